This design comes from an exercise in tuning for small area on the open sky130 flow, not from production work. At most, simulation tests tie the RTL to the original design; equivalence was not proved. Runs are listed by start time; runs that overlapped did not see each other's results, and the first one shown may already differ from the original design. Not every run is shown, and edits may drop behaviour that the tests do not exercise. Function not checked in runs 16 to 19 and 26: the RTL went through the layout flow alone. Power and IR drop assume default switching activity.

==> flow/design.v <==
module udp_rx #(
    parameter       BOARD_MAC   =   48'h00_11_22_33_44_55       , 
    parameter       BOARD_IP    =   {8'd192,8'd168,8'd1,8'd10}  , 
    parameter       BOARD_PORT  =   16'd1234                      
)(
    input                           clk                         , 
    input                           rst_n                       , 
    input                           gmii_rx_dv                  , 
    input           [7 : 0]         gmii_rxd                    , 
    input           [31 : 0]        crc_out                     , 
    output  reg     [7 : 0]         crc_data                    , 
    output  reg                     crc_en                      , 
    output  reg                     crc_clr                     , 
    output  reg     [1 : 0]         eth_rx_type                 , 
    output  reg                     rx_done                     , 
    output  reg     [ 7 : 0]        iudp_rx_data                , 
    output  reg                     iudp_rx_data_vld            , 
    output  reg     [15 : 0]        iudp_data_length            , 
    output  reg     [31 : 0]        data_checksum               , 
    output  reg     [7 : 0]         icmp_rx_type                , 
    output  reg     [7 : 0]         icmp_rx_code                , 
    output  reg     [15 : 0]        icmp_rx_id                  , 
    output  reg     [15 : 0]        icmp_rx_seq                 , 
    output  reg     [47 : 0]        src_mac                     , 
    output  reg     [31 : 0]        src_ip                      , 
    output  reg                     arp_rx_type                   
);
    localparam      IDLE        =   8'b0000_0001                ; 
    localparam      ETH_HEAD    =   8'b0000_0010                ; 
    localparam      IP_HEAD     =   8'b0000_0100                ; 
    localparam      IUDP_HEAD   =   8'b0000_1000                ; 
    localparam      IUDP_DATA   =   8'b0001_0000                ; 
    localparam      ARP_DATA    =   8'b0010_0000                ; 
    localparam      CRC         =   8'b0100_0000                ; 
    localparam      RX_END      =   8'b1000_0000                ; 
    localparam      IP_TPYE     =   16'h0800                    ; 
    localparam      ARP_TPYE    =   16'h0806                    ; 
    localparam      ICMP_TYPE   =   8'd01                       ; 
    localparam      UDP_TYPE    =   8'd17                       ; 
    reg                             start                       ; 
    reg                             error_flag                  ; 
    reg             [7 : 0]	        state_n                     ; 
    reg             [7 : 0]	        state_c                     ; 
    reg             [15 : 0]        cnt                         ; 
    reg             [15 : 0]        cnt_num                     ; 
    reg             [5 : 0]         ip_head_byte_num            ; 
    reg             [15 : 0]        ip_total_length             ; 
    reg             [15 : 0]        des_ip                      ; 
    reg             [7 : 0]         gmii_rxd_r      [6 : 0]     ; 
    reg             [6 : 0]         gmii_rx_dv_r                ;
    reg             [23 : 0]        des_crc                     ; 
    reg             [47 : 0]        des_mac                     ;
    reg             [15 : 0]        opcode                      ;
    reg             [47 : 0]        src_mac_t                   ;
    reg             [31 : 0]        src_ip_t                    ;
    reg             [31 : 0]        reply_checksum_add          ;
    wire       		                add_cnt                     ;
    wire       		                end_cnt                     ;
    always@(posedge clk)begin
        if(!rst_n)begin
            state_c <= IDLE;
        end
        else begin
            state_c <= state_n;
        end
    end
    always@(*)begin
        case(state_c)
            IDLE:begin
                if(start)begin 
                    state_n = ETH_HEAD;
                end
                else begin
                    state_n = state_c;
                end
            end
            ETH_HEAD:begin
                if(error_flag)begin 
                    state_n = RX_END;
                end
                else if(end_cnt)begin 
                    if(eth_rx_type == 2'd1) 
                        state_n = ARP_DATA;
                    else 
                        state_n = IP_HEAD;
                end
                else begin
                    state_n = state_c;
                end
            end
            IP_HEAD:begin
                if(error_flag)begin 
                    state_n = RX_END;
                end
                else if(end_cnt)begin 
                    state_n = IUDP_HEAD; 
                end
                else begin
                    state_n = state_c;
                end
            end
            IUDP_HEAD:begin
                if(end_cnt)begin 
                    state_n = IUDP_DATA;
                end
                else begin
                    state_n = state_c;
                end
            end
            IUDP_DATA:begin
                if(end_cnt)begin 
                    state_n = CRC;
                end
                else begin
                    state_n = state_c;
                end
            end
            ARP_DATA:begin
                if(error_flag)begin 
                    state_n = RX_END;
                end
                else if(end_cnt)begin 
                    state_n = CRC;
                end
                else begin
                    state_n = state_c;
                end
            end
            CRC:begin
                if(end_cnt)begin 
                    state_n = RX_END;
                end
                else begin
                    state_n = state_c;
                end
            end
            RX_END:begin
                if(~gmii_rx_dv)begin 
                    state_n = IDLE;
                end
                else begin
                    state_n = state_c;
                end
            end
            default:begin
                state_n = IDLE;
            end
        endcase
    end
    always@(posedge clk)begin
        gmii_rxd_r[6] <= gmii_rxd_r[5];
        gmii_rxd_r[5] <= gmii_rxd_r[4];
        gmii_rxd_r[4] <= gmii_rxd_r[3];
        gmii_rxd_r[3] <= gmii_rxd_r[2];
        gmii_rxd_r[2] <= gmii_rxd_r[1];
        gmii_rxd_r[1] <= gmii_rxd_r[0];
        gmii_rxd_r[0] <= gmii_rxd;
        gmii_rx_dv_r <= {gmii_rx_dv_r[5 : 0],gmii_rx_dv};
    end
    always@(posedge clk)begin
        if(rst_n==1'b0)begin 
            start <= 1'b0;
        end
        else if(state_c == IDLE)begin
            start <= ({gmii_rx_dv_r,gmii_rx_dv} == 8'hFF) && ({gmii_rxd,gmii_rxd_r[0],gmii_rxd_r[1],gmii_rxd_r[2],gmii_rxd_r[3],gmii_rxd_r[4],gmii_rxd_r[5],gmii_rxd_r[6]} == 64'hD5_55_55_55_55_55_55_55);
        end
    end
    always@(posedge clk)begin
        if(rst_n==1'b0)begin
            cnt <= 0;
        end
        else if(add_cnt)begin
            if(end_cnt)
                cnt <= 0;
            else
                cnt <= cnt + 1;
        end
        else begin 
            cnt <= 0;
        end
    end
    assign add_cnt = (state_c != IDLE) && (state_c != RX_END) && gmii_rx_dv_r[0];
    assign end_cnt = add_cnt && cnt == cnt_num - 1;
    always@(posedge clk)begin
        if(rst_n==1'b0)begin 
            cnt_num <= 16'd20;
        end
        else begin
            case(state_c)
                ETH_HEAD : cnt_num <= 16'd14; 
                IP_HEAD  : cnt_num <= ip_head_byte_num; 
                IUDP_HEAD : cnt_num <= 16'd8; 
                IUDP_DATA : cnt_num <= iudp_data_length; 
                ARP_DATA  : cnt_num <= 16'd46; 
                CRC      : cnt_num <= 16'd4; 
                default: cnt_num <= 16'd20;
            endcase
        end
    end
    always@(posedge clk)begin
        if(rst_n==1'b0)begin 
            des_mac <= 48'd0;
        end
        else if((state_c == ETH_HEAD) && add_cnt && cnt < 16'd6)begin
            des_mac <= {des_mac[39:0],gmii_rxd_r[0]};
        end
    end
    always@(posedge clk)begin
        if(rst_n==1'b0)begin 
            error_flag <= 1'b0;
        end
        else if(add_cnt)begin
            case(state_c)
                ETH_HEAD : begin
                    if(cnt == 6) 
                        error_flag <= ((des_mac != BOARD_MAC) && (des_mac != 48'HFF_FF_FF_FF_FF_FF));
                    else if(cnt == 12) 
                        error_flag <= ({gmii_rxd_r[0],gmii_rxd} != IP_TPYE) && ({gmii_rxd_r[0],gmii_rxd} != ARP_TPYE);
                end
                IP_HEAD : begin
                    if(cnt == 9) 
                        error_flag <= (gmii_rxd_r[0] != UDP_TYPE) && (gmii_rxd_r[0] != ICMP_TYPE);
                    else if(cnt == 16'd18) 
                        error_flag <= ({des_ip,gmii_rxd_r[0],gmii_rxd} != BOARD_IP);
                end
                ARP_DATA : begin
                    if(cnt == 27)begin 
                        error_flag <= ((opcode != 16'd1) && (opcode != 16'd2)) || ({des_ip,gmii_rxd_r[1],gmii_rxd_r[0]} != BOARD_IP);
                    end
                end
                IUDP_DATA : begin
                    if((cnt == 3) && (eth_rx_type == 2'd3))begin 
                        error_flag <= ({gmii_rxd_r[1],gmii_rxd_r[0]} != BOARD_PORT);
                    end
                end
                default: error_flag <= 1'b0;
            endcase
        end
        else begin
            error_flag <= 1'b0;
        end
    end
    always@(posedge clk)begin
        if(rst_n==1'b0)begin 
            eth_rx_type <= 2'd0;
        end 
        else if(state_c == ETH_HEAD && add_cnt && cnt == 12)begin
            if({gmii_rxd_r[0],gmii_rxd} == ARP_TPYE)begin
                eth_rx_type <= 1;
            end
            else begin
                eth_rx_type <= 0;
            end
        end
        else if(state_c == IP_HEAD && add_cnt && cnt == 9)begin
            if(gmii_rxd_r[0] == UDP_TYPE) 
                eth_rx_type <= 3;
            else if(gmii_rxd_r[0] == ICMP_TYPE) 
                eth_rx_type <= 2;
        end
    end
    always@(posedge clk)begin
        if(rst_n==1'b0)begin 
            ip_head_byte_num <= 6'd20;
            ip_total_length <= 16'd28;
            des_ip <= 16'd0;
            iudp_data_length <= 16'd0;
            opcode <= 16'd0; 
            src_mac_t <= 48'd0; 
            src_ip_t <= 32'd0; 
        end
        else if(state_c == IP_HEAD && add_cnt)begin
            case(cnt)
                16'd0 : ip_head_byte_num <= {gmii_rxd_r[0][3:0],2'd0}; 
                16'd3 : ip_total_length <= {gmii_rxd_r[1],gmii_rxd_r[0]}; 
                16'd4 : iudp_data_length <= ip_total_length - ip_head_byte_num - 8; 
                16'd17: des_ip <= {gmii_rxd_r[1],gmii_rxd_r[0]}; 
                default: ;
            endcase
        end
        else if(state_c == ARP_DATA && add_cnt)begin
            case(cnt)
                16'd7 : opcode <= {gmii_rxd_r[1],gmii_rxd_r[0]}; 
                16'd13 : src_mac_t <= {gmii_rxd_r[5],gmii_rxd_r[4],gmii_rxd_r[3],gmii_rxd_r[2],gmii_rxd_r[1],gmii_rxd_r[0]}; 
                16'd17 : src_ip_t <= {gmii_rxd_r[3],gmii_rxd_r[2],gmii_rxd_r[1],gmii_rxd_r[0]}; 
                16'd25 : des_ip <= {gmii_rxd_r[1],gmii_rxd_r[0]}; 
                default: ;
            endcase
        end
    end
    always@(posedge clk)begin
        if(rst_n==1'b0)begin 
            icmp_rx_type <= 8'd0; 
            icmp_rx_code <= 8'd0; 
            icmp_rx_id <= 16'd0; 
            icmp_rx_seq <= 16'd0; 
        end
        else if(state_c == IUDP_HEAD && add_cnt)begin
            if(eth_rx_type == 2'd2) 
                case(cnt)
                    16'd0 : icmp_rx_type <= gmii_rxd_r[0]; 
                    16'd1 : icmp_rx_code <= gmii_rxd_r[0]; 
                    16'd5 : icmp_rx_id <= {gmii_rxd_r[1],gmii_rxd_r[0]}; 
                    16'd7 : icmp_rx_seq <= {gmii_rxd_r[1],gmii_rxd_r[0]}; 
                    default: ;
                endcase
        end
    end
    always@(posedge clk)begin
        iudp_rx_data <= (state_c == IUDP_DATA) ? gmii_rxd_r[0] : iudp_rx_data; 
        iudp_rx_data_vld <= (state_c == IUDP_DATA); 
    end
    always@(posedge clk)begin
        crc_data <= gmii_rxd_r[0]; 
        crc_clr <= (state_c == IDLE); 
        crc_en <= (state_c != IDLE) && (state_c != RX_END) && (state_c != CRC); 
    end
    always@(posedge clk)begin
        if(rst_n==1'b0)begin 
            des_crc <= 24'hff_ff_ff;
        end
        else if(add_cnt && state_c == CRC)begin 
            des_crc <= {gmii_rxd_r[0],des_crc[23:8]};
        end
    end
    always@(posedge clk)begin
        if(rst_n==1'b0)begin 
            reply_checksum_add <= 32'd0;
        end
        else if(state_c == RX_END)begin 
            reply_checksum_add <= 32'd0;
        end
        else if(state_c == IUDP_DATA && add_cnt && eth_rx_type == 2'd2)begin
            if(end_cnt && iudp_data_length[0])begin 
                reply_checksum_add <= reply_checksum_add + {8'd0,gmii_rxd_r[0]};
            end
            else if(cnt[0]) 
                reply_checksum_add <= reply_checksum_add + {gmii_rxd_r[1],gmii_rxd_r[0]};
        end
    end
    always@(posedge clk)begin
        if(rst_n==1'b0)begin 
            rx_done <= 1'b0; 
            src_mac <= 48'd0; 
            src_ip <= 32'd0; 
            arp_rx_type <= 1'b0;
            data_checksum <= 32'd0; 
        end 
        else if(state_c == CRC && end_cnt && ({gmii_rxd_r[0],des_crc[23:0]} == crc_out))begin 
            if(eth_rx_type == 2'd1)begin 
                src_mac <= src_mac_t; 
                src_ip <= src_ip_t; 
                arp_rx_type <= (opcode == 16'd1) ? 1'b0 : 1'b1; 
            end
            else begin 
                data_checksum <= (eth_rx_type == 2'd2) ? reply_checksum_add : data_checksum; 
            end
            rx_done <= 1'b1; 
        end
        else begin
            rx_done <= 1'b0;
        end
    end
endmodule
==> flow/run.sh <==
#!/bin/bash
# synth_recipe.tcl (not shown) runs the flow's synth.tcl, then flattens the netlist and writes it again
# the make line also repeats each setting of config.mk as NAME=value (left out here)
make -C /OpenROAD-flow-scripts/flow DESIGN_CONFIG=/design/flow/config.mk WORK_HOME=/design/flow/orfs CLKGATE_MAP_FILE= SYNTH_SCRIPT=/design/flow/synth_recipe.tcl finish
==> flow/config.mk <==
export PLATFORM = sky130hd
export DESIGN_NAME = udp_rx
export DESIGN_NICKNAME = udp_rx
export VERILOG_FILES = /design/flow/design.v
export SDC_FILE = /design/flow/constraint.sdc
export NUM_CORES = 4
export LEC_CHECK = 0
export CAP_MARGIN = 20
export CORE_MARGIN = 2
export CORE_UTILIZATION = 40
export SLEW_MARGIN = 20
==> flow/constraint.sdc <==
create_clock -name core_clock -period 8.0 [get_ports {clk}]
set_input_delay 1.6000 -clock core_clock [delete_from_list [all_inputs] [get_ports {clk}]]
set_output_delay 1.6000 -clock core_clock [all_outputs]
set_load 0.01 [all_outputs]
==> flow_summary.ini, run 1 <==
[worst_hold_path]
worstHoldStart = gmii_rx_dv_r[2]
hp-class = flop to flop
worstHoldEndpoint = gmii_rx_dv_r[3]
hold-path-cell-count = 0

[yosys]
post_synthesis_cells = 2397
ys_dominant_reg_cell = sky130_fd_sc_hd__dfxtp_1
synth_nets = 2472
synth.cell_area_sq_um = 21200
yosys_warnings = 2
synth.lib_cells_used.distinct = 72
synth.area.top_cells = sky130_fd_sc_hd__dfxtp_1 (49%), sky130_fd_sc_hd__nand2_1 (9.0%), sky130_fd_sc_hd__mux2i_1 (7.4%)
synth_largest_area_cell = sky130_fd_sc_hd__dfxtp_1
synth_enable_flop_cells = 8
seq_area_frac_synth = 0.505
synth.ff_latch_count = 532
synth_top_area_frac = 0.494
async_set_or_reset_flop_fraction_in_the_synthesized_netlist = 0
postSynthAreaPerCell_sq_um = 8.86

[clock_tree]
cts.sinks = 532
bufs_on_longest_clock_path = 3
clk_latency_ps = 640
cts_htree_levels = 2
postCtsSetupRepairBufs = 0
cts_root_buf = sky130_fd_sc_hd__clkbuf_16
cts.hold.buffers_added = 0
cts.clk_slew.worst_paths_ps = 60
postCtsResizedCells = 0
cts_made_buffers = 57
clock_tree_from_tritoncts = built

[power]
power.leakage_nw = 9.16
power-per-cell-area_nw_per_um2 = 217
peak_supply_drop_mv = 0.162
post-layout-total-power_mw = 5.63

[detailed_routing]
wl_per_cell_microns = 19.0
vias_per_cell = 5.32
drt-pass1-iter-count = 5
final_antenna_net_count = 0
drt_wl_total_microns = 62800
drcViolationCount = 0
dr_total_vias = 17586
drt_iter0_drc = 1295

[floorplan]
ioPinCount = 242
dieArea_sq_um = 55000
die_width_microns = 234
std_cell_rows = 84
initial_core_util = 0.404
core_area_sq_um = 52600
die_height_microns = 234

[final_layout]
diodes = 0
synthToLayoutAreaGrowth_pct = 22.1
num-nets-final = 2648
final_cell_mix = sky130_fd_sc_hd__dfxtp_1 (524), sky130_fd_sc_hd__nand2_1 (509), sky130_fd_sc_hd__a21oi_1 (247), sky130_fd_sc_hd__clkdlybuf4s50_1 (240), sky130_fd_sc_hd__nor2_1 (220)
stdcell_count = 3308
fin_util = 0.493
fin_area_sq_um = 25900
share_of_layout_cells_above_drive_strength_1 = 0.0580
layout.cells.most_common = sky130_fd_sc_hd__dfxtp_1

[timing]
timing.final.crit_share = 0.666
tightestPinTransition_ps = 1090
max_freq_mhz = 188
setup_violations = 0
hold_violations = 0
period_needed_ps = 5330
rsz0062_at_grt = no
timing.clock.skew_ps = 40.4
max-slew-margin-rel = 0.273
final_max_slew_viol_count = 0
summed_negative_setup_slack_over_all_endpoints_ps = 0

[grt]
grtUsageMet3 = 0.0470
grt_use_met1 = 0.305
track_usage = 0.225
initial_antenna_violation_count = 4
vias_in_the_first_global_route = 16716
maximum_number_of_pins_on_one_net_before_global_route_repair = 244
grt_most_used_layer = met2
grt_first_pass_wirelength_microns = 96400
globalRouteOverflowTotal = 0
use_met2 = 0.358

[worst_setup_path]
endpoint_required_time_on_the_critical_path_ps = 8500
worst_ep_arrival_time_ps = 5820
critical_path.startpoint_type = flop
timing.rr.end = reply_checksum_add[13]
critical_path_class = flop to flop
reg2regPathDepth = 18
worstReg2RegStart = cnt_num[0]
critPathMaxFanout = 8
timing.critical_path.to_type = flop
r2r_slack_ps = 2670

[placement]
place.gp.congestion = 0.872
place.detailed.hpwl_microns = 41000
post_dp_cell_area_sq_um = 24000
portBuffers = 241
numPlacedInstances = 3202

[status]
status = timing/DRC/antenna clean

[flow_run]
timing.max_cap.violations = 0
## how the worst max path moves through the flow
stage	from	end	slack, ps	depth (start not counted)
after floorplan	cnt_num[3]	reply_checksum_add[31]	3810	18
after global placement	cnt_num[0]	reply_checksum_add[16]	2870	18
after detailed placement	cnt_num[0]	reply_checksum_add[16]	2740	18
after CTS	cnt_num[0]	reply_checksum_add[16]	2700	18
after global routing	cnt_num[0]	reply_checksum_add[30]	2320	18
final	cnt_num[0]	reply_checksum_add[13]	2670	18
## flip-flops by register name, summed over array words and instances (netlist names), 24 cells and up
name / count
reply_checksum_add: 32
src_mac: 48
src_ip_t: 32
gmii_rxd_r: 48
des_crc: 24
src_ip: 32
src_mac_t: 48
data_checksum: 32
des_mac: 48
## synthesized netlist by cell type (all sizes together) (2+ instances only)
library cell	count
dfxtp	524
nand2	510
a21oi	247
nor2	221
mux2i	157
clkbuf	124
xnor2	60
nand3	51
o21ai	49
nand4	45
inv	34
ha	31
nor4	31
xor2	31
buf	30
and3	27
nor3	23
nand4b	22
or4	15
and2	13
o211ai	13
or3	13
nand2b	10
a211oi	9
a31oi	8
edfxtp	8
nor4b	8
or2	8
nor4bb	7
and4	6
nor2b	6
o31ai	5
a2111oi	4
a21o	4
and4b	4
nor3b	4
o21bai	4
a221oi	3
a311oi	3
o21a	3
o211a	2
or4b	2
## routing by layer
layer / wire length [microns] / vias up
li1: - / 8548
met1: 28300 / 8364
met2: 28600 / 548
met3: 4070 / 124
met4: 1810 / 2
met5: 13 / -
## power breakdown
group	internal (mW)	total (mW)	switching [mW]	leakage (nW)
clock	1.53	2.64	1.11	0.929
combinational	0.0846	0.278	0.194	3.92
sequential	2.68	2.71	0.0254	4.32
total	4.30	5.63	1.33	9.16
## layout make-up
cell class,count,area (sq um)
sequential,532,10700
fill,4954,26600
multi-input combinational,1677,9630
tap,688,861
clock inverter,22,260
clock buffer,84,1650
inverter,34,135
timing repair buffer,271,2660
## through the flow
step | worst slack (ps) | hold WS (ps)
4_1_cts | 2700 | 352
5_1_grt | 2320 | 363
2_1_floorplan | 3810 | 330
3_5_place_dp | 2740 | 338
3_3_place_gp | 2870 | 339
6_report | 2670 | 352
## critical path: stages, from the launching register on
cell and delay [ps]:
sky130_fd_sc_hd__dfxtp_1 340, sky130_fd_sc_hd__inv_1 70, sky130_fd_sc_hd__ha_1 160, sky130_fd_sc_hd__nor2b_1 500, sky130_fd_sc_hd__nand4b_1 180, sky130_fd_sc_hd__xnor2_1 200, sky130_fd_sc_hd__or3_1 430, sky130_fd_sc_hd__nor4_4 550
sky130_fd_sc_hd__nand2_1 350, sky130_fd_sc_hd__and2_1 260, sky130_fd_sc_hd__ha_1 350, sky130_fd_sc_hd__a21o_1 200, sky130_fd_sc_hd__a221oi_1 280, sky130_fd_sc_hd__a21boi_0 460, sky130_fd_sc_hd__nor2_1 110, sky130_fd_sc_hd__a2111oi_0 480
sky130_fd_sc_hd__nor2_1 80, sky130_fd_sc_hd__mux2i_1 140, sky130_fd_sc_hd__nor2_1 60
## logic make-up after synthesis
logic type | share of synthesized area
flip-flops | 0.505
XOR/XNOR | 0.0375
multiplexers | 0.0745
adder cells (fa/ha/maj) | 0.0192
AND/OR/NAND/NOR | 0.224
AO/OA/AOI/OAI | 0.0970
buffers and inverters | 0.0422
==> inputs of run 2 (changes only) <==
==> flow/design.v (replaced) <==
module udp_rx #(
    parameter       BOARD_MAC   =   48'h00_11_22_33_44_55       ,
    parameter       BOARD_IP    =   {8'd192,8'd168,8'd1,8'd10}  ,
    parameter       BOARD_PORT  =   16'd1234
)(
    input                           clk                         ,
    input                           rst_n                       ,
    input                           gmii_rx_dv                  ,
    input           [7 : 0]         gmii_rxd                    ,
    input           [31 : 0]        crc_out                     ,
    output  reg     [7 : 0]         crc_data                    ,
    output  reg                     crc_en                      ,
    output  reg                     crc_clr                     ,
    output  reg     [1 : 0]         eth_rx_type                 ,
    output  reg                     rx_done                     ,
    output  reg     [ 7 : 0]        iudp_rx_data                ,
    output  reg                     iudp_rx_data_vld            ,
    output  reg     [15 : 0]        iudp_data_length            ,
    output  reg     [31 : 0]        data_checksum               ,
    output  reg     [7 : 0]         icmp_rx_type                ,
    output  reg     [7 : 0]         icmp_rx_code                ,
    output  reg     [15 : 0]        icmp_rx_id                  ,
    output  reg     [15 : 0]        icmp_rx_seq                 ,
    output  reg     [47 : 0]        src_mac                     ,
    output  reg     [31 : 0]        src_ip                      ,
    output  reg                     arp_rx_type
);
    localparam [2:0] IDLE      = 3'd0;
    localparam [2:0] ETH_HEAD  = 3'd1;
    localparam [2:0] IP_HEAD   = 3'd2;
    localparam [2:0] IUDP_HEAD = 3'd3;
    localparam [2:0] IUDP_DATA = 3'd4;
    localparam [2:0] ARP_DATA  = 3'd5;
    localparam [2:0] CRC       = 3'd6;
    localparam [2:0] RX_END    = 3'd7;
    reg     [2:0]   state_c, state_n;
    reg             start;
    reg     [2:0]   pre_cnt;         
    reg     [7:0]   rxd_r0;          
    reg             dv_r0;
    reg     [7:0]   rxd_r2;          
    reg     [15:0]  cnt;
    reg             error_flag;
    reg             mac_uc, mac_bc;  
    reg             hdr_ok;          
    reg             op_b1;           
    reg     [3:0]   ihl;
    reg     [79:0]  arp_sh;          
    reg     [23:0]  des_crc;
    wire    [7:0]   rxd_r1 = crc_data;
    wire    st_idle = (state_c == IDLE);
    wire    st_eth  = (state_c == ETH_HEAD);
    wire    st_ip   = (state_c == IP_HEAD);
    wire    st_uh   = (state_c == IUDP_HEAD);
    wire    st_data = (state_c == IUDP_DATA);
    wire    st_arp  = (state_c == ARP_DATA);
    wire    st_crc  = (state_c == CRC);
    wire    st_end  = (state_c == RX_END);
    wire    add_cnt = dv_r0 && !st_idle && !st_end;
    wire    [15:0] cnt_p1 = cnt + 16'd1;
    reg     end_hit;
    always @(*) begin
        case (state_c)
            ETH_HEAD  : end_hit = (cnt == 16'd13);
            IP_HEAD   : end_hit = (cnt_p1 == {10'd0, ihl, 2'd0});
            IUDP_HEAD : end_hit = (cnt == 16'd7);
            IUDP_DATA : end_hit = iudp_rx_data_vld && (cnt_p1 == iudp_data_length);
            ARP_DATA  : end_hit = (cnt == 16'd45);
            CRC       : end_hit = iudp_rx_data_vld ? (iudp_data_length == 16'd1) : (cnt == 16'd3);
            default   : end_hit = 1'b0;
        endcase
    end
    wire    end_cnt = add_cnt && end_hit;
    always @(*) begin
        state_n = state_c;
        case (state_c)
            IDLE      : if (start) state_n = ETH_HEAD;
            ETH_HEAD  : if (error_flag) state_n = RX_END;
                        else if (end_cnt) state_n = (eth_rx_type == 2'd1) ? ARP_DATA : IP_HEAD;
            IP_HEAD   : if (error_flag) state_n = RX_END;
                        else if (end_cnt) state_n = IUDP_HEAD;
            IUDP_HEAD : if (end_cnt) state_n = IUDP_DATA;
            IUDP_DATA : if (end_cnt) state_n = CRC;
            ARP_DATA  : if (error_flag) state_n = RX_END;
                        else if (end_cnt) state_n = CRC;
            CRC       : if (end_cnt) state_n = RX_END;
            RX_END    : if (!gmii_rx_dv) state_n = IDLE;
        endcase
    end
    always @(posedge clk) begin
        if (!rst_n) state_c <= IDLE;
        else        state_c <= state_n;
    end
    always @(posedge clk) begin
        rxd_r0   <= gmii_rxd;
        dv_r0    <= gmii_rx_dv;
        crc_data <= rxd_r0;
        rxd_r2   <= crc_data;
        if (gmii_rx_dv && gmii_rxd == 8'h55)
            pre_cnt <= (pre_cnt == 3'd7) ? 3'd7 : pre_cnt + 3'd1;
        else
            pre_cnt <= 3'd0;
    end
    always @(posedge clk) begin
        if (!rst_n)
            start <= 1'b0;
        else if (st_idle)
            start <= gmii_rx_dv && (gmii_rxd == 8'hD5) && (pre_cnt == 3'd7);
    end
    always @(posedge clk) begin
        if (add_cnt && !end_cnt) cnt <= cnt_p1;
        else                     cnt <= 16'd0;
    end
    reg [7:0] mac_byte;
    always @(*) begin
        case (cnt[2:0])
            3'd0: mac_byte = BOARD_MAC[47:40];
            3'd1: mac_byte = BOARD_MAC[39:32];
            3'd2: mac_byte = BOARD_MAC[31:24];
            3'd3: mac_byte = BOARD_MAC[23:16];
            3'd4: mac_byte = BOARD_MAC[15:8];
            default: mac_byte = BOARD_MAC[7:0];
        endcase
    end
    always @(posedge clk) begin
        if (st_eth && add_cnt && cnt < 16'd6) begin
            mac_uc <= (mac_uc || cnt == 16'd0) && (rxd_r0 == mac_byte);
            mac_bc <= (mac_bc || cnt == 16'd0) && (rxd_r0 == 8'hFF);
        end
    end
    always @(posedge clk) begin
        if (!add_cnt)
            error_flag <= 1'b0;
        else if (st_eth) begin
            if (cnt == 16'd6)
                error_flag <= !(mac_uc || mac_bc);
            else if (cnt == 16'd12)
                error_flag <= ({rxd_r0, gmii_rxd} != 16'h0800) && ({rxd_r0, gmii_rxd} != 16'h0806);
        end
        else if (st_ip) begin
            if (cnt == 16'd9)
                error_flag <= (rxd_r0 != 8'd17) && (rxd_r0 != 8'd1);
            else if (cnt == 16'd18)
                error_flag <= !(hdr_ok && {rxd_r0, gmii_rxd} == BOARD_IP[15:0]);
        end
        else if (st_arp) begin
            if (cnt == 16'd27)
                error_flag <= !(hdr_ok && {rxd_r1, rxd_r0} == BOARD_IP[15:0]);
        end
        else
            error_flag <= 1'b0;
    end
    always @(posedge clk) begin
        if (!rst_n)
            eth_rx_type <= 2'd0;
        else if (st_eth && add_cnt && cnt == 16'd12)
            eth_rx_type <= ({rxd_r0, gmii_rxd} == 16'h0806) ? 2'd1 : 2'd0;
        else if (st_ip && add_cnt && cnt == 16'd9) begin
            if (rxd_r0 == 8'd17)     eth_rx_type <= 2'd3;
            else if (rxd_r0 == 8'd1) eth_rx_type <= 2'd2;
        end
    end
    always @(posedge clk) begin
        if (st_ip && add_cnt && cnt == 16'd0)
            ihl <= rxd_r0[3:0];
        if (st_ip && add_cnt && cnt == 16'd17)
            hdr_ok <= ({rxd_r1, rxd_r0} == BOARD_IP[31:16]);
        else if (st_arp && add_cnt && cnt == 16'd7)
            hdr_ok <= ({rxd_r1, rxd_r0} == 16'd1) || ({rxd_r1, rxd_r0} == 16'd2);
        else if (st_arp && add_cnt && cnt == 16'd25)
            hdr_ok <= hdr_ok && ({rxd_r1, rxd_r0} == BOARD_IP[31:16]);
        if (st_arp && add_cnt && cnt == 16'd7)
            op_b1 <= rxd_r0[1];
    end
    always @(posedge clk) begin
        if (!rst_n)
            iudp_data_length <= 16'd0;
        else if (st_ip && add_cnt && cnt == 16'd4)
            iudp_data_length <= {rxd_r2, rxd_r1} - {10'd0, ihl, 2'd0} - 16'd8;
    end
    always @(posedge clk) begin
        if (!rst_n) begin
            icmp_rx_type <= 8'd0;
            icmp_rx_code <= 8'd0;
            icmp_rx_id   <= 16'd0;
            icmp_rx_seq  <= 16'd0;
        end
        else if (st_uh && add_cnt && eth_rx_type == 2'd2) begin
            case (cnt)
                16'd0 : icmp_rx_type <= rxd_r0;
                16'd1 : icmp_rx_code <= rxd_r0;
                16'd5 : icmp_rx_id   <= {rxd_r1, rxd_r0};
                16'd7 : icmp_rx_seq  <= {rxd_r1, rxd_r0};
                default: ;
            endcase
        end
    end
    always @(posedge clk) begin
        if (st_data) iudp_rx_data <= rxd_r0;
        iudp_rx_data_vld <= st_data;
        crc_clr <= st_idle;
        crc_en  <= !st_idle && !st_end && !st_crc;
    end
    always @(posedge clk) begin
        if (!rst_n)
            des_crc <= 24'hff_ff_ff;
        else if (add_cnt && st_crc)
            des_crc <= {rxd_r0, des_crc[23:8]};
    end
    wire arp_shift = st_arp && add_cnt && cnt >= 16'd8 && cnt <= 16'd17;
    always @(posedge clk) begin
        if (arp_shift)
            arp_sh[79:32] <= arp_sh[71:24];
    end
    always @(posedge clk) begin
        if (!rst_n || st_end)
            arp_sh[31:0] <= 32'd0;
        else if (arp_shift)
            arp_sh[31:0] <= {arp_sh[23:0], rxd_r0};
        else if (st_data && add_cnt && eth_rx_type == 2'd2) begin
            if (end_cnt && iudp_data_length[0])
                arp_sh[31:0] <= arp_sh[31:0] + {24'd0, rxd_r0};
            else if (cnt[0])
                arp_sh[31:0] <= arp_sh[31:0] + {16'd0, rxd_r1, rxd_r0};
        end
    end
    always @(posedge clk) begin
        if (!rst_n) begin
            rx_done       <= 1'b0;
            src_mac       <= 48'd0;
            src_ip        <= 32'd0;
            arp_rx_type   <= 1'b0;
            data_checksum <= 32'd0;
        end
        else if (st_crc && end_cnt && ({rxd_r0, des_crc} == crc_out)) begin
            if (eth_rx_type == 2'd1) begin
                src_mac     <= arp_sh[79:32];
                src_ip      <= arp_sh[31:0];
                arp_rx_type <= op_b1;
            end
            else if (eth_rx_type == 2'd2)
                data_checksum <= arp_sh[31:0];
            rx_done <= 1'b1;
        end
        else
            rx_done <= 1'b0;
    end
endmodule
==> flow_summary.ini, run 2 <==
[detailed_routing]
drt_iter0_drc = 1145
vias_per_cell = 5.46
dr_total_vias = 13503
wl_per_cell_microns = 20.2
final_antenna_net_count = 0
drt-pass1-iter-count = 5
drt_wl_total_microns = 49900
drcViolationCount = 0

[final_layout]
top_regs = arp_sh (80), src_mac (48)
fin_util = 0.509
final.fill_count = 3648
registers.top_by_ff_count = arp_sh
synthToLayoutAreaGrowth_pct = 26.2
num-nets-final = 1991
share_of_layout_cells_above_drive_strength_1 = 0.0565
fin_area_sq_um = 20100
final_cell_mix = sky130_fd_sc_hd__dfxtp_1 (288), sky130_fd_sc_hd__clkdlybuf4s50_1 (241), sky130_fd_sc_hd__nor2_1 (235), sky130_fd_sc_hd__nand2_1 (193), sky130_fd_sc_hd__mux2i_1 (140)
diodes = 0
largest_reg_flops = 80
layout.cells.most_common = sky130_fd_sc_hd__dfxtp_1

[worst_setup_path]
path_buf_inv = 1
r2r_slack_ps = 890
critical_path_class = flop to flop
max_stage_delay_ps = 770
worstReg2RegStart = cnt[0]
timing.rr.end = arp_sh[30]
family_with_the_most_delay_on_the_worst_path = simple AND/OR/NAND/NOR gates
reg2regPathDepth = 20
cp_slowest_cell = sky130_fd_sc_hd__nor3_1
critPathMaxFanout = 16
endpoint_required_time_on_the_critical_path_ps = 8500
timing.critical_path.to_type = flop
worst_ep_arrival_time_ps = 7610
critical_path.startpoint_type = flop
critical_path.cell_chain = ha_1, nand4_1, nor4_1, mux2_2, o22a_1, o41ai_1, a41oi_1, buf_4, nor2_1, nor2_1, ha_1, and3_1, and3_1, nand3_1, a2111oi_0, nor3_1, nor3_1, nand3_1, xor2_1, o21ai_0

[timing]
period_needed_ps = 7110
rsz0062_at_grt = no
timing.clock.skew_ps = 20.7
hold_violations = 0
final_max_slew_viol_count = 0
summed_negative_setup_slack_over_all_endpoints_ps = 0
max_freq_mhz = 141
timing.final.crit_share = 0.889
tightestPinTransition_ps = 1180
setup_violations = 0
max-slew-margin-rel = 0.211

[clock_tree]
cts.sinks = 352
clk_latency_ps = 570
clock_tree_from_tritoncts = built
cts_root_buf = sky130_fd_sc_hd__clkbuf_16
bufs_on_longest_clock_path = 3
cts.clk_slew.worst_paths_ps = 60
cts_made_buffers = 40
cts_htree_levels = 2
postCtsSetupRepairBufs = 0
cts.hold.buffers_added = 0
postCtsResizedCells = 0

[power]
power.leakage_nw = 7.91
power_switching_mw = 0.865
power-per-cell-area_nw_per_um2 = 191
pwr-share-seq = 0.472
share_comb_of_total_power = 0.035
power.clock.fraction = 0.493
switching_share = 0.225
peak_supply_drop_mv = 0.155
p_int_mw = 2.98

[yosys]
synth.cell_area_sq_um = 16000
yosys_warnings = 1
synth.area.top_cells = sky130_fd_sc_hd__dfxtp_1 (36%), sky130_fd_sc_hd__edfxtp_1 (12%), sky130_fd_sc_hd__mux2i_1 (8.8%)
synth_nets = 1785
synth_top_area_frac = 0.361
synth.lib_cells_used.distinct = 75
synth.ff_latch_count = 352
most_instantiated_library_cell_after_synthesis = sky130_fd_sc_hd__dfxtp_1
synth_largest_area_cell = sky130_fd_sc_hd__dfxtp_1
async_set_or_reset_flop_fraction_in_the_synthesized_netlist = 0
seq_area_frac_synth = 0.482
synth_enable_flop_cells = 64
ys_dominant_reg_cell = sky130_fd_sc_hd__dfxtp_1
synth_commonest_cells = sky130_fd_sc_hd__dfxtp_1 (288), sky130_fd_sc_hd__nor2_1 (236), sky130_fd_sc_hd__nand2_1 (193), sky130_fd_sc_hd__mux2i_1 (140), sky130_fd_sc_hd__clkbuf_1 (75)
post_synthesis_cells = 1709
postSynthAreaPerCell_sq_um = 9.34

[floorplan]
dieArea_sq_um = 41500
ioPinCount = 242
die_height_microns = 204
initial_core_util = 0.404
die_width_microns = 204
core_area_sq_um = 39500
std_cell_rows = 73

[placement]
place.gp.congestion = 0.944
portBuffers = 241
post_dp_cell_area_sq_um = 18800
place.detailed.hpwl_microns = 34800

[grt]
initial_antenna_violation_count = 0
globalRouteOverflowTotal = 0
grt_first_pass_wirelength_microns = 77100
maximum_number_of_pins_on_one_net_before_global_route_repair = 92
vias_in_the_first_global_route = 13173
track_usage = 0.238

[status]
status = timing/DRC/antenna clean

[flow_run]
timing.max_cap.violations = 0

[worst_hold_path]
worstHoldStart = arp_sh[58]
hp-class = flop to flop
hold-path-cell-count = 0
worstHoldEndpoint = arp_sh[66]
-- run 2: cell count changes after synthesis, moves of 14 or more --
cell / change
sky130_fd_sc_hd__nand2_1: -316
sky130_fd_sc_hd__dfxtp_1: -236
sky130_fd_sc_hd__a21oi_1: -179
sky130_fd_sc_hd__edfxtp_1: +56
sky130_fd_sc_hd__clkbuf_1: -49
sky130_fd_sc_hd__nand4b_1: -19
sky130_fd_sc_hd__mux2i_1: -17
sky130_fd_sc_hd__nor3_1: +17
sky130_fd_sc_hd__nor2_1: +15
sky130_fd_sc_hd__nor2b_1: +14
-- run 2: through the flow --
step,setup slack [ps],hold slack (ps),instances,total power [mW]
after floorplan,2790,364,1709,1.92
after global placement,1230,424,2398,1.99
after detailed placement,980,432,2398,1.99
after CTS,955,446,2472,3.89
after global routing,344,455,2472,3.96
final,890,445,2472,3.85
-- run 2: how the worst max path moves through the flow --
| stage | slack (ps) | end | start | cells past startpoint |
|---|---|---|---|---|
| after floorplan | 2790 | arp_sh[30] | cnt[0] | 19 |
| after global placement | 1230 | arp_sh[30] | cnt[0] | 20 |
| after detailed placement | 980 | arp_sh[30] | cnt[0] | 20 |
| after CTS | 950 | arp_sh[30] | cnt[0] | 20 |
| after global routing | 340 | arp_sh[30] | cnt[0] | 20 |
| final | 890 | arp_sh[30] | cnt[0] | 20 |
-- run 2: kinds of logic after synthesis --
group / synth area share
AOI/OAI and AO/OA: 0.106
DFF: 0.482
buffers and inverters: 0.0405
muxes: 0.0892
xor gates and xnor gates: 0.0528
adders and majority gates: 0.0263
and+or+nand+nor: 0.204
-- run 2: power groups by stage --
stage | Combinational (mW) | Sequential, mW | Clock (mW)
2_1_floorplan | 0.0672 | 1.85 | 0
3_3_place_gp | 0.131 | 1.85 | 0
3_5_place_dp | 0.132 | 1.85 | 0
4_1_cts | 0.132 | 1.82 | 1.95
5_1_grt | 0.143 | 1.82 | 2.00
6_report | 0.133 | 1.82 | 1.90
-- run 2: area by class of cell --
type	count	area (sq um)	share of cell area
flip-flops and latches	352	7690	0.382
clock buffers	59	1160	0.0578
clock inverters	15	216	0.0107
inverters	42	163	0.00807
repair buffers	268	2620	0.130
well taps	525	657	0.0326
multi-input cells	1211	7640	0.379
-- run 2: per-layer routing --
metal,wire [microns],GRT usage,up-vias
li1,-,-,6461
met1,22500,0.318,6510
met2,22700,0.383,450
met3,3230,0.0492,82
met4,1450,0.0795,0
met5,0,0,-
==> inputs of run 3 (changes only) <==
==> flow/flow/run.sh (new file) <==
#!/bin/bash
# Standard ORFS layout with smaller port buffers and a leaner clock tree.
set -euo pipefail
bash standard.sh \
  BUFFER_PORTS_ARGS="-buffer_cell sky130_fd_sc_hd__buf_1" \
  CTS_ARGS="-sink_clustering_enable -repair_clock_nets -dont_use_dummy_load -buf_list sky130_fd_sc_hd__clkbuf_8 -sink_clustering_size 22 -sink_clustering_max_diameter 60" \
  finish > standard.log 2>&1
==> flow/standard.sh (new file) <==
#!/bin/bash
# synth_recipe.tcl (not shown) runs the flow's synth.tcl, then flattens the netlist and writes it again
# the make line also repeats each setting of config.mk as NAME=value (left out here)
make -C /OpenROAD-flow-scripts/flow DESIGN_CONFIG=/design/flow/config.mk WORK_HOME=/design/flow/orfs CLKGATE_MAP_FILE= SYNTH_SCRIPT=/design/flow/synth_recipe.tcl "${@:-finish}"
removed: flow/run.sh
==> flow_summary.ini, run 3 <==
[status]
status = timing/DRC/antenna clean

[floorplan]
die_width_microns = 204
initial_core_util = 0.404
core_area_sq_um = 39500
die_height_microns = 204
std_cell_rows = 73
ioPinCount = 242
dieArea_sq_um = 41500

[timing]
summed_negative_setup_slack_over_all_endpoints_ps = 0
max-slew-margin-rel = 0.249
hold_violations = 0
timing.clock.skew_ps = 119
tightestPinTransition_ps = 1120
timing.final.crit_share = 0.876
rsz0062_at_grt = no
final_max_slew_viol_count = 0
period_needed_ps = 7010
max_freq_mhz = 143
post-route-worst-setup-slack_ps = 991
setup_violations = 0

[detailed_routing]
drt_wl_total_microns = 48100
drcViolationCount = 0
wl_per_cell_microns = 19.8
drt_iter0_drc = 1178
drt-pass1-iter-count = 8
vias_per_cell = 5.53
final_antenna_net_count = 0
dr_total_vias = 13415

[yosys]
ys_dominant_reg_cell = sky130_fd_sc_hd__dfxtp_1
synth.area.top_cells = sky130_fd_sc_hd__dfxtp_1 (36%), sky130_fd_sc_hd__edfxtp_1 (12%), sky130_fd_sc_hd__mux2i_1 (8.8%)
largest_family_of_logic_cells_by_synthesized_area = simple AND/OR/NAND/NOR gates
simple_gate_share_of_the_synthesized_area = 0.204
synth.lib_cells_used.distinct = 75
most_instantiated_library_cell_after_synthesis = sky130_fd_sc_hd__dfxtp_1
synth_largest_area_cell = sky130_fd_sc_hd__dfxtp_1
postSynthAreaPerCell_sq_um = 9.34
multiplexer_share_of_the_synthesized_area = 0.0892
synth_nets = 1785
synth_commonest_cells = sky130_fd_sc_hd__dfxtp_1 (288), sky130_fd_sc_hd__nor2_1 (236), sky130_fd_sc_hd__nand2_1 (193), sky130_fd_sc_hd__mux2i_1 (140), sky130_fd_sc_hd__clkbuf_1 (75)
yosys.area_share.xor_xnor = 0.0528
synth.ff_latch_count = 352
synth.cell_area_sq_um = 16000
synth_top_area_frac = 0.361
synth_compound_gate_area_share = 0.106
seq_area_frac_synth = 0.482
synth_enable_flop_cells = 64
yosys_warnings = 1
async_set_or_reset_flop_fraction_in_the_synthesized_netlist = 0
synth_fa_ha_area_frac = 0.0263
post_synthesis_cells = 1709

[grt]
track_usage = 0.228
grt_first_pass_wirelength_microns = 74500
maximum_number_of_pins_on_one_net_before_global_route_repair = 94
globalRouteOverflowTotal = 0
vias_in_the_first_global_route = 12764
initial_antenna_violation_count = 0

[placement]
portBuffers = 241
numPlacedInstances = 2397
dp_worst_setup_slack_ps = 1020
place.gp.congestion = 0.935
place.detailed.hpwl_microns = 33900
post_dp_cell_area_sq_um = 17200

[clock_tree]
postCtsSetupRepairBufs = 0
postCtsResizedCells = 0
cts_root_buf = sky130_fd_sc_hd__clkbuf_8
cts.clk_slew.worst_paths_ps = 120
clock_tree_from_tritoncts = built
clk_latency_ps = 690
cts_htree_levels = 1
cts_made_buffers = 31
cts.sinks = 352
cts.hold.buffers_added = 0
bufs_on_longest_clock_path = 3

[worst_setup_path]
path_buf_inv = 1
worstReg2RegStart = cnt[0]
reg2regPathDepth = 20
max_stage_delay_ps = 760
critical_path.cell_chain = ha_1, nand4_1, nor4_1, mux2_2, o22a_1, o41ai_1, a41oi_1, buf_4, nor2_1, nor2_1, ha_1, and3_1, and3_1, nand3_1, a2111oi_0, nor3_1, nor3_1, nand3_1, xor2_1, o21ai_0
r2r_slack_ps = 990
timing.critical_path.from = cnt[0]
family_with_the_most_delay_on_the_worst_path = simple AND/OR/NAND/NOR gates
critical_path.startpoint_type = flop
endpoint_required_time_on_the_critical_path_ps = 8600
timing.critical_path.to_type = flop
timing.rr.end = arp_sh[30]
cp_slowest_cell = sky130_fd_sc_hd__nor4_1
critPathMaxFanout = 16
critical_path_class = flop to flop
worst_ep_arrival_time_ps = 7610

[final_layout]
top_regs = arp_sh (80), src_mac (48)
stdcell_count = 2428
final.fill_count = 3942
largest_reg_flops = 80
final_cell_mix = sky130_fd_sc_hd__dfxtp_1 (288), sky130_fd_sc_hd__buf_1 (241), sky130_fd_sc_hd__nor2_1 (236), sky130_fd_sc_hd__nand2_1 (193), sky130_fd_sc_hd__mux2i_1 (140)
synthToLayoutAreaGrowth_pct = 10.7
share_of_layout_cells_above_drive_strength_1 = 0.0405
layout.cells.most_common = sky130_fd_sc_hd__dfxtp_1
registers.top_by_ff_count = arp_sh
diodes = 0
fin_area_sq_um = 17700
num-nets-final = 1981

[power]
switching_share = 0.231
p_int_mw = 2.18
power-per-cell-area_nw_per_um2 = 161
power.leakage_nw = 6.89
share_comb_of_total_power = 0.041
post-layout-total-power_mw = 2.84
pwr-share-seq = 0.639
peak_supply_drop_mv = 0.127
power_switching_mw = 0.655
power.clock.fraction = 0.320

[flow_run]
timing.max_cap.violations = 0

[worst_hold_path]
worstHoldStart = arp_sh[32]
hp-class = flop to flop
worstHoldEndpoint = arp_sh[40]
hold-path-cell-count = 0
-- run 3: cell counts after synthesis --
Identical to the previous run, type by type.
-- run 3: worst reg2reg max path: stages (launching register included) --
cell and delay [ps]:
sky130_fd_sc_hd__dfxtp_1 650, sky130_fd_sc_hd__ha_1 560, sky130_fd_sc_hd__nand4_1 390, sky130_fd_sc_hd__nor4_1 760, sky130_fd_sc_hd__mux2_2 410, sky130_fd_sc_hd__o22a_1 210
sky130_fd_sc_hd__o41ai_1 420, sky130_fd_sc_hd__a41oi_1 90, sky130_fd_sc_hd__buf_4 190, sky130_fd_sc_hd__nor2_1 450, sky130_fd_sc_hd__nor2_1 120, sky130_fd_sc_hd__ha_1 390
sky130_fd_sc_hd__and3_1 210, sky130_fd_sc_hd__and3_1 210, sky130_fd_sc_hd__nand3_1 90, sky130_fd_sc_hd__a2111oi_0 400, sky130_fd_sc_hd__nor3_1 190, sky130_fd_sc_hd__nor3_1 730
sky130_fd_sc_hd__nand3_1 200, sky130_fd_sc_hd__xor2_1 180, sky130_fd_sc_hd__o21ai_0 140
-- run 3: through the flow --
step / util / hold WS (ps)
floorplan: - / 364
global placement: 0.436 / 427
detailed placement: 0.436 / 431
CTS: 0.447 / 424
global route: 0.447 / 429
finish: 0.447 / 433
-- run 3: final cells by class --
class / count / area [sq um] / area share
Sequential cell: 352 / 7690 / 0.435
Multi-Input combinational cell: 1211 / 7640 / 0.432
Timing Repair Buffer: 267 / 1100 / 0.0622
Tap cell: 525 / 657 / 0.0372
Clock buffer: 31 / 427 / 0.0241
Inverter: 42 / 163 / 0.00920
-- run 3: cell families (layout without fill, tap and decap cells) --
logic type | Yosys count | in the layout
multiplexers | 142 | 142
AND/OR/NAND/NOR | 698 | 698
adder cells (fa/ha/maj) | 33 | 33
AO/OA/AOI/OAI | 245 | 245
XOR/XNOR | 93 | 93
flip-flops | 352 | 352
buffers and inverters | 146 | 340
-- run 3: how the worst max path moves through the flow --
stage / to / depth (start not counted)
3_5_place_dp: arp_sh[30] / 20
6_report: arp_sh[30] / 20
2_1_floorplan: arp_sh[30] / 19
3_3_place_gp: arp_sh[30] / 20
4_1_cts: arp_sh[30] / 20
5_1_grt: arp_sh[30] / 20
-- run 3: metal layers --
| layer | GRT usage | wire length, microns |
|---|---|---|
| met1 | 0.322 | 22000 |
| met2 | 0.356 | 21500 |
| met3 | 0.0347 | 3040 |
| met4 | 0.0795 | 1560 |
| met5 | 0 | 0 |
-- run 3: power groups by stage --
| stage | clock (mW) | combinational (mW) | sequential [mW] |
|---|---|---|---|
| floorplan | 0 | 0.0672 | 1.85 |
| global placement | 0 | 0.115 | 1.85 |
| detailed placement | 0 | 0.117 | 1.85 |
| CTS | 0.943 | 0.117 | 1.81 |
| global route | 1.01 | 0.128 | 1.81 |
| finish | 0.908 | 0.118 | 1.81 |
==> inputs of run 4 (changes only) <==
==> flow/flow/run.sh (replaced) <==
#!/bin/bash
# Standard ORFS layout with smaller port buffers and a leaner clock tree.
set -euo pipefail
bash standard.sh \
  BUFFER_PORTS_ARGS="-buffer_cell sky130_fd_sc_hd__buf_1" \
  CTS_ARGS="-sink_clustering_enable -repair_clock_nets -dont_use_dummy_load -buf_list sky130_fd_sc_hd__clkbuf_8 -sink_clustering_size 16 -sink_clustering_max_diameter 60" \
  finish > standard.log 2>&1
==> flow_summary.ini, run 4 <==
[clock_tree]
cts.clk_slew.worst_paths_ps = 90
clock_tree_from_tritoncts = built
cts_made_buffers = 34
postCtsSetupRepairBufs = 0
cts_root_buf = sky130_fd_sc_hd__clkbuf_8
postCtsResizedCells = 0
cts.hold.buffers_added = 0
clk_latency_ps = 600
bufs_on_longest_clock_path = 3
cts.sinks = 352
cts_htree_levels = 2

[timing]
holdWs_ps = 434
hold_violations = 0
summed_negative_setup_slack_over_all_endpoints_ps = 0
timing.clock.skew_ps = 74.2
final_max_slew_viol_count = 0
timing.final.crit_share = 0.879
max-slew-margin-rel = 0.251
tightestPinTransition_ps = 1120
rsz0062_at_grt = no
setup_violations = 0
max_freq_mhz = 142
period_needed_ps = 7030

[detailed_routing]
dr_total_vias = 13374
drt_wl_total_microns = 48300
drt-pass1-iter-count = 7
highest-signal-layer = met4
wl_per_cell_microns = 19.9
drt_iter0_drc = 1105
vias_per_cell = 5.50
metal1_wirelength_microns = 21900
met2RoutedLength_microns = 21700
final_antenna_net_count = 0
drcViolationCount = 0
met3_wirelength_microns = 3060

[grt]
track_usage = 0.230
grt_first_pass_wirelength_microns = 74700
vias_in_the_first_global_route = 12740
initial_antenna_violation_count = 0
globalRouteOverflowTotal = 0
maximum_number_of_pins_on_one_net_before_global_route_repair = 94

[placement]
portBuffers = 241
numPlacedInstances = 2397
post_dp_cell_area_sq_um = 17200
place.gp.congestion = 0.935
place.detailed.hpwl_microns = 33900

[floorplan]
die_width_microns = 204
die_height_microns = 204
std_cell_rows = 73
dieArea_sq_um = 41500
ioPinCount = 242
initial_core_util = 0.404
core_area_sq_um = 39500

[final_layout]
share_of_layout_cells_above_drive_strength_1 = 0.0420
layout.cells.most_common = sky130_fd_sc_hd__dfxtp_1
num-nets-final = 1984
stdcell_count = 2431
top_regs = arp_sh (80), src_mac (48)
registers.top_by_ff_count = arp_sh
final_cell_mix = sky130_fd_sc_hd__dfxtp_1 (288), sky130_fd_sc_hd__buf_1 (241), sky130_fd_sc_hd__nor2_1 (236), sky130_fd_sc_hd__nand2_1 (193), sky130_fd_sc_hd__mux2i_1 (140)
synthToLayoutAreaGrowth_pct = 11.0
fin_area_sq_um = 17700
diodes = 0
largest_reg_flops = 80

[status]
status = timing/DRC/antenna clean

[yosys]
synth.cell_area_sq_um = 16000
yosys.area_share.xor_xnor = 0.0528
synth_compound_gate_area_share = 0.106
post_synthesis_cells = 1709
ys_dominant_reg_cell = sky130_fd_sc_hd__dfxtp_1
yosys_warnings = 1
synth_top_area_frac = 0.361
multiplexer_share_of_the_synthesized_area = 0.0892
synth.area.top_cells = sky130_fd_sc_hd__dfxtp_1 (36%), sky130_fd_sc_hd__edfxtp_1 (12%), sky130_fd_sc_hd__mux2i_1 (8.8%)
most_instantiated_library_cell_after_synthesis = sky130_fd_sc_hd__dfxtp_1
seq_area_frac_synth = 0.482
synth_nets = 1785
synth_enable_flop_cells = 64
synth.ff_latch_count = 352
synth_largest_area_cell = sky130_fd_sc_hd__dfxtp_1
synth_commonest_cells = sky130_fd_sc_hd__dfxtp_1 (288), sky130_fd_sc_hd__nor2_1 (236), sky130_fd_sc_hd__nand2_1 (193), sky130_fd_sc_hd__mux2i_1 (140), sky130_fd_sc_hd__clkbuf_1 (75)
synth.lib_cells_used.distinct = 75
async_set_or_reset_flop_fraction_in_the_synthesized_netlist = 0
synth_fa_ha_area_frac = 0.0263
postSynthAreaPerCell_sq_um = 9.34
largest_family_of_logic_cells_by_synthesized_area = simple AND/OR/NAND/NOR gates
simple_gate_share_of_the_synthesized_area = 0.204

[worst_setup_path]
critical_path_class = flop to flop
max_stage_delay_ps = 760
endpoint_required_time_on_the_critical_path_ps = 8510
critPathMaxFanout = 16
timing.critical_path.from = cnt[0]
path_buf_inv = 1
family_with_the_most_delay_on_the_worst_path = simple AND/OR/NAND/NOR gates
critical_path.cell_chain = ha_1, nand4_1, nor4_1, mux2_2, o22a_1, o41ai_1, a41oi_1, buf_4, nor2_1, nor2_1, ha_1, and3_1, and3_1, nand3_1, a2111oi_0, nor3_1, nor3_1, nand3_1, xor2_1, o21ai_0
cp_slowest_cell = sky130_fd_sc_hd__nor4_1
worstReg2RegStart = cnt[0]
worst_ep_arrival_time_ps = 7540
timing.critical_path.to_type = flop
critical_path.startpoint_type = flop

[power]
peak_supply_drop_mv = 0.129
post-layout-total-power_mw = 2.89
power-per-cell-area_nw_per_um2 = 163
power.leakage_nw = 6.91

[flow_run]
timing.max_cap.violations = 0

[worst_hold_path]
worstHoldStart = arp_sh[45]
hp-class = flop to flop
==> run 4: routing by layer <==
| layer | track usage | vias to the layer above |
|---|---|---|
| li1 | - | 6389 |
| met1 | 0.321 | 6429 |
| met2 | 0.358 | 462 |
| met3 | 0.0355 | 94 |
| met4 | 0.0871 | 0 |
| met5 | 0 | - |
==> run 4: area by class of cell <==
| cell class | count | area [sq um] |
|---|---|---|
| Sequential cell | 352 | 7690 |
| Timing Repair Buffer | 267 | 1100 |
| Inverter | 42 | 163 |
| Multi-Input combinational cell | 1211 | 7640 |
| Tap cell | 525 | 657 |
| Fill cell | 3936 | 21800 |
| Clock buffer | 34 | 468 |
==> run 4: worst paths after layout <==
kind	to	slack, ps	cells past startpoint
worst min-delay path	arp_sh[53]	430	0
worst max register to register	arp_sh[30]	970	20
worst min register to register	arp_sh[53]	430	0
worst max-delay path	arp_sh[30]	970	20
==> run 4: worst reg2reg max path: cells and delay by family (launching register included) <==
kind	cells	cell delay, ps
muxes	1	410
and+or+nand+nor	10	3340
AOI/OAI and AO/OA	5	1270
buffers and inverters	1	190
adders and majority gates	2	960
xor gates and xnor gates	1	180
DFF	1	650
==> run 4: cells by family (layout without fill, tap and decap cells) <==
family | Yosys count | in the layout
AND/OR/NAND/NOR | 698 | 698
flip-flops | 352 | 352
multiplexers | 142 | 142
AO/OA/AOI/OAI | 245 | 245
XOR/XNOR | 93 | 93
adder cells (fa/ha/maj) | 33 | 33
buffers and inverters | 146 | 343
==> run 4: through the flow <==
stage,utilization,setup WS [ps]
final,0.448,970
after global routing,0.448,214
after CTS,0.448,1040
after detailed placement,0.436,1020
after global placement,0.436,1350
after floorplan,-,2790
==> run 4: power by group <==
group          internal (mW)  total [mW]  switching, mW
logic                 0.0369       0.117         0.0803
registers               1.80        1.81        0.00868
clock network          0.381       0.958          0.578
total                   2.22        2.89          0.666
==> inputs of run 5 (changes only) <==
--- a/flow/flow/run.sh
+++ b/flow/flow/run.sh
@@ -1,5 +1,37 @@
 #!/bin/bash
-# Standard ORFS layout with smaller port buffers and a leaner clock tree.
+# Standard ORFS synthesis, then an area-oriented ABC re-mapping of the
+# combinational logic (registers untouched), then the standard layout with
+# small port buffers and a leaner clock tree.
 set -euo pipefail
+HERE=$(pwd)
+R=$HERE/orfs/results/sky130hd/udp_rx/base
+LIB=$FLOW_HOME/platforms/sky130hd/lib/sky130_fd_sc_hd__tt_025C_1v80.lib
+YOSYS=$(command -v yosys || echo $FLOW_HOME/../tools/install/yosys/bin/yosys)
+
+bash standard.sh synth > standard_synth.log 2>&1
+
+cp $R/1_2_yosys.v $HERE/std_1_2_yosys.v
+FFS=$(grep -o 'sky130_fd_sc_hd__[a-z0-9_]*' $R/1_2_yosys.v | sort -u | grep -E '__(df|edf|sdf|dl|conb)' | tr '\n' ' ')
+cat > remap.ys <<EOY
+read_liberty -ignore_miss_func -ignore_miss_data_latch $LIB
+blackbox $FFS
+read_verilog $HERE/std_1_2_yosys.v
+hierarchy -top $FLOW_TOP
+flatten
+opt_clean -purge
+abc -dont_use sky130_fd_sc_hd__probe_p_8 -dont_use sky130_fd_sc_hd__probec_p_8 -dont_use sky130_fd_sc_hd__lpflow_* -liberty $LIB -script $HERE/flow/abc_remap.script
+opt_clean -purge
+setundef -zero
+hilomap -singleton -hicell sky130_fd_sc_hd__conb_1 HI -locell sky130_fd_sc_hd__conb_1 LO
+splitnets
+opt_clean -purge
+rename -enumerate -pattern remap_n% w:*:* w:*/*
+rename -enumerate -pattern remap_c% c:*:* c:*/*
+stat -liberty $LIB
+write_verilog -noattr -nohex -nodec $R/1_2_yosys.v
+EOY
+$YOSYS -l remap_yosys.log remap.ys > /dev/null 2>&1
+rm -f $R/1_synth.odb $R/1_synth.sdc
+
 bash standard.sh \
   BUFFER_PORTS_ARGS="-buffer_cell sky130_fd_sc_hd__buf_1" \
==> flow/flow/abc_remap.script (new file) <==
strash
&get -n
&deepsyn -T 60
&dch -f
&nf -R 1000
&put
==> flow_summary.ini, run 5 <==
[detailed_routing]
drcViolationCount = 0
final_antenna_net_count = 0
drt_wl_total_microns = 39200
drt_iter0_drc = 695
wl_per_cell_microns = 19.9
drt-pass1-iter-count = 5
vias_per_cell = 5.54
dr_total_vias = 10933

[final_layout]
synthToLayoutAreaGrowth_pct = 16.9
num-nets-final = 1575
stdcell_count = 1972
multi_input_comb_area_sq_um = 5560
final_cell_mix = sky130_fd_sc_hd__dfxtp_1 (285), sky130_fd_sc_hd__buf_1 (241), sky130_fd_sc_hd__a22o_1 (163), sky130_fd_sc_hd__nand2_1 (113), sky130_fd_sc_hd__nor2_1 (83)
fin_area_sq_um = 15400
diodes = 0
fin_util = 0.474
layout.cells.most_common = sky130_fd_sc_hd__dfxtp_1
largest_reg_flops = 80
share_of_layout_cells_above_drive_strength_1 = 0.0582
top_regs = arp_sh (80), src_mac (48)
registers.top_by_ff_count = arp_sh
final.fill_count = 3130
seqCellArea_sq_um = 7690

[clock_tree]
cts_root_buf = sky130_fd_sc_hd__clkbuf_8
bufs_on_longest_clock_path = 3
cts.sinks = 352
clock_tree_from_tritoncts = built
cts_made_buffers = 30
clk_latency_ps = 630
cts_htree_levels = 1
cts.clk_slew.worst_paths_ps = 100
cts.hold.buffers_added = 0

[worst_setup_path]
r2r_slack_ps = 460
max_stage_delay_ps = 410
critical_path.startpoint_type = flop
worst_ep_arrival_time_ps = 8020
endpoint_required_time_on_the_critical_path_ps = 8480
family_with_the_most_delay_on_the_worst_path = simple AND/OR/NAND/NOR gates
critPathMaxFanout = 12
cp_slowest_cell = sky130_fd_sc_hd__or3_4
path_buf_inv = 1
timing.critical_path.to_type = flop
critical_path_class = flop to flop

[yosys]
postSynthAreaPerCell_sq_um = 10.8
synth_nets = 1270
synth.cell_area_sq_um = 13200
yosys_warnings = 1
post_synthesis_cells = 1227

[timing]
post-route-worst-setup-slack_ps = 462
timing.clock.skew_ps = 90.4
period_needed_ps = 7540
final_max_slew_viol_count = 0
max_freq_mhz = 133
summed_negative_setup_slack_over_all_endpoints_ps = 0
hold_violations = 0
max-slew-margin-rel = 0.287
setup_violations = 0
timing.final.crit_share = 0.942
holdWs_ps = 415
tightestPinTransition_ps = 1060

[placement]
dp_worst_setup_slack_ps = -226
portBuffers = 241
place.gp.congestion = 0.929
post_dp_cell_area_sq_um = 14900
numPlacedInstances = 1941
place.detailed.hpwl_microns = 27200

[power]
post-layout-total-power_mw = 2.81
power.leakage_nw = 5.46
peak_supply_drop_mv = 0.104
power-per-cell-area_nw_per_um2 = 182

[grt]
track_usage = 0.219
vias_in_the_first_global_route = 10096
initial_antenna_violation_count = 0
globalRouteOverflowTotal = 0
grt_first_pass_wirelength_microns = 58900
maximum_number_of_pins_on_one_net_before_global_route_repair = 73

[floorplan]
ioPinCount = 242
die_width_microns = 186
core_area_sq_um = 32500
dieArea_sq_um = 34500
die_height_microns = 186
initial_core_util = 0.406
std_cell_rows = 66

[worst_hold_path]
hp-class = flop to flop

[flow_run]
timing.max_cap.violations = 0

[status]
status = timing/DRC/antenna clean
run 5: path summary, 6_finish.rpt:
| check | to | cells past startpoint | from |
|---|---|---|---|
| min reg2reg | arp_sh[71] | 0 | arp_sh[63] |
| max | arp_sh[31] | 38 | cnt[1] |
| max reg2reg | arp_sh[31] | 38 | cnt[1] |
| min | arp_sh[71] | 0 | arp_sh[63] |
run 5: final cells by class:
class	count	share of cell area
Clock buffer	30	0.0268
Inverter	18	0.00438
Multi-Input combinational cell	857	0.360
Sequential cell	352	0.498
Tap cell	442	0.0358
Timing Repair Buffer	273	0.0744
run 5: power by group:
| part | switching, mW | internal (mW) |
|---|---|---|
| sequential | 0.0166 | 1.80 |
| clock | 0.555 | 0.333 |
| combinational | 0.0684 | 0.0327 |
| total | 0.640 | 2.17 |
run 5: timing repair:
| action | in CTS | in global routing |
|---|---|---|
| resized for setup | 3 | 21 |
| buffers inserted | 0 | 1 |
| gates cloned | 0 | 0 |
| pin swaps | 0 | 3 |
| endpoints found under the setup margin | 3 | 5 |
run 5: layer usage:
metal | GRT usage | vias up | routed length (microns)
met4 | 0.0602 | 0 | 964
met5 | 0 | - | 0
met3 | 0.0444 | 61 | 2660
li1 | - | 5213 | -
met1 | 0.310 | 5269 | 18200
met2 | 0.339 | 390 | 17400
==> inputs of run 6 (changes only) <==
--- a/flow/design.v
+++ b/flow/design.v
@@ -39,5 +39,4 @@
     reg     [7:0]   rxd_r0;          
     reg             dv_r0;
-    reg     [7:0]   rxd_r2;          
     reg     [15:0]  cnt;
     reg             error_flag;
@@ -45,6 +44,6 @@
     reg             hdr_ok;          
     reg             op_b1;           
-    reg     [3:0]   ihl;
     reg     [79:0]  arp_sh;          
+    wire    [3:0]   ihl = arp_sh[71:68];
     reg     [23:0]  des_crc;
     wire    [7:0]   rxd_r1 = crc_data;
@@ -96,5 +95,4 @@
         dv_r0    <= gmii_rx_dv;
         crc_data <= rxd_r0;
-        rxd_r2   <= crc_data;
         if (gmii_rx_dv && gmii_rxd == 8'h55)
             pre_cnt <= (pre_cnt == 3'd7) ? 3'd7 : pre_cnt + 3'd1;
@@ -162,6 +160,4 @@
     end
     always @(posedge clk) begin
-        if (st_ip && add_cnt && cnt == 16'd0)
-            ihl <= rxd_r0[3:0];
         if (st_ip && add_cnt && cnt == 16'd17)
             hdr_ok <= ({rxd_r1, rxd_r0} == BOARD_IP[31:16]);
@@ -177,5 +173,5 @@
             iudp_data_length <= 16'd0;
         else if (st_ip && add_cnt && cnt == 16'd4)
-            iudp_data_length <= {rxd_r2, rxd_r1} - {10'd0, ihl, 2'd0} - 16'd8;
+            iudp_data_length <= {arp_sh[79:72], rxd_r1} - {10'd0, ihl, 2'd0} - 16'd8;
     end
     always @(posedge clk) begin
@@ -212,4 +208,10 @@
         if (arp_shift)
             arp_sh[79:32] <= arp_sh[71:24];
+        else begin
+            if (st_ip && add_cnt && cnt == 16'd3)
+                arp_sh[79:72] <= rxd_r1;
+            if (st_ip && add_cnt && cnt == 16'd0)
+                arp_sh[71:68] <= rxd_r0[3:0];
+        end
     end
     always @(posedge clk) begin
--- a/flow/flow/run.sh
+++ b/flow/flow/run.sh
@@ -28,4 +28,5 @@
 rename -enumerate -pattern remap_n% w:*:* w:*/*
 rename -enumerate -pattern remap_c% c:*:* c:*/*
+rename -enumerate -pattern remap_w% w:*.*
 stat -liberty $LIB
 write_verilog -noattr -nohex -nodec $R/1_2_yosys.v
==> flow_summary.ini, run 6 <==
[status]
status = timing/DRC/antenna clean

[power]
power.leakage_nw = 5.24
pwr-share-seq = 0.637
p_int_mw = 2.11
power.clock.fraction = 0.320
power_switching_mw = 0.642
peak_supply_drop_mv = 0.112
power-per-cell-area_nw_per_um2 = 183
post-layout-total-power_mw = 2.75
switching_share = 0.233
share_comb_of_total_power = 0.043

[clock_tree]
bufs_on_longest_clock_path = 3
cts_root_buf = sky130_fd_sc_hd__clkbuf_8
clock_tree_from_tritoncts = built
postCtsSetupRepairBufs = 0
clk_latency_ps = 630
cts.hold.buffers_added = 0
cts_made_buffers = 30
cts_htree_levels = 1
cts.sinks = 340
postCtsResizedCells = 0
cts.clk_slew.worst_paths_ps = 110

[timing]
final_max_slew_viol_count = 0
tightestPinTransition_ps = 1130
max-slew-margin-rel = 0.247
period_needed_ps = 6580
timing.final.crit_share = 0.823
timing.clock.skew_ps = 72.9
setup_violations = 0
summed_negative_setup_slack_over_all_endpoints_ps = 0
max_freq_mhz = 152
hold_violations = 0
rsz0062_at_grt = no

[final_layout]
largest_reg_flops = 80
fin_area_sq_um = 15000
num-nets-final = 1542
seqCellArea_sq_um = 7410
final_cell_mix = sky130_fd_sc_hd__dfxtp_1 (280), sky130_fd_sc_hd__buf_1 (241), sky130_fd_sc_hd__a22o_1 (164), sky130_fd_sc_hd__nand2_1 (108), sky130_fd_sc_hd__nor2_1 (70)
synthToLayoutAreaGrowth_pct = 15.9
registers.top_by_ff_count = arp_sh
multi_input_comb_area_sq_um = 5540
share_of_layout_cells_above_drive_strength_1 = 0.0428
top_regs = arp_sh (80), src_mac (48)
stdcell_count = 1900
layout.cells.most_common = sky130_fd_sc_hd__dfxtp_1
final.fill_count = 3047

[worst_setup_path]
family_with_the_most_delay_on_the_worst_path = adder cells
critical_path.most_common_cell = sky130_fd_sc_hd__maj3_1
path_buf_inv = 0
cp_slowest_cell = sky130_fd_sc_hd__dfxtp_1
critPathMaxFanout = 6
critical_path_class = flop to flop
r2r_slack_ps = 1420
max_stage_delay_ps = 450
endpoint_required_time_on_the_critical_path_ps = 8500
worst_ep_arrival_time_ps = 7080
critical_path.startpoint_type = flop
timing.critical_path.to_type = flop

[detailed_routing]
drcViolationCount = 0
vias_per_cell = 5.71
drt_iter0_drc = 796
drt_wl_total_microns = 39800
wl_per_cell_microns = 21.0
final_antenna_net_count = 0
drt-pass1-iter-count = 5
dr_total_vias = 10840

[placement]
numPlacedInstances = 1869
place.detailed.hpwl_microns = 27500
place.gp.congestion = 0.867
portBuffers = 241
post_dp_cell_area_sq_um = 14600

[yosys]
synth.cell_area_sq_um = 12900
yosys_warnings = 1
post_synthesis_cells = 1202
synth_nets = 1245
postSynthAreaPerCell_sq_um = 10.8

[floorplan]
std_cell_rows = 65
die_width_microns = 184
ioPinCount = 242
core_area_sq_um = 31700
initial_core_util = 0.408
die_height_microns = 184
dieArea_sq_um = 33800

[grt]
maximum_number_of_pins_on_one_net_before_global_route_repair = 82
vias_in_the_first_global_route = 10201
grt_first_pass_wirelength_microns = 60600
initial_antenna_violation_count = 2
globalRouteOverflowTotal = 0
track_usage = 0.229

[worst_hold_path]
hp-class = flop to flop

[flow_run]
timing.max_cap.violations = 0
run 6: cell types whose count changed in the layout (fill, tap and decap cells not counted), sizes merged, moves of 8 or more:
cell    change
nor2b      -39
buf         -8
o21ai      +10
nor3        +8
nor2       -13
dfxtp       -8
nand2b      +8
xnor2      +12
a22oi      +11
xor2       +13
run 6: cell type report:
type,count,area share
diodes,1,0.000167
well taps,402,0.0335
inverters,16,0.00400
repair buffers,265,0.0723
clock buffers,30,0.0275
flip-flops and latches,340,0.494
multi-input cells,846,0.369
run 6: final timing paths:
kind | from | endpoint | cells after the start
setup reg to reg | arp_sh[1] | arp_sh[31] | 28
hold / removal | arp_sh[54] | arp_sh[62] | 0
setup / recovery | arp_sh[1] | arp_sh[31] | 28
hold reg to reg | arp_sh[54] | arp_sh[62] | 0
run 6: metal layers:
layer / track usage / up-vias / wire length [microns] / share of wire
met5: 0 / - / 0 / 0
met4: 0.0544 / 0 / 963 / 0.024
met3: 0.0339 / 55 / 2580 / 0.065
met1: 0.335 / 5285 / 18600 / 0.47
met2: 0.356 / 369 / 17700 / 0.45
li1: - / 5131 / - / -
run 6: power groups by stage:
| stage | combinational [mW] | sequential [mW] | clock (mW) |
|---|---|---|---|
| after floorplan | 0.0553 | 1.80 | 0 |
| after global placement | 0.115 | 1.79 | 0 |
| after CTS | 0.116 | 1.75 | 0.908 |
| final | 0.117 | 1.75 | 0.881 |
| after detailed placement | 0.115 | 1.79 | 0 |
| after global routing | 0.126 | 1.76 | 0.970 |
run 6: through the flow:
stage / worst slack (ps) / utilization / hold slack, ps
6_report: 1420 / 0.473 / 442
5_1_grt: 875 / 0.473 / 450
4_1_cts: 1430 / 0.473 / 443
3_5_place_dp: 1470 / 0.460 / 423
3_3_place_gp: 1600 / 0.459 / 416
2_1_floorplan: 1160 / - / 427
==> inputs of run 7 (changes only) <==
--- a/flow/flow/run.sh
+++ b/flow/flow/run.sh
@@ -37,4 +37,5 @@
 bash standard.sh \
   BUFFER_PORTS_ARGS="-buffer_cell sky130_fd_sc_hd__buf_1" \
-  CTS_ARGS="-sink_clustering_enable -repair_clock_nets -dont_use_dummy_load -buf_list sky130_fd_sc_hd__clkbuf_8 -sink_clustering_size 16 -sink_clustering_max_diameter 60" \
+  CTS_ARGS="-sink_clustering_enable -repair_clock_nets -dont_use_dummy_load -buf_list sky130_fd_sc_hd__clkbuf_8 -sink_clustering_size 20 -sink_clustering_max_diameter 40" \
+  GPL_TIMING_DRIVEN=0 \
   finish > standard.log 2>&1
==> flow_summary.ini, run 7 <==
[worst_setup_path]
critPathMaxFanout = 16
worstSetupEndpoint = arp_sh[31]
r2r_slack_ps = 860
timing.rr.end = arp_sh[31]
critical_path_class = flop to flop
endpoint_required_time_on_the_critical_path_ps = 8390
critical_path.most_common_cell = sky130_fd_sc_hd__maj3_1
path_buf_inv = 0
cp.depth = 27
reg2regPathDepth = 27
timing.critical_path.to_type = flop
family_with_the_most_delay_on_the_worst_path = adder cells
timing.critical_path.from = rxd_r0[2]
worst_ep_arrival_time_ps = 7530
critical_path.startpoint_type = flop
max_stage_delay_ps = 930
worstReg2RegStart = rxd_r0[2]
cp_slowest_cell = sky130_fd_sc_hd__dfxtp_1

[yosys]
post_synthesis_cells = 1202
synth.cell_area_sq_um = 12900
postSynthAreaPerCell_sq_um = 10.8
yosys_warnings = 1
synth_nets = 1245

[detailed_routing]
drcViolationCount = 0
drt-pass1-iter-count = 5
drt_wl_total_microns = 38800
final_antenna_net_count = 0
vias_per_cell = 5.70
wl_per_cell_microns = 20.4
drt_iter0_drc = 827
dr_total_vias = 10866

[worst_hold_path]
hold-path-cell-count = 0
hp-class = flop to flop

[final_layout]
largest_reg_flops = 80
share_of_layout_cells_above_drive_strength_1 = 0.0505
fin_util = 0.481
fin_area_sq_um = 15300
num-nets-final = 1549
diodes = 0
final.fill_count = 3113
synthToLayoutAreaGrowth_pct = 17.8
top_regs = arp_sh (80), src_mac (48)
registers.top_by_ff_count = arp_sh
final_cell_mix = sky130_fd_sc_hd__dfxtp_1 (279), sky130_fd_sc_hd__buf_1 (241), sky130_fd_sc_hd__a22o_1 (164), sky130_fd_sc_hd__nand2_1 (108), sky130_fd_sc_hd__nor2_1 (68)
layout.cells.most_common = sky130_fd_sc_hd__dfxtp_1

[timing]
max-slew-margin-rel = 0.268
setup_violations = 0
timing.final.crit_share = 0.892
holdWs_ps = 439
timing.clock.skew_ps = 71.0
hold_violations = 0
summed_negative_setup_slack_over_all_endpoints_ps = 0
rsz0062_at_grt = no
tightestPinTransition_ps = 1100
max_freq_mhz = 140
final_max_slew_viol_count = 0
period_needed_ps = 7140

[clock_tree]
cts_made_buffers = 45
clock_tree_from_tritoncts = built
bufs_on_longest_clock_path = 3
cts.sinks = 340
cts.hold.buffers_added = 0
postCtsResizedCells = 0
postCtsSetupRepairBufs = 0
cts_root_buf = sky130_fd_sc_hd__clkbuf_8
clk_latency_ps = 590
cts.clk_slew.worst_paths_ps = 70
cts_htree_levels = 2

[power]
power.clock.fraction = 0.367
share_comb_of_total_power = 0.032
switching_share = 0.229
pwr-share-seq = 0.601
peak_supply_drop_mv = 0.147
power-per-cell-area_nw_per_um2 = 193
p_int_mw = 2.27
power_switching_mw = 0.677
power.leakage_nw = 5.33

[grt]
maximum_number_of_pins_on_one_net_before_global_route_repair = 34
track_usage = 0.225
globalRouteOverflowTotal = 0
vias_in_the_first_global_route = 10262
grt_first_pass_wirelength_microns = 59200
initial_antenna_violation_count = 0

[placement]
portBuffers = 241
place.gp.congestion = 0.869
post_dp_cell_area_sq_um = 14600
place.detailed.hpwl_microns = 26900

[floorplan]
std_cell_rows = 65
dieArea_sq_um = 33800
initial_core_util = 0.408
ioPinCount = 242
core_area_sq_um = 31700
die_height_microns = 184
die_width_microns = 184

[status]
status = timing/DRC/antenna clean

[flow_run]
timing.max_cap.violations = 0
-- run 7: cell count changes in the layout (fill, tap and decap cells not counted), moves of 2 or more --
cell / previous run / this run
sky130_fd_sc_hd__buf_12: 0 / 3
sky130_fd_sc_hd__buf_4: 24 / 3
sky130_fd_sc_hd__buf_6: 0 / 9
sky130_fd_sc_hd__clkbuf_8: 30 / 45
sky130_fd_sc_hd__nor2_1: 70 / 68
sky130_fd_sc_hd__nor2_4: 1 / 3
-- run 7: worst min-delay path by stage --
stage                from          to  slack, ps
3_5_place_dp   arp_sh[38]  arp_sh[46]        440
6_report       arp_sh[38]  arp_sh[46]        440
2_1_floorplan  arp_sh[32]  arp_sh[40]        430
4_1_cts        arp_sh[38]  arp_sh[46]        430
3_3_place_gp   arp_sh[38]  arp_sh[46]        430
5_1_grt        arp_sh[38]  arp_sh[46]        430
-- run 7: layout make-up --
type                       count  area [sq um]  share of cell area
clock buffer                  45           619              0.0406
inverter                      16          61.3             0.00402
multi-input combinational    846          5550               0.364
sequential                   340          7410               0.486
tap                          402           503              0.0330
timing repair buffer         257          1120              0.0732
-- run 7: metal layers --
metal  vias to the layer above  GRT usage  share of wire
li1                       5159          -              -
met1                      5265      0.312           0.46
met2                       370      0.355           0.45
met3                        72     0.0456          0.065
met4                         0     0.0659          0.023
met5                         -          0              0
-- run 7: worst reg2reg max path: stages (launching register included) --
cell and delay, ps:
sky130_fd_sc_hd__dfxtp_1 930, sky130_fd_sc_hd__xnor2_1 220, sky130_fd_sc_hd__nor3_1 110, sky130_fd_sc_hd__a21oi_1 220, sky130_fd_sc_hd__a21oi_1 160, sky130_fd_sc_hd__maj3_1 410
sky130_fd_sc_hd__nand2_1 100, sky130_fd_sc_hd__nand3_1 110, sky130_fd_sc_hd__a21oi_1 210, sky130_fd_sc_hd__nor2_1 90, sky130_fd_sc_hd__a21o_1 190, sky130_fd_sc_hd__maj3_1 370
sky130_fd_sc_hd__maj3_1 360, sky130_fd_sc_hd__and3_1 240, sky130_fd_sc_hd__maj3_1 360, sky130_fd_sc_hd__a41o_1 230, sky130_fd_sc_hd__maj3_1 380, sky130_fd_sc_hd__maj3_1 390
sky130_fd_sc_hd__maj3_1 380, sky130_fd_sc_hd__nand2_1 110, sky130_fd_sc_hd__nor2_1 60, sky130_fd_sc_hd__and3_1 220, sky130_fd_sc_hd__and3_1 250, sky130_fd_sc_hd__and4_1 270
sky130_fd_sc_hd__and3_1 240, sky130_fd_sc_hd__nand3_1 130, sky130_fd_sc_hd__xor2_1 150, sky130_fd_sc_hd__o21ai_0 80
-- run 7: through the flow --
stage	total power, mW	cells	setup slack [ps]
global route	3.06	1906	379
floorplan	1.85	1202	1160
finish	2.95	1906	863
global placement	1.90	1845	-4450
detailed placement	1.91	1861	625
CTS	2.98	1906	540
-- run 7: power by group through the flow --
stage / Combinational, mW / Clock (mW) / Sequential [mW]
after global routing: 0.105 / 1.18 / 1.77
after CTS: 0.0944 / 1.11 / 1.77
final: 0.0949 / 1.08 / 1.77
after global placement: 0.0883 / 0 / 1.81
after detailed placement: 0.0941 / 0 / 1.81
after floorplan: 0.0553 / 0 / 1.80
==> inputs of run 8 (changes only) <==
--- a/flow/flow/run.sh
+++ b/flow/flow/run.sh
@@ -37,5 +37,5 @@
 bash standard.sh \
   BUFFER_PORTS_ARGS="-buffer_cell sky130_fd_sc_hd__buf_1" \
-  CTS_ARGS="-sink_clustering_enable -repair_clock_nets -dont_use_dummy_load -buf_list sky130_fd_sc_hd__clkbuf_8 -sink_clustering_size 20 -sink_clustering_max_diameter 40" \
+  CTS_ARGS="-sink_clustering_enable -repair_clock_nets -dont_use_dummy_load -buf_list sky130_fd_sc_hd__clkbuf_8 -sink_clustering_size 16 -sink_clustering_max_diameter 60" \
   GPL_TIMING_DRIVEN=0 \
   finish > standard.log 2>&1
==> flow_summary.ini, run 8 <==
[status]
status = timing/DRC/antenna clean

[worst_setup_path]
critPathMaxFanout = 22
timing.critical_path.to_type = flop
endpoint_required_time_on_the_critical_path_ps = 8460
critical_path.startpoint_type = flop
cp_slowest_cell = sky130_fd_sc_hd__dfxtp_1
critical_path_class = flop to flop
worst_ep_arrival_time_ps = 7880
max_stage_delay_ps = 1050
critical_path.most_common_cell = sky130_fd_sc_hd__maj3_1

[power]
power.leakage_nw = 5.22
peak_supply_drop_mv = 0.127
power-per-cell-area_nw_per_um2 = 182
post-layout-total-power_mw = 2.73

[clock_tree]
cts.sinks = 340
postCtsSetupRepairBufs = 0
clock_tree_from_tritoncts = built
cts_made_buffers = 29
bufs_on_longest_clock_path = 3
cts_root_buf = sky130_fd_sc_hd__clkbuf_8
postCtsResizedCells = 0
clk_latency_ps = 600
cts_htree_levels = 1
cts.hold.buffers_added = 0
cts.clk_slew.worst_paths_ps = 100

[detailed_routing]
drt_iter0_drc = 762
wl_per_cell_microns = 20.3
vias_per_cell = 5.64
drt_wl_total_microns = 38400
dr_total_vias = 10664
drt-pass1-iter-count = 5
drcViolationCount = 0
final_antenna_net_count = 0

[timing]
period_needed_ps = 7430
summed_negative_setup_slack_over_all_endpoints_ps = 0
holdWs_ps = 437
hold_violations = 0
max-slew-margin-rel = 0.253
max_freq_mhz = 135
tightestPinTransition_ps = 1120
final_max_slew_viol_count = 0
timing.final.crit_share = 0.928
timing.clock.skew_ps = 45.0
setup_violations = 0
rsz0062_at_grt = no

[grt]
vias_in_the_first_global_route = 10165
globalRouteOverflowTotal = 0
track_usage = 0.222
grt_first_pass_wirelength_microns = 58800
initial_antenna_violation_count = 0
maximum_number_of_pins_on_one_net_before_global_route_repair = 34

[final_layout]
layout.cells.most_common = sky130_fd_sc_hd__dfxtp_1
share_of_layout_cells_above_drive_strength_1 = 0.0397
num-nets-final = 1533
synthToLayoutAreaGrowth_pct = 16.1
stdcell_count = 1890
largest_reg_flops = 80
registers.top_by_ff_count = arp_sh
fin_util = 0.474
top_regs = arp_sh (80), src_mac (48)
diodes = 0
final_cell_mix = sky130_fd_sc_hd__dfxtp_1 (280), sky130_fd_sc_hd__buf_1 (241), sky130_fd_sc_hd__a22o_1 (164), sky130_fd_sc_hd__nand2_1 (108), sky130_fd_sc_hd__nor2_1 (68)

[floorplan]
dieArea_sq_um = 33800
ioPinCount = 242
initial_core_util = 0.408
core_area_sq_um = 31700
die_width_microns = 184
die_height_microns = 184
std_cell_rows = 65

[placement]
place.gp.congestion = 0.869
portBuffers = 241
numPlacedInstances = 1861
place.detailed.hpwl_microns = 26900

[worst_hold_path]
hp-class = flop to flop

[yosys]
post_synthesis_cells = 1202
postSynthAreaPerCell_sq_um = 10.8
synth.cell_area_sq_um = 12900
synth_nets = 1245
yosys_warnings = 1

[flow_run]
timing.max_cap.violations = 0
-- run 8: layout make-up --
type                    instances  area [sq um]
fillers                      3114         16700
flip-flops and latches        340          7410
multi-input cells             846          5550
repair buffers                257          1120
well taps                     402           503
clock buffers                  29           399
inverters                      16          61.3
-- run 8: critical path, delay by kind of cell, from the launching register on --
| family | cells | cell delay [ps] |
|---|---|---|
| AOI/OAI and AO/OA | 7 | 1340 |
| xor gates and xnor gates | 2 | 320 |
| adders and majority gates | 7 | 2660 |
| DFF | 1 | 1050 |
| and+or+nand+nor | 12 | 1910 |
-- run 8: metrics by stage --
stage	setup slack, ps	cell area [sq um]
2_1_floorplan	1160	13000
3_3_place_gp	-4450	14400
3_5_place_dp	625	14600
4_1_cts	564	15000
5_1_grt	21.7	15000
6_report	575	15000
-- run 8: path summary, 6_finish.rpt --
path / endpoint / start / depth (start not counted) / slack (ps)
worst max-delay path: arp_sh[31] / rxd_r0[1] / 28 / 570
worst min-delay path: arp_sh[62] / arp_sh[54] / 0 / 440
worst max register to register: arp_sh[31] / rxd_r0[1] / 28 / 570
worst min register to register: arp_sh[62] / arp_sh[54] / 0 / 440
-- run 8: routing by layer --
| layer | global-route usage | share of wire | vias to the layer above |
|---|---|---|---|
| met5 | 0 | 0 | - |
| met4 | 0.0554 | 0.024 | 0 |
| met3 | 0.0368 | 0.052 | 50 |
| met2 | 0.355 | 0.45 | 298 |
| met1 | 0.313 | 0.47 | 5193 |
| li1 | - | - | 5123 |
-- run 8: power by group --
part | total (mW) | switching [mW] | internal, mW
combinational | 0.0950 | 0.0600 | 0.0350
sequential | 1.77 | 0.0304 | 1.74
clock | 0.867 | 0.545 | 0.322
==> inputs of run 9 (changes only) <==
--- a/flow/design.v
+++ b/flow/design.v
@@ -127,25 +127,13 @@
         end
     end
-    always @(posedge clk) begin
-        if (!add_cnt)
-            error_flag <= 1'b0;
-        else if (st_eth) begin
-            if (cnt == 16'd6)
-                error_flag <= !(mac_uc || mac_bc);
-            else if (cnt == 16'd12)
-                error_flag <= ({rxd_r0, gmii_rxd} != 16'h0800) && ({rxd_r0, gmii_rxd} != 16'h0806);
-        end
-        else if (st_ip) begin
-            if (cnt == 16'd9)
-                error_flag <= (rxd_r0 != 8'd17) && (rxd_r0 != 8'd1);
-            else if (cnt == 16'd18)
-                error_flag <= !(hdr_ok && {rxd_r0, gmii_rxd} == BOARD_IP[15:0]);
-        end
-        else if (st_arp) begin
-            if (cnt == 16'd27)
-                error_flag <= !(hdr_ok && {rxd_r1, rxd_r0} == BOARD_IP[15:0]);
-        end
-        else
-            error_flag <= 1'b0;
+    always @(*) begin
+        case (state_c)
+            ETH_HEAD : error_flag = (cnt == 16'd7  && !(mac_uc || mac_bc)) ||
+                                    (cnt == 16'd13 && {rxd_r1, rxd_r0} != 16'h0800 && {rxd_r1, rxd_r0} != 16'h0806);
+            IP_HEAD  : error_flag = (cnt == 16'd10 && rxd_r1 != 8'd17 && rxd_r1 != 8'd1) ||
+                                    (cnt == 16'd19 && !(hdr_ok && {rxd_r1, rxd_r0} == BOARD_IP[15:0]));
+            ARP_DATA : error_flag = (cnt == 16'd28 && !(hdr_ok && rxd_r1 == BOARD_IP[7:0]));
+            default  : error_flag = 1'b0;
+        endcase
     end
     always @(posedge clk) begin
@@ -166,4 +154,6 @@
         else if (st_arp && add_cnt && cnt == 16'd25)
             hdr_ok <= hdr_ok && ({rxd_r1, rxd_r0} == BOARD_IP[31:16]);
+        else if (st_arp && add_cnt && cnt == 16'd26)
+            hdr_ok <= hdr_ok && (rxd_r0 == BOARD_IP[15:8]);
         if (st_arp && add_cnt && cnt == 16'd7)
             op_b1 <= rxd_r0[1];
--- a/flow/flow/run.sh
+++ b/flow/flow/run.sh
@@ -37,5 +37,4 @@
 bash standard.sh \
   BUFFER_PORTS_ARGS="-buffer_cell sky130_fd_sc_hd__buf_1" \
-  CTS_ARGS="-sink_clustering_enable -repair_clock_nets -dont_use_dummy_load -buf_list sky130_fd_sc_hd__clkbuf_8 -sink_clustering_size 16 -sink_clustering_max_diameter 60" \
-  GPL_TIMING_DRIVEN=0 \
+  CTS_ARGS="-sink_clustering_enable -repair_clock_nets -dont_use_dummy_load -buf_list sky130_fd_sc_hd__clkbuf_16 -sink_clustering_size 30 -sink_clustering_max_diameter 80" \
   finish > standard.log 2>&1
--- a/flow/config.mk
+++ b/flow/config.mk
@@ -6,6 +6,6 @@
 export NUM_CORES = 4
 export LEC_CHECK = 0
-export CAP_MARGIN = 20
+export CAP_MARGIN = 0
 export CORE_MARGIN = 2
 export CORE_UTILIZATION = 40
-export SLEW_MARGIN = 20
+export SLEW_MARGIN = 0
==> flow_summary.ini, run 9 <==
[grt]
globalRouteOverflowTotal = 0
grt_most_used_layer = met2
initial_antenna_violation_count = 0
vias_in_the_first_global_route = 9887
use_met2 = 0.368
grt_use_met1 = 0.320
grt_first_pass_wirelength_microns = 59200
grtUsageMet3 = 0.0293
maximum_number_of_pins_on_one_net_before_global_route_repair = 82
track_usage = 0.225

[floorplan]
std_cell_rows = 65
die_width_microns = 182
core_area_sq_um = 31400
ioPinCount = 242
die_height_microns = 182
initial_core_util = 0.404
dieArea_sq_um = 33100

[timing]
max_freq_mhz = 135
period_needed_ps = 7430
timing.final.crit_share = 0.929
setup_violations = 0
post-route-worst-setup-slack_ps = 567
max-slew-margin-rel = 0.231
tightestPinTransition_ps = 1150
holdWs_ps = 454
final_max_slew_viol_count = 0
timing.clock.skew_ps = 36.7
hold_violations = 0

[detailed_routing]
drt_iter0_drc = 941
drt-pass1-iter-count = 7
drt_wl_total_microns = 38600
vias_per_cell = 5.69
final_antenna_net_count = 0
dr_total_vias = 10530
drcViolationCount = 0
wl_per_cell_microns = 20.9

[worst_setup_path]
max_stage_delay_ps = 460
cp_slowest_cell = sky130_fd_sc_hd__dfxtp_4
reg2regPathDepth = 34
critical_path_class = flop to flop
timing.rr.end = arp_sh[31]
critPathMaxFanout = 17
r2r_slack_ps = 570
endpoint_required_time_on_the_critical_path_ps = 8420
critical_path.most_common_cell = sky130_fd_sc_hd__and3_1
worst_ep_arrival_time_ps = 7850
worstReg2RegStart = cnt[2]
timing.critical_path.to_type = flop
critical_path.startpoint_type = flop

[yosys]
synth.cell_area_sq_um = 12700
post_synthesis_cells = 1158
yosys_warnings = 1
postSynthAreaPerCell_sq_um = 10.9
synth_nets = 1201

[placement]
place.gp.congestion = 0.960
portBuffers = 241
dp_worst_setup_slack_ps = 416
place.detailed.hpwl_microns = 26900

[status]
status = timing/DRC/antenna clean

[worst_hold_path]
hold-path-cell-count = 0
worstHoldStart = arp_sh[53]
worstHoldEndpoint = arp_sh[61]
hp-class = flop to flop

[final_layout]
registers.top_by_ff_count = arp_sh
share_of_layout_cells_above_drive_strength_1 = 0.0428
synthToLayoutAreaGrowth_pct = 16.8
final.fill_count = 3054
diodes = 0
top_regs = arp_sh (80), src_mac (48)
final_cell_mix = sky130_fd_sc_hd__dfxtp_1 (277), sky130_fd_sc_hd__buf_1 (241), sky130_fd_sc_hd__a22o_1 (166), sky130_fd_sc_hd__nand2_1 (82), sky130_fd_sc_hd__nor2_1 (73)
layout.cells.most_common = sky130_fd_sc_hd__dfxtp_1
largest_reg_flops = 80
num-nets-final = 1493

[power]
peak_supply_drop_mv = 0.176
power.leakage_nw = 5.17
post-layout-total-power_mw = 2.90
power-per-cell-area_nw_per_um2 = 196

[clock_tree]
clk_latency_ps = 520
cts_htree_levels = 1
bufs_on_longest_clock_path = 3
cts_root_buf = sky130_fd_sc_hd__clkbuf_16
cts_made_buffers = 17
cts.hold.buffers_added = 0
cts.sinks = 339
clock_tree_from_tritoncts = built
cts.clk_slew.worst_paths_ps = 110

[flow_run]
timing.max_cap.violations = 0
run 9: cell types whose count changed in the layout (fill, tap and decap cells not counted), moves of 15 or more:
cell / previous run / this run
sky130_fd_sc_hd__clkbuf_8: 29 / 0
sky130_fd_sc_hd__clkinv_1: 15 / 39
sky130_fd_sc_hd__buf_4: 3 / 32
sky130_fd_sc_hd__xnor2_1: 42 / 27
sky130_fd_sc_hd__nand2b_1: 55 / 9
sky130_fd_sc_hd__clkbuf_16: 0 / 17
sky130_fd_sc_hd__nand2_1: 108 / 82
run 9: where the power goes:
| part | switching [mW] | total [mW] | internal [mW] | leakage (nW) |
|---|---|---|---|---|
| clock network | 0.526 | 0.910 | 0.383 | 0.209 |
| logic | 0.153 | 0.222 | 0.0694 | 2.18 |
| registers | 0.0196 | 1.77 | 1.75 | 2.78 |
| total | 0.699 | 2.90 | 2.20 | 5.17 |
run 9: metal layers:
layer	share of wire	wire length, microns
met5	0	0
met4	0.019	736
met3	0.055	2140
met2	0.47	18000
met1	0.46	17700
run 9: critical path, delay by kind of cell (launching register included):
| kind | cells | cell delay, ps |
|---|---|---|
| AO/OA/AOI/OAI | 8 | 1630 |
| XOR/XNOR | 4 | 800 |
| adder cells (fa/ha/maj) | 1 | 390 |
| buffers and inverters | 2 | 160 |
| flip-flops | 1 | 460 |
| AND/OR/NAND/NOR | 19 | 3900 |
run 9: timing repair:
item / in CTS / in global routing
resized for setup: 0 / 7
setup buffers: 0 / 0
setup endpoints to repair: 0 / 5
run 9: final cells by class:
class | count | area (sq um) | area share
Multi-Input combinational cell | 779 | 5180 | 0.350
Tap cell | 402 | 503 | 0.0340
Sequential cell | 339 | 7390 | 0.500
Timing Repair Buffer | 273 | 1140 | 0.0774
Clock buffer | 17 | 425 | 0.0288
Inverter | 40 | 150 | 0.0101
run 9: metrics by stage:
| step | utilization | instances | instance area (sq um) | TNS [ps] |
|---|---|---|---|---|
| floorplan | - | 1158 | 12700 | 0 |
| global placement | 0.457 | 1833 | 14300 | 0 |
| detailed placement | 0.457 | 1833 | 14300 | 0 |
| CTS | 0.471 | 1850 | 14800 | 0 |
| global route | 0.471 | 1850 | 14800 | -21.0 |
| finish | 0.471 | 1850 | 14800 | 0 |
run 9: how the worst max path moves through the flow:
| stage | start | to | slack, ps | depth (start not counted) |
|---|---|---|---|---|
| after global placement | cnt[2] | arp_sh[31] | 640 | 34 |
| final | cnt[2] | arp_sh[31] | 570 | 34 |
| after detailed placement | cnt[2] | arp_sh[31] | 420 | 34 |
| after floorplan | state_c[2] | arp_sh[31] | 880 | 32 |
| after global routing | cnt[2] | arp_sh[30] | -20 | 34 |
| after CTS | cnt[2] | arp_sh[31] | 370 | 34 |
==> inputs of run 10 (changes only) <==
--- a/flow/flow/run.sh
+++ b/flow/flow/run.sh
@@ -37,4 +37,4 @@
 bash standard.sh \
   BUFFER_PORTS_ARGS="-buffer_cell sky130_fd_sc_hd__buf_1" \
-  CTS_ARGS="-sink_clustering_enable -repair_clock_nets -dont_use_dummy_load -buf_list sky130_fd_sc_hd__clkbuf_16 -sink_clustering_size 30 -sink_clustering_max_diameter 80" \
+  CTS_ARGS="-sink_clustering_enable -repair_clock_nets -dont_use_dummy_load -buf_list sky130_fd_sc_hd__clkbuf_8 -sink_clustering_size 16 -sink_clustering_max_diameter 60" \
   finish > standard.log 2>&1
==> flow_summary.ini, run 10 <==
[status]
status = timing/DRC/antenna clean

[timing]
holdWs_ps = 391
timing.final.crit_share = 0.926
tightestPinTransition_ps = 1190
max_freq_mhz = 135
setup_violations = 0
final_max_slew_viol_count = 0
max-slew-margin-rel = 0.205
summed_negative_setup_slack_over_all_endpoints_ps = 0
period_needed_ps = 7410
hold_violations = 0
timing.clock.skew_ps = 97.5

[final_layout]
stdcell_count = 1862
num-nets-final = 1505
registers.top_by_ff_count = arp_sh
final_cell_mix = sky130_fd_sc_hd__dfxtp_1 (277), sky130_fd_sc_hd__buf_1 (241), sky130_fd_sc_hd__a22o_1 (166), sky130_fd_sc_hd__nand2_1 (82), sky130_fd_sc_hd__nor2_1 (73)
largest_reg_flops = 80
diodes = 0
share_of_layout_cells_above_drive_strength_1 = 0.0500
top_regs = arp_sh (80), src_mac (48)
layout.cells.most_common = sky130_fd_sc_hd__dfxtp_1
synthToLayoutAreaGrowth_pct = 16.5

[floorplan]
die_height_microns = 182
std_cell_rows = 65
core_area_sq_um = 31400
dieArea_sq_um = 33100
die_width_microns = 182
ioPinCount = 242
initial_core_util = 0.404

[worst_setup_path]
cp_slowest_cell = sky130_fd_sc_hd__dfxtp_4
critical_path.startpoint_type = flop
reg2regPathDepth = 34
path_buf_inv = 1
worstReg2RegStart = cnt[2]
timing.rr.end = arp_sh[31]
critical_path_class = flop to flop
family_with_the_most_delay_on_the_worst_path = simple AND/OR/NAND/NOR gates
endpoint_required_time_on_the_critical_path_ps = 8510
critPathMaxFanout = 17
timing.critical_path.to_type = flop
critical_path.most_common_cell = sky130_fd_sc_hd__and3_1
r2r_slack_ps = 590
cp.depth = 34
worst_ep_arrival_time_ps = 7920
max_stage_delay_ps = 460

[worst_hold_path]
worstHoldStart = rxd_r0[4]
hp-class = flop to flop
hold-path-cell-count = 0
worstHoldEndpoint = crc_data[4]

[detailed_routing]
drt_iter0_drc = 927
wl_per_cell_microns = 20.8
drt_wl_total_microns = 38800
drcViolationCount = 0
dr_total_vias = 10574
vias_per_cell = 5.68
drt-pass1-iter-count = 6
final_antenna_net_count = 0

[placement]
place.gp.congestion = 0.960
portBuffers = 241
place.detailed.hpwl_microns = 26900
numPlacedInstances = 1833

[power]
peak_supply_drop_mv = 0.142
share_comb_of_total_power = 0.078
power-per-cell-area_nw_per_um2 = 193
post-layout-total-power_mw = 2.85
p_int_mw = 2.14
pwr-share-seq = 0.622
power.leakage_nw = 5.17
power_switching_mw = 0.706
power.clock.fraction = 0.300
switching_share = 0.248

[yosys]
synth_nets = 1201
postSynthAreaPerCell_sq_um = 10.9
yosys_warnings = 1
post_synthesis_cells = 1158
synth.cell_area_sq_um = 12700

[clock_tree]
cts.clk_slew.worst_paths_ps = 110
bufs_on_longest_clock_path = 3
cts_htree_levels = 1
cts_made_buffers = 29
postCtsResizedCells = 0
clock_tree_from_tritoncts = built
clk_latency_ps = 620
cts.hold.buffers_added = 0
cts.sinks = 339
postCtsSetupRepairBufs = 0
cts_root_buf = sky130_fd_sc_hd__clkbuf_8

[grt]
globalRouteOverflowTotal = 0
grt_first_pass_wirelength_microns = 59300
track_usage = 0.226
vias_in_the_first_global_route = 9943
initial_antenna_violation_count = 0
maximum_number_of_pins_on_one_net_before_global_route_repair = 82

[flow_run]
timing.max_cap.violations = 0
## run 10: cell type report
type / instances / area (sq um)
inverter: 40 / 150
timing repair buffer: 273 / 1140
tap: 402 / 503
sequential: 339 / 7390
clock buffer: 29 / 399
multi-input combinational: 779 / 5170
fill: 3051 / 16600
## run 10: how the worst max path moves through the flow
stage | start | endpoint | slack, ps
CTS | cnt[2] | arp_sh[31] | 400
detailed placement | cnt[2] | arp_sh[31] | 420
finish | cnt[2] | arp_sh[31] | 590
global route | cnt[2] | arp_sh[30] | -30
global placement | cnt[2] | arp_sh[31] | 640
floorplan | state_c[2] | arp_sh[31] | 880
## run 10: worst register-to-register path, delay by kind of cell (launching register included)
family	cells	cell delay, ps
and+or+nand+nor	15	2880
buffers and inverters	1	80
xor gates and xnor gates	4	850
adders and majority gates	1	390
AOI/OAI and AO/OA	13	2710
DFF	1	460
## run 10: through the flow
| stage | cell area [sq um] | setup WS, ps | util |
|---|---|---|---|
| final | 14800 | 589 | 0.470 |
| after global routing | 14800 | -32.3 | 0.470 |
| after CTS | 14700 | 400 | 0.470 |
| after detailed placement | 14300 | 416 | 0.457 |
| after global placement | 14300 | 643 | 0.457 |
| after floorplan | 12700 | 880 | - |
## run 10: metal layers
layer	wire (microns)	vias to the layer above	GRT usage	part of all wire
met2	18100	316	0.366	0.47
met1	17800	5167	0.320	0.46
met3	1990	50	0.0331	0.051
li1	-	5041	-	-
met4	815	0	0.0539	0.021
met5	0	-	0	0
## run 10: power by group through the flow
stage / Sequential [mW] / Clock (mW) / Combinational [mW]
floorplan: 1.83 / 0 / 0.107
global placement: 1.81 / 0 / 0.218
detailed placement: 1.81 / 0 / 0.220
CTS: 1.77 / 0.885 / 0.221
global route: 1.77 / 0.945 / 0.245
finish: 1.77 / 0.855 / 0.223
==> inputs of run 11 (changes only) <==
--- a/flow/config.mk
+++ b/flow/config.mk
@@ -8,4 +8,4 @@
 export CAP_MARGIN = 0
 export CORE_MARGIN = 2
-export CORE_UTILIZATION = 40
+export CORE_UTILIZATION = 65
 export SLEW_MARGIN = 0
==> flow_summary.ini, run 11 <==
[detailed_routing]
final_antenna_net_count = 0
vias_per_cell = 6.25
drt-pass1-iter-count = 5
wl_per_cell_microns = 20.1
drcViolationCount = 0
drt_wl_total_microns = 34600
dr_total_vias = 10757
drt_iter0_drc = 823

[clock_tree]
cts_root_buf = sky130_fd_sc_hd__clkbuf_8
clock_tree_from_tritoncts = built
cts.clk_slew.worst_paths_ps = 100
cts_made_buffers = 26
cts_htree_levels = 1
clk_latency_ps = 570
cts.hold.buffers_added = 0
bufs_on_longest_clock_path = 3
cts.sinks = 339

[timing]
period_needed_ps = 7400
holdWs_ps = 453
summed_negative_setup_slack_over_all_endpoints_ps = 0
timing.final.crit_share = 0.925
max-slew-margin-rel = 0.195
timing.clock.skew_ps = 32.7
final_max_slew_viol_count = 0
max_freq_mhz = 135
tightestPinTransition_ps = 1210
setup_violations = 0
hold_violations = 0

[worst_setup_path]
critical_path_class = flop to flop
endpoint_required_time_on_the_critical_path_ps = 8470
critPathMaxFanout = 18
reg2regPathDepth = 34
cp_slowest_cell = sky130_fd_sc_hd__dfxtp_4
max_stage_delay_ps = 460
critical_path.startpoint_type = flop
timing.critical_path.to_type = flop
worst_ep_arrival_time_ps = 7860
timing.rr.end = arp_sh[31]
worstReg2RegStart = cnt[0]
critical_path.most_common_cell = sky130_fd_sc_hd__and3_1
r2r_slack_ps = 600

[placement]
place.gp.congestion = 0.926
post_dp_cell_area_sq_um = 14200
place.detailed.hpwl_microns = 24100
portBuffers = 241

[grt]
globalRouteOverflowTotal = 0
vias_in_the_first_global_route = 9801
track_usage = 0.321
grt_first_pass_wirelength_microns = 52500
maximum_number_of_pins_on_one_net_before_global_route_repair = 55
initial_antenna_violation_count = 0

[floorplan]
die_width_microns = 144
dieArea_sq_um = 20600
initial_core_util = 0.657
core_area_sq_um = 19300
die_height_microns = 144
ioPinCount = 242
std_cell_rows = 51

[worst_hold_path]
worstHoldStart = arp_sh[36]
hold-path-cell-count = 0
worstHoldEndpoint = arp_sh[44]
hp-class = flop to flop

[final_layout]
diodes = 0
share_of_layout_cells_above_drive_strength_1 = 0.0481
layout.cells.most_common = sky130_fd_sc_hd__dfxtp_1
num-nets-final = 1501
fin_util = 0.755
registers.top_by_ff_count = arp_sh
seqCellArea_sq_um = 7390
top_regs = arp_sh (80), src_mac (48)
largest_reg_flops = 80
final_cell_mix = sky130_fd_sc_hd__dfxtp_1 (278), sky130_fd_sc_hd__buf_1 (241), sky130_fd_sc_hd__a22o_1 (166), sky130_fd_sc_hd__nand2_1 (81), sky130_fd_sc_hd__nor2_1 (72)
final.fill_count = 1372
synthToLayoutAreaGrowth_pct = 14.8
multi_input_comb_area_sq_um = 5170
fin_area_sq_um = 14500

[status]
status = timing/DRC/antenna clean

[power]
pwr-share-seq = 0.640
power_switching_mw = 0.673
power.leakage_nw = 5.14
peak_supply_drop_mv = 0.148
share_comb_of_total_power = 0.074
power.clock.fraction = 0.287
switching_share = 0.242
post-layout-total-power_mw = 2.78
p_int_mw = 2.11
power-per-cell-area_nw_per_um2 = 191

[yosys]
postSynthAreaPerCell_sq_um = 10.9
synth_nets = 1201
post_synthesis_cells = 1158
yosys_warnings = 1
synth.cell_area_sq_um = 12700

[flow_run]
timing.max_cap.violations = 0
## run 11: worst max-delay path, delay by kind of cell, from the launching register on
kind                     cells  cell delay [ps]
AND/OR/NAND/NOR             17             3330
AO/OA/AOI/OAI               11             2430
XOR/XNOR                     3              500
flip-flops                   1              460
adder cells (fa/ha/maj)      1              390
buffers and inverters        2              180
## run 11: worst max-delay path by stage
stage,slack (ps),endpoint,start,depth (start not counted)
final,600,arp_sh[31],cnt[0],34
after CTS,300,arp_sh[31],cnt[0],34
after floorplan,880,arp_sh[31],state_c[2],32
after global placement,670,arp_sh[31],cnt[0],34
after detailed placement,360,arp_sh[31],cnt[0],34
after global routing,-9,arp_sh[31],cnt[0],34
## run 11: routing by layer
metal	vias up	GRT usage	wire [microns]
met5	-	0	0
met4	0	0.104	1100
met2	487	0.512	15900
met1	5164	0.450	14800
met3	76	0.0553	2850
li1	5030	-	-
## run 11: through the flow
stage / cells / setup WS, ps
global placement: 1694 / 666
finish: 1721 / 603
CTS: 1720 / 299
detailed placement: 1694 / 361
floorplan: 1158 / 880
global route: 1721 / -8.99
## run 11: power by group through the flow
stage	Sequential (mW)	Combinational (mW)	Clock, mW
6_report	1.78	0.206	0.797
2_1_floorplan	1.83	0.107	0
5_1_grt	1.78	0.222	0.860
3_3_place_gp	1.82	0.198	0
3_5_place_dp	1.82	0.200	0
4_1_cts	1.78	0.201	0.803
## run 11: layout make-up
| cell class | instances | area share |
|---|---|---|
| inverter | 40 | 0.0103 |
| tap | 265 | 0.0228 |
| clock buffer | 26 | 0.0246 |
| sequential | 339 | 0.508 |
| timing repair buffer | 272 | 0.0782 |
| multi-input combinational | 779 | 0.356 |
## run 11: repair_timing
| action | CTS | global route |
|---|---|---|
| hold endpoints to repair | 0 | 0 |
| setup endpoints to repair | 0 | 6 |
| gates resized for setup | 0 | 6 |
| setup buffers | 0 | 1 |
==> inputs of run 12 (changes only) <==
--- a/flow/config.mk
+++ b/flow/config.mk
@@ -9,3 +9,4 @@
 export CORE_MARGIN = 2
 export CORE_UTILIZATION = 65
+export PLACE_DENSITY = 0.75
 export SLEW_MARGIN = 0
==> flow_summary.ini, run 12 <==
[detailed_routing]
wl_per_cell_microns = 20.4
dr_total_vias = 10827
final_antenna_net_count = 0
drcViolationCount = 0
drt_iter0_drc = 922
drt_wl_total_microns = 35100
drt-pass1-iter-count = 6
vias_per_cell = 6.30

[power]
switching_share = 0.245
p_int_mw = 2.12
power-per-cell-area_nw_per_um2 = 193
power.clock.fraction = 0.293
power_switching_mw = 0.686
pwr-share-seq = 0.634
peak_supply_drop_mv = 0.167
post-layout-total-power_mw = 2.81
share_comb_of_total_power = 0.073
power.leakage_nw = 5.13

[clock_tree]
cts_made_buffers = 27
cts.sinks = 339
cts.clk_slew.worst_paths_ps = 100
cts.hold.buffers_added = 0
bufs_on_longest_clock_path = 3
clk_latency_ps = 580
cts_htree_levels = 1
clock_tree_from_tritoncts = built
cts_root_buf = sky130_fd_sc_hd__clkbuf_8

[worst_setup_path]
endpoint_required_time_on_the_critical_path_ps = 8470
timing.critical_path.to_type = flop
critPathMaxFanout = 17
cp_slowest_cell = sky130_fd_sc_hd__dfxtp_4
critical_path_class = flop to flop
max_stage_delay_ps = 460
critical_path.startpoint_type = flop
worst_ep_arrival_time_ps = 7950
critical_path.most_common_cell = sky130_fd_sc_hd__and3_1

[grt]
vias_in_the_first_global_route = 10016
maximum_number_of_pins_on_one_net_before_global_route_repair = 56
grt_first_pass_wirelength_microns = 54000
globalRouteOverflowTotal = 0
initial_antenna_violation_count = 0
track_usage = 0.332

[placement]
portBuffers = 241
place.detailed.hpwl_microns = 24500
numPlacedInstances = 1692
place.gp.congestion = 0.947

[yosys]
yosys_warnings = 1
synth_nets = 1201
postSynthAreaPerCell_sq_um = 10.9
post_synthesis_cells = 1158
synth.cell_area_sq_um = 12700

[flow_run]
timing.max_cap.violations = 0

[timing]
period_needed_ps = 7480
setup_violations = 0
tightestPinTransition_ps = 1200
final_max_slew_viol_count = 0
max-slew-margin-rel = 0.200
max_freq_mhz = 134
timing.clock.skew_ps = 54.9
summed_negative_setup_slack_over_all_endpoints_ps = 0
timing.final.crit_share = 0.935
holdWs_ps = 454
hold_violations = 0

[floorplan]
std_cell_rows = 51
initial_core_util = 0.657
ioPinCount = 242
core_area_sq_um = 19300
dieArea_sq_um = 20600
die_height_microns = 144
die_width_microns = 144

[final_layout]
synthToLayoutAreaGrowth_pct = 14.7
diodes = 0
fin_util = 0.754
top_regs = arp_sh (80), src_mac (48)
final_cell_mix = sky130_fd_sc_hd__dfxtp_1 (277), sky130_fd_sc_hd__buf_1 (241), sky130_fd_sc_hd__a22o_1 (166), sky130_fd_sc_hd__nand2_1 (81), sky130_fd_sc_hd__nor2_1 (73)
num-nets-final = 1499
largest_reg_flops = 80
registers.top_by_ff_count = arp_sh
stdcell_count = 1719
share_of_layout_cells_above_drive_strength_1 = 0.0461
layout.cells.most_common = sky130_fd_sc_hd__dfxtp_1

[status]
status = timing/DRC/antenna clean

[worst_hold_path]
hp-class = flop to flop
-- run 12: worst paths after layout --
check,from,to,slack [ps],cells past startpoint
setup / recovery,cnt[2],arp_sh[31],520,34
hold reg to reg,arp_sh[46],arp_sh[54],450,0
setup reg to reg,cnt[2],arp_sh[31],520,34
hold / removal,arp_sh[46],arp_sh[54],450,0
-- run 12: per-stage QoR --
step | instance area [sq um] | setup slack [ps]
2_1_floorplan | 12700 | 880
3_3_place_gp | 14100 | 755
3_5_place_dp | 14100 | 350
4_1_cts | 14500 | 283
5_1_grt | 14500 | -11.1
6_report | 14500 | 519
-- run 12: power by group through the flow --
| stage | registers, mW | logic (mW) | clock network [mW] |
|---|---|---|---|
| after floorplan | 1.83 | 0.107 | 0 |
| after global placement | 1.82 | 0.199 | 0 |
| after detailed placement | 1.82 | 0.200 | 0 |
| after CTS | 1.78 | 0.201 | 0.826 |
| after global routing | 1.78 | 0.226 | 0.889 |
| final | 1.78 | 0.206 | 0.821 |
-- run 12: final cells by class --
cell class	instances	area (sq um)
fillers	1432	4740
flip-flops and latches	339	7390
clock buffers	27	372
repair buffers	269	1110
multi-input cells	779	5170
inverters	40	150
well taps	265	332
-- run 12: layer usage --
layer	vias to the layer above	global-route usage	routed length [microns]
li1	5019	-	-
met1	5207	0.453	14900
met2	519	0.543	16300
met3	82	0.0523	2720
met4	0	0.113	1140
met5	-	0	0
-- run 12: timing repair --
action                     CTS  global route
gates resized for setup      0             7
setup endpoints to repair    0             5
setup buffers                0             0
-- run 12: critical path, delay by kind of cell, from the launching register on --
family          cells  cell delay (ps)
xor+xnor            4              820
simple gates       19             3890
flops               1              460
compound gates      8             1640
fa+ha+maj           1              390
buf+inv             2              160
==> inputs of run 13 (changes only) <==
--- a/flow/flow/run.sh
+++ b/flow/flow/run.sh
@@ -37,4 +37,4 @@
 bash standard.sh \
   BUFFER_PORTS_ARGS="-buffer_cell sky130_fd_sc_hd__buf_1" \
-  CTS_ARGS="-sink_clustering_enable -repair_clock_nets -dont_use_dummy_load -buf_list sky130_fd_sc_hd__clkbuf_8 -sink_clustering_size 16 -sink_clustering_max_diameter 60" \
+  CTS_ARGS="-sink_clustering_enable -repair_clock_nets -dont_use_dummy_load -buf_list sky130_fd_sc_hd__clkbuf_8 -sink_clustering_size 20 -sink_clustering_max_diameter 40" \
   finish > standard.log 2>&1
==> flow_summary.ini, run 13 <==
[floorplan]
initial_core_util = 0.657
die_width_microns = 144
std_cell_rows = 51
ioPinCount = 242
core_area_sq_um = 19300
die_height_microns = 144
dieArea_sq_um = 20600

[grt]
initial_antenna_violation_count = 0
globalRouteOverflowTotal = 0
track_usage = 0.341
maximum_number_of_pins_on_one_net_before_global_route_repair = 56
vias_in_the_first_global_route = 10169
grt_first_pass_wirelength_microns = 55000

[timing]
tightestPinTransition_ps = 1150
hold_violations = 0
max_freq_mhz = 134
timing.final.crit_share = 0.932
max-slew-margin-rel = 0.235
summed_negative_setup_slack_over_all_endpoints_ps = 0
period_needed_ps = 7450
final_max_slew_viol_count = 0
rsz0062_at_grt = no
setup_violations = 0
timing.clock.skew_ps = 76.1
holdWs_ps = 410

[detailed_routing]
drt_iter0_drc = 1000
vias_per_cell = 6.30
metal1_wirelength_microns = 14800
dr_total_vias = 10899
drt-pass1-iter-count = 5
drcViolationCount = 0
wl_per_cell_microns = 20.6
highest-signal-layer = met4
drt_wl_total_microns = 35700
met3_wirelength_microns = 2890
final_antenna_net_count = 0
met2RoutedLength_microns = 16700

[worst_setup_path]
critPathMaxFanout = 17
critical_path_class = flop to flop
critical_path.startpoint_type = flop
critical_path.most_common_cell = sky130_fd_sc_hd__and3_1
cp_slowest_cell = sky130_fd_sc_hd__dfxtp_4
max_stage_delay_ps = 460
timing.critical_path.to_type = flop
worst_ep_arrival_time_ps = 7870
endpoint_required_time_on_the_critical_path_ps = 8420

[power]
power.leakage_nw = 5.21
power-per-cell-area_nw_per_um2 = 201
share_comb_of_total_power = 0.070
p_int_mw = 2.24
peak_supply_drop_mv = 0.139
power.clock.fraction = 0.328
switching_share = 0.241
power_switching_mw = 0.712
pwr-share-seq = 0.603

[placement]
portBuffers = 241
place.gp.congestion = 0.947
place.detailed.hpwl_microns = 24500

[yosys]
post_synthesis_cells = 1158
synth_nets = 1201
synth.cell_area_sq_um = 12700
yosys_warnings = 1
postSynthAreaPerCell_sq_um = 10.9

[final_layout]
layout.cells.most_common = sky130_fd_sc_hd__dfxtp_1
multi_input_comb_area_sq_um = 5170
final_cell_mix = sky130_fd_sc_hd__dfxtp_1 (277), sky130_fd_sc_hd__buf_1 (241), sky130_fd_sc_hd__a22o_1 (166), sky130_fd_sc_hd__nand2_1 (81), sky130_fd_sc_hd__nor2_1 (73)
final.fill_count = 1407
num-nets-final = 1510
share_of_layout_cells_above_drive_strength_1 = 0.0539
diodes = 0
registers.top_by_ff_count = arp_sh
synthToLayoutAreaGrowth_pct = 15.9
seqCellArea_sq_um = 7390
top_regs = arp_sh (80), src_mac (48)
largest_reg_flops = 80

[clock_tree]
cts_root_buf = sky130_fd_sc_hd__clkbuf_8
cts_htree_levels = 2
clock_tree_from_tritoncts = built
bufs_on_longest_clock_path = 3
cts.sinks = 339
cts.clk_slew.worst_paths_ps = 70
clk_latency_ps = 570
cts.hold.buffers_added = 0
cts_made_buffers = 38

[flow_run]
timing.max_cap.violations = 0

[status]
status = timing/DRC/antenna clean

[worst_hold_path]
hp-class = flop to flop
## run 13: stage by stage
| step | util | instances | power, mW | worst slack, ps | cell area (sq um) |
|---|---|---|---|---|---|
| after floorplan | - | 1158 | 1.93 | 880 | 12700 |
| after global placement | 0.734 | 1692 | 2.01 | 755 | 14100 |
| after detailed placement | 0.734 | 1692 | 2.02 | 350 | 14100 |
| after CTS | 0.761 | 1730 | 2.95 | 260 | 14700 |
| after global routing | 0.762 | 1730 | 3.05 | 28.4 | 14700 |
| final | 0.762 | 1730 | 2.95 | 547 | 14700 |
## run 13: cell type report
| type | instances | share of cell area |
|---|---|---|
| timing repair buffer | 269 | 0.0759 |
| inverter | 40 | 0.0102 |
| sequential | 339 | 0.504 |
| multi-input combinational | 779 | 0.352 |
| tap | 265 | 0.0226 |
| clock buffer | 38 | 0.0356 |
## run 13: worst paths after layout
check | startpoint | cells past startpoint | slack, ps | end
worst max-delay path | cnt[2] | 34 | 550 | arp_sh[31]
worst max register to register | cnt[2] | 34 | 550 | arp_sh[31]
worst min register to register | arp_sh[46] | 0 | 410 | arp_sh[54]
worst min-delay path | arp_sh[46] | 0 | 410 | arp_sh[54]
## run 13: routing by layer
layer | global-route usage | up-vias
li1 | - | 5041
met1 | 0.457 | 5210
met2 | 0.550 | 541
met3 | 0.0640 | 107
met4 | 0.132 | 0
met5 | 0 | -
## run 13: critical path, delay by kind of cell (launching register included)
family                   cells  cell delay (ps)
AO/OA/AOI/OAI                8             1640
XOR/XNOR                     4              810
adder cells (fa/ha/maj)      1              390
buffers and inverters        2              160
flip-flops                   1              460
AND/OR/NAND/NOR             19             3840
## run 13: timing repair
item	4_1_cts	5_1_grt
buffers inserted	0	0
endpoints found under the setup margin	0	5
gates resized for setup	0	8
## run 13: power by group through the flow
stage / Sequential (mW) / Clock, mW / Combinational, mW
2_1_floorplan: 1.83 / 0 / 0.107
3_5_place_dp: 1.82 / 0 / 0.200
3_3_place_gp: 1.82 / 0 / 0.199
4_1_cts: 1.78 / 0.974 / 0.201
6_report: 1.78 / 0.968 / 0.206
5_1_grt: 1.78 / 1.04 / 0.226
==> inputs of run 14 (changes only) <==
--- a/flow/flow/run.sh
+++ b/flow/flow/run.sh
@@ -37,4 +37,4 @@
 bash standard.sh \
   BUFFER_PORTS_ARGS="-buffer_cell sky130_fd_sc_hd__buf_1" \
-  CTS_ARGS="-sink_clustering_enable -repair_clock_nets -dont_use_dummy_load -buf_list sky130_fd_sc_hd__clkbuf_8 -sink_clustering_size 20 -sink_clustering_max_diameter 40" \
+  CTS_ARGS="-sink_clustering_enable -repair_clock_nets -dont_use_dummy_load -buf_list sky130_fd_sc_hd__clkbuf_8 -sink_clustering_size 18 -sink_clustering_max_diameter 100" \
   finish > standard.log 2>&1
==> flow_summary.ini, run 14 <==
[clock_tree]
postCtsSetupRepairBufs = 0
cts.sinks = 339
cts.hold.buffers_added = 0
cts_made_buffers = 22
cts_htree_levels = 1
clock_tree_from_tritoncts = built
bufs_on_longest_clock_path = 3
cts.clk_slew.worst_paths_ps = 120
postCtsResizedCells = 0
clk_latency_ps = 570
cts_root_buf = sky130_fd_sc_hd__clkbuf_8

[final_layout]
final_cell_mix = sky130_fd_sc_hd__dfxtp_1 (277), sky130_fd_sc_hd__buf_1 (241), sky130_fd_sc_hd__a22o_1 (166), sky130_fd_sc_hd__nand2_1 (81), sky130_fd_sc_hd__nor2_1 (73)
num-nets-final = 1494
registers.top_by_ff_count = arp_sh
final.fill_count = 1437
share_of_layout_cells_above_drive_strength_1 = 0.0428
layout.cells.most_common = sky130_fd_sc_hd__dfxtp_1
top_regs = arp_sh (80), src_mac (48)
stdcell_count = 1714
diodes = 0
synthToLayoutAreaGrowth_pct = 14.2
largest_reg_flops = 80

[placement]
place.gp.congestion = 0.947
portBuffers = 241
numPlacedInstances = 1692
place.detailed.hpwl_microns = 24500

[floorplan]
core_area_sq_um = 19300
initial_core_util = 0.657
std_cell_rows = 51
dieArea_sq_um = 20600
die_height_microns = 144
ioPinCount = 242
die_width_microns = 144

[power]
power-per-cell-area_nw_per_um2 = 190
peak_supply_drop_mv = 0.172
pwr-share-seq = 0.649
p_int_mw = 2.07
post-layout-total-power_mw = 2.74
power_switching_mw = 0.674
switching_share = 0.246
power.clock.fraction = 0.277
share_comb_of_total_power = 0.075
power.leakage_nw = 5.09

[worst_hold_path]
hp-class = flop to flop
worstHoldStart = arp_sh[46]
worstHoldEndpoint = arp_sh[54]
hold-path-cell-count = 0

[worst_setup_path]
reg2regPathDepth = 34
endpoint_required_time_on_the_critical_path_ps = 8470
worstReg2RegStart = cnt[2]
cp_slowest_cell = sky130_fd_sc_hd__dfxtp_4
timing.rr.end = arp_sh[31]
max_stage_delay_ps = 480
critical_path.most_common_cell = sky130_fd_sc_hd__and3_1
critical_path.startpoint_type = flop
worst_ep_arrival_time_ps = 7930
timing.critical_path.to_type = flop
critical_path_class = flop to flop
critPathMaxFanout = 17
r2r_slack_ps = 540

[timing]
setup_violations = 0
period_needed_ps = 7460
summed_negative_setup_slack_over_all_endpoints_ps = 0
max-slew-margin-rel = 0.203
tightestPinTransition_ps = 1190
timing.final.crit_share = 0.933
max_freq_mhz = 134
final_max_slew_viol_count = 0
hold_violations = 0
timing.clock.skew_ps = 36.7
rsz0062_at_grt = no

[grt]
grt_first_pass_wirelength_microns = 53800
vias_in_the_first_global_route = 9901
globalRouteOverflowTotal = 0
track_usage = 0.331
maximum_number_of_pins_on_one_net_before_global_route_repair = 56
initial_antenna_violation_count = 0

[flow_run]
timing.max_cap.violations = 0

[detailed_routing]
vias_per_cell = 6.23
final_antenna_net_count = 0
drt_iter0_drc = 924
drcViolationCount = 0
drt-pass1-iter-count = 5
drt_wl_total_microns = 34800
wl_per_cell_microns = 20.3
dr_total_vias = 10685

[status]
status = timing/DRC/antenna clean

[yosys]
yosys_warnings = 1
post_synthesis_cells = 1158
synth.cell_area_sq_um = 12700
postSynthAreaPerCell_sq_um = 10.9
synth_nets = 1201
## run 14: cell type report
class / count / area, sq um / area share
Sequential cell: 339 / 7390 / 0.511
Multi-Input combinational cell: 779 / 5170 / 0.357
Timing Repair Buffer: 269 / 1110 / 0.0771
Tap cell: 265 / 332 / 0.0229
Clock buffer: 22 / 303 / 0.0209
Inverter: 40 / 150 / 0.0104
## run 14: power groups by stage
stage	sequential [mW]	clock (mW)	combinational (mW)
6_report	1.78	0.759	0.204
5_1_grt	1.78	0.827	0.225
2_1_floorplan	1.83	0	0.107
3_5_place_dp	1.82	0	0.200
4_1_cts	1.78	0.764	0.201
3_3_place_gp	1.82	0	0.199
## run 14: how the worst max path moves through the flow
stage / start / to / slack [ps] / depth (start not counted)
floorplan: state_c[2] / arp_sh[31] / 880 / 32
global placement: cnt[2] / arp_sh[31] / 750 / 34
detailed placement: cnt[2] / arp_sh[31] / 350 / 34
CTS: cnt[2] / arp_sh[31] / 280 / 34
global route: cnt[2] / arp_sh[31] / 0.9 / 34
finish: cnt[2] / arp_sh[31] / 540 / 34
## run 14: routing by layer
metal  track usage  vias up  share of wire
met4         0.106        0          0.031
met3        0.0630       82          0.083
met2         0.533      488           0.46
met1         0.456     5107           0.42
li1              -     5008              -
met5             0        -              0
## run 14: critical path: cells and delay by family (launching register included)
kind | cells | cell delay (ps)
and+or+nand+nor | 19 | 3880
AOI/OAI and AO/OA | 8 | 1630
xor gates and xnor gates | 4 | 810
DFF | 1 | 480
adders and majority gates | 1 | 390
buffers and inverters | 2 | 160
## run 14: through the flow
stage	cell area, sq um	hold slack, ps	worst slack [ps]	util
4_1_cts	14400	455	276	0.749
6_report	14500	454	539	0.750
3_3_place_gp	14100	430	755	0.734
5_1_grt	14500	471	0.884	0.750
3_5_place_dp	14100	434	350	0.734
2_1_floorplan	12700	427	880	-
==> inputs of run 15 (changes only) <==
--- a/flow/flow/run.sh
+++ b/flow/flow/run.sh
@@ -37,4 +37,4 @@
 bash standard.sh \
   BUFFER_PORTS_ARGS="-buffer_cell sky130_fd_sc_hd__buf_1" \
-  CTS_ARGS="-sink_clustering_enable -repair_clock_nets -dont_use_dummy_load -buf_list sky130_fd_sc_hd__clkbuf_8 -sink_clustering_size 18 -sink_clustering_max_diameter 100" \
+  CTS_ARGS="-sink_clustering_enable -repair_clock_nets -dont_use_dummy_load -buf_list sky130_fd_sc_hd__clkbuf_16 -sink_clustering_size 26 -sink_clustering_max_diameter 120" \
   finish > standard.log 2>&1
==> flow_summary.ini, run 15 <==
[clock_tree]
clk_latency_ps = 510
cts.sinks = 339
clock_tree_from_tritoncts = built
bufs_on_longest_clock_path = 3
cts_made_buffers = 17
cts_root_buf = sky130_fd_sc_hd__clkbuf_16
cts_htree_levels = 1
cts.hold.buffers_added = 0
postCtsSetupRepairBufs = 0
cts.clk_slew.worst_paths_ps = 110

[detailed_routing]
drt_wl_total_microns = 35600
dr_total_vias = 10866
drt_iter0_drc = 886
final_antenna_net_count = 0
vias_per_cell = 6.36
wl_per_cell_microns = 20.8
drt-pass1-iter-count = 5
drcViolationCount = 0

[final_layout]
largest_reg_flops = 80
stdcell_count = 1709
fin_area_sq_um = 14600
synthToLayoutAreaGrowth_pct = 15.2
share_of_layout_cells_above_drive_strength_1 = 0.0402
registers.top_by_ff_count = arp_sh
final.fill_count = 1412
fin_util = 0.757
top_regs = arp_sh (80), src_mac (48)
layout.cells.most_common = sky130_fd_sc_hd__dfxtp_1
final_cell_mix = sky130_fd_sc_hd__dfxtp_1 (277), sky130_fd_sc_hd__buf_1 (241), sky130_fd_sc_hd__a22o_1 (166), sky130_fd_sc_hd__nand2_1 (81), sky130_fd_sc_hd__nor2_1 (73)
num-nets-final = 1489
diodes = 0

[grt]
grt_first_pass_wirelength_microns = 54800
maximum_number_of_pins_on_one_net_before_global_route_repair = 56
initial_antenna_violation_count = 0
track_usage = 0.337
globalRouteOverflowTotal = 0
vias_in_the_first_global_route = 10035

[worst_setup_path]
timing.critical_path.to_type = flop
critical_path.most_common_cell = sky130_fd_sc_hd__and3_1
worst_ep_arrival_time_ps = 7840
cp_slowest_cell = sky130_fd_sc_hd__dfxtp_4
critical_path.startpoint_type = flop
critPathMaxFanout = 17
endpoint_required_time_on_the_critical_path_ps = 8390
critical_path_class = flop to flop
max_stage_delay_ps = 470

[yosys]
yosys_warnings = 1
post_synthesis_cells = 1158
postSynthAreaPerCell_sq_um = 10.9
synth.cell_area_sq_um = 12700
synth_nets = 1201

[placement]
place.detailed.hpwl_microns = 24500
post_dp_cell_area_sq_um = 14100
portBuffers = 241
dp_worst_setup_slack_ps = 350
numPlacedInstances = 1692
place.gp.congestion = 0.947

[timing]
summed_negative_setup_slack_over_all_endpoints_ps = 0
post-route-worst-setup-slack_ps = 552
hold_violations = 0
tightestPinTransition_ps = 1200
timing.clock.skew_ps = 64.9
rsz0062_at_grt = no
timing.final.crit_share = 0.931
final_max_slew_viol_count = 0
max_freq_mhz = 134
holdWs_ps = 452
max-slew-margin-rel = 0.202
period_needed_ps = 7450
setup_violations = 0

[floorplan]
die_height_microns = 144
core_area_sq_um = 19300
ioPinCount = 242
initial_core_util = 0.657
die_width_microns = 144
dieArea_sq_um = 20600
std_cell_rows = 51

[power]
power.leakage_nw = 5.15
power-per-cell-area_nw_per_um2 = 197
post-layout-total-power_mw = 2.88
peak_supply_drop_mv = 0.170

[worst_hold_path]
hp-class = flop to flop

[status]
status = timing/DRC/antenna clean

[flow_run]
timing.max_cap.violations = 0
run 15: final timing paths:
kind / cells past startpoint / end / slack [ps] / start
worst max-delay path: 34 / arp_sh[31] / 550 / cnt[2]
worst min-delay path: 0 / arp_sh[54] / 450 / arp_sh[46]
worst min register to register: 0 / arp_sh[54] / 450 / arp_sh[46]
worst max register to register: 34 / arp_sh[31] / 550 / cnt[2]
run 15: critical path, delay by kind of cell (launching register included):
kind,cells,cell delay [ps]
AND/OR/NAND/NOR,19,3890
adder cells (fa/ha/maj),1,400
buffers and inverters,2,160
XOR/XNOR,4,810
flip-flops,1,470
AO/OA/AOI/OAI,8,1600
run 15: cell type report:
class	instances	area [sq um]	area share
tap	265	332	0.0227
sequential	339	7390	0.507
multi-input combinational	779	5170	0.354
clock buffer	17	425	0.0292
inverter	40	150	0.0103
timing repair buffer	269	1110	0.0764
run 15: where the power goes:
group / switching, mW / internal [mW] / total, mW
clock: 0.509 / 0.383 / 0.892
sequential: 0.0273 / 1.75 / 1.78
combinational: 0.140 / 0.0669 / 0.207
run 15: what timing repair did:
action                                  CTS  global route
resized for setup                         0             8
hold endpoints to repair                  0             0
endpoints found under the setup margin    0             5
run 15: metal layers:
layer  up-vias  wire (microns)  GRT usage
met5         -               0          0
met4         0            1340      0.109
met3       106            2930     0.0536
met2       534           16600      0.552
met1      5222           14800      0.462
li1       5004               -          -
==> inputs of run 16 (changes only) <==
--- a/flow/design.v
+++ b/flow/design.v
@@ -41,5 +41,4 @@
     reg     [15:0]  cnt;
     reg             error_flag;
-    reg             mac_uc, mac_bc;  
     reg             hdr_ok;          
     reg             op_b1;           
@@ -100,10 +99,8 @@
             pre_cnt <= 3'd0;
     end
-    always @(posedge clk) begin
-        if (!rst_n)
-            start <= 1'b0;
-        else if (st_idle)
-            start <= gmii_rx_dv && (gmii_rxd == 8'hD5) && (pre_cnt == 3'd7);
-    end
+    reg sfd_seen;
+    always @(posedge clk)
+        sfd_seen <= rst_n && gmii_rx_dv && (gmii_rxd == 8'hD5) && (pre_cnt == 3'd7);
+    always @(*) start = crc_clr && sfd_seen;
     always @(posedge clk) begin
         if (add_cnt && !end_cnt) cnt <= cnt_p1;
@@ -121,10 +118,7 @@
         endcase
     end
-    always @(posedge clk) begin
-        if (st_eth && add_cnt && cnt < 16'd6) begin
-            mac_uc <= (mac_uc || cnt == 16'd0) && (rxd_r0 == mac_byte);
-            mac_bc <= (mac_bc || cnt == 16'd0) && (rxd_r0 == 8'hFF);
-        end
-    end
+    wire mac_uc = arp_sh[32];
+    wire mac_bc = arp_sh[33];
+    wire mac_upd = st_eth && add_cnt && cnt < 16'd6;
     always @(*) begin
         case (state_c)
@@ -203,4 +197,8 @@
             if (st_ip && add_cnt && cnt == 16'd0)
                 arp_sh[71:68] <= rxd_r0[3:0];
+            if (mac_upd) begin
+                arp_sh[32] <= (mac_uc || cnt == 16'd0) && (rxd_r0 == mac_byte);
+                arp_sh[33] <= (mac_bc || cnt == 16'd0) && (rxd_r0 == 8'hFF);
+            end
         end
     end
==> flow/flow/run.sh (replaced) <==
#!/bin/bash
# Standard ORFS synthesis, then an area-oriented ABC re-mapping of the
# combinational logic (registers untouched; several random seeds, smallest
# kept), then the standard layout with small port buffers and a leaner
# clock tree.
set -euo pipefail
HERE=$(pwd)
R=$HERE/orfs/results/sky130hd/udp_rx/base
LIB=$FLOW_HOME/platforms/sky130hd/lib/sky130_fd_sc_hd__tt_025C_1v80.lib
YOSYS=$(command -v yosys || echo $FLOW_HOME/../tools/install/yosys/bin/yosys)
SEEDS="0 1 2 3"

bash standard.sh synth > standard_synth.log 2>&1

cp $R/1_2_yosys.v $HERE/std_1_2_yosys.v
FFS=$(grep -o 'sky130_fd_sc_hd__[a-z0-9_]*' $R/1_2_yosys.v | sort -u | grep -E '__(df|edf|sdf|dl|conb)' | tr '\n' ' ')
for s in $SEEDS; do
  sed "s/@SEED@/$s/" flow/abc_remap.script > abc_remap_$s.script
  cat > remap_$s.ys <<EOY
read_liberty -ignore_miss_func -ignore_miss_data_latch $LIB
blackbox $FFS
read_verilog $HERE/std_1_2_yosys.v
hierarchy -top $FLOW_TOP
flatten
opt_clean -purge
abc -dont_use sky130_fd_sc_hd__probe_p_8 -dont_use sky130_fd_sc_hd__probec_p_8 -dont_use sky130_fd_sc_hd__lpflow_* -liberty $LIB -script $HERE/abc_remap_$s.script
opt_clean -purge
setundef -zero
hilomap -singleton -hicell sky130_fd_sc_hd__conb_1 HI -locell sky130_fd_sc_hd__conb_1 LO
splitnets
opt_clean -purge
rename -enumerate -pattern remap_n% w:*:* w:*/*
rename -enumerate -pattern remap_c% c:*:* c:*/*
rename -enumerate -pattern remap_w% w:*.*
tee -o remap_area_$s.txt stat -liberty $LIB
write_verilog -noattr -nohex -nodec $HERE/remap_$s.v
EOY
  ( $YOSYS -l remap_yosys_$s.log remap_$s.ys > /dev/null 2>&1 || true ) &
done
wait
best=""; best_area=""
for s in $SEEDS; do
  a=$(grep 'Chip area' remap_area_$s.txt 2>/dev/null | awk '{print $NF}')
  [[ -n "$a" && -s remap_$s.v ]] || continue
  echo "seed $s area $a" >> remap_choice.log
  if [[ -z "$best" ]] || awk "BEGIN{exit !($a < $best_area)}"; then best=$s; best_area=$a; fi
done
if [[ -n "$best" ]]; then
  echo "chosen seed $best area $best_area" >> remap_choice.log
  cp remap_$best.v $R/1_2_yosys.v
  rm -f $R/1_synth.odb $R/1_synth.sdc
else
  echo "remap failed; keeping the standard netlist" >> remap_choice.log
fi

bash standard.sh \
  BUFFER_PORTS_ARGS="-buffer_cell sky130_fd_sc_hd__buf_1" \
  CTS_ARGS="-sink_clustering_enable -repair_clock_nets -dont_use_dummy_load -buf_list sky130_fd_sc_hd__clkbuf_8 -sink_clustering_size 16 -sink_clustering_max_diameter 100" \
  finish > standard.log 2>&1
==> flow/flow/abc_remap.script (replaced) <==
strash
&get -n
&deepsyn -T 60 -S @SEED@
&dch -f
&nf -R 1000
&put
==> flow_summary.ini, run 16 <==
[status]
status = timing/DRC/antenna clean

[placement]
place.detailed.hpwl_microns = 25200
place.gp.congestion = 0.980
dp_worst_setup_slack_ps = 561
numPlacedInstances = 1741
portBuffers = 241

[final_layout]
top_regs = arp_sh (80), src_mac (48)
synthToLayoutAreaGrowth_pct = 14.9
registers.top_by_ff_count = arp_sh
stdcell_count = 1767
final_cell_mix = sky130_fd_sc_hd__dfxtp_1 (274), sky130_fd_sc_hd__buf_1 (241), sky130_fd_sc_hd__a22o_1 (160), sky130_fd_sc_hd__nand2_1 (123), sky130_fd_sc_hd__nor2_1 (76)
diodes = 0
num-nets-final = 1547
share_of_layout_cells_above_drive_strength_1 = 0.0546
largest_reg_flops = 80
layout.cells.most_common = sky130_fd_sc_hd__dfxtp_1

[timing]
post-route-worst-setup-slack_ps = 547
holdWs_ps = 451
max_freq_mhz = 134
tightestPinTransition_ps = 1240
setup_violations = 0
period_needed_ps = 7450
timing.final.crit_share = 0.932
hold_violations = 0
final_max_slew_viol_count = 0
timing.clock.skew_ps = 90.5
max-slew-margin-rel = 0.168

[clock_tree]
cts_root_buf = sky130_fd_sc_hd__clkbuf_8
bufs_on_longest_clock_path = 3
clock_tree_from_tritoncts = built
clk_latency_ps = 580
cts.sinks = 337
cts.clk_slew.worst_paths_ps = 100
cts.hold.buffers_added = 0
cts_made_buffers = 25
cts_htree_levels = 1

[power]
post-layout-total-power_mw = 2.62
power-per-cell-area_nw_per_um2 = 180
power.leakage_nw = 5.10
peak_supply_drop_mv = 0.174

[floorplan]
die_height_microns = 144
dieArea_sq_um = 20700
die_width_microns = 144
core_area_sq_um = 19300
ioPinCount = 242
std_cell_rows = 51
initial_core_util = 0.657

[grt]
globalRouteOverflowTotal = 0
vias_in_the_first_global_route = 10535
track_usage = 0.342
grt_first_pass_wirelength_microns = 55900
initial_antenna_violation_count = 0
maximum_number_of_pins_on_one_net_before_global_route_repair = 83

[worst_setup_path]
path_buf_inv = 2
timing.critical_path.from = cnt[4]
cp_slowest_cell = sky130_fd_sc_hd__dfxtp_1
family_with_the_most_delay_on_the_worst_path = simple AND/OR/NAND/NOR gates
endpoint_required_time_on_the_critical_path_ps = 8500
critical_path.startpoint_type = flop
critPathMaxFanout = 11
worstReg2RegStart = cnt[4]
max_stage_delay_ps = 550
critical_path_class = flop to flop
critical_path.most_common_cell = sky130_fd_sc_hd__and3_1
timing.critical_path.to_type = flop
worst_ep_arrival_time_ps = 7950

[detailed_routing]
final_antenna_net_count = 0
wl_per_cell_microns = 20.6
drcViolationCount = 0
vias_per_cell = 6.29
dr_total_vias = 11112
drt-pass1-iter-count = 6
drt_iter0_drc = 902
drt_wl_total_microns = 36500

[worst_hold_path]
hp-class = flop to flop
worstHoldStart = arp_sh[55]

[yosys]
yosys_warnings = 1
synth.cell_area_sq_um = 12700
post_synthesis_cells = 1204
synth_nets = 1247
postSynthAreaPerCell_sq_um = 10.6

[flow_run]
timing.max_cap.violations = 0
## run 16: timing repair
action                                  in CTS  in global routing
endpoints found under the setup margin       0                  4
setup buffers                                0                  1
resized for setup                            0                 20
## run 16: cell type report
cell class                      instances  area [sq um]
Inverter                               53           199
Sequential cell                       337          7330
Tap cell                              265           332
Timing Repair Buffer                  273          1140
Clock buffer                           25           344
Multi-Input combinational cell        814          5250
Fill cell                            1421          4730
## run 16: worst reg2reg max path, delay by kind of cell, from the launching register on
kind,cells,cell delay (ps)
AOI/OAI and AO/OA,11,2160
xor gates and xnor gates,4,650
buffers and inverters,2,170
DFF,1,550
and+or+nand+nor,22,3840
## run 16: power by group
group          internal (mW)  total [mW]  switching (mW)
logic                 0.0299       0.101          0.0707
clock network          0.280       0.789           0.509
registers               1.72        1.73          0.0104
total                   2.03        2.62           0.590
## run 16: final timing paths
kind                            cells after the start          to  slack, ps
worst max-delay path                               39  arp_sh[31]        550
worst min-delay path                                0  arp_sh[63]        450
worst max register to register                     39  arp_sh[31]        550
worst min register to register                      0  arp_sh[63]        450
## run 16: metrics by stage
stage               utilization  area, sq um  TNS (ps)
global placement          0.734        14200         0
detailed placement        0.734        14200         0
global route              0.755        14600     -76.8
CTS                       0.752        14500         0
finish                    0.755        14600         0
floorplan                     -        12700         0
## run 16: layer usage
layer / share of wire / global-route usage / up-vias
met2: 0.46 / 0.545 / 550
met5: 0 / 0 / -
met1: 0.42 / 0.472 / 5337
met4: 0.038 / 0.132 / 0
met3: 0.079 / 0.0516 / 107
li1: - / - / 5118
==> inputs of run 17 (changes only) <==
--- a/flow/flow/run.sh
+++ b/flow/flow/run.sh
@@ -56,4 +56,4 @@
 bash standard.sh \
   BUFFER_PORTS_ARGS="-buffer_cell sky130_fd_sc_hd__buf_1" \
-  CTS_ARGS="-sink_clustering_enable -repair_clock_nets -dont_use_dummy_load -buf_list sky130_fd_sc_hd__clkbuf_8 -sink_clustering_size 16 -sink_clustering_max_diameter 100" \
+  CTS_ARGS="-sink_clustering_enable -repair_clock_nets -dont_use_dummy_load -buf_list sky130_fd_sc_hd__clkbuf_8 -sink_clustering_size 14 -sink_clustering_max_diameter 100" \
   finish > standard.log 2>&1
==> flow_summary.ini, run 17 <==
[detailed_routing]
drt-pass1-iter-count = 5
dr_total_vias = 11194
final_antenna_net_count = 0
drt_wl_total_microns = 36500
drt_iter0_drc = 944
drcViolationCount = 0
wl_per_cell_microns = 20.6
vias_per_cell = 6.31

[clock_tree]
cts_made_buffers = 28
cts.clk_slew.worst_paths_ps = 100
cts_root_buf = sky130_fd_sc_hd__clkbuf_8
clock_tree_from_tritoncts = built
bufs_on_longest_clock_path = 3
cts_htree_levels = 1
clk_latency_ps = 570
cts.sinks = 337

[grt]
maximum_number_of_pins_on_one_net_before_global_route_repair = 83
grtUsageMet3 = 0.0550
grt_use_met1 = 0.464
grt_most_used_layer = met2
use_met2 = 0.534
grt_first_pass_wirelength_microns = 54500
track_usage = 0.334
vias_in_the_first_global_route = 10281
globalRouteOverflowTotal = 0
initial_antenna_violation_count = 0

[timing]
timing.clock.skew_ps = 63.4
post-route-worst-setup-slack_ps = 351
hold_violations = 0
timing.final.crit_share = 0.956
max-slew-margin-rel = 0.187
max_freq_mhz = 131
final_max_slew_viol_count = 0
period_needed_ps = 7650
setup_violations = 0
tightestPinTransition_ps = 1220

[placement]
place.detailed.hpwl_microns = 25200
numPlacedInstances = 1743
place.gp.congestion = 0.960
dp_worst_setup_slack_ps = 21.9
post_dp_cell_area_sq_um = 14200
portBuffers = 241

[floorplan]
initial_core_util = 0.658
std_cell_rows = 51
die_width_microns = 144
ioPinCount = 242
core_area_sq_um = 19300
dieArea_sq_um = 20700
die_height_microns = 144

[final_layout]
num-nets-final = 1553
largest_reg_flops = 80
synthToLayoutAreaGrowth_pct = 15.3
diodes = 0
final.fill_count = 1467
top_regs = arp_sh (80), src_mac (48)
registers.top_by_ff_count = arp_sh
final_cell_mix = sky130_fd_sc_hd__dfxtp_1 (274), sky130_fd_sc_hd__buf_1 (241), sky130_fd_sc_hd__a22o_1 (163), sky130_fd_sc_hd__nor2_1 (115), sky130_fd_sc_hd__nand2_1 (103)
stdcell_count = 1773
layout.cells.most_common = sky130_fd_sc_hd__dfxtp_1
share_of_layout_cells_above_drive_strength_1 = 0.0537
fin_area_sq_um = 14700

[worst_setup_path]
reg2regPathDepth = 38
timing.rr.end = arp_sh[31]
path_buf_inv = 2
cp_slowest_cell = sky130_fd_sc_hd__dfxtp_2
critical_path_class = flop to flop
worstReg2RegStart = cnt[0]
endpoint_required_time_on_the_critical_path_ps = 8480
max_stage_delay_ps = 420
critPathMaxFanout = 13
critical_path.most_common_cell = sky130_fd_sc_hd__and3_1
worst_ep_arrival_time_ps = 8130
critical_path.startpoint_type = flop
timing.critical_path.to_type = flop
r2r_slack_ps = 350
family_with_the_most_delay_on_the_worst_path = simple AND/OR/NAND/NOR gates

[worst_hold_path]
hp-class = flop to flop
worstHoldEndpoint = arp_sh[59]
hold-path-cell-count = 0
worstHoldStart = arp_sh[51]

[yosys]
yosys_warnings = 1
synth_nets = 1247
synth.cell_area_sq_um = 12700
postSynthAreaPerCell_sq_um = 10.6
post_synthesis_cells = 1204

[power]
power.leakage_nw = 5.20
p_int_mw = 2.09
pwr-share-seq = 0.643
power_switching_mw = 0.636
switching_share = 0.233
share_comb_of_total_power = 0.054
post-layout-total-power_mw = 2.72
power.clock.fraction = 0.303
peak_supply_drop_mv = 0.153
power-per-cell-area_nw_per_um2 = 186

[status]
status = timing/DRC/antenna clean

[flow_run]
timing.max_cap.violations = 0
run 17: how the worst max path moves through the flow:
stage,start,to,slack [ps],depth (start not counted)
2_1_floorplan,cnt[2],arp_sh[31],160,37
3_3_place_gp,cnt[1],arp_sh[31],340,38
3_5_place_dp,cnt[1],arp_sh[31],20,38
4_1_cts,cnt[3],arp_sh[31],30,38
5_1_grt,cnt[2],arp_sh[31],-9,39
6_report,cnt[0],arp_sh[31],350,38
run 17: through the flow:
step / utilization / hold WS (ps) / setup TNS (ps)
global placement: 0.736 / 428 / 0
detailed placement: 0.736 / 436 / 0
finish: 0.759 / 452 / 0
floorplan: - / 427 / 0
CTS: 0.756 / 453 / 0
global route: 0.759 / 467 / -8.79
run 17: layout make-up:
class,instances,area (sq um),area share
flip-flops and latches,337,7340,0.500
repair buffers,276,1170,0.0798
multi-input cells,821,5280,0.360
well taps,265,332,0.0226
inverters,46,173,0.0118
clock buffers,28,385,0.0263
run 17: what timing repair did:
action | CTS | global route
gates resized for setup | 1 | 19
hold buffers | 0 | 0
setup endpoints to repair | 1 | 7
buffers inserted | 0 | 2
pin swaps | 0 | 2
run 17: power by group through the flow:
stage          Sequential, mW  Clock [mW]  Combinational (mW)
6_report                 1.75       0.827               0.146
3_3_place_gp             1.79           0               0.138
5_1_grt                  1.75       0.885               0.157
2_1_floorplan            1.79           0              0.0723
4_1_cts                  1.75       0.828               0.141
3_5_place_dp             1.79           0               0.140
run 17: layer usage:
metal  wire length, microns  vias to the layer above
met2                  17000                      571
li1                       -                     5147
met1                  15300                     5395
met4                   1150                        0
met3                   3020                       81
met5                      0                        -
==> inputs of run 18 (changes only) <==
--- a/flow/design.v
+++ b/flow/design.v
@@ -142,5 +142,7 @@
     end
     always @(posedge clk) begin
-        if (st_ip && add_cnt && cnt == 16'd17)
+        if (!rst_n)
+            hdr_ok <= 1'b0;
+        else if (st_ip && add_cnt && cnt == 16'd17)
             hdr_ok <= ({rxd_r1, rxd_r0} == BOARD_IP[31:16]);
         else if (st_arp && add_cnt && cnt == 16'd7)
@@ -150,5 +152,7 @@
         else if (st_arp && add_cnt && cnt == 16'd26)
             hdr_ok <= hdr_ok && (rxd_r0 == BOARD_IP[15:8]);
-        if (st_arp && add_cnt && cnt == 16'd7)
+        if (!rst_n)
+            op_b1 <= 1'b0;
+        else if (st_arp && add_cnt && cnt == 16'd7)
             op_b1 <= rxd_r0[1];
     end
@@ -190,5 +194,7 @@
     wire arp_shift = st_arp && add_cnt && cnt >= 16'd8 && cnt <= 16'd17;
     always @(posedge clk) begin
-        if (arp_shift)
+        if (!rst_n)
+            arp_sh[79:32] <= 48'd0;
+        else if (arp_shift)
             arp_sh[79:32] <= arp_sh[71:24];
         else begin
--- a/flow/flow/run.sh
+++ b/flow/flow/run.sh
@@ -56,4 +56,4 @@
 bash standard.sh \
   BUFFER_PORTS_ARGS="-buffer_cell sky130_fd_sc_hd__buf_1" \
-  CTS_ARGS="-sink_clustering_enable -repair_clock_nets -dont_use_dummy_load -buf_list sky130_fd_sc_hd__clkbuf_8 -sink_clustering_size 14 -sink_clustering_max_diameter 100" \
+  CTS_ARGS="-sink_clustering_enable -repair_clock_nets -dont_use_dummy_load -buf_list sky130_fd_sc_hd__clkbuf_8 -sink_clustering_size 16 -sink_clustering_max_diameter 60" \
   finish > standard.log 2>&1
==> flow_summary.ini, run 18 <==
[worst_hold_path]
hp-class = flop to flop

[final_layout]
final.fill_count = 1448
num-nets-final = 1632
synthToLayoutAreaGrowth_pct = 14.7
layout.cells.most_common = sky130_fd_sc_hd__dfxtp_1
share_of_layout_cells_above_drive_strength_1 = 0.0460
top_regs = arp_sh (80), src_mac (48)
registers.top_by_ff_count = arp_sh
stdcell_count = 1852
largest_reg_flops = 80
final_cell_mix = sky130_fd_sc_hd__dfxtp_1 (328), sky130_fd_sc_hd__buf_1 (241), sky130_fd_sc_hd__a22o_1 (196), sky130_fd_sc_hd__nand2_1 (140), sky130_fd_sc_hd__nor2_1 (87)
diodes = 0

[detailed_routing]
drcViolationCount = 0
drt_wl_total_microns = 37400
final_antenna_net_count = 0
vias_per_cell = 6.32
drt-pass1-iter-count = 5
wl_per_cell_microns = 20.2
dr_total_vias = 11703
drt_iter0_drc = 1103

[timing]
setup_violations = 0
final_max_slew_viol_count = 0
tightestPinTransition_ps = 1250
hold_violations = 0
summed_negative_setup_slack_over_all_endpoints_ps = 0
max-slew-margin-rel = 0.164
timing.clock.skew_ps = 78.8
period_needed_ps = 7570
timing.final.crit_share = 0.946
max_freq_mhz = 132
post-route-worst-setup-slack_ps = 432

[worst_setup_path]
timing.critical_path.to_type = flop
family_with_the_most_delay_on_the_worst_path = simple AND/OR/NAND/NOR gates
worstSetupEndpoint = arp_sh[31]
endpoint_required_time_on_the_critical_path_ps = 8460
critical_path.startpoint_type = flop
cp_slowest_cell = sky130_fd_sc_hd__maj3_1
critical_path.most_common_cell = sky130_fd_sc_hd__nor2_1
cp.depth = 42
r2r_slack_ps = 430
path_buf_inv = 0
worstReg2RegStart = arp_sh[1]
timing.rr.end = arp_sh[31]
timing.critical_path.from = arp_sh[1]
critPathMaxFanout = 8
max_stage_delay_ps = 410
critical_path_class = flop to flop
worst_ep_arrival_time_ps = 8030
reg2regPathDepth = 42

[yosys]
synth_nets = 1336
postSynthAreaPerCell_sq_um = 9.92
yosys_warnings = 1
synth.cell_area_sq_um = 12800
post_synthesis_cells = 1293

[placement]
place.gp.congestion = 0.957
place.detailed.hpwl_microns = 25600
numPlacedInstances = 1823
portBuffers = 241
dp_worst_setup_slack_ps = 252

[grt]
grt_first_pass_wirelength_microns = 56400
vias_in_the_first_global_route = 10428
globalRouteOverflowTotal = 0
initial_antenna_violation_count = 0
track_usage = 0.342
maximum_number_of_pins_on_one_net_before_global_route_repair = 82

[floorplan]
dieArea_sq_um = 20900
ioPinCount = 242
die_width_microns = 144
die_height_microns = 144
initial_core_util = 0.661
std_cell_rows = 51
core_area_sq_um = 19400

[status]
status = timing/DRC/antenna clean

[clock_tree]
clk_latency_ps = 600
clock_tree_from_tritoncts = built
cts.hold.buffers_added = 0
bufs_on_longest_clock_path = 3
cts_htree_levels = 1
cts.sinks = 337
cts.clk_slew.worst_paths_ps = 90
cts_made_buffers = 27
cts_root_buf = sky130_fd_sc_hd__clkbuf_8

[power]
peak_supply_drop_mv = 0.183
power-per-cell-area_nw_per_um2 = 180
power.leakage_nw = 5.34
post-layout-total-power_mw = 2.65

[flow_run]
timing.max_cap.violations = 0
run 18: report_power, final:
part           internal, mW  total (mW)  switching, mW  leakage [nW]
Sequential             1.69        1.71         0.0152          2.73
Clock                 0.301       0.814          0.513         0.194
Combinational        0.0374       0.127         0.0896          2.41
Total                  2.03        2.65          0.618          5.34
run 18: per-layer routing:
layer | share of wire | routed length (microns) | track usage
met5 | 0 | 0 | 0
met4 | 0.034 | 1290 | 0.108
met3 | 0.082 | 3050 | 0.0510
met2 | 0.45 | 16900 | 0.543
met1 | 0.43 | 16200 | 0.483
run 18: metrics by stage:
step                utilization  hold WS [ps]  area [sq um]
floorplan                     -           431         12800
global placement          0.736           452         14300
detailed placement        0.736           452         14300
CTS                       0.755           468         14600
global route              0.758           499         14700
finish                    0.758           477         14700
run 18: worst min-delay path by stage:
stage,start,to,slack [ps],depth (start not counted)
2_1_floorplan,arp_sh[65],arp_sh[73],430,2
3_3_place_gp,des_crc[5],des_crc[5],450,1
3_5_place_dp,icmp_rx_id[0],icmp_rx_id[0],450,1
4_1_cts,rxd_r0[2],arp_sh[2],470,2
5_1_grt,src_ip[10],src_ip[10],500,1
6_report,rxd_r0[2],arp_sh[2],480,2
run 18: layout make-up:
cell class / instances / area, sq um / share of cell area
well taps: 265 / 332 / 0.0225
multi-input cells: 929 / 5980 / 0.406
flip-flops and latches: 337 / 6830 / 0.464
clock buffers: 27 / 372 / 0.0253
repair buffers: 267 / 1100 / 0.0748
inverters: 27 / 101 / 0.00689
run 18: worst min-delay path: stages (launching register included):
cell and delay, ps:
sky130_fd_sc_hd__dfxtp_1 350, sky130_fd_sc_hd__nand2_1 70, sky130_fd_sc_hd__nand2_1 40
run 18: timing repair:
action | in CTS | in global routing
setup endpoints to repair | 0 | 5
endpoints found under the hold margin | 0 | 0
gates resized for setup | 0 | 20
setup buffers | 0 | 2
==> inputs of run 19 (changes only) <==
--- a/flow/flow/run.sh
+++ b/flow/flow/run.sh
@@ -56,4 +56,4 @@
 bash standard.sh \
   BUFFER_PORTS_ARGS="-buffer_cell sky130_fd_sc_hd__buf_1" \
-  CTS_ARGS="-sink_clustering_enable -repair_clock_nets -dont_use_dummy_load -buf_list sky130_fd_sc_hd__clkbuf_8 -sink_clustering_size 16 -sink_clustering_max_diameter 60" \
+  CTS_ARGS="-sink_clustering_enable -repair_clock_nets -dont_use_dummy_load -buf_list sky130_fd_sc_hd__clkbuf_8 -sink_clustering_size 16 -sink_clustering_max_diameter 100" \
   finish > standard.log 2>&1
==> flow_summary.ini, run 19 <==
[status]
status = timing/DRC/antenna clean

[timing]
holdWs_ps = 470
setup_violations = 0
timing.final.crit_share = 0.953
period_needed_ps = 7620
hold_violations = 0
summed_negative_setup_slack_over_all_endpoints_ps = 0
max_freq_mhz = 131
final_max_slew_viol_count = 0
timing.clock.skew_ps = 111
tightestPinTransition_ps = 1290
max-slew-margin-rel = 0.140

[detailed_routing]
drcViolationCount = 0
dr_total_vias = 11722
drt-pass1-iter-count = 5
wl_per_cell_microns = 20.1
vias_per_cell = 6.34
drt_iter0_drc = 1243
drt_wl_total_microns = 37200
final_antenna_net_count = 0

[final_layout]
registers.top_by_ff_count = arp_sh
fin_util = 0.756
diodes = 0
share_of_layout_cells_above_drive_strength_1 = 0.0435
final.fill_count = 1460
top_regs = arp_sh (80), src_mac (48)
num-nets-final = 1630
fin_area_sq_um = 14700
final_cell_mix = sky130_fd_sc_hd__dfxtp_1 (328), sky130_fd_sc_hd__buf_1 (241), sky130_fd_sc_hd__a22o_1 (196), sky130_fd_sc_hd__nand2_1 (140), sky130_fd_sc_hd__nor2_1 (88)
layout.cells.most_common = sky130_fd_sc_hd__dfxtp_1
synthToLayoutAreaGrowth_pct = 14.4
largest_reg_flops = 80

[floorplan]
std_cell_rows = 51
ioPinCount = 242
initial_core_util = 0.661
die_height_microns = 144
dieArea_sq_um = 20900
core_area_sq_um = 19400
die_width_microns = 144

[placement]
place.detailed.hpwl_microns = 25600
post_dp_cell_area_sq_um = 14300
portBuffers = 241
place.gp.congestion = 0.957

[clock_tree]
cts_htree_levels = 1
cts.sinks = 337
cts_root_buf = sky130_fd_sc_hd__clkbuf_8
clock_tree_from_tritoncts = built
cts.clk_slew.worst_paths_ps = 110
cts.hold.buffers_added = 0
bufs_on_longest_clock_path = 3
clk_latency_ps = 600
cts_made_buffers = 25

[worst_setup_path]
critical_path_class = flop to flop
endpoint_required_time_on_the_critical_path_ps = 8450
timing.critical_path.to_type = flop
max_stage_delay_ps = 420
worst_ep_arrival_time_ps = 8070
cp_slowest_cell = sky130_fd_sc_hd__maj3_1
critical_path.most_common_cell = sky130_fd_sc_hd__nor2_1
critPathMaxFanout = 8
critical_path.startpoint_type = flop
r2r_slack_ps = 380

[power]
post-layout-total-power_mw = 2.62
power-per-cell-area_nw_per_um2 = 179
peak_supply_drop_mv = 0.157
power.leakage_nw = 5.32

[grt]
initial_antenna_violation_count = 0
grt_first_pass_wirelength_microns = 56200
track_usage = 0.341
globalRouteOverflowTotal = 0
vias_in_the_first_global_route = 10334
maximum_number_of_pins_on_one_net_before_global_route_repair = 82

[yosys]
post_synthesis_cells = 1293
postSynthAreaPerCell_sq_um = 9.92
synth.cell_area_sq_um = 12800
yosys_warnings = 1
synth_nets = 1336

[flow_run]
timing.max_cap.violations = 0

[worst_hold_path]
hp-class = flop to flop
run 19: area by class of cell:
type                    instances  area, sq um  share of cell area
inverters                      27          101             0.00691
repair buffers                267         1100              0.0749
flip-flops and latches        337         6830               0.465
clock buffers                  25          344              0.0234
well taps                     265          332              0.0226
multi-input cells             929         5970               0.407
run 19: stage by stage:
step,setup WS (ps),cells
after detailed placement,252,1823
after global placement,685,1823
after global routing,-164,1850
after CTS,168,1848
final,380,1850
after floorplan,875,1293
run 19: worst paths after layout:
check | start | endpoint | cells past startpoint
setup / recovery | arp_sh[1] | arp_sh[31] | 42
hold reg to reg | des_crc[21] | des_crc[13] | 1
hold / removal | des_crc[21] | des_crc[13] | 1
setup reg to reg | arp_sh[1] | arp_sh[31] | 42
run 19: layer usage:
layer	global-route usage	wire length, microns
met4	0.100	1270
met1	0.485	16000
met3	0.0460	3150
met5	0	0
met2	0.545	16900
run 19: timing repair:
action / 4_1_cts / 5_1_grt
resized for setup: 0 / 18
endpoints found under the hold margin: 0 / 0
buffers inserted: 0 / 2
setup endpoints to repair: 0 / 5
run 19: report_power, final:
part           total [mW]  internal (mW)  switching [mW]
combinational       0.126         0.0373          0.0891
clock               0.789          0.280           0.509
sequential           1.71           1.69          0.0152
total                2.62           2.01           0.613
run 19: critical path, delay by kind of cell, from the launching register on:
| family | cells | cell delay [ps] |
|---|---|---|
| AND/OR/NAND/NOR | 28 | 4260 |
| AO/OA/AOI/OAI | 10 | 1750 |
| adder cells (fa/ha/maj) | 2 | 830 |
| flip-flops | 1 | 370 |
| XOR/XNOR | 2 | 300 |
==> inputs of run 20 (changes only) <==
==> flow/design.v: back to that of run 9 <==
--- a/flow/flow/run.sh
+++ b/flow/flow/run.sh
@@ -9,5 +9,5 @@
 LIB=$FLOW_HOME/platforms/sky130hd/lib/sky130_fd_sc_hd__tt_025C_1v80.lib
 YOSYS=$(command -v yosys || echo $FLOW_HOME/../tools/install/yosys/bin/yosys)
-SEEDS="0 1 2 3"
+SEEDS="0 1 2 3 4 5 6 7"
 
 bash standard.sh synth > standard_synth.log 2>&1
@@ -37,4 +37,5 @@
 EOY
   ( $YOSYS -l remap_yosys_$s.log remap_$s.ys > /dev/null 2>&1 || true ) &
+  while [[ $(jobs -r | wc -l) -ge 4 ]]; do sleep 1; done
 done
 wait
--- a/flow/config.mk
+++ b/flow/config.mk
@@ -8,5 +8,5 @@
 export CAP_MARGIN = 0
 export CORE_MARGIN = 2
-export CORE_UTILIZATION = 65
-export PLACE_DENSITY = 0.75
+export CORE_UTILIZATION = 80
+export PLACE_DENSITY = 0.88
 export SLEW_MARGIN = 0
==> flow_summary.ini, run 20 <==
[status]
status = stopped before the end
stop_stage = global routing (5_1_grt)
stop_error = [ERROR GRT-0232] Routing congestion too high. Check the congestion heatmap in the GUI.

[yosys]
post_synthesis_cells = 1158
yosys_warnings = 1
synth.cell_area_sq_um = 12700
synth_nets = 1201
postSynthAreaPerCell_sq_um = 10.9

[floorplan]
die_height_microns = 130
die_width_microns = 130
ioPinCount = 242
std_cell_rows = 45
initial_core_util = 0.827

[clock_tree]
cts.hold.buffers_added = 0
cts_htree_levels = 1
cts_made_buffers = 25
postCtsSetupRepairBufs = 0
cts_root_buf = sky130_fd_sc_hd__clkbuf_8
bufs_on_longest_clock_path = 3

[timing]
endpoint_type = register data pin
globalroute.repair_timing.worst_endpoint = arp_sh[31]$_SDFFE_PP0P_/D

[grt]
maximum_number_of_pins_on_one_net_before_global_route_repair = 55
track_usage = 0.771
globalRouteOverflowTotal = 28

[placement]
place.detailed.hpwl_microns = 27900
place.gp.congestion = 1.08
dp_worst_setup_slack_ps = 20.9
portBuffers = 241
==> run 20: per-stage QoR <==
step | hold WS, ps | cell area [sq um] | power [mW] | std cells | util
after CTS | 460 | 14400 | 2.79 | 1659 | 0.940
after detailed placement | 440 | 14000 | 2.02 | 1634 | 0.917
after global placement | 428 | 14000 | 2.00 | 1634 | 0.917
after floorplan | 427 | 12700 | 1.93 | 1158 | -
==> run 20: worst max path at each step <==
stage,from,endpoint,slack (ps),depth (start not counted)
floorplan,state_c[2],arp_sh[31],880,32
CTS,cnt[1],arp_sh[31],30,35
global placement,cnt[2],arp_sh[31],660,35
detailed placement,cnt[2],arp_sh[31],20,35
==> run 20: power by group through the flow <==
stage	logic [mW]	registers (mW)	clock network, mW
after CTS	0.204	1.79	0.796
after detailed placement	0.194	1.82	0
after global placement	0.183	1.82	0
after floorplan	0.107	1.83	0
==> run 20: routing by layer <==
layer | GRT usage | overflow
met5 | 0.382 | 0
met3 | 0.645 | 5
met2 | 0.914 | 14
met1 | 0.778 | 0
met4 | 0.738 | 9
==> run 20: timing repair <==
item | in CTS
pin swaps | 0
setup endpoints to repair | 3
resized for setup | 6
==> inputs of run 21 (changes only) <==
--- a/flow/config.mk
+++ b/flow/config.mk
@@ -8,5 +8,5 @@
 export CAP_MARGIN = 0
 export CORE_MARGIN = 2
-export CORE_UTILIZATION = 80
-export PLACE_DENSITY = 0.88
+export CORE_UTILIZATION = 65
+export PLACE_DENSITY = 0.75
 export SLEW_MARGIN = 0
==> flow_summary.ini, run 21 <==
[floorplan]
core_area_sq_um = 19300
dieArea_sq_um = 20600
ioPinCount = 242
die_height_microns = 144
die_width_microns = 144
initial_core_util = 0.657
std_cell_rows = 51

[final_layout]
num-nets-final = 1497
synthToLayoutAreaGrowth_pct = 14.5
layout.cells.most_common = sky130_fd_sc_hd__dfxtp_1
largest_reg_flops = 80
multi_input_comb_area_sq_um = 5170
seqCellArea_sq_um = 7390
top_regs = arp_sh (80), src_mac (48)
final_cell_mix = sky130_fd_sc_hd__dfxtp_1 (277), sky130_fd_sc_hd__buf_1 (241), sky130_fd_sc_hd__a22o_1 (166), sky130_fd_sc_hd__nand2_1 (81), sky130_fd_sc_hd__nor2_1 (73)
share_of_layout_cells_above_drive_strength_1 = 0.0448
final.fill_count = 1443
registers.top_by_ff_count = arp_sh
diodes = 0
stdcell_count = 1717

[clock_tree]
cts.sinks = 339
cts_root_buf = sky130_fd_sc_hd__clkbuf_8
bufs_on_longest_clock_path = 3
cts.clk_slew.worst_paths_ps = 110
cts_htree_levels = 1
clock_tree_from_tritoncts = built
cts.hold.buffers_added = 0
clk_latency_ps = 580
cts_made_buffers = 25
postCtsResizedCells = 0
postCtsSetupRepairBufs = 0

[placement]
place.gp.congestion = 0.947
portBuffers = 241
numPlacedInstances = 1692
place.detailed.hpwl_microns = 24500

[timing]
tightestPinTransition_ps = 1170
setup_violations = 0
max_freq_mhz = 134
final_max_slew_viol_count = 0
hold_violations = 0
summed_negative_setup_slack_over_all_endpoints_ps = 0
period_needed_ps = 7440
timing.clock.skew_ps = 59.8
max-slew-margin-rel = 0.221
rsz0062_at_grt = no
timing.final.crit_share = 0.930

[power]
switching_share = 0.244
post-layout-total-power_mw = 2.78
p_int_mw = 2.10
peak_supply_drop_mv = 0.177
power_switching_mw = 0.678
power-per-cell-area_nw_per_um2 = 191
power.clock.fraction = 0.286
power.leakage_nw = 5.12
share_comb_of_total_power = 0.074
pwr-share-seq = 0.640

[detailed_routing]
wl_per_cell_microns = 20.3
final_antenna_net_count = 0
drt_iter0_drc = 944
vias_per_cell = 6.25
drt-pass1-iter-count = 5
dr_total_vias = 10728
drcViolationCount = 0
drt_wl_total_microns = 34900

[worst_setup_path]
timing.critical_path.from = cnt[2]
max_stage_delay_ps = 470
worst_ep_arrival_time_ps = 7910
endpoint_required_time_on_the_critical_path_ps = 8470
worstReg2RegStart = cnt[2]
cp_slowest_cell = sky130_fd_sc_hd__dfxtp_4
critical_path.startpoint_type = flop
critPathMaxFanout = 17
critical_path.most_common_cell = sky130_fd_sc_hd__and3_1
critical_path_class = flop to flop
timing.critical_path.to_type = flop

[grt]
globalRouteOverflowTotal = 0
maximum_number_of_pins_on_one_net_before_global_route_repair = 56
initial_antenna_violation_count = 0
vias_in_the_first_global_route = 9974
grt_first_pass_wirelength_microns = 54000
track_usage = 0.332

[yosys]
synth_nets = 1201
post_synthesis_cells = 1158
synth.cell_area_sq_um = 12700
postSynthAreaPerCell_sq_um = 10.9
yosys_warnings = 1

[status]
status = timing/DRC/antenna clean

[worst_hold_path]
worstHoldStart = arp_sh[44]
hp-class = flop to flop

[flow_run]
timing.max_cap.violations = 0
==> run 21: routing by layer <==
metal	track usage	share of wire	up-vias	routed length [microns]
met2	0.534	0.46	500	16100
met5	0	0	-	0
li1	-	-	5017	-
met3	0.0556	0.078	96	2730
met4	0.113	0.038	0	1320
met1	0.457	0.42	5115	14700
==> run 21: path summary, 6_finish.rpt <==
| path | endpoint | slack, ps | depth (start not counted) |
|---|---|---|---|
| setup / recovery | arp_sh[31] | 560 | 34 |
| hold reg to reg | arp_sh[52] | 460 | 0 |
| setup reg to reg | arp_sh[31] | 560 | 34 |
| hold / removal | arp_sh[52] | 460 | 0 |
==> run 21: per-stage QoR <==
stage                     utilization  hold WS [ps]  cell area [sq um]  setup slack (ps)
after floorplan                     -           427              12700               880
after global placement          0.734           430              14100               755
after detailed placement        0.734           434              14100               350
after CTS                       0.752           455              14500               312
after global routing            0.753           468              14500              1.75
final                           0.753           456              14500               562
==> run 21: area by class of cell <==
cell class / count / area share
Sequential cell: 339 / 0.510
Multi-Input combinational cell: 779 / 0.356
Timing Repair Buffer: 269 / 0.0769
Clock buffer: 25 / 0.0237
Tap cell: 265 / 0.0229
Inverter: 40 / 0.0104
==> run 21: power groups by stage <==
stage	combinational (mW)	clock [mW]	sequential, mW
6_report	0.205	0.793	1.78
5_1_grt	0.226	0.861	1.78
4_1_cts	0.201	0.800	1.78
3_5_place_dp	0.200	0	1.82
3_3_place_gp	0.199	0	1.82
2_1_floorplan	0.107	0	1.83
==> run 21: critical path: cells and delay by family, from the launching register on <==
family                   cells  cell delay (ps)
AND/OR/NAND/NOR             19             3870
AO/OA/AOI/OAI                8             1630
flip-flops                   1              470
XOR/XNOR                     4              810
buffers and inverters        2              160
adder cells (fa/ha/maj)      1              400
==> inputs of run 22 (changes only) <==
--- a/flow/flow/run.sh
+++ b/flow/flow/run.sh
@@ -57,4 +57,4 @@
 bash standard.sh \
   BUFFER_PORTS_ARGS="-buffer_cell sky130_fd_sc_hd__buf_1" \
-  CTS_ARGS="-sink_clustering_enable -repair_clock_nets -dont_use_dummy_load -buf_list sky130_fd_sc_hd__clkbuf_8 -sink_clustering_size 16 -sink_clustering_max_diameter 100" \
+  CTS_ARGS="-sink_clustering_enable -repair_clock_nets -dont_use_dummy_load -buf_list sky130_fd_sc_hd__clkbuf_8 -sink_clustering_size 16 -sink_clustering_max_diameter 140" \
   finish > standard.log 2>&1
==> flow_summary.ini, run 22 <==
[detailed_routing]
drt_iter0_drc = 944
dr_total_vias = 10728
wl_per_cell_microns = 20.3
drt_wl_total_microns = 34900
vias_per_cell = 6.25
drt-pass1-iter-count = 5
final_antenna_net_count = 0
drcViolationCount = 0

[yosys]
synth.cell_area_sq_um = 12700
post_synthesis_cells = 1158
postSynthAreaPerCell_sq_um = 10.9
yosys_warnings = 1
synth_nets = 1201

[worst_setup_path]
reg2regPathDepth = 34
max_stage_delay_ps = 470
critical_path.most_common_cell = sky130_fd_sc_hd__and3_1
worst_ep_arrival_time_ps = 7910
endpoint_required_time_on_the_critical_path_ps = 8470
timing.rr.end = arp_sh[31]
critical_path_class = flop to flop
timing.critical_path.to_type = flop
cp_slowest_cell = sky130_fd_sc_hd__dfxtp_4
worstReg2RegStart = cnt[2]
r2r_slack_ps = 560
critPathMaxFanout = 17
critical_path.startpoint_type = flop

[final_layout]
diodes = 0
num-nets-final = 1497
final_cell_mix = sky130_fd_sc_hd__dfxtp_1 (277), sky130_fd_sc_hd__buf_1 (241), sky130_fd_sc_hd__a22o_1 (166), sky130_fd_sc_hd__nand2_1 (81), sky130_fd_sc_hd__nor2_1 (73)
layout.cells.most_common = sky130_fd_sc_hd__dfxtp_1
largest_reg_flops = 80
final.fill_count = 1443
top_regs = arp_sh (80), src_mac (48)
fin_area_sq_um = 14500
registers.top_by_ff_count = arp_sh
synthToLayoutAreaGrowth_pct = 14.5
share_of_layout_cells_above_drive_strength_1 = 0.0448

[timing]
final_max_slew_viol_count = 0
summed_negative_setup_slack_over_all_endpoints_ps = 0
tightestPinTransition_ps = 1170
timing.final.crit_share = 0.930
post-route-worst-setup-slack_ps = 562
setup_violations = 0
period_needed_ps = 7440
hold_violations = 0
timing.clock.skew_ps = 59.8
max_freq_mhz = 134
max-slew-margin-rel = 0.221
rsz0062_at_grt = no

[grt]
initial_antenna_violation_count = 0
maximum_number_of_pins_on_one_net_before_global_route_repair = 56
vias_in_the_first_global_route = 9974
grt_first_pass_wirelength_microns = 54000
track_usage = 0.332
globalRouteOverflowTotal = 0

[power]
power.leakage_nw = 5.12
pwr-share-seq = 0.640
p_int_mw = 2.10
share_comb_of_total_power = 0.074
power_switching_mw = 0.678
power-per-cell-area_nw_per_um2 = 191
power.clock.fraction = 0.286
switching_share = 0.244
peak_supply_drop_mv = 0.177

[floorplan]
die_width_microns = 144
std_cell_rows = 51
initial_core_util = 0.657
core_area_sq_um = 19300
ioPinCount = 242
die_height_microns = 144
dieArea_sq_um = 20600

[clock_tree]
cts.clk_slew.worst_paths_ps = 110
cts_root_buf = sky130_fd_sc_hd__clkbuf_8
bufs_on_longest_clock_path = 3
clock_tree_from_tritoncts = built
cts_htree_levels = 1
cts.sinks = 339
postCtsSetupRepairBufs = 0
cts.hold.buffers_added = 0
clk_latency_ps = 580
cts_made_buffers = 25

[placement]
dp_worst_setup_slack_ps = 350
portBuffers = 241
place.gp.congestion = 0.947
place.detailed.hpwl_microns = 24500
post_dp_cell_area_sq_um = 14100

[worst_hold_path]
hp-class = flop to flop
worstHoldEndpoint = arp_sh[52]
hold-path-cell-count = 0
worstHoldStart = arp_sh[44]

[status]
status = timing/DRC/antenna clean

[flow_run]
timing.max_cap.violations = 0
## run 22: worst max-delay path by stage
stage          startpoint          to  slack (ps)
6_report           cnt[2]  arp_sh[31]         560
5_1_grt            cnt[2]  arp_sh[31]           2
4_1_cts            cnt[2]  arp_sh[31]         310
3_5_place_dp       cnt[2]  arp_sh[31]         350
3_3_place_gp       cnt[2]  arp_sh[31]         750
2_1_floorplan  state_c[2]  arp_sh[31]         880
## run 22: per-stage QoR
step	hold slack [ps]	total power, mW	std cells	utilization
3_3_place_gp	430	2.01	1692	0.734
5_1_grt	468	2.87	1717	0.753
4_1_cts	455	2.78	1717	0.752
2_1_floorplan	427	1.93	1158	-
3_5_place_dp	434	2.02	1692	0.734
6_report	456	2.78	1717	0.753
## run 22: power by group through the flow
stage | sequential [mW] | clock, mW | combinational (mW)
final | 1.78 | 0.793 | 0.205
after global routing | 1.78 | 0.861 | 0.226
after CTS | 1.78 | 0.800 | 0.201
after detailed placement | 1.82 | 0 | 0.200
after global placement | 1.82 | 0 | 0.199
after floorplan | 1.83 | 0 | 0.107
## run 22: layer usage
layer | vias up | share of wire | track usage
met5 | - | 0 | 0
met4 | 0 | 0.038 | 0.113
met3 | 96 | 0.078 | 0.0556
met2 | 500 | 0.46 | 0.534
met1 | 5115 | 0.42 | 0.457
li1 | 5017 | - | -
## run 22: final cells by class
class                   instances  area [sq um]  area share
flip-flops and latches        339          7390       0.510
well taps                     265           332      0.0229
inverters                      40           150      0.0104
multi-input cells             779          5170       0.356
repair buffers                269          1110      0.0769
clock buffers                  25           344      0.0237
## run 22: critical path: cells and delay by family (launching register included)
| kind | cells | cell delay [ps] |
|---|---|---|
| and+or+nand+nor | 19 | 3870 |
| AOI/OAI and AO/OA | 8 | 1630 |
| xor gates and xnor gates | 4 | 810 |
| DFF | 1 | 470 |
| adders and majority gates | 1 | 400 |
| buffers and inverters | 2 | 160 |
## run 22: repair_timing
action                     in CTS  in global routing
setup endpoints to repair       0                  5
hold endpoints to repair        0                  0
gates resized for setup         0                  7
==> inputs of run 23 (changes only) <==
--- a/flow/flow/run.sh
+++ b/flow/flow/run.sh
@@ -57,4 +57,4 @@
 bash standard.sh \
   BUFFER_PORTS_ARGS="-buffer_cell sky130_fd_sc_hd__buf_1" \
-  CTS_ARGS="-sink_clustering_enable -repair_clock_nets -dont_use_dummy_load -buf_list sky130_fd_sc_hd__clkbuf_8 -sink_clustering_size 16 -sink_clustering_max_diameter 140" \
+  CTS_ARGS="-sink_clustering_enable -repair_clock_nets -dont_use_dummy_load -buf_list sky130_fd_sc_hd__clkbuf_8 -sink_clustering_size 17 -sink_clustering_max_diameter 100" \
   finish > standard.log 2>&1
==> flow_summary.ini, run 23 <==
[timing]
timing.final.crit_share = 0.926
rsz0062_at_grt = no
max_freq_mhz = 135
summed_negative_setup_slack_over_all_endpoints_ps = 0
setup_violations = 0
max-slew-margin-rel = 0.200
holdWs_ps = 456
period_needed_ps = 7410
final_max_slew_viol_count = 0
hold_violations = 0
tightestPinTransition_ps = 1200
timing.clock.skew_ps = 79.6

[worst_hold_path]
worstHoldEndpoint = arp_sh[54]
hp-class = flop to flop
worstHoldStart = arp_sh[46]
hold-path-cell-count = 0

[final_layout]
final_cell_mix = sky130_fd_sc_hd__dfxtp_1 (277), sky130_fd_sc_hd__buf_1 (241), sky130_fd_sc_hd__a22o_1 (166), sky130_fd_sc_hd__nand2_1 (81), sky130_fd_sc_hd__nor2_1 (73)
synthToLayoutAreaGrowth_pct = 14.3
registers.top_by_ff_count = arp_sh
num-nets-final = 1495
layout.cells.most_common = sky130_fd_sc_hd__dfxtp_1
final.fill_count = 1439
top_regs = arp_sh (80), src_mac (48)
diodes = 0
share_of_layout_cells_above_drive_strength_1 = 0.0434
largest_reg_flops = 80
stdcell_count = 1715

[grt]
use_met2 = 0.533
globalRouteOverflowTotal = 0
maximum_number_of_pins_on_one_net_before_global_route_repair = 56
grt_most_used_layer = met2
track_usage = 0.331
vias_in_the_first_global_route = 9900
initial_antenna_violation_count = 0
grtUsageMet3 = 0.0550
grt_use_met1 = 0.459
grt_first_pass_wirelength_microns = 53700

[worst_setup_path]
critical_path.startpoint_type = flop
reg2regPathDepth = 34
timing.rr.end = arp_sh[31]
timing.critical_path.to_type = flop
critical_path.most_common_cell = sky130_fd_sc_hd__and3_1
r2r_slack_ps = 590
cp_slowest_cell = sky130_fd_sc_hd__dfxtp_4
max_stage_delay_ps = 470
worstReg2RegStart = cnt[2]
critical_path_class = flop to flop
critPathMaxFanout = 17
worst_ep_arrival_time_ps = 7890
endpoint_required_time_on_the_critical_path_ps = 8480

[floorplan]
die_height_microns = 144
die_width_microns = 144
initial_core_util = 0.657
std_cell_rows = 51
core_area_sq_um = 19300
dieArea_sq_um = 20600
ioPinCount = 242

[detailed_routing]
final_antenna_net_count = 0
drt_iter0_drc = 904
wl_per_cell_microns = 20.3
vias_per_cell = 6.29
drt-pass1-iter-count = 5
drcViolationCount = 0
dr_total_vias = 10789
drt_wl_total_microns = 34900

[status]
status = timing/DRC/antenna clean

[clock_tree]
cts.sinks = 339
clock_tree_from_tritoncts = built
cts_htree_levels = 1
cts.hold.buffers_added = 0
cts_root_buf = sky130_fd_sc_hd__clkbuf_8
bufs_on_longest_clock_path = 3
cts.clk_slew.worst_paths_ps = 110
cts_made_buffers = 23
clk_latency_ps = 600

[yosys]
synth_nets = 1201
yosys_warnings = 1
synth.cell_area_sq_um = 12700
postSynthAreaPerCell_sq_um = 10.9
post_synthesis_cells = 1158

[power]
power-per-cell-area_nw_per_um2 = 190
power.leakage_nw = 5.10
peak_supply_drop_mv = 0.157

[placement]
place.gp.congestion = 0.947
portBuffers = 241
place.detailed.hpwl_microns = 24500
numPlacedInstances = 1692

[flow_run]
timing.max_cap.violations = 0
==> run 23: final cells by class <==
| cell class | count | area (sq um) | share of cell area |
|---|---|---|---|
| multi-input combinational | 779 | 5170 | 0.357 |
| timing repair buffer | 269 | 1110 | 0.0770 |
| sequential | 339 | 7390 | 0.511 |
| clock buffer | 23 | 317 | 0.0219 |
| inverter | 40 | 150 | 0.0104 |
| tap | 265 | 332 | 0.0229 |
==> run 23: through the flow <==
stage | area [sq um] | util | worst slack, ps | power [mW]
floorplan | 12700 | - | 880 | 1.93
global placement | 14100 | 0.734 | 755 | 2.01
detailed placement | 14100 | 0.734 | 350 | 2.02
CTS | 14500 | 0.750 | 335 | 2.75
global route | 14500 | 0.751 | 33.5 | 2.85
finish | 14500 | 0.751 | 592 | 2.75
==> run 23: timing repair <==
item,4_1_cts,5_1_grt
gates resized for setup,0,7
setup endpoints to repair,0,5
setup buffers,0,0
endpoints found under the hold margin,0,0
==> run 23: worst max path at each step <==
stage                          start    endpoint  slack, ps  cells past startpoint
final                         cnt[2]  arp_sh[31]        590                     34
after global placement        cnt[2]  arp_sh[31]        750                     34
after floorplan           state_c[2]  arp_sh[31]        880                     32
after CTS                     cnt[2]  arp_sh[31]        340                     34
after global routing          cnt[2]  arp_sh[31]         30                     34
after detailed placement      cnt[2]  arp_sh[31]        350                     34
==> run 23: worst max-delay path, delay by kind of cell (launching register included) <==
family | cells | cell delay (ps)
AO/OA/AOI/OAI | 8 | 1660
XOR/XNOR | 4 | 810
adder cells (fa/ha/maj) | 1 | 390
buffers and inverters | 2 | 160
flip-flops | 1 | 470
AND/OR/NAND/NOR | 19 | 3850
==> run 23: routing by layer <==
metal | share of wire | routed length, microns | vias up
met4 | 0.034 | 1200 | 0
met3 | 0.079 | 2760 | 93
met1 | 0.43 | 14900 | 5158
li1 | - | - | 5003
met5 | 0 | 0 | -
met2 | 0.46 | 16000 | 535
==> run 23: power by group <==
part / internal (mW) / switching (mW) / total (mW)
sequential: 1.75 / 0.0275 / 1.78
combinational: 0.0668 / 0.137 / 0.204
clock: 0.259 / 0.509 / 0.769
==> inputs of run 24 (changes only) <==
--- a/flow/flow/run.sh
+++ b/flow/flow/run.sh
@@ -57,4 +57,4 @@
 bash standard.sh \
   BUFFER_PORTS_ARGS="-buffer_cell sky130_fd_sc_hd__buf_1" \
-  CTS_ARGS="-sink_clustering_enable -repair_clock_nets -dont_use_dummy_load -buf_list sky130_fd_sc_hd__clkbuf_8 -sink_clustering_size 17 -sink_clustering_max_diameter 100" \
+  CTS_ARGS="-sink_clustering_enable -repair_clock_nets -dont_use_dummy_load -buf_list sky130_fd_sc_hd__clkbuf_8 -sink_clustering_size 16 -sink_clustering_max_diameter 100" \
   finish > standard.log 2>&1
--- a/flow/config.mk
+++ b/flow/config.mk
@@ -9,4 +9,5 @@
 export CORE_MARGIN = 2
 export CORE_UTILIZATION = 65
+export GPL_TIMING_DRIVEN = 0
 export PLACE_DENSITY = 0.75
 export SLEW_MARGIN = 0
==> flow_summary.ini, run 24 <==
[status]
status = timing/DRC/antenna clean

[final_layout]
share_of_layout_cells_above_drive_strength_1 = 0.0397
fin_util = 0.753
registers.top_by_ff_count = arp_sh
diodes = 0
final_cell_mix = sky130_fd_sc_hd__dfxtp_1 (275), sky130_fd_sc_hd__buf_1 (241), sky130_fd_sc_hd__a22o_1 (166), sky130_fd_sc_hd__nand2_1 (80), sky130_fd_sc_hd__nor2_1 (72)
stdcell_count = 1699
top_regs = arp_sh (80), src_mac (48)
largest_reg_flops = 80
num-nets-final = 1479
synthToLayoutAreaGrowth_pct = 14.6
layout.cells.most_common = sky130_fd_sc_hd__dfxtp_1

[worst_setup_path]
critical_path.startpoint_type = flop
family_with_the_most_delay_on_the_worst_path = simple AND/OR/NAND/NOR gates
timing.rr.end = arp_sh[31]
cp_slowest_cell = sky130_fd_sc_hd__dfxtp_4
endpoint_required_time_on_the_critical_path_ps = 8490
r2r_slack_ps = 510
critPathMaxFanout = 17
max_stage_delay_ps = 490
worst_ep_arrival_time_ps = 7980
reg2regPathDepth = 34
worstReg2RegStart = cnt[2]
critical_path.most_common_cell = sky130_fd_sc_hd__and3_1
timing.critical_path.to_type = flop
critical_path_class = flop to flop
path_buf_inv = 2

[timing]
max_freq_mhz = 133
holdWs_ps = 454
timing.clock.skew_ps = 91.7
setup_violations = 0
final_max_slew_viol_count = 0
rsz0062_at_grt = no
timing.final.crit_share = 0.936
max-slew-margin-rel = 0.0814
hold_violations = 0
tightestPinTransition_ps = 1370
period_needed_ps = 7490

[yosys]
post_synthesis_cells = 1158
yosys_warnings = 1
postSynthAreaPerCell_sq_um = 10.9
synth_nets = 1201
synth.cell_area_sq_um = 12700

[detailed_routing]
final_antenna_net_count = 0
drt_wl_total_microns = 34800
vias_per_cell = 6.33
drcViolationCount = 0
drt_iter0_drc = 901
wl_per_cell_microns = 20.5
dr_total_vias = 10760
drt-pass1-iter-count = 7

[floorplan]
core_area_sq_um = 19300
die_height_microns = 144
die_width_microns = 144
dieArea_sq_um = 20600
initial_core_util = 0.657
std_cell_rows = 51
ioPinCount = 242

[grt]
grtUsageMet3 = 0.0453
grt_use_met1 = 0.448
vias_in_the_first_global_route = 9872
maximum_number_of_pins_on_one_net_before_global_route_repair = 76
grt_most_used_layer = met2
use_met2 = 0.522
globalRouteOverflowTotal = 0
initial_antenna_violation_count = 0
track_usage = 0.322
grt_first_pass_wirelength_microns = 52500

[worst_hold_path]
worstHoldEndpoint = arp_sh[51]
hold-path-cell-count = 0
hp-class = flop to flop
worstHoldStart = arp_sh[43]

[power]
power-per-cell-area_nw_per_um2 = 191
peak_supply_drop_mv = 0.132
power.leakage_nw = 5.09

[clock_tree]
cts_made_buffers = 25
cts.hold.buffers_added = 0
bufs_on_longest_clock_path = 3
clk_latency_ps = 590
cts_htree_levels = 1
cts_root_buf = sky130_fd_sc_hd__clkbuf_8
clock_tree_from_tritoncts = built
cts.clk_slew.worst_paths_ps = 100
cts.sinks = 339

[flow_run]
timing.max_cap.violations = 0

[placement]
place.gp.congestion = 0.972
numPlacedInstances = 1671
place.detailed.hpwl_microns = 23900
portBuffers = 241
## run 24: how the worst max path moves through the flow
| stage | startpoint | to | slack [ps] | depth (start not counted) |
|---|---|---|---|---|
| after floorplan | state_c[2] | arp_sh[31] | 880 | 32 |
| after global placement | state_c[2] | arp_sh[31] | -680 | 32 |
| after detailed placement | cnt[2] | arp_sh[31] | -260 | 34 |
| after CTS | cnt[2] | arp_sh[31] | 40 | 34 |
| after global routing | cnt[2] | arp_sh[31] | 3 | 34 |
| final | cnt[2] | arp_sh[31] | 510 | 34 |
## run 24: power by group
group | internal, mW | switching (mW)
sequential | 1.75 | 0.0563
combinational | 0.0634 | 0.110
clock | 0.280 | 0.516
total | 2.10 | 0.683
## run 24: per-layer routing
metal / share of wire / vias up / wire length (microns)
li1: - / 4982 / -
met1: 0.42 / 5186 / 14700
met2: 0.47 / 511 / 16400
met3: 0.077 / 81 / 2690
met4: 0.028 / 0 / 973
met5: 0 / - / 0
## run 24: what timing repair did
item | in CTS | in global routing
pin swaps | 0 | 1
setup endpoints to repair | 3 | 8
setup buffers | 1 | 2
resized for setup | 5 | 13
## run 24: cell type report
type,instances,area (sq um)
flip-flops and latches,339,7400
multi-input cells,779,5220
fillers,1405,4750
repair buffers,251,1070
clock buffers,25,344
well taps,265,332
inverters,40,151
## run 24: stage by stage
stage | area, sq um | power (mW) | setup TNS (ps) | setup slack, ps
6_report | 14500 | 2.78 | 0 | 509
5_1_grt | 14500 | 2.86 | 0 | 2.85
3_5_place_dp | 14100 | 2.01 | -589 | -256
2_1_floorplan | 12700 | 1.93 | 0 | 880
4_1_cts | 14500 | 2.77 | 0 | 38.5
3_3_place_gp | 13900 | 2.00 | -2940 | -677
==> inputs of run 25 (changes only) <==
--- a/flow/config.mk
+++ b/flow/config.mk
@@ -8,6 +8,5 @@
 export CAP_MARGIN = 0
 export CORE_MARGIN = 2
-export CORE_UTILIZATION = 65
-export GPL_TIMING_DRIVEN = 0
-export PLACE_DENSITY = 0.75
+export CORE_UTILIZATION = 72
+export PLACE_DENSITY = 0.8
 export SLEW_MARGIN = 0
==> flow_summary.ini, run 25 <==
[status]
status = timing/DRC/antenna clean

[yosys]
post_synthesis_cells = 1158
yosys_warnings = 1
synth_nets = 1201
postSynthAreaPerCell_sq_um = 10.9
synth.cell_area_sq_um = 12700

[power]
power.leakage_nw = 5.13
power-per-cell-area_nw_per_um2 = 191
peak_supply_drop_mv = 0.193

[floorplan]
ioPinCount = 242
core_area_sq_um = 17200
dieArea_sq_um = 18700
die_width_microns = 137
initial_core_util = 0.735
die_height_microns = 137
std_cell_rows = 48

[clock_tree]
clock_tree_from_tritoncts = built
cts.hold.buffers_added = 0
clk_latency_ps = 590
cts_made_buffers = 25
bufs_on_longest_clock_path = 3
cts_htree_levels = 1
cts_root_buf = sky130_fd_sc_hd__clkbuf_8
cts.clk_slew.worst_paths_ps = 110
cts.sinks = 339

[worst_setup_path]
critical_path.most_common_cell = sky130_fd_sc_hd__and3_1
timing.critical_path.to_type = flop
max_stage_delay_ps = 460
critical_path_class = flop to flop
cp_slowest_cell = sky130_fd_sc_hd__dfxtp_4
critPathMaxFanout = 16
critical_path.startpoint_type = flop
endpoint_required_time_on_the_critical_path_ps = 8480
worst_ep_arrival_time_ps = 8110

[final_layout]
stdcell_count = 1680
final_cell_mix = sky130_fd_sc_hd__dfxtp_1 (278), sky130_fd_sc_hd__buf_1 (241), sky130_fd_sc_hd__a22o_1 (166), sky130_fd_sc_hd__nand2_1 (81), sky130_fd_sc_hd__nor2_1 (73)
registers.top_by_ff_count = arp_sh
layout.cells.most_common = sky130_fd_sc_hd__dfxtp_1
share_of_layout_cells_above_drive_strength_1 = 0.0488
synthToLayoutAreaGrowth_pct = 14.4
diodes = 0
top_regs = arp_sh (80), src_mac (48)
fin_area_sq_um = 14500
largest_reg_flops = 80
num-nets-final = 1500

[detailed_routing]
drcViolationCount = 0
final_antenna_net_count = 0
drt_iter0_drc = 1059
vias_per_cell = 6.65
drt-pass1-iter-count = 8
dr_total_vias = 11177
wl_per_cell_microns = 21.8
drt_wl_total_microns = 36700

[timing]
tightestPinTransition_ps = 1180
timing.final.crit_share = 0.954
final_max_slew_viol_count = 0
holdWs_ps = 462
timing.clock.skew_ps = 62.9
period_needed_ps = 7630
setup_violations = 0
max-slew-margin-rel = 0.215
hold_violations = 0
summed_negative_setup_slack_over_all_endpoints_ps = 0
max_freq_mhz = 131

[grt]
initial_antenna_violation_count = 0
vias_in_the_first_global_route = 10476
globalRouteOverflowTotal = 0
grt_first_pass_wirelength_microns = 55000
maximum_number_of_pins_on_one_net_before_global_route_repair = 77
track_usage = 0.376

[placement]
portBuffers = 241
post_dp_cell_area_sq_um = 14100
numPlacedInstances = 1654
place.gp.congestion = 0.996
place.detailed.hpwl_microns = 25500

[flow_run]
timing.max_cap.violations = 0

[worst_hold_path]
hp-class = flop to flop
## run 25: critical path, delay by kind of cell, from the launching register on
family / cells / cell delay [ps]
and+or+nand+nor: 15 / 2900
DFF: 1 / 460
xor gates and xnor gates: 4 / 830
buffers and inverters: 1 / 100
adders and majority gates: 1 / 400
AOI/OAI and AO/OA: 13 / 2870
## run 25: through the flow
| stage | power (mW) | utilization | setup slack, ps |
|---|---|---|---|
| floorplan | 1.93 | - | 880 |
| global placement | 2.01 | 0.818 | 777 |
| detailed placement | 2.02 | 0.818 | 312 |
| CTS | 2.76 | 0.838 | 280 |
| global route | 2.84 | 0.841 | -109 |
| finish | 2.77 | 0.841 | 372 |
## run 25: area by class of cell
type,count,area [sq um]
Clock buffer,25,344
Fill cell,959,2750
Inverter,40,150
Multi-Input combinational cell,779,5190
Sequential cell,339,7390
Tap cell,225,282
Timing Repair Buffer,272,1140
## run 25: final timing paths
kind                    from         end  slack (ps)  cells after the start
setup / recovery      cnt[1]  arp_sh[31]         370                     34
hold / removal    arp_sh[49]  arp_sh[57]         460                      0
setup reg to reg      cnt[1]  arp_sh[31]         370                     34
hold reg to reg   arp_sh[49]  arp_sh[57]         460                      0
## run 25: repair_timing
item / in CTS / in global routing
setup buffers: 0 / 1
endpoints found under the hold margin: 0 / 0
gates resized for setup: 0 / 8
endpoints found under the setup margin: 0 / 5
## run 25: metal layers
layer  share of wire  global-route usage  wire (microns)  vias up
met5               0                   0               0        -
met4           0.035               0.141            1300        0
met3           0.096              0.0689            3540      122
met2            0.49               0.639           17800      724
met1            0.38               0.479           14000     5303
li1                -                   -               -     5028
## run 25: report_power, final
group          leakage, nW  internal [mW]  switching, mW  total (mW)
clock network        0.180          0.280          0.507       0.788
registers             2.77           1.75         0.0215        1.77
logic                 2.18         0.0685          0.146       0.214
total                 5.13           2.10          0.675        2.77
==> inputs of run 26 (changes only) <==
--- a/flow/design.v
+++ b/flow/design.v
@@ -211,5 +211,5 @@
             arp_sh[31:0] <= {arp_sh[23:0], rxd_r0};
         else if (st_data && add_cnt && eth_rx_type == 2'd2) begin
-            if (end_cnt && iudp_data_length[0])
+            if (iudp_rx_data_vld && iudp_data_length[0] && !cnt[0] && cnt[15:1] == iudp_data_length[15:1])
                 arp_sh[31:0] <= arp_sh[31:0] + {24'd0, rxd_r0};
             else if (cnt[0])
--- a/flow/config.mk
+++ b/flow/config.mk
@@ -8,5 +8,5 @@
 export CAP_MARGIN = 0
 export CORE_MARGIN = 2
-export CORE_UTILIZATION = 72
-export PLACE_DENSITY = 0.8
+export CORE_UTILIZATION = 65
+export PLACE_DENSITY = 0.75
 export SLEW_MARGIN = 0
==> flow_summary.ini, run 26 <==
[clock_tree]
clock_tree_from_tritoncts = built
cts_root_buf = sky130_fd_sc_hd__clkbuf_8
cts.clk_slew.worst_paths_ps = 100
bufs_on_longest_clock_path = 3
clk_latency_ps = 580
cts_made_buffers = 25
cts_htree_levels = 1
cts.sinks = 339

[status]
status = timing/DRC/antenna clean

[detailed_routing]
wl_per_cell_microns = 20.9
drcViolationCount = 0
drt-pass1-iter-count = 7
drt_iter0_drc = 886
dr_total_vias = 11161
vias_per_cell = 6.35
final_antenna_net_count = 0
drt_wl_total_microns = 36700

[floorplan]
die_height_microns = 144
initial_core_util = 0.660
ioPinCount = 242
die_width_microns = 144
std_cell_rows = 51
core_area_sq_um = 19400
dieArea_sq_um = 20800

[worst_setup_path]
endpoint_required_time_on_the_critical_path_ps = 8460
max_stage_delay_ps = 410
path_buf_inv = 0
worst_ep_arrival_time_ps = 7950
timing.critical_path.to_type = flop
critPathMaxFanout = 7
family_with_the_most_delay_on_the_worst_path = simple AND/OR/NAND/NOR gates
critical_path_class = flop to flop
critical_path.most_common_cell = sky130_fd_sc_hd__maj3_1
r2r_slack_ps = 500
critical_path.startpoint_type = flop
cp_slowest_cell = sky130_fd_sc_hd__maj3_1

[timing]
summed_negative_setup_slack_over_all_endpoints_ps = 0
final_max_slew_viol_count = 0
max_freq_mhz = 133
period_needed_ps = 7500
timing.final.crit_share = 0.937
timing.clock.skew_ps = 65.6
setup_violations = 0
max-slew-margin-rel = 0.155
holdWs_ps = 457
tightestPinTransition_ps = 1260
hold_violations = 0

[yosys]
postSynthAreaPerCell_sq_um = 10.7
synth_nets = 1242
yosys_warnings = 1
post_synthesis_cells = 1199
synth.cell_area_sq_um = 12800

[final_layout]
final_cell_mix = sky130_fd_sc_hd__dfxtp_1 (278), sky130_fd_sc_hd__buf_1 (241), sky130_fd_sc_hd__a22o_1 (160), sky130_fd_sc_hd__nand2_1 (124), sky130_fd_sc_hd__nor2_1 (73)
top_regs = arp_sh (80), src_mac (48)
registers.top_by_ff_count = arp_sh
synthToLayoutAreaGrowth_pct = 14.6
layout.cells.most_common = sky130_fd_sc_hd__dfxtp_1
share_of_layout_cells_above_drive_strength_1 = 0.0449
num-nets-final = 1538
largest_reg_flops = 80
stdcell_count = 1758
diodes = 0

[grt]
vias_in_the_first_global_route = 10302
initial_antenna_violation_count = 0
grt_first_pass_wirelength_microns = 55800
globalRouteOverflowTotal = 0
track_usage = 0.341
maximum_number_of_pins_on_one_net_before_global_route_repair = 82

[placement]
place.gp.congestion = 0.993
place.detailed.hpwl_microns = 24900
portBuffers = 241
numPlacedInstances = 1733

[flow_run]
timing.max_cap.violations = 0

[power]
power.leakage_nw = 5.31
power-per-cell-area_nw_per_um2 = 180
peak_supply_drop_mv = 0.161

[worst_hold_path]
hp-class = flop to flop
run 26: worst reg2reg max path: cells and delay by family, from the launching register on:
family	cells	cell delay, ps
adder cells (fa/ha/maj)	6	2350
AND/OR/NAND/NOR	20	3150
flip-flops	1	350
AO/OA/AOI/OAI	9	1530
run 26: report_power, final:
part | internal [mW] | total [mW] | switching (mW)
clock network | 0.280 | 0.794 | 0.514
logic | 0.0291 | 0.104 | 0.0751
registers | 1.73 | 1.74 | 0.00823
total | 2.04 | 2.64 | 0.597
run 26: metal layers:
layer | track usage | vias to the layer above | routed length, microns
met5 | 0 | - | 0
met3 | 0.0563 | 114 | 3310
met1 | 0.477 | 5379 | 15200
li1 | - | 5111 | -
met2 | 0.543 | 557 | 16900
met4 | 0.115 | 0 | 1320
run 26: metrics by stage:
| step | util | setup slack (ps) | area (sq um) | total power [mW] |
|---|---|---|---|---|
| 2_1_floorplan | - | 288 | 12800 | 1.83 |
| 3_3_place_gp | 0.737 | 491 | 14300 | 1.88 |
| 3_5_place_dp | 0.737 | 294 | 14300 | 1.88 |
| 4_1_cts | 0.755 | 249 | 14600 | 2.64 |
| 5_1_grt | 0.757 | -60.7 | 14700 | 2.71 |
| 6_report | 0.757 | 504 | 14700 | 2.64 |
run 26: final timing paths:
check,startpoint,endpoint,cells past startpoint
worst max-delay path,arp_sh[0],arp_sh[30],35
worst min-delay path,arp_sh[40],arp_sh[48],0
worst max register to register,arp_sh[0],arp_sh[30],35
worst min register to register,arp_sh[40],arp_sh[48],0
run 26: final cells by class:
| cell class | count | area (sq um) |
|---|---|---|
| flip-flops and latches | 339 | 7390 |
| multi-input cells | 815 | 5340 |
| fillers | 1398 | 4710 |
| repair buffers | 269 | 1110 |
| clock buffers | 25 | 344 |
| well taps | 265 | 332 |
| inverters | 45 | 169 |
run 26: repair_timing:
item / in CTS / in global routing
hold buffers: 0 / 0
setup endpoints to repair: 0 / 5
buffers inserted: 0 / 0
resized for setup: 0 / 10

afterwards: timing with drivers on the ports:
The flow's constraints put no driver on any port. The routed layouts listed below were extracted and timed again, unchanged, in two steps. Step 1 (the two cells are an assumption about what drives the block):
set clk [get_ports {clk}]
set_driving_cell -lib_cell sky130_fd_sc_hd__clkbuf_16 $clk
set_driving_cell -lib_cell sky130_fd_sc_hd__buf_2 [delete_from_list [all_inputs] $clk]
Step 2 times the ports against the registers' clock, not the clock port: input delays grow and output delays shrink by t, the midpoint of the rising clock arrivals with the driver on. Three values: no drivers, after step 1, after step 2; two values: the first two.
| run | t (ns) | setup WS [ns] | hold slack, ns | worst setup path after step 2 | worst register clock-pin slew, ns |
|---|---|---|---|---|---|
| run 1 | 0.683 | 2.673 / 2.673 / 2.673 | 0.352 / 0.352 / 0.352 | register to register | 0.06 / 0.06 |
| run 2 | 0.617 | 0.890 / 0.890 / 0.890 | 0.445 / 0.445 / 0.445 | register to register | 0.07 / 0.07 |
| run 3 | 0.677 | 0.991 / 0.991 / 0.991 | 0.433 / 0.433 / 0.433 | register to register | 0.12 / 0.12 |
| run 4 | 0.613 | 0.970 / 0.970 / 0.970 | 0.434 / 0.434 / 0.434 | register to register | 0.10 / 0.10 |
| run 5 | 0.637 | 0.462 / 0.462 / 0.462 | 0.415 / 0.415 / 0.415 | register to register | 0.10 / 0.10 |
| run 6 | 0.643 | 1.417 / 1.417 / 1.417 | 0.442 / 0.442 / 0.442 | register to register | 0.11 / 0.11 |
| run 7 | 0.603 | 0.863 / 0.863 / 0.863 | 0.439 / 0.439 / 0.439 | register to register | 0.09 / 0.09 |
| run 8 | 0.630 | 0.575 / 0.575 / 0.575 | 0.437 / 0.437 / 0.437 | register to register | 0.11 / 0.11 |
| run 9 | 0.558 | 0.567 / 0.567 / 0.567 | 0.454 / 0.454 / 0.454 | register to register | 0.12 / 0.12 |
| run 10 | 0.613 | 0.589 / 0.589 / 0.589 | 0.391 / 0.391 / 0.391 | register to register | 0.11 / 0.11 |
| run 11 | 0.597 | 0.603 / 0.603 / 0.603 | 0.453 / 0.453 / 0.453 | register to register | 0.10 / 0.10 |
| run 12 | 0.597 | 0.519 / 0.519 / 0.519 | 0.454 / 0.454 / 0.454 | register to register | 0.11 / 0.11 |
| run 13 | 0.573 | 0.547 / 0.547 / 0.547 | 0.410 / 0.410 / 0.410 | register to register | 0.10 / 0.10 |
| run 14 | 0.599 | 0.539 / 0.539 / 0.539 | 0.454 / 0.454 / 0.454 | register to register | 0.12 / 0.12 |
| run 15 | 0.522 | 0.552 / 0.552 / 0.552 | 0.452 / 0.452 / 0.452 | register to register | 0.11 / 0.11 |
| run 16 | 0.586 | 0.547 / 0.547 / 0.547 | 0.451 / 0.451 / 0.451 | register to register | 0.11 / 0.11 |
| run 17 | 0.589 | 0.351 / 0.351 / 0.351 | 0.452 / 0.452 / 0.452 | register to register | 0.10 / 0.10 |
| run 18 | 0.605 | 0.432 / 0.432 / 0.432 | 0.477 / 0.477 / 0.477 | register to register | 0.10 / 0.10 |
| run 19 | 0.590 | 0.380 / 0.380 / 0.380 | 0.470 / 0.470 / 0.470 | register to register | 0.12 / 0.12 |
| run 21 | 0.592 | 0.562 / 0.562 / 0.562 | 0.456 / 0.456 / 0.456 | register to register | 0.11 / 0.11 |
| run 22 | 0.592 | 0.562 / 0.562 / 0.562 | 0.456 / 0.456 / 0.456 | register to register | 0.11 / 0.11 |
| run 23 | 0.601 | 0.592 / 0.592 / 0.592 | 0.456 / 0.456 / 0.456 | register to register | 0.12 / 0.12 |
| run 24 | 0.589 | 0.509 / 0.509 / 0.509 | 0.454 / 0.454 / 0.454 | register to register | 0.11 / 0.11 |
| run 25 | 0.599 | 0.372 / 0.372 / 0.372 | 0.462 / 0.462 / 0.462 | register to register | 0.11 / 0.11 |
| run 26 | 0.599 | 0.504 / 0.504 / 0.504 | 0.457 / 0.457 / 0.457 | register to register | 0.11 / 0.11 |
After both steps every run listed still meets setup and hold.
